From an optimization exercise on the open Yosys and OpenROAD flow, aimed at small area; shortcuts taken in it are not production practice.
At most, simulation tests tie the RTL to the original design; equivalence was not proved.
The runs stand in the order in which they began. Some may have run side by side, so a run need not build on the results above it, and the first need not be the original design.
The series may have gaps, and a smaller design here may also do less where the tests do not look.
Only the layout flow was run in runs 6, 13, 18, 20 and 22; the RTL was not checked for function there.
In runs 3 to 22 the design's own scripts or RTL, not TritonCTS, make the clock network.
The clock input has no modelled driver; a real chip could not lean on it and would need a root buffer or a full tree.
Power and IR drop assume default switching activity.

==> design.v <==
module debouncer #(
  parameter DB_CNT_W = 20
)(
  input  logic clk_i,
  input  logic s_rst_i,
  input  logic pin_i,
  output logic pin_state_o
);
logic [2:0] pin_d;
always_ff @( posedge clk_i )
  begin
    pin_d[0] <= pin_i;
    pin_d[1] <= pin_d[0];
    pin_d[2] <= pin_d[1];
  end
logic [DB_CNT_W-1:0] db_counter;
logic                pin_differ;
logic                db_counter_max;
assign db_counter_max = ( &db_counter );
assign pin_differ = pin_d[2] ^ pin_d[1];
always_ff @( posedge clk_i )
  if( s_rst_i )
    db_counter <= '0;
  else
    begin
      if( db_counter_max || pin_differ )
        db_counter <= '0;
      else
        db_counter <= db_counter + (DB_CNT_W)'(1);
    end
always_ff @( posedge clk_i )
  if( s_rst_i )
    pin_state_o <= 1'b0;
  else
    if( db_counter_max )
      pin_state_o <= pin_d[2];
endmodule
module posedge_detector (
  input  clk_i,
  input  d_i,
  output posedge_stb_o
);
logic d_delay;
always_ff @( posedge clk_i )
  d_delay <= d_i;
assign posedge_stb_o = d_i && !d_delay;
endmodule
module lfsr_9bit(
  input  logic clk_i,
  input  logic s_rst_i,
  input  logic ack_i,
  output logic prbs_o
);
parameter WIDTH = 9;
parameter TAP1  = WIDTH-1;
parameter TAP2  = 4;
logic [WIDTH-1:0] prbs_state;
always_ff @( posedge clk_i )
  if( s_rst_i )
    prbs_state <= (WIDTH)'(1);
  else
    begin
      if( ack_i )
        begin
          prbs_state[0]         <= prbs_state[TAP1] ^ prbs_state[TAP2];
          prbs_state[WIDTH-1:1] <= prbs_state[WIDTH-2:0];
        end
    end
assign prbs_o = prbs_state[0];
endmodule
module nback_logic #(
  parameter N                        = 3,
  parameter SYMBOL_W                 = 7,
  parameter SYMBOL_DURATION_HW_TICKS = 3000,
  parameter PAUSE_DURATINON_HW_TICKS = 500
)(
  input  logic                clk_i,
  input  logic                s_rst_i,
  input  logic                answer_stb_i,
  input  logic                prbs_i,
  output logic                prbs_ack_o,
  output logic [SYMBOL_W-1:0] current_symbol_o,
  output logic                user_in_game_o,
  output logic                user_win_nlost_o
);
localparam PAUSE_CNT_W  = $clog2(PAUSE_DURATINON_HW_TICKS);
localparam SYMBOL_CNT_W = $clog2( SYMBOL_W );
localparam SYMBOL_DUR_W = $clog2(SYMBOL_DURATION_HW_TICKS);
logic [PAUSE_CNT_W-1:0]   pause_cnt;
logic                     pause_done;
logic [SYMBOL_W-1:0]      collected_symbol;
logic [SYMBOL_CNT_W-1:0]  symbol_cnt;
logic                     symbol_collected;
logic [SYMBOL_W-1:0]      next_symbol;
logic [N:0][SYMBOL_W-1:0] symbols_queue;
logic [$clog2(N+1):0]     symbols_queue_size;
logic [SYMBOL_DUR_W-1:0]  symbol_pause_cnt;
logic                     symbol_pause_done;
enum logic [2:0] {
  IDLE_S,
  PAUSE_S,
  COLLECT_PRBS_S,
  REPLACE_SYMBOL_S,
  SHIFT_SYMBOL_QUEUE_S,
  SHOW_SYNBOL_S,
  WIN_S,
  LOOSE_S
} state, next_state;
always_ff @( posedge clk_i )
  if( s_rst_i )
    state <= IDLE_S;
  else
    state <= next_state;
always_comb
  begin
    next_state = state;
    case( state )
      IDLE_S:
        begin
          if( answer_stb_i )
            next_state = PAUSE_S;
        end
      PAUSE_S:
        begin
          if( pause_done )
            next_state = COLLECT_PRBS_S;
        end
      COLLECT_PRBS_S:
        begin
          if( symbol_collected )
            next_state = REPLACE_SYMBOL_S;
        end
      REPLACE_SYMBOL_S:
        begin
          next_state = SHIFT_SYMBOL_QUEUE_S;
        end
      SHIFT_SYMBOL_QUEUE_S:
        begin
          next_state = SHOW_SYNBOL_S;
        end
      SHOW_SYNBOL_S:
        begin
          if( answer_stb_i )
            begin
              if( ( symbols_queue[0] == symbols_queue[N] ) &&
                  ( symbols_queue_size == N + 1          ) )
                next_state = WIN_S;
              else
                next_state = LOOSE_S;
            end
          if( symbol_pause_done )
            begin
              if( ( symbols_queue[0] == symbols_queue[N] ) &&
                  ( symbols_queue_size == N + 1          ) )
                next_state = LOOSE_S;
              else
                next_state = PAUSE_S;
            end
        end
      WIN_S,
      LOOSE_S:
        begin
          if( symbol_pause_done )
            next_state = IDLE_S;
        end
      default:
        begin
          next_state = IDLE_S;
        end
    endcase
  end
always_ff @( posedge clk_i )
  if( state == PAUSE_S )
    pause_cnt <= pause_cnt + (PAUSE_CNT_W)'(1);
  else
    pause_cnt <= '0;
assign pause_done = ( pause_cnt == ( PAUSE_DURATINON_HW_TICKS - 1 ) );
always_ff @( posedge clk_i )
  if( state == COLLECT_PRBS_S )
    begin
      collected_symbol[0]            <= prbs_i;
      collected_symbol[SYMBOL_W-1:1] <= collected_symbol[SYMBOL_W-2:0];
    end
assign prbs_ack_o = (state == COLLECT_PRBS_S);
always_ff @( posedge clk_i )
  if( state == COLLECT_PRBS_S )
    symbol_cnt <= symbol_cnt + (SYMBOL_CNT_W)'(1);
  else
    symbol_cnt <= '0;
assign symbol_collected = ( symbol_cnt == ( SYMBOL_W - 1 ) );
always_ff @( posedge clk_i )
  if( state == REPLACE_SYMBOL_S )
    begin
      if( ( symbols_queue_size >= N ) && ( collected_symbol[1:0] == 2'b00 ) )
        next_symbol <= symbols_queue[N-1];
      else
        next_symbol <= collected_symbol;
    end
always_ff @( posedge clk_i )
  if( s_rst_i )
    symbols_queue_size <= '0;
  else
    if( state == IDLE_S )
      symbols_queue_size <= '0;
    else
      if( state == SHIFT_SYMBOL_QUEUE_S )
        if( symbols_queue_size != N + 1 )
          symbols_queue_size <= symbols_queue_size + ($clog2(N+1)+1)'(1);
always_ff @( posedge clk_i )
  if( state == SHIFT_SYMBOL_QUEUE_S )
    begin
      symbols_queue[0]   <= next_symbol;
      symbols_queue[N:1] <= symbols_queue[N-1:0];
    end
always_ff @( posedge clk_i )
  if( state != next_state )
    symbol_pause_cnt <= '0;
  else
    begin
      if( ( state == SHOW_SYNBOL_S ) ||
          ( state == WIN_S         ) ||
          ( state == LOOSE_S       ) )
          symbol_pause_cnt <= symbol_pause_cnt + (SYMBOL_DUR_W)'(1);
    end
assign symbol_pause_done = ( symbol_pause_cnt == SYMBOL_DURATION_HW_TICKS - 1 );
always_comb
  begin
    current_symbol_o = '0;
    user_in_game_o   = 1'b0;
    user_win_nlost_o = 1'b0;
    case( state )
      IDLE_S:
        begin
          user_in_game_o   = 1'b0;
          user_win_nlost_o = 1'b0;
         end
      PAUSE_S,
      COLLECT_PRBS_S,
      REPLACE_SYMBOL_S,
      SHIFT_SYMBOL_QUEUE_S:
        begin
          user_in_game_o   = 1'b1;
          current_symbol_o = '0;
        end
      SHOW_SYNBOL_S:
        begin
          user_in_game_o   = 1'b1;
          current_symbol_o = symbols_queue[0];
        end
      WIN_S:
        begin
          user_in_game_o   = 1'b0;
          user_win_nlost_o = 1'b1;
        end
      LOOSE_S:
        begin
          user_in_game_o   = 1'b0;
          user_win_nlost_o = 1'b0;
        end
      default:
        begin
          current_symbol_o = '0;
          user_in_game_o   = 1'b0;
          user_win_nlost_o = 1'b0;
        end
    endcase
  end
endmodule
module led_driver #(
  parameter SYMBOL_W = 8,
  parameter LEDS_CNT = 8
)(
  input  logic                clk_i,
  input  logic                s_rst_i,
  input  logic [SYMBOL_W-1:0] current_symbol_i,
  input  logic                user_in_game_i,
  input  logic                user_win_nlost_i,
  output logic [LEDS_CNT-1:0] leds_o
);
localparam WIN_LOOSE_PAUSE   = 625;
localparam WIN_LOOSE_PAUSE_W = $clog2(WIN_LOOSE_PAUSE);
logic [LEDS_CNT-1:0]          leds;
logic [WIN_LOOSE_PAUSE_W-1:0] win_cnt_period;
logic [WIN_LOOSE_PAUSE_W-1:0] loose_cnt_period;
logic [LEDS_CNT-1:0] win_cnt;
logic [LEDS_CNT-1:0] loose_cnt;
always_ff @( posedge clk_i )
  begin
    if( s_rst_i )
      begin
        win_cnt_period   <= '0;
        loose_cnt_period <= '0;
      end
    else
      if( win_cnt_period == ( WIN_LOOSE_PAUSE - 1 ) )
        begin
          win_cnt_period   <= '0;
          loose_cnt_period <= '0;
        end
      else
        begin
          win_cnt_period   <= win_cnt_period   + (WIN_LOOSE_PAUSE_W)'(1);
          loose_cnt_period <= loose_cnt_period + (WIN_LOOSE_PAUSE_W)'(1);
        end
  end
always_ff @( posedge clk_i )
  begin
    if( s_rst_i )
      win_cnt <= (LEDS_CNT)'(1);
    if( win_cnt_period == ( WIN_LOOSE_PAUSE - 1 ) )
      begin
        if( win_cnt[LEDS_CNT-1] )
          begin
            win_cnt[0]            <= 1'b1;
            win_cnt[LEDS_CNT-1:1] <= '0;
          end
        else
          begin
            win_cnt[0] <= 1'b0;
            win_cnt[LEDS_CNT-1:1] <= win_cnt[LEDS_CNT-2:0];
          end
      end
  end
always_ff @( posedge clk_i )
  begin
    if( s_rst_i )
      loose_cnt <= '1;
    if( win_cnt_period == ( WIN_LOOSE_PAUSE - 1 ) )
      begin
        loose_cnt <= ~loose_cnt;
      end
  end
always_comb
  case( { user_in_game_i, user_win_nlost_i } )
    2'b11,
    2'b10:
      begin
        leds = current_symbol_i;
      end
    2'b01:
      begin
        leds = win_cnt;
      end
    2'b00:
      begin
        leds = loose_cnt;
      end
    default:
      begin
        leds = '0;
      end
  endcase
always_ff @( posedge clk_i )
  if( s_rst_i )
    leds_o <= '0;
  else
    leds_o <= leds;
endmodule
module nback_top (
  input  logic       clk_50_mhz_i,
  input  logic       key_0_i,
  input  logic       key_1_i,
  output logic [7:0] leds_o
);
logic [1:0] pin_1_d;
logic       s_rst;
logic       user_answer;
logic       user_answer_stb;
logic      key_0_inv;
logic      key_1_inv;
assign key_0_inv = !key_0_i;
assign key_1_inv = !key_1_i;
always_ff @( posedge clk_50_mhz_i )
  begin
    pin_1_d[0] <= key_1_inv;
    pin_1_d[1] <= pin_1_d[0];
  end
assign s_rst = pin_1_d[1];
debouncer #(
  .DB_CNT_W      ( 10              )
) db_inst (
  .clk_i         ( clk_50_mhz_i    ),
  .s_rst_i       ( s_rst           ),
  .pin_i         ( key_0_inv       ),
  .pin_state_o   ( user_answer     )
);
posedge_detector pd_inst(
  .clk_i         ( clk_50_mhz_i    ),
  .d_i           ( user_answer     ),
  .posedge_stb_o ( user_answer_stb )
);
logic prbs_ack;
logic prbs;
logic [7:0] current_symbol;
logic       user_in_game;
logic       user_win_nlost;
nback_logic #(
  .N                        ( 3              ),
  .SYMBOL_W                 ( 8              ),
  .SYMBOL_DURATION_HW_TICKS ( 20000          ),
  .PAUSE_DURATINON_HW_TICKS ( 20000          )
) nback_inst (
  .clk_i                    ( clk_50_mhz_i   ),
  .s_rst_i                  ( s_rst          ),
  .answer_stb_i             ( user_answer_stb ),
  .prbs_i                   ( prbs           ),
  .prbs_ack_o               ( prbs_ack       ),
  .current_symbol_o         ( current_symbol ),
  .user_in_game_o           ( user_in_game   ),
  .user_win_nlost_o         ( user_win_nlost )
);
lfsr_9bit prbs_inst(
 .clk_i   ( clk_50_mhz_i ),
 .s_rst_i ( s_rst        ),
 .ack_i   ( prbs_ack     ),
 .prbs_o  ( prbs         )
);
led_driver #(
  .SYMBOL_W         ( 8              ),
  .LEDS_CNT         ( 8              )
) leds_inst (
  .clk_i            ( clk_50_mhz_i   ),
  .s_rst_i          ( s_rst          ),
  .current_symbol_i ( current_symbol ),
  .user_in_game_i   ( user_in_game   ),
  .user_win_nlost_i ( user_win_nlost ),
  .leds_o           ( leds_o         )
);
endmodule
==> run.sh <==
#!/bin/bash
# synth_recipe.tcl (not shown) runs the flow's synth.tcl, then flattens the netlist and writes it again
# the make line also repeats each setting of config.mk as NAME=value (left out here)
make -C /OpenROAD-flow-scripts/flow DESIGN_CONFIG=/design/flow/config.mk WORK_HOME=/design/flow/orfs CLKGATE_MAP_FILE= SYNTH_SCRIPT=/design/flow/synth_recipe.tcl finish
==> config.mk <==
export PLATFORM = sky130hd
export DESIGN_NAME = nback_top
export DESIGN_NICKNAME = nback_top
export VERILOG_FILES = /design/flow/design.v
export SDC_FILE = /design/flow/constraint.sdc
export NUM_CORES = 4
export LEC_CHECK = 0
export CAP_MARGIN = 20
export CORE_MARGIN = 2
export CORE_UTILIZATION = 40
export SLEW_MARGIN = 20
==> constraint.sdc <==
create_clock -name core_clock -period 5.0 [get_ports {clk_50_mhz_i}]
set_input_delay 1.0000 -clock core_clock [delete_from_list [all_inputs] [get_ports {clk_50_mhz_i}]]
set_output_delay 1.0000 -clock core_clock [all_outputs]
set_load 0.01 [all_outputs]
==> impl_metrics.toml, run 1 <==
[critical_path]
required_ns = 5.05
startpoint_type = "register"
critPathMaxStageDelay_ns = 0.85
crit_path_end_kind = "register"
timing.rr.start = "nback_inst.state[1]$_SDFF_PP0_"
crit_type = "register to register"
startpoint = "nback_inst.state[1]$_SDFF_PP0_"
cp_cell_sequence = "nand3b_1 > inv_1"
critPathArrivalTime_ns = 2.42
cpMaxStageDelayCell = "dfxtp_1"
crit_fanout = 26

[status]
status = "no timing/DRC/antenna violations"

[placed_design]
dp.cells = 697
gp_congestion = 0.772
port_buffers = 10
hpwl_mm = 6.77

[logic_synthesis]
synth_fp_nets = 537
synth-seq-cells = 147
synth_cell_type_count = 51
syn_inst = 524
yosysWarnings = 6
syn_area_per_cell_um2 = 11.1
synth_edf_count = 64
async_flop_share_pct = 0
synth_area_um2 = 5790
ys_seq_area_share_pct = 61.9
synthFlopType = "dfxtp_1"

[clock_tree]
root_buffer = "clkbuf_16"
numCtsBuffers = 17
clk_latency_ns = 0.42
cts_tree = "built"
h-tree-depth = 4
cts_resized = 0
cts_max_path_buffers = 2
ctsHoldBuffers = 0
cts.sinks = 147
postCtsSetupBuffers = 0
clkSlewWorstSetupHoldPaths_ns = 0.06

[detailed_routing]
drt-wirelength-per-cell_um = 13.9
remaining_drc_errors = 0
dr.pass1.iters = 4
via_per_inst = 5.05
ant_nets = 0
via_count = 3678
routed_wl_mm = 10.1
drt-initial-drc-count = 265

[pwr]
powerDensity_nw_per_um2 = 409
power.leakage_uw = 0.00238
ir_worst_vdd_mv = 0.283

[grt]
grt_pass1_wl_mm = 17.2
grt_usage_pct = 14.0
grt_overflow_total = 0
grt_max_degree = 33
grt_pass1_vias = 3594
antenna_found_initial = 0

[sta]
period_share_pct = 47.3
hold_slack_ns = 0.326
fmax_ghz = 0.422
fin_crit_ns = 2.37
finalSetupViolCount = 0
worst_pin_slew_ns = 0.961
tns_ns = 0
finalHoldViolCount = 0
slew_viol_final = 0
rsz0062_at_grt = "false"
relSlewSlack_pct = 35.4
final.setup_skew_ns = 0.00728

[floorplan]
fp-row-count = 43
fp.coreArea_um2 = 14000
die_h_um = 124
start_util_pct = 41.4
die_w_um = 124
die-area_um2 = 15500
pin_count = 11

[layout]
drive_above_1_share_pct = 8.74
area_growth_pct = 15.6
nets = 549
fillers = 1258
finalNonFillerCells = 729
diodes = 0

[worst_hold_path]
worstHoldStart = "pin_1_d[0]$_DFF_P_"
min_path_type = "register to register"

[flow_run]
cap_viol_max_count = 0
through the flow:
| stage | instance area, um^2 | total power, uW | worst slack [ns] | utilization (%) |
|---|---|---|---|---|
| global route | 6690 | 2850 | 2.39 | 47.8 |
| floorplan | 5790 | 1410 | 2.66 | - |
| detailed placement | 6060 | 1460 | 2.42 | 43.3 |
| CTS | 6690 | 2770 | 2.41 | 47.8 |
| finish | 6690 | 2740 | 2.63 | 47.8 |
| global placement | 6060 | 1450 | 2.54 | 43.3 |
cell usage in the layout, fill, tap and decap left out, drive strengths merged, types with 5 or more instances in the layout:
cell           instances
nand3                 16
clkinv                 5
and2                  10
dfxtp                 83
a21oi                 18
ha                    10
and3                   9
nand4                 10
a22oi                  8
inv                   21
nor3                   7
mux2                   8
nand2                 67
nor2                  68
xor2                  25
xnor2                 26
a22o                   8
edfxtp                64
clkdlybuf4s50         10
clkbuf                23
final cells by class:
class / count / area [um^2] / area share (%)
Clock buffer: 23 / 543 / 8.11
Clock inverter: 9 / 85.1 / 1.27
Inverter: 19 / 71.3 / 1.07
Multi-Input combinational cell: 339 / 2070 / 30.9
Sequential cell: 147 / 3580 / 53.5
Tap cell: 180 / 225 / 3.37
Timing Repair Buffer: 12 / 115 / 1.72
synthesized netlist by cell type (4+ instances only):
master	count	area share [%]
or3_1	4	0.43
mux2_2	8	1.6
xor2_1	25	3.8
and2_1	10	1.1
edfxtp_1	64	33
clkbuf_1	15	0.97
ha_1	10	2.2
a22oi_1	8	1.0
nand2_1	67	4.3
a21oi_1	18	1.6
dfxtp_1	83	29
nor2_1	68	4.4
nor2b_1	4	0.43
o21ai_0	4	0.35
nand4_1	10	1.1
and3_1	9	0.97
a22o_1	8	1.2
or4_1	4	0.52
inv_1	18	1.2
nor3_1	7	0.60
xnor2_1	26	3.9
nand3_1	16	1.4
final timing paths:
check        cells after the start                                        to  slack (ns)
max reg2reg                      2  nback_inst.collected_symbol[1]$_DFFE_PP_        2.63
max                              2  nback_inst.collected_symbol[1]$_DFFE_PP_        2.63
min reg2reg                      0                        pin_1_d[1]$_DFF_P_        0.33
min                              0                        pin_1_d[1]$_DFF_P_        0.33
cell families (layout without fill, tap and decap cells):
| logic type | after synthesis | in the layout | synth area share, % |
|---|---|---|---|
| flip-flops | 147 | 147 | 61.9 |
| XOR/XNOR | 51 | 51 | 7.71 |
| AND/OR/NAND/NOR | 217 | 217 | 17.9 |
| buffers and inverters | 38 | 63 | 2.51 |
| adder cells (fa/ha/maj) | 11 | 11 | 2.33 |
| AO/OA/AOI/OAI | 51 | 51 | 5.94 |
| multiplexers | 9 | 9 | 1.73 |
power by group:
part | internal (uW) | switching [uW]
logic | 52.7 | 59.9
clock network | 818 | 490
registers | 1290 | 30.4
registers in the layout (all words and copies together) (netlist names):
name                           flops
pin_1_d                            2
db_inst.pin_state_o                1
leds_inst.win_cnt                  8
nback_inst.pause_cnt              15
nback_inst.symbols_queue_size      3
nback_inst.symbol_pause_cnt       15
nback_inst.symbol_cnt              3
leds_inst.loose_cnt                8
prbs_inst.prbs_state               9
nback_inst.next_symbol             8
leds_inst.leds_o                   8
nback_inst.collected_symbol        8
nback_inst.state                   3
db_inst.pin_d                      3
leds_inst.win_cnt_period          10
nback_inst.symbols_queue          32
db_inst.db_counter                10
pd_inst.d_delay                    1
layer usage:
metal  vias up  GRT usage [%]  routed length [um]
met5         -              0                   0
met3        10           5.15                 322
li1       1837              -                   -
met2        47           21.3                4650
met1      1784           18.0                5000
met4         0           5.75                 135
worst max-delay path: cells and delay by family (launching register included):
family	cells	cell delay (ns)
flops	1	0.85
simple gates	1	0.53
buf+inv	1	0.62
==> run 2: changes to the inputs <==
==> design.v (replaced) <==
module nback_top (
  input  logic       clk_50_mhz_i,
  input  logic       key_0_i,
  input  logic       key_1_i,
  output logic [7:0] leds_o
);
logic [1:0] rst_d;
always_ff @( posedge clk_50_mhz_i )
  rst_d <= { rst_d[0], !key_1_i };
logic rst;
assign rst = rst_d[1];
logic [2:0] pin_d;
always_ff @( posedge clk_50_mhz_i )
  pin_d <= { pin_d[1:0], !key_0_i };
logic [9:0] db_cnt;
logic       db_low0;
logic       db_max;
logic       pin_state;
logic       pin_state_d;
logic       answer;
assign db_low0 = ( db_cnt[8:0] == '0 );
assign db_max  = db_cnt[9] && db_low0;
always_ff @( posedge clk_50_mhz_i )
  if( rst || ( pin_d[2] ^ pin_d[1] ) )
    db_cnt <= '0;
  else
    db_cnt <= { db_cnt[8:0], db_cnt[9] ^ db_cnt[6] ^ db_low0 };
always_ff @( posedge clk_50_mhz_i )
  if( rst )
    pin_state <= 1'b0;
  else
    if( db_max )
      pin_state <= pin_d[2];
always_ff @( posedge clk_50_mhz_i )
  pin_state_d <= pin_state;
assign answer = pin_state && !pin_state_d;
logic [9:0] led_cnt;
logic       led_low0;
logic       led_end;
logic [2:0] led_pos;
assign led_low0 = ( led_cnt[8:0] == '0 );
assign led_end  = ( led_cnt == 10'd419 );
always_ff @( posedge clk_50_mhz_i )
  if( rst || led_end )
    led_cnt <= '0;
  else
    led_cnt <= { led_cnt[8:0], led_cnt[9] ^ led_cnt[6] ^ led_low0 };
always_ff @( posedge clk_50_mhz_i )
  if( led_end )
    led_pos <= led_pos + 3'd1;
  else
    if( rst )
      led_pos <= '0;
localparam logic [2:0] IDLE_S = 3'd0,
                       PRE_S  = 3'd1,
                       SHOW_S = 3'd2,
                       WIN_S  = 3'd3,
                       LOSE_S = 3'd4;
logic [2:0]  state;
logic [14:0] cnt;
logic        done;
logic [1:0]  shown;
logic [8:0]  w;
logic [7:0]  sym_new;
logic [7:0]  sym_old;
logic        repl;
logic        match;
assign done    = ( cnt == 15'd1 );
assign sym_new = { w[8], w[7], w[6], w[5], w[4], w[3], w[2], w[1] };
assign sym_old = { w[1] ^ w[3] ^ w[5] ^ w[7] ^ w[8], w[0] ^ w[2] ^ w[4] ^ w[6] ^ w[7], w[1] ^ w[3] ^ w[4] ^ w[5] ^ w[6] ^ w[8], w[0] ^ w[2] ^ w[3] ^ w[4] ^ w[5] ^ w[7], w[1] ^ w[2] ^ w[3] ^ w[6] ^ w[8], w[0] ^ w[1] ^ w[2] ^ w[5] ^ w[7], w[0] ^ w[1] ^ w[6] ^ w[8], w[0] ^ w[4] ^ w[5] ^ w[7] ^ w[8] };
assign repl    = ( shown == 2'd3 ) && ( sym_new[1:0] == 2'b00 );
assign match   = repl || ( ( shown == 2'd3 ) && ( w == 9'd215 ) );
always_ff @( posedge clk_50_mhz_i )
  if( rst )
    state <= IDLE_S;
  else
    case( state )
      IDLE_S: if( answer ) state <= PRE_S;
      PRE_S:  if( done )   state <= SHOW_S;
      SHOW_S:
        if( done )
          state <= match ? LOSE_S : PRE_S;
        else
          if( answer )
            state <= match ? WIN_S : LOSE_S;
      default: if( done ) state <= IDLE_S;
    endcase
always_ff @( posedge clk_50_mhz_i )
  if( ( state == IDLE_S ) || ( ( state == SHOW_S ) && done && !match ) )
    cnt <= 15'd30673;
  else
    if( done || ( ( state == SHOW_S ) && answer ) )
      cnt <= 15'd17603;
    else
      cnt <= { cnt[13:0], cnt[14] ^ cnt[13] };
always_ff @( posedge clk_50_mhz_i )
  if( state == IDLE_S )
    shown <= '0;
  else
    if( ( state == SHOW_S ) && done && !match && ( shown != 2'd3 ) )
      shown <= shown + 2'd1;
always_ff @( posedge clk_50_mhz_i )
  if( rst )
    w <= 9'd1;
  else
    if( ( state == PRE_S ) && done )
      w <= { w[0], w[4] ^ w[8], w[3] ^ w[7], w[2] ^ w[6], w[1] ^ w[5], w[0] ^ w[4], w[3] ^ w[4] ^ w[8], w[2] ^ w[3] ^ w[7], w[1] ^ w[2] ^ w[6] };
logic [7:0] leds;
always_comb
  case( state )
    IDLE_S,
    LOSE_S:  leds = { 8{ !led_pos[0] } };
    WIN_S:   leds = 8'd1 << led_pos;
    SHOW_S:  leds = repl ? sym_old : sym_new;
    default: leds = '0;
  endcase
always_ff @( posedge clk_50_mhz_i )
  if( rst )
    leds_o <= '0;
  else
    leds_o <= leds;
endmodule
==> run 2 against run 1 <==
Still clean on timing, DRC and antenna. Routed wire length decreased by 53%. Flip-flop and latch count decreased by 80. Maximum frequency increased by 8.6%. Sequential share of layout area decreased by 11 points. Synthesized area decreased by 51%. Critical endpoint is now leds_o[6]. Largest power group unchanged.
==> impl_metrics.toml, run 2 <==
[clock_tree]
root_buffer = "clkbuf_8"
postCtsSetupBuffers = 0
cts_max_path_buffers = 2
numCtsBuffers = 9
clkSlewWorstSetupHoldPaths_ns = 0.07
h-tree-depth = 3
clk_latency_ns = 0.34
cts.sinks = 67
ctsHoldBuffers = 0
cts_resized = 0
cts_tree = "built"

[critical_path]
cpMaxStageDelayCell = "clkdlybuf4s50_1"
required_ns = 4.00
cp.buffers_inverters = 1
startpoint_type = "register"
r2r_setup_slack_ns = 2.99
critPathMaxStageDelay_ns = 0.53
crit_type = "register to output port"
crit_path_end_kind = "output port"
cp_cell_sequence = "clkdlybuf4s50_1"
critPathArrivalTime_ns = 1.18
crit_fanout = 1
cpLargestDelayFamily = "buffers and inverters"

[floorplan]
die_h_um = 88.4
die_w_um = 88.4
fp-row-count = 30
die-area_um2 = 7820
pin_count = 11
fp.coreArea_um2 = 6830
start_util_pct = 41.7

[layout]
finish.utilization_pct = 46.9
top_register = "cnt"
diodes = 0
largest_reg_flops = 15
layout_common_cells = "64 x dfxtp_1, 22 x nor2_1, 21 x and2_1"
drive_above_1_share_pct = 8.45
nets = 305
reg.largest.list = "cnt (15), db_cnt (10), led_cnt (10)"
area_growth_pct = 12.4
finalNonFillerCells = 392
final_common_cell = "dfxtp_1"

[placed_design]
gp_congestion = 0.836
pre_cts_ws_ns = 3.02
port_buffers = 10
hpwl_mm = 3.33
dp.cells = 376

[pwr]
seqPwrFrac_pct = 54.2
power.leakage_uw = 0.00127
p_sw_uw = 227
p_int_uw = 792
powerDensity_nw_per_um2 = 318
p_sw_share_pct = 22.3
pwr-share-clk_pct = 42.6
ir_worst_vdd_mv = 0.140
pwr-share-comb_pct = 3.2

[logic_synthesis]
synth_fp_nets = 295
synth_area_um2 = 2850
synth-seq-cells = 67
synth_edf_count = 3
async_flop_share_pct = 0
synthFlopType = "dfxtp_1"
yosysWarnings = 1
synth_area_leaders = "dfxtp_1 45%, xnor2_1 5.5%, ha_1 4.8%, and2_1 4.6%, mux2i_1 3.2%"
ys_seq_area_share_pct = 48.1
synth_cell_type_count = 46
syn_inst = 281
yosysMostFrequentCell = "dfxtp_1"
synth_top_area_share_pct = 44.9
yosys-top-cells-count = "64 x dfxtp_1, 22 x nor2_1, 21 x and2_1, 18 x xnor2_1, 12 x a21oi_1"
syn_area_per_cell_um2 = 10.1
yosysTopAreaCell = "dfxtp_1"

[worst_hold_path]
min_path_type = "register to register"

[sta]
relSlewSlack_pct = 45.0
slew_viol_final = 0
period_share_pct = 43.6
tns_ns = 0
worst_pin_slew_ns = 0.818
finalSetupViolCount = 0
final.setup_skew_ns = 0.00508
fin_crit_ns = 2.18
rsz0062_at_grt = "false"
fmax_ghz = 0.459
finalHoldViolCount = 0
fin_ws_ns = 2.82

[detailed_routing]
dr.pass1.iters = 4
remaining_drc_errors = 0
routed_wl_mm = 4.77
via_per_inst = 4.76
via_count = 1864
ant_nets = 0
drt-wirelength-per-cell_um = 12.2
drt-initial-drc-count = 68

[flow_run]
cap_viol_max_count = 0

[status]
status = "no timing/DRC/antenna violations"

[grt]
grt_pass1_wl_mm = 8.39
antenna_found_initial = 0
grt_pass1_vias = 1829
grt_max_degree = 22
grt_usage_pct = 14.3
grt_overflow_total = 0
==> run 2: changes by cell type after synthesis, moves of 10 or more <==
cell	before	now
nor2_1	68	22
xor2_1	25	8
dfxtp_1	83	64
nand3_1	16	2
nand2_1	67	11
and2_1	10	21
clkbuf_1	15	5
edfxtp_1	64	3
==> run 2: cell type report <==
class,count,area (um^2)
fillers,649,3630
well taps,96,120
clock inverters,7,67.6
flip-flops and latches,67,1370
inverters,11,41.3
repair buffers,11,108
clock buffers,9,124
multi-input cells,191,1370
==> run 2: metrics by stage <==
stage / total power [uW] / hold WS, ns / cell area [um^2]
floorplan: 584 / 0.310 / 2850
global placement: 598 / 0.313 / 3010
detailed placement: 598 / 0.313 / 3010
CTS: 1040 / 0.330 / 3210
global route: 1060 / 0.335 / 3210
finish: 1020 / 0.329 / 3210
==> run 2: final timing paths <==
| check | startpoint | to | cells past startpoint |
|---|---|---|---|
| min reg2reg | rst_d[0]$_DFF_P_ | rst_d[1]$_DFF_P_ | 0 |
| max reg2reg | w[1]$_SDFFE_PP0P_ | leds_o[1]$_SDFF_PP0_ | 6 |
| max | leds_o[6]$_SDFF_PP0_ | leds_o[6] | 1 |
| min | rst_d[0]$_DFF_P_ | rst_d[1]$_DFF_P_ | 0 |
==> run 2: logic make-up (layout without fill, tap and decap cells) <==
family	after synthesis	in the layout	share of synthesized area, %
multiplexers	11	11	3.95
AO/OA/AOI/OAI	41	41	9.08
XOR/XNOR	28	28	9.57
buffers and inverters	23	38	3.73
adder cells (fa/ha/maj)	11	11	4.83
flip-flops	67	67	48.1
AND/OR/NAND/NOR	100	100	20.8
==> run 2: metal layers <==
metal / vias up / routed length (um) / track usage [%]
met5: - / 0 / 0
li1: 984 / - / -
met2: 33 / 1960 / 20.1
met1: 838 / 2510 / 19.4
met3: 9 / 179 / 4.20
met4: 0 / 125 / 8.26
==> run 2: power by group through the flow <==
| stage | combinational, uW | sequential (uW) | clock (uW) |
|---|---|---|---|
| finish | 33.1 | 552 | 434 |
| floorplan | 18.6 | 565 | 0 |
| detailed placement | 33.5 | 564 | 0 |
| CTS | 33.6 | 552 | 451 |
| global route | 37.9 | 553 | 472 |
| global placement | 33.2 | 564 | 0 |
==> run 3: changes to the inputs <==
--- a/design.v
+++ b/design.v
@@ -4,14 +4,14 @@
   input  logic       key_1_i,
   output logic [7:0] leds_o
 );
-logic [1:0] rst_d;
+logic [2:0] rst_d;
 always_ff @( posedge clk_50_mhz_i )
-  rst_d <= { rst_d[0], !key_1_i };
+  rst_d <= { rst_d[1:0], !key_1_i };
 logic rst;
-assign rst = rst_d[1];
-logic [2:0] pin_d;
+assign rst = rst_d[2];
+logic [3:0] pin_d;
 always_ff @( posedge clk_50_mhz_i )
-  pin_d <= { pin_d[1:0], !key_0_i };
+  pin_d <= { pin_d[2:0], !key_0_i };
 logic [9:0] db_cnt;
 logic       db_low0;
 logic       db_max;
@@ -21,7 +21,7 @@
 assign db_low0 = ( db_cnt[8:0] == '0 );
 assign db_max  = db_cnt[9] && db_low0;
 always_ff @( posedge clk_50_mhz_i )
-  if( rst || ( pin_d[2] ^ pin_d[1] ) )
+  if( rst || ( pin_d[3] ^ pin_d[2] ) )
     db_cnt <= '0;
   else
     db_cnt <= { db_cnt[8:0], db_cnt[9] ^ db_cnt[6] ^ db_low0 };
@@ -30,7 +30,7 @@
     pin_state <= 1'b0;
   else
     if( db_max )
-      pin_state <= pin_d[2];
+      pin_state <= pin_d[3];
 always_ff @( posedge clk_50_mhz_i )
   pin_state_d <= pin_state;
 assign answer = pin_state && !pin_state_d;
@@ -67,7 +67,7 @@
 logic        match;
 assign done    = ( cnt == 15'd1 );
 assign sym_new = { w[8], w[7], w[6], w[5], w[4], w[3], w[2], w[1] };
-assign sym_old = { w[1] ^ w[3] ^ w[5] ^ w[7] ^ w[8], w[0] ^ w[2] ^ w[4] ^ w[6] ^ w[7], w[1] ^ w[3] ^ w[4] ^ w[5] ^ w[6] ^ w[8], w[0] ^ w[2] ^ w[3] ^ w[4] ^ w[5] ^ w[7], w[1] ^ w[2] ^ w[3] ^ w[6] ^ w[8], w[0] ^ w[1] ^ w[2] ^ w[5] ^ w[7], w[0] ^ w[1] ^ w[6] ^ w[8], w[0] ^ w[4] ^ w[5] ^ w[7] ^ w[8] };
+assign sym_old = { w[3] ^ w[5] ^ w[7] ^ w[8], w[0] ^ w[4] ^ w[6] ^ w[7], w[3] ^ w[4] ^ w[5] ^ w[6] ^ w[8], w[0] ^ w[3] ^ w[4] ^ w[5] ^ w[7], w[3] ^ w[6] ^ w[8], w[0] ^ w[5] ^ w[7], w[0] ^ w[6] ^ w[8], w[0] ^ w[4] ^ w[5] ^ w[7] ^ w[8] };   
 assign repl    = ( shown == 2'd3 ) && ( sym_new[1:0] == 2'b00 );
 assign match   = repl || ( ( shown == 2'd3 ) && ( w == 9'd215 ) );
 always_ff @( posedge clk_50_mhz_i )
@@ -114,9 +114,5 @@
     SHOW_S:  leds = repl ? sym_old : sym_new;
     default: leds = '0;
   endcase
-always_ff @( posedge clk_50_mhz_i )
-  if( rst )
-    leds_o <= '0;
-  else
-    leds_o <= leds;
+assign leds_o = rst ? '0 : leds;
 endmodule
==> flow/run.sh (new file) <==
#!/bin/bash
# Layout flow: the standard synthesis, then the combinational logic is
# mapped again for area (registers untouched), then the standard layout
# steps with adjusted clock tree and port buffer settings.
set -euo pipefail
LIB=$FLOW_HOME/platforms/sky130hd/lib/sky130_fd_sc_hd__tt_025C_1v80.lib
R=orfs/results/sky130hd/nback_top/base
L=orfs/logs/sky130hd/nback_top/base

bash standard.sh synth > flow_1_synth.log 2>&1
cp $R/1_2_yosys.v $R/1_2_yosys_standard.v

DU=$(grep -o -- '-dont_use [A-Za-z0-9_]*' $L/1_2_yosys.log | sort -u | tr '\n' ' ')
cat > remap.ys <<EOS
read_liberty -ignore_miss_func $LIB
read_verilog $R/1_2_yosys_standard.v
hierarchy -top $FLOW_TOP
blackbox sky130_fd_sc_hd__*df*
flatten
hierarchy -top $FLOW_TOP
opt -purge
read_liberty -lib -nooverwrite -ignore_miss_func $LIB
abc -liberty $LIB $DU -script flow/area.abc
opt_clean -purge
splitnets
opt_clean -purge
rename -hide w:*.*
hilomap -singleton -hicell sky130_fd_sc_hd__conb_1 HI -locell sky130_fd_sc_hd__conb_1 LO
insbuf -buf sky130_fd_sc_hd__buf_4 A X
check -assert -mapped
stat -liberty $LIB
write_verilog -noattr -nohex -nodec $R/1_2_yosys.v
EOS
yosys -s remap.ys > flow_2_remap.log 2>&1
rm -f $R/1_synth.odb $R/1_synth.sdc

export CLOCK_GROUPS=${CLOCK_GROUPS:-3}
export CLOCK_BUF=${CLOCK_BUF:-sky130_fd_sc_hd__clkbuf_8}
bash standard.sh finish \
  "PRE_CTS_TCL=$PWD/flow/pre_cts.tcl" \
  "BUFFER_PORTS_ARGS=-buffer_cell sky130_fd_sc_hd__buf_1" \
  > flow_3_finish.log 2>&1
==> flow/area.abc (new file) <==
strash
balance
 rewrite
 refactor
 balance
 rewrite
 rewrite -z
 balance
 refactor -z
 rewrite -z
 balance
dch -f
amap
strash
balance
 rewrite
 refactor
 balance
 rewrite
 rewrite -z
 balance
 refactor -z
 rewrite -z
 balance
dch -f
amap
topo
==> flow/pre_cts.tcl (new file) <==
# Clock tree: the registers are split into CLOCK_GROUPS groups of equal size
# by their angle around the registers' centre; one clock buffer at the centre
# of each group drives that group's clock pins, and the clock port drives
# only those buffers.
set block [ord::get_db_block]
set dbu [$block getDbUnitsPerMicron]
set regs {}
set sx 0.0
set sy 0.0
foreach inst [$block getInsts] {
  if { [string match "*df*" [[$inst getMaster] getName]] } {
    set bb [$inst getBBox]
    set x [expr { ([$bb xMin] + [$bb xMax]) / 2.0 / $dbu }]
    set y [expr { ([$bb yMin] + [$bb yMax]) / 2.0 / $dbu }]
    lappend regs [list [$inst getName] $x $y]
    set sx [expr { $sx + $x }]
    set sy [expr { $sy + $y }]
  }
}
set n [llength $regs]
set cx [expr { $sx / $n }]
set cy [expr { $sy / $n }]
set k $::env(CLOCK_GROUPS)
set tagged {}
foreach r $regs {
  lappend tagged [concat $r [expr { atan2([lindex $r 2] - $cy, [lindex $r 1] - $cx) }]]
}
set tagged [lsort -real -index 3 $tagged]
for { set i 0 } { $i < $k } { incr i } {
  set lo [expr { $i * $n / $k }]
  set hi [expr { ($i + 1) * $n / $k - 1 }]
  set g [lrange $tagged $lo $hi]
  set pins {}
  set gx 0.0
  set gy 0.0
  foreach r $g {
    lappend pins [get_pins "[lindex $r 0]/CLK"]
    set gx [expr { $gx + [lindex $r 1] }]
    set gy [expr { $gy + [lindex $r 2] }]
  }
  set m [llength $g]
  set loc [list [expr { $gx / $m }] [expr { $gy / $m }]]
  puts "Clock buffer $i at $loc for $m registers"
  insert_buffer -buffer_cell $::env(CLOCK_BUF) -net clk_50_mhz_i \
    -load_pins $pins -location $loc -buffer_name clkbuf_leaf_$i -net_name clk_leaf_$i
}
set_propagated_clock [all_clocks]
proc clock_tree_synthesis { args } {
  puts "clock_tree_synthesis skipped: the clock buffers are already in place"
}
==> standard.sh (new file) <==
#!/bin/bash
# synth_recipe.tcl (not shown) runs the flow's synth.tcl, then flattens the netlist and writes it again
# the make line also repeats each setting of config.mk as NAME=value (left out here)
make -C /OpenROAD-flow-scripts/flow DESIGN_CONFIG=/design/flow/config.mk WORK_HOME=/design/flow/orfs CLKGATE_MAP_FILE= SYNTH_SCRIPT=/design/flow/synth_recipe.tcl "${@:-finish}"
removed: run.sh
==> run 3 against run 2 <==
Via count up 2.4%. Synthesized cell count unchanged. Core utilization down 4.0 points. Power down 31%. Maximum frequency down 35%. Sequential power down 9.2%. Largest power group unchanged. Critical path depth up 7. Synthesized area down 15%. Cell count down 7.9%. Flip-flop and latch count down 6. Critical path type unchanged. Still clean.
==> impl_metrics.toml, run 3 <==
[status]
status = "no timing/DRC/antenna violations"

[sta]
relSlewSlack_pct = 53.4
tns_ns = 0
finalHoldViolCount = 0
finalSetupViolCount = 0
final.setup_skew_ns = 0.0107
worst_pin_slew_ns = 0.696
fin_crit_ns = 3.34
fmax_ghz = 0.299
period_share_pct = 66.9
slew_viol_final = 0
rsz0062_at_grt = "false"

[critical_path]
startpoint = "shown[0]$_SDFFE_PN0P_"
cpMaxStageDelayCell = "nor3_1"
crit_path_end_kind = "output port"
critPathArrivalTime_ns = 2.34
crit_fanout = 6
cp.buffers_inverters = 2
startpoint_type = "register"
r2r_setup_slack_ns = 2.52
cpLargestDelayFamily = "simple AND/OR/NAND/NOR gates"
crit_type = "register to output port"
required_ns = 4.00
critPathMaxStageDelay_ns = 0.54
cp_cell_sequence = "nand2_1 > nor3_1 > clkinv_1 > a211oi_1 > nor2_1 > a21oi_1 > o22ai_1 > buf_1"
timing.rr.start = "cnt[9]$_SDFF_PP1_"

[floorplan]
die_h_um = 81.7
fp-row-count = 28
fp.coreArea_um2 = 5890
die-area_um2 = 6670
start_util_pct = 41.0
die_w_um = 81.7
pin_count = 11

[flow_run]
cap_viol_max_count = 0

[clock_tree]
cts_resized = 0
clk_latency_ns = 0.18
postCtsSetupBuffers = 0
ctsHoldBuffers = 0
clkSlewWorstSetupHoldPaths_ns = 0.11

[worst_hold_path]
worstHoldStart = "pin_d[0]$_DFF_P_"
min_path_type = "register to register"

[layout]
diodes = 0
finish.utilization_pct = 42.9
largest_reg_flops = 15
fillers = 608
final_common_cell = "dfxtp_1"
reg.largest.list = "cnt (15), db_cnt (10), led_cnt (10)"
nets = 291
layout_common_cells = "58 x dfxtp_1, 47 x clkinv_1, 30 x nor2_1"
drive_above_1_share_pct = 1.05
top_register = "cnt"
finalNonFillerCells = 361
area_growth_pct = 4.67

[pwr]
powerDensity_nw_per_um2 = 279
power.leakage_uw = 0.000852
ir_worst_vdd_mv = 0.178
p_total_uw = 705

[detailed_routing]
drt-wirelength-per-cell_um = 12.2
via_per_inst = 5.29
remaining_drc_errors = 0
drt-initial-drc-count = 74
dr.pass1.iters = 4
ant_nets = 0
routed_wl_mm = 4.39
via_count = 1908

[grt]
grt_pass1_vias = 1676
grt_overflow_total = 0
grt_pass1_wl_mm = 7.35
antenna_found_initial = 0
grt_usage_pct = 13.2
grt_max_degree = 22

[logic_synthesis]
synth_area_um2 = 2410
synth_fp_nets = 284
syn_area_per_cell_um2 = 8.58
syn_inst = 281
yosysWarnings = 1

[placed_design]
dp.cells = 358
gp_congestion = 0.911
port_buffers = 10
hpwl_mm = 3.30
-- run 3: where the power goes --
part           switching, uW  total [uW]  internal (uW)
logic                   17.6        28.4           10.8
registers               4.30         501            497
clock network            119         176           56.4
-- run 3: final cells by class, without the clock buffers --
class	instances	area, um^2	share of cell area [%]
Multi-Input combinational cell	165	925	36.6
Tap cell	75	93.8	3.72
Timing Repair Buffer	10	37.5	1.49
Sequential cell	61	1250	49.6
Inverter	47	176	6.99
-- run 3: stage by stage --
step	hold WS [ns]	setup WS [ns]	cell area, um^2
floorplan	0.310	2.28	2410
global placement	0.310	1.98	2480
detailed placement	0.314	1.95	2480
CTS	0.341	1.75	2520
global route	0.345	1.45	2520
finish	0.337	1.66	2520
-- run 3: worst paths after layout --
check	endpoint	cells after the start
worst max-delay path	leds_o[6]	8
worst max register to register	w[4]$_SDFFE_PP0P_	6
worst min register to register	pin_d[1]$_DFF_P_	0
worst min-delay path	pin_d[1]$_DFF_P_	0
-- run 3: layer usage --
metal	routed length, um	global-route usage [%]	vias to the layer above
met5	0	0	-
met4	53	1.67	0
met3	196	0.989	7
met2	1910	22.5	45
met1	2230	19.0	867
li1	-	-	989
==> run 4: changes to the inputs <==
--- a/flow/run.sh
+++ b/flow/run.sh
@@ -34,8 +34,8 @@
 yosys -s remap.ys > flow_2_remap.log 2>&1
 rm -f $R/1_synth.odb $R/1_synth.sdc
 
-export CLOCK_GROUPS=${CLOCK_GROUPS:-3}
-export CLOCK_BUF=${CLOCK_BUF:-sky130_fd_sc_hd__clkbuf_8}
+export CLOCK_GROUPS=${CLOCK_GROUPS:-2}
+export CLOCK_BUF=${CLOCK_BUF:-sky130_fd_sc_hd__clkbuf_16}
 bash standard.sh finish \
   "PRE_CTS_TCL=$PWD/flow/pre_cts.tcl" \
   "BUFFER_PORTS_ARGS=-buffer_cell sky130_fd_sc_hd__buf_1" \
==> run 4 against run 3 <==
Still clean on timing, DRC and antenna. Combinational power about the same. Core utilization up 0.15 points. Synthesized cell count unchanged. Maximum frequency up 0.68%. Via count down 0.63%. Synthesized area unchanged. Die area unchanged. Critical path type unchanged. Critical endpoint unchanged. Largest power group unchanged. Highest routed layer unchanged.
==> impl_metrics.toml, run 4 <==
[layout]
fin_area_um2 = 2530
diodes = 0
area_growth_pct = 5.03
fillers = 606
drive_above_1_share_pct = 0.702
final_common_cell = "dfxtp_1"
largest_reg_flops = 15
layout_common_cells = "58 x dfxtp_1, 47 x clkinv_1, 30 x nor2_1"
finalNonFillerCells = 360
nets = 290
top_register = "cnt"
reg.largest.list = "cnt (15), db_cnt (10), led_cnt (10)"

[critical_path]
startpoint = "shown[0]$_SDFFE_PN0P_"
critPathArrivalTime_ns = 2.32
crit_path_end_kind = "output port"
critPathMaxStageDelay_ns = 0.53
crit_type = "register to output port"
crit_fanout = 6
timing.rr.start = "cnt[9]$_SDFF_PP1_"
cpMaxStageDelayCell = "nor3_1"
required_ns = 4.00
startpoint_type = "register"
r2r_cells = 6
cp_cell_sequence = "nand2_1 > nor3_1 > clkinv_1 > a211oi_1 > nor2_1 > a21oi_1 > o22ai_1 > buf_1"

[sta]
fmax_ghz = 0.301
period_share_pct = 66.4
final.setup_skew_ns = 0.00697
fin_crit_ns = 3.32
finalSetupViolCount = 0
tns_ns = 0
slew_viol_final = 0
fin_ws_ns = 1.68
rsz0062_at_grt = "false"
finalHoldViolCount = 0
worst_pin_slew_ns = 0.695
relSlewSlack_pct = 53.4

[floorplan]
fp.coreArea_um2 = 5890
die_w_um = 81.7
pin_count = 11
start_util_pct = 41.0
fp-row-count = 28
die_h_um = 81.7
die-area_um2 = 6670

[grt]
antenna_found_initial = 0
grt_max_degree = 32
grt_pass1_wl_mm = 7.31
grt_usage_pct = 13.1
grt_pass1_vias = 1682
grt_overflow_total = 0

[placed_design]
port_buffers = 10
place_area_um2 = 2480
hpwl_mm = 3.30
gp_congestion = 0.911
pre_cts_ws_ns = 1.95
dp.cells = 358

[pwr]
powerDensity_nw_per_um2 = 286
p_sw_uw = 142
ir_worst_vdd_mv = 0.214
p_sw_share_pct = 19.6
power.leakage_uw = 0.000855
p_total_uw = 725
seqPwrFrac_pct = 69.2
p_int_uw = 582
pwr-share-clk_pct = 26.9
pwr-share-comb_pct = 3.9

[detailed_routing]
ant_nets = 0
routed_wl_mm = 4.36
dr.pass1.iters = 5
via_per_inst = 5.27
remaining_drc_errors = 0
drt-wirelength-per-cell_um = 12.1
drt-initial-drc-count = 79
via_count = 1896

[logic_synthesis]
syn_area_per_cell_um2 = 8.58
synth_fp_nets = 284
yosysWarnings = 1
synth_area_um2 = 2410
syn_inst = 281

[worst_hold_path]
min_path_type = "register to register"
worstHoldStart = "pin_d[1]$_DFF_P_"
min_path_cells = 0

[clock_tree]
ctsHoldBuffers = 0
cts_resized = 0
postCtsSetupBuffers = 0
clkSlewWorstSetupHoldPaths_ns = 0.11
clk_latency_ns = 0.17

[flow_run]
cap_viol_max_count = 0

[status]
status = "no timing/DRC/antenna violations"
## run 4: power groups by stage
stage / Sequential, uW / Clock, uW / Combinational, uW
3_3_place_gp: 512 / 0 / 28.2
3_5_place_dp: 512 / 0 / 28.4
4_1_cts: 502 / 202 / 28.5
6_report: 501 / 195 / 28.3
2_1_floorplan: 511 / 0 / 25.6
5_1_grt: 502 / 217 / 31.6
## run 4: critical path: cells and delay by family (launching register included)
kind	cells	cell delay [ns]
buffers and inverters	2	0.49
AO/OA/AOI/OAI	3	0.59
flip-flops	1	0.39
AND/OR/NAND/NOR	3	0.69
## run 4: final cells by class, without the clock buffers
cell class	instances	area (um^2)	area share, %
flip-flops and latches	61	1250	49.4
multi-input cells	165	925	36.5
inverters	47	176	6.96
well taps	75	93.8	3.70
repair buffers	10	37.5	1.48
## run 4: routing by layer
layer  track usage (%)  wire length, um
met1              18.7             2230
met2              22.5             1890
met3             0.659              160
met4              2.33               70
met5                 0                0
## run 4: per-stage QoR
stage	hold slack (ns)	utilization, %
after floorplan	0.310	-
final	0.338	43.0
after global placement	0.310	42.2
after CTS	0.340	43.0
after detailed placement	0.314	42.2
after global routing	0.344	43.0
## run 4: path summary, 6_finish.rpt
path | endpoint | slack [ns]
worst max-delay path | leds_o[6] | 1.68
worst min-delay path | pin_d[2]$_DFF_P_ | 0.34
worst max register to register | w[4]$_SDFFE_PP0P_ | 2.50
worst min register to register | pin_d[2]$_DFF_P_ | 0.34
==> run 5: changes to the inputs <==
--- a/design.v
+++ b/design.v
@@ -4,47 +4,49 @@
   input  logic       key_1_i,
   output logic [7:0] leds_o
 );
-logic [2:0] rst_d;
+logic [2:0] key_1_d;
 always_ff @( posedge clk_50_mhz_i )
-  rst_d <= { rst_d[1:0], !key_1_i };
+  key_1_d <= { key_1_d[1:0], key_1_i };
 logic rst;
-assign rst = rst_d[2];
+assign rst = !key_1_d[2];
 logic [3:0] pin_d;
 always_ff @( posedge clk_50_mhz_i )
-  pin_d <= { pin_d[2:0], !key_0_i };
+  pin_d <= { pin_d[2:0], key_0_i };
+logic [9:0] db_s;
 logic [9:0] db_cnt;
 logic       db_low0;
 logic       db_max;
-logic       pin_state;
-logic       pin_state_d;
+logic       released;
+logic       released_d;
 logic       answer;
+assign db_cnt  = db_s ^ 10'h2aa;
 assign db_low0 = ( db_cnt[8:0] == '0 );
 assign db_max  = db_cnt[9] && db_low0;
 always_ff @( posedge clk_50_mhz_i )
   if( rst || ( pin_d[3] ^ pin_d[2] ) )
-    db_cnt <= '0;
+    db_s <= 10'h2aa;
   else
-    db_cnt <= { db_cnt[8:0], db_cnt[9] ^ db_cnt[6] ^ db_low0 };
+    db_s <= { db_cnt[8:0], db_cnt[9] ^ db_cnt[6] ^ db_low0 } ^ 10'h2aa;
 always_ff @( posedge clk_50_mhz_i )
   if( rst )
-    pin_state <= 1'b0;
+    released <= 1'b1;
   else
     if( db_max )
-      pin_state <= pin_d[3];
+      released <= pin_d[3];
 always_ff @( posedge clk_50_mhz_i )
-  pin_state_d <= pin_state;
-assign answer = pin_state && !pin_state_d;
+  released_d <= released;
+assign answer = !released && released_d;
+logic [9:0] led_s;
 logic [9:0] led_cnt;
-logic       led_low0;
 logic       led_end;
 logic [2:0] led_pos;
-assign led_low0 = ( led_cnt[8:0] == '0 );
-assign led_end  = ( led_cnt == 10'd419 );
+assign led_cnt = led_s ^ 10'h2aa;
+assign led_end = ( led_cnt == 10'd838 );
 always_ff @( posedge clk_50_mhz_i )
   if( rst || led_end )
-    led_cnt <= '0;
+    led_s <= 10'd1 ^ 10'h2aa;
   else
-    led_cnt <= { led_cnt[8:0], led_cnt[9] ^ led_cnt[6] ^ led_low0 };
+    led_s <= { led_cnt[8:0], led_cnt[9] ^ led_cnt[6] } ^ 10'h2aa;
 always_ff @( posedge clk_50_mhz_i )
   if( led_end )
     led_pos <= led_pos + 3'd1;
@@ -57,6 +59,7 @@
                        WIN_S  = 3'd3,
                        LOSE_S = 3'd4;
 logic [2:0]  state;
+logic [14:0] cnt_s;
 logic [14:0] cnt;
 logic        done;
 logic [1:0]  shown;
@@ -65,6 +68,7 @@
 logic [7:0]  sym_old;
 logic        repl;
 logic        match;
+assign cnt     = cnt_s ^ 15'h2aaa;
 assign done    = ( cnt == 15'd1 );
 assign sym_new = { w[8], w[7], w[6], w[5], w[4], w[3], w[2], w[1] };
 assign sym_old = { w[3] ^ w[5] ^ w[7] ^ w[8], w[0] ^ w[4] ^ w[6] ^ w[7], w[3] ^ w[4] ^ w[5] ^ w[6] ^ w[8], w[0] ^ w[3] ^ w[4] ^ w[5] ^ w[7], w[3] ^ w[6] ^ w[8], w[0] ^ w[5] ^ w[7], w[0] ^ w[6] ^ w[8], w[0] ^ w[4] ^ w[5] ^ w[7] ^ w[8] };   
@@ -87,12 +91,12 @@
     endcase
 always_ff @( posedge clk_50_mhz_i )
   if( ( state == IDLE_S ) || ( ( state == SHOW_S ) && done && !match ) )
-    cnt <= 15'd30673;
+    cnt_s <= 15'd30673 ^ 15'h2aaa;
   else
     if( done || ( ( state == SHOW_S ) && answer ) )
-      cnt <= 15'd17603;
+      cnt_s <= 15'd17603 ^ 15'h2aaa;
     else
-      cnt <= { cnt[13:0], cnt[14] ^ cnt[13] };
+      cnt_s <= { cnt[13:0], cnt[14] ^ cnt[13] } ^ 15'h2aaa;
 always_ff @( posedge clk_50_mhz_i )
   if( state == IDLE_S )
     shown <= '0;
--- a/flow/run.sh
+++ b/flow/run.sh
@@ -11,27 +11,47 @@
 cp $R/1_2_yosys.v $R/1_2_yosys_standard.v
 
 DU=$(grep -o -- '-dont_use [A-Za-z0-9_]*' $L/1_2_yosys.log | sort -u | tr '\n' ' ')
-cat > remap.ys <<EOS
+# One mapping pass: the combinational cells are turned back into logic and
+# mapped again by ABC with an area script; the registers stay as they are.
+remap() {
+  cat > remap_$3.ys <<EOS
 read_liberty -ignore_miss_func $LIB
-read_verilog $R/1_2_yosys_standard.v
+read_verilog $1
 hierarchy -top $FLOW_TOP
 blackbox sky130_fd_sc_hd__*df*
 flatten
 hierarchy -top $FLOW_TOP
 opt -purge
 read_liberty -lib -nooverwrite -ignore_miss_func $LIB
-abc -liberty $LIB $DU -script flow/area.abc
+abc -liberty $LIB $DU -script $4
 opt_clean -purge
 splitnets
 opt_clean -purge
 rename -hide w:*.*
 hilomap -singleton -hicell sky130_fd_sc_hd__conb_1 HI -locell sky130_fd_sc_hd__conb_1 LO
-insbuf -buf sky130_fd_sc_hd__buf_4 A X
 check -assert -mapped
-stat -liberty $LIB
-write_verilog -noattr -nohex -nodec $R/1_2_yosys.v
+tee -o $2.stat stat -liberty $LIB
+write_verilog -noattr -nohex -nodec $2
 EOS
-yosys -s remap.ys > flow_2_remap.log 2>&1
+  yosys -s remap_$3.ys > flow_2_remap_$3.log 2>&1
+  grep 'Chip area' $2.stat | awk '{print $NF}'
+}
+# Several passes, each starting from the best netlist so far; keep the best.
+best=$R/1_2_yosys_standard.v
+best_area=1e9
+for k in 1 2 3 4; do
+  for sc in area area2; do
+    a=$(remap $best remap_${k}_$sc.v ${k}_$sc flow/$sc.abc)
+    echo "pass $k script $sc area $a" >> flow_2_remap.log
+    if awk -v a="$a" -v b="$best_area" 'BEGIN { exit !(a != "" && a + 0 < b + 0) }'; then
+      best_next=remap_${k}_$sc.v
+      best_area=$a
+    fi
+  done
+  best=${best_next:-$best}
+done
+echo "kept $best area $best_area" >> flow_2_remap.log
+cp $best $R/1_2_yosys.v
 rm -f $R/1_synth.odb $R/1_synth.sdc
 
 export CLOCK_GROUPS=${CLOCK_GROUPS:-2}
==> flow/area2.abc (new file) <==
strash
dc2
balance
 rewrite
 refactor
 balance
 rewrite
 rewrite -z
 balance
 refactor -z
 rewrite -z
 balance
dc2
balance
 rewrite
 refactor
 balance
 rewrite
 rewrite -z
 balance
 refactor -z
 rewrite -z
 balance
dch -f
amap
topo
==> run 5 against run 4 <==
Via count fell by 5.7%. Largest cell class unchanged. Highest routed layer unchanged. Core utilization rose by 1.3 points. Cell count fell by 4.7%. Synthesized area fell by 6.7%. Sequential share of layout area rose by 2.2 points. Critical path depth rose by 2. Power fell by 1.4%. Synthesized cell count fell by 7.8%. Clock skew rose by 0.0041 ns. Die area fell by 6.4%. Sequential power barely moved. Still clean.
==> impl_metrics.toml, run 5 <==
[layout]
largest_reg_flops = 15
diodes = 0
fillers = 540
drive_above_1_share_pct = 0.738
layout_common_cells = "58 x dfxtp_1, 40 x clkinv_1, 33 x nor2_1"
finish.utilization_pct = 44.4
nets = 276
final_common_cell = "dfxtp_1"
area_growth_pct = 7.90
top_register = "cnt_s"
reg.largest.list = "cnt_s (15), db_s (10), led_s (10)"

[grt]
grt_overflow_total = 0
grt_max_degree = 32
grt_pass1_vias = 1666
grt_usage_pct = 13.7
use_met1_pct = 19.7
grtUsageMet3_pct = 0.682
antenna_found_initial = 0
grt-busiest-layer = "met2"
grt_pass1_wl_mm = 7.36
met2_usage_pct = 22.7

[critical_path]
required_ns = 4.00
timing.rr.start = "cnt_s[13]$_SDFF_PP0_"
cpMaxStageDelayCell = "dfxtp_1"
crit_path_end_kind = "output port"
r2r_cells = 6
reg2reg_to = "w[3]$_SDFFE_PN0P_"
crit_top_cell = "clkinv_1"
crit_type = "register to output port"
startpoint_type = "register"
r2r_setup_slack_ns = 2.60
critPathArrivalTime_ns = 2.23
cp_cell_sequence = "clkinv_1 > o21ai_0 > clkinv_1 > o22ai_1 > clkinv_1 > o221ai_1 > nor2_1 > a21oi_1 > o22ai_1 > buf_1"
cp.buffers_inverters = 4
cpLargestDelayFamily = "compound AO/OA/AOI/OAI gates"
critPathMaxStageDelay_ns = 0.40
crit_fanout = 4

[sta]
period_share_pct = 64.6
tns_ns = 0
fmax_ghz = 0.309
finalHoldViolCount = 0
finalSetupViolCount = 0
worst_pin_slew_ns = 0.864
fin_ws_ns = 1.77
final.setup_skew_ns = 0.0111
relSlewSlack_pct = 41.9
slew_viol_final = 0
hold_slack_ns = 0.331
rsz0062_at_grt = "false"
fin_crit_ns = 3.23

[status]
status = "no timing/DRC/antenna violations"

[floorplan]
fp.coreArea_um2 = 5470
fp-row-count = 27
die_h_um = 79.0
die-area_um2 = 6240
start_util_pct = 41.1
pin_count = 11
die_w_um = 79.0

[detailed_routing]
via_count = 1787
routed_wl_mm = 4.20
drt-initial-drc-count = 197
dr.pass1.iters = 5
ant_nets = 0
drt-wirelength-per-cell_um = 12.2
via_per_inst = 5.21
remaining_drc_errors = 0

[placed_design]
pre_cts_ws_ns = 2.04
hpwl_mm = 3.11
port_buffers = 10
gp_congestion = 0.889

[logic_synthesis]
syn_inst = 259
yosysWarnings = 1
synth_fp_nets = 262
synth_area_um2 = 2250
syn_area_per_cell_um2 = 8.69

[worst_hold_path]
min_path_cells = 0
worstHoldStart = "key_1_d[0]$_DFF_P_"
min_path_type = "register to register"
hold_end = "key_1_d[1]$_DFF_P_"

[pwr]
ir_worst_vdd_mv = 0.163
power.leakage_uw = 0.000801
powerDensity_nw_per_um2 = 294

[clock_tree]
clk_latency_ns = 0.17
ctsHoldBuffers = 0
postCtsSetupBuffers = 0
cts_resized = 0
clkSlewWorstSetupHoldPaths_ns = 0.11

[flow_run]
cap_viol_max_count = 0
==> run 5: worst max-delay path by stage <==
stage / endpoint / from / slack [ns] / cells past startpoint
final: leds_o[5] / w[8]$_SDFFE_PN0P_ / 1.77 / 10
after global routing: leds_o[5] / w[8]$_SDFFE_PN0P_ / 1.58 / 10
after floorplan: leds_o[0] / w[5]$_SDFFE_PN0P_ / 2.31 / 8
after global placement: leds_o[0] / w[5]$_SDFFE_PN0P_ / 2.11 / 9
after detailed placement: leds_o[0] / w[5]$_SDFFE_PN0P_ / 2.04 / 9
after CTS: leds_o[0] / w[5]$_SDFFE_PN0P_ / 1.82 / 9
==> run 5: stage by stage <==
stage / area (um^2) / total power, uW / std cells
after global routing: 2430 / 743 / 343
after global placement: 2380 / 533 / 341
after floorplan: 2250 / 526 / 259
after CTS: 2430 / 723 / 343
after detailed placement: 2380 / 533 / 341
final: 2430 / 714 / 343
==> run 5: cell type report, without the clock buffers <==
type	instances	area, um^2	area share, %
Timing Repair Buffer	10	37.5	1.55
Inverter	40	150	6.19
Multi-Input combinational cell	158	848	34.9
Sequential cell	61	1250	51.5
Tap cell	72	90.1	3.71
==> run 5: power breakdown <==
part	switching, uW	internal [uW]
Sequential	4.29	496
Clock	118	74.4
Combinational	13.8	7.26
==> run 5: routing by layer <==
metal / vias to the layer above / share of wire [%]
li1: 945 / -
met1: 796 / 50
met2: 38 / 46
met3: 8 / 2.3
met4: 0 / 2.1
met5: - / 0
==> run 6: changes to the inputs <==
--- a/design.v
+++ b/design.v
@@ -54,7 +54,8 @@
     if( rst )
       led_pos <= '0;
 localparam logic [2:0] IDLE_S = 3'd0,
-                       PRE_S  = 3'd1,
+                       PRE2_S = 3'd1,
+                       PRE1_S = 3'd5,
                        SHOW_S = 3'd2,
                        WIN_S  = 3'd3,
                        LOSE_S = 3'd4;
@@ -63,37 +64,37 @@
 logic [14:0] cnt;
 logic        done;
 logic [1:0]  shown;
+logic        flag;
 logic [8:0]  w;
-logic [7:0]  sym_new;
-logic [7:0]  sym_old;
-logic        repl;
 logic        match;
-assign cnt     = cnt_s ^ 15'h2aaa;
-assign done    = ( cnt == 15'd1 );
-assign sym_new = { w[8], w[7], w[6], w[5], w[4], w[3], w[2], w[1] };
-assign sym_old = { w[3] ^ w[5] ^ w[7] ^ w[8], w[0] ^ w[4] ^ w[6] ^ w[7], w[3] ^ w[4] ^ w[5] ^ w[6] ^ w[8], w[0] ^ w[3] ^ w[4] ^ w[5] ^ w[7], w[3] ^ w[6] ^ w[8], w[0] ^ w[5] ^ w[7], w[0] ^ w[6] ^ w[8], w[0] ^ w[4] ^ w[5] ^ w[7] ^ w[8] };   
-assign repl    = ( shown == 2'd3 ) && ( sym_new[1:0] == 2'b00 );
-assign match   = repl || ( ( shown == 2'd3 ) && ( w == 9'd215 ) );
+logic        next_pre;
+logic        fwd;
+logic        back;
+assign cnt      = cnt_s ^ 15'h2aaa;
+assign done     = ( cnt == 15'd1 );
+assign match    = flag || ( ( shown == 2'd3 ) && ( w == 9'd215 ) );
+assign next_pre = ( state == SHOW_S ) && done && !match;
 always_ff @( posedge clk_50_mhz_i )
   if( rst )
     state <= IDLE_S;
   else
     case( state )
-      IDLE_S: if( answer ) state <= PRE_S;
-      PRE_S:  if( done )   state <= SHOW_S;
+      IDLE_S: if( answer ) state <= PRE2_S;
+      PRE2_S: if( done )   state <= PRE1_S;
+      PRE1_S: if( done )   state <= SHOW_S;
       SHOW_S:
         if( done )
-          state <= match ? LOSE_S : PRE_S;
+          state <= match ? LOSE_S : PRE2_S;
         else
           if( answer )
             state <= match ? WIN_S : LOSE_S;
       default: if( done ) state <= IDLE_S;
     endcase
 always_ff @( posedge clk_50_mhz_i )
-  if( ( state == IDLE_S ) || ( ( state == SHOW_S ) && done && !match ) )
-    cnt_s <= 15'd30673 ^ 15'h2aaa;
+  if( ( state == PRE2_S ) && done )
+    cnt_s <= 15'd32704 ^ 15'h2aaa;
   else
-    if( done || ( ( state == SHOW_S ) && answer ) )
+    if( ( state == IDLE_S ) || done || ( ( state == SHOW_S ) && answer ) )
       cnt_s <= 15'd17603 ^ 15'h2aaa;
     else
       cnt_s <= { cnt[13:0], cnt[14] ^ cnt[13] } ^ 15'h2aaa;
@@ -101,21 +102,33 @@
   if( state == IDLE_S )
     shown <= '0;
   else
-    if( ( state == SHOW_S ) && done && !match && ( shown != 2'd3 ) )
+    if( next_pre && ( shown != 2'd3 ) )
       shown <= shown + 2'd1;
+always_ff @( posedge clk_50_mhz_i )
+  if( state == IDLE_S )
+    flag <= 1'b0;
+  else
+    if( next_pre )
+      flag <= shown[1] && !( w[2] ^ w[3] ^ w[7] ) && !( w[3] ^ w[4] ^ w[8] );
+assign fwd  = led_end && ( ( ( state == PRE2_S ) && !flag && ( led_pos[1:0] == 2'd1 ) ) ||
+                           ( ( ( state == WIN_S ) || ( state == LOSE_S ) ) && flag && ( led_pos[1:0] != 2'd0 ) ) );
+assign back = led_end && ( state == PRE2_S ) && flag && led_pos[0];
 always_ff @( posedge clk_50_mhz_i )
   if( rst )
     w <= 9'd1;
   else
-    if( ( state == PRE_S ) && done )
-      w <= { w[0], w[4] ^ w[8], w[3] ^ w[7], w[2] ^ w[6], w[1] ^ w[5], w[0] ^ w[4], w[3] ^ w[4] ^ w[8], w[2] ^ w[3] ^ w[7], w[1] ^ w[2] ^ w[6] };
+    if( fwd )
+      w <= { w[7:0], w[8] ^ w[4] };
+    else
+      if( back )
+        w <= { w[0] ^ w[5], w[8:1] };
 logic [7:0] leds;
 always_comb
   case( state )
     IDLE_S,
     LOSE_S:  leds = { 8{ !led_pos[0] } };
     WIN_S:   leds = 8'd1 << led_pos;
-    SHOW_S:  leds = repl ? sym_old : sym_new;
+    SHOW_S:  leds = w[8:1];
     default: leds = '0;
   endcase
 assign leds_o = rst ? '0 : leds;
==> run 6 against run 5 <==
Die area increased by 2.4%. Critical endpoint is now leds_o[1]. Synthesized area rose by 2.5%. Combinational power rose by 120%. Register-to-register slack lost 0.48 ns. Routed wire length increased by 7.7%. Sequential share of layout area fell by 0.64 points.
==> impl_metrics.toml, run 6 <==
[status]
status = "no timing/DRC/antenna violations"

[clock_tree]
cts_resized = 0
postCtsSetupBuffers = 0
ctsHoldBuffers = 0
clk_latency_ns = 0.17
clkSlewWorstSetupHoldPaths_ns = 0.11

[layout]
layout_common_cells = "59 x dfxtp_1, 36 x nor2_1, 35 x clkinv_1"
nets = 286
drive_above_1_share_pct = 1.42
largest_reg_flops = 15
area_growth_pct = 8.30
fillers = 563
reg.largest.list = "cnt_s (15), db_s (10), led_s (10)"
top_register = "cnt_s"
final_common_cell = "dfxtp_1"
diodes = 0
fin_area_um2 = 2500

[sta]
tns_ns = 0
final.setup_skew_ns = 0.0135
fmax_ghz = 0.305
finalSetupViolCount = 0
finalHoldViolCount = 0
rsz0062_at_grt = "false"
fin_crit_ns = 3.28
fin_ws_ns = 1.72
period_share_pct = 65.6
slew_viol_final = 0
worst_pin_slew_ns = 0.723
relSlewSlack_pct = 51.6
hold_slack_ns = 0.337

[logic_synthesis]
syn_inst = 268
syn_area_per_cell_um2 = 8.60
synth_fp_nets = 271
synth_area_um2 = 2310
yosysWarnings = 1

[grt]
grtUsageMet3_pct = 0.566
grt_pass1_wl_mm = 7.93
use_met1_pct = 22.0
antenna_found_initial = 0
grt_pass1_vias = 1718
met2_usage_pct = 24.1
grt_usage_pct = 14.8
grt_max_degree = 32
grt-busiest-layer = "met2"
grt_overflow_total = 0

[critical_path]
crit_path_end_kind = "output port"
reg2reg_to = "w[6]$_SDFFE_PN0P_"
startpoint = "state[1]$_SDFFE_PN0P_"
crit_type = "register to output port"
critPathArrivalTime_ns = 2.28
startpoint_type = "register"
timing.rr.start = "led_s[0]$_SDFF_PP1_"
crit_fanout = 11
r2r_cells = 9
required_ns = 4.00
r2r_setup_slack_ns = 2.12

[pwr]
seqPwrFrac_pct = 68.3
pwr-share-clk_pct = 25.6
ir_worst_vdd_mv = 0.218
pwr-share-comb_pct = 6.1
p_int_uw = 601
power.leakage_uw = 0.000850
p_sw_uw = 162
p_sw_share_pct = 21.2
p_total_uw = 764
powerDensity_nw_per_um2 = 306

[floorplan]
pin_count = 11
die_w_um = 79.9
start_util_pct = 41.6
fp.coreArea_um2 = 5540
die_h_um = 79.9
die-area_um2 = 6390
fp-row-count = 27

[detailed_routing]
drt-wirelength-per-cell_um = 12.8
via_per_inst = 5.44
via_count = 1922
ant_nets = 0
routed_wl_mm = 4.52
remaining_drc_errors = 0
drt-initial-drc-count = 142
dr.pass1.iters = 5

[worst_hold_path]
worstHoldStart = "pin_d[0]$_DFF_P_"
min_path_type = "register to register"
min_path_cells = 0
hold_end = "pin_d[1]$_DFF_P_"

[placed_design]
gp_congestion = 0.858
place_area_um2 = 2440
pre_cts_ws_ns = 1.73
hpwl_mm = 3.40
port_buffers = 10

[flow_run]
cap_viol_max_count = 0
## run 6: worst max path at each step
stage | endpoint | slack (ns)
finish | leds_o[1] | 1.72
global route | leds_o[1] | 1.52
CTS | w[6]$_SDFFE_PN0P_ | 1.71
detailed placement | w[6]$_SDFFE_PN0P_ | 1.73
global placement | w[6]$_SDFFE_PN0P_ | 1.86
floorplan | w[2]$_SDFFE_PN0P_ | 2.31
## run 6: through the flow
stage                     instances  utilization (%)
after floorplan                 268                -
after detailed placement        351             44.1
after CTS                       353             45.0
after global routing            353             45.1
final                           353             45.1
after global placement          351             44.1
## run 6: area by class of cell, without the clock buffers
cell class	count	area [um^2]	share of cell area, %
repair buffers	11	45.0	1.80
multi-input cells	171	910	36.4
inverters	35	131	5.26
well taps	72	90.1	3.61
flip-flops and latches	62	1270	50.9
## run 6: worst max-delay path: stages, from the launching register on
cell and delay, ns:
dfxtp_1 0.48, clkinv_1 0.14, nor2_1 0.57, nand3_1 0.22, or3_1 0.36, a31oi_1 0.17, buf_1 0.17
## run 6: layer usage
layer | up-vias | wire length [um]
li1 | 983 | -
met1 | 880 | 2200
met2 | 52 | 2030
met3 | 7 | 198
met4 | 0 | 91
met5 | - | 0
## run 6: power by group through the flow
stage / clock [uW] / combinational [uW] / sequential [uW]
finish: 195 / 47.0 / 521
global route: 227 / 54.0 / 523
CTS: 206 / 46.8 / 521
detailed placement: 0 / 46.6 / 533
global placement: 0 / 46.5 / 532
floorplan: 0 / 32.6 / 531
==> run 7: changes to the inputs <==
--- a/design.v
+++ b/design.v
@@ -68,8 +68,7 @@
 logic [8:0]  w;
 logic        match;
 logic        next_pre;
-logic        fwd;
-logic        back;
+logic        step;
 assign cnt      = cnt_s ^ 15'h2aaa;
 assign done     = ( cnt == 15'd1 );
 assign match    = flag || ( ( shown == 2'd3 ) && ( w == 9'd215 ) );
@@ -110,18 +109,15 @@
   else
     if( next_pre )
       flag <= shown[1] && !( w[2] ^ w[3] ^ w[7] ) && !( w[3] ^ w[4] ^ w[8] );
-assign fwd  = led_end && ( ( ( state == PRE2_S ) && !flag && ( led_pos[1:0] == 2'd1 ) ) ||
-                           ( ( ( state == WIN_S ) || ( state == LOSE_S ) ) && flag && ( led_pos[1:0] != 2'd0 ) ) );
-assign back = led_end && ( state == PRE2_S ) && flag && led_pos[0];
+assign step = cnt[0] && (
+                ( ( state == PRE2_S ) && ( flag ? ( cnt[1] && cnt[9] ) : ( cnt[7] && !cnt[13] ) ) ) ||
+                ( ( ( state == WIN_S ) || ( state == LOSE_S ) ) && flag && ( cnt[10] && cnt[11] ) ) );
 always_ff @( posedge clk_50_mhz_i )
   if( rst )
     w <= 9'd1;
   else
-    if( fwd )
+    if( step )
       w <= { w[7:0], w[8] ^ w[4] };
-    else
-      if( back )
-        w <= { w[0] ^ w[5], w[8:1] };
 logic [7:0] leds;
 always_comb
   case( state )
--- a/flow/run.sh
+++ b/flow/run.sh
@@ -40,7 +40,7 @@
 best=$R/1_2_yosys_standard.v
 best_area=1e9
 for k in 1 2 3 4; do
-  for sc in area area2; do
+  for sc in area area2 area3; do
     a=$(remap $best remap_${k}_$sc.v ${k}_$sc flow/$sc.abc)
     echo "pass $k script $sc area $a" >> flow_2_remap.log
     if awk -v a="$a" -v b="$best_area" 'BEGIN { exit !(a != "" && a + 0 < b + 0) }'; then
==> flow/area3.abc (new file) <==
strash
balance
 rewrite
 refactor
 balance
 rewrite
 rewrite -z
 balance
 refactor -z
 rewrite -z
 balance
dch -f
if -a -K 4
mfs2
strash
dch -f
amap
topo
==> run 7 against run 6 <==
Critical path depth is 2 lower. Core utilization rose by 0.38 points. Clock power shrank 2%. Sequential share of layout area increased by 3.2 points. Largest power group unchanged.
==> impl_metrics.toml, run 7 <==
[detailed_routing]
dr.pass1.iters = 4
drt-wirelength-per-cell_um = 11.5
drt-initial-drc-count = 136
via_count = 1654
via_per_inst = 5.00
ant_nets = 0
remaining_drc_errors = 0
routed_wl_mm = 3.79

[layout]
fin_area_um2 = 2350
nets = 266
largest_reg_flops = 15
area_growth_pct = 8.42
finish.utilization_pct = 45.5
top_register = "cnt_s"
reg.largest.list = "cnt_s (15), db_s (10), led_s (10)"
diodes = 0
final_common_cell = "dfxtp_1"
layout_common_cells = "59 x dfxtp_1, 46 x nor2_1, 26 x nand2_1"
drive_above_1_share_pct = 1.15

[sta]
rsz0062_at_grt = "false"
final.setup_skew_ns = 0.00525
fmax_ghz = 0.321
tns_ns = 0
period_share_pct = 62.3
slew_viol_final = 0
relSlewSlack_pct = 53.8
fin_crit_ns = 3.12
finalHoldViolCount = 0
worst_pin_slew_ns = 0.688
hold_slack_ns = 0.336
finalSetupViolCount = 0

[logic_synthesis]
yosysWarnings = 1
synth_area_um2 = 2170
syn_inst = 248
synth_fp_nets = 251
syn_area_per_cell_um2 = 8.74

[grt]
grt_max_degree = 32
grt_pass1_vias = 1549
antenna_found_initial = 0
grt_overflow_total = 0
grt_pass1_wl_mm = 6.87
grt_usage_pct = 13.2

[critical_path]
crit_type = "register to output port"
crit_path_end_kind = "output port"
r2r_setup_slack_ns = 2.57
timing.rr.start = "key_1_d[2]$_DFF_P_"
required_ns = 4.00
startpoint_type = "register"
crit_fanout = 21
critPathArrivalTime_ns = 2.12
startpoint = "key_1_d[2]$_DFF_P_"
reg2reg_to = "db_s[0]$_SDFF_PP0_"
r2r_cells = 4

[pwr]
power.leakage_uw = 0.000802
powerDensity_nw_per_um2 = 306
ir_worst_vdd_mv = 0.163

[floorplan]
fp-row-count = 26
die_w_um = 77.6
pin_count = 11
die_h_um = 77.6
fp.coreArea_um2 = 5170
die-area_um2 = 6030
start_util_pct = 41.9

[clock_tree]
cts_resized = 0
ctsHoldBuffers = 0
clk_latency_ns = 0.17
clkSlewWorstSetupHoldPaths_ns = 0.11
postCtsSetupBuffers = 0

[worst_hold_path]
worstHoldStart = "pin_d[1]$_DFF_P_"
min_path_type = "register to register"
min_path_cells = 0
hold_end = "pin_d[2]$_DFF_P_"

[placed_design]
hpwl_mm = 2.86
place_area_um2 = 2300
port_buffers = 10
gp_congestion = 0.827

[flow_run]
cap_viol_max_count = 0

[status]
status = "no timing/DRC/antenna violations"
-- run 7: worst max-delay path: stages (launching register included) --
cell and delay [ns]:
dfxtp_1 0.51, clkinv_1 0.52, or3_1 0.56, o21ai_0 0.17, buf_1 0.18
-- run 7: worst max-delay path by stage --
stage	end	slack, ns
after floorplan	leds_o[4]	2.44
after global placement	leds_o[6]	2.17
after detailed placement	leds_o[4]	2.07
after CTS	leds_o[4]	1.86
after global routing	leds_o[0]	1.61
final	leds_o[4]	1.88
-- run 7: cell type report, without the clock buffers --
| class | count | area, um^2 |
|---|---|---|
| Timing Repair Buffer | 11 | 45.0 |
| Multi-Input combinational cell | 161 | 803 |
| Tap cell | 70 | 87.6 |
| Inverter | 25 | 93.8 |
| Fill cell | 509 | 2820 |
| Sequential cell | 62 | 1270 |
-- run 7: metal layers --
| layer | GRT usage (%) | share of wire, % | vias to the layer above |
|---|---|---|---|
| li1 | - | - | 886 |
| met1 | 19.6 | 53 | 742 |
| met2 | 22.2 | 43 | 22 |
| met3 | 0.698 | 2.8 | 4 |
| met4 | 1.25 | 1.1 | 0 |
| met5 | 0 | 0 | - |
-- run 7: report_power, final --
group / switching (uW) / internal [uW] / leakage, uW
combinational: 13.8 / 6.78 / 0.000266
clock: 116 / 74.4 / 0.0000246
sequential: 4.29 / 504 / 0.000511
total: 134 / 585 / 0.000802
-- run 7: per-stage QoR --
stage,cells,total power [uW],worst slack (ns)
after floorplan,248,533,2.44
after global placement,329,540,2.17
after detailed placement,329,540,2.07
after CTS,331,730,1.86
after global routing,331,748,1.61
final,331,720,1.88
==> run 8: changes to the inputs <==
--- a/flow/run.sh
+++ b/flow/run.sh
@@ -36,19 +36,28 @@
   yosys -s remap_$3.ys > flow_2_remap_$3.log 2>&1
   grep 'Chip area' $2.stat | awk '{print $NF}'
 }
-# Several passes, each starting from the best netlist so far; keep the best.
+# Several passes; in each, every script maps the best netlist so far (4 at a
+# time); keep the smallest.
 best=$R/1_2_yosys_standard.v
 best_area=1e9
-for k in 1 2 3 4; do
-  for sc in area area2 area3; do
-    a=$(remap $best remap_${k}_$sc.v ${k}_$sc flow/$sc.abc)
-    echo "pass $k script $sc area $a" >> flow_2_remap.log
+for k in 1 2 3; do
+  for sc in flow/abc_*.abc; do
+    n=$(basename $sc .abc)
+    ( remap $best remap_${k}_$n.v ${k}_$n $sc > remap_${k}_$n.area ) &
+    while [ $(jobs -r | wc -l) -ge 4 ]; do sleep 0.2; done
+  done
+  wait
+  prev=$best
+  for sc in flow/abc_*.abc; do
+    n=$(basename $sc .abc)
+    a=$(cat remap_${k}_$n.area)
+    echo "pass $k script $n area $a" >> flow_2_remap.log
     if awk -v a="$a" -v b="$best_area" 'BEGIN { exit !(a != "" && a + 0 < b + 0) }'; then
-      best_next=remap_${k}_$sc.v
+      best=remap_${k}_$n.v
       best_area=$a
     fi
   done
-  best=${best_next:-$best}
+  if [ "$best" = "$prev" ]; then break; fi
 done
 echo "kept $best area $best_area" >> flow_2_remap.log
 cp $best $R/1_2_yosys.v
==> flow/abc_a7.abc (new file) <==
strash
balance
 rewrite
 refactor
 balance
 rewrite
 rewrite -z
 balance
 refactor -z
 rewrite -z
 balance
dch -f
amap
strash
balance
 rewrite
 refactor
 balance
 rewrite
 rewrite -z
 balance
 refactor -z
 rewrite -z
 balance
dch -f
amap
topo
==> flow/abc_b2.abc (new file) <==
strash
dc2
balance
 rewrite
 refactor
 balance
 rewrite
 rewrite -z
 balance
 refactor -z
 rewrite -z
 balance
dc2
balance
 rewrite
 refactor
 balance
 rewrite
 rewrite -z
 balance
 refactor -z
 rewrite -z
 balance
dch -f
amap
topo
==> flow/abc_c7.abc (new file) <==
strash
balance
 rewrite
 refactor
 balance
 rewrite
 rewrite -z
 balance
 refactor -z
 rewrite -z
 balance
dch -f
if -a -K 4
mfs2
strash
dch -f
amap
topo
==> flow/abc_d2.abc (new file) <==
strash
balance
 rewrite
 refactor
 balance
 rewrite
 rewrite -z
 balance
 refactor -z
 rewrite -z
 balance
dch -f
if -a -K 5
mfs2
strash
dch -f
amap
topo
==> flow/abc_d3.abc (new file) <==
strash
balance
 rewrite
 refactor
 balance
 rewrite
 rewrite -z
 balance
 refactor -z
 rewrite -z
 balance
dch -f
if -a -K 3
mfs2
strash
dch -f
amap
topo
==> flow/abc_d7.abc (new file) <==
strash
balance
 rewrite
 refactor
 balance
 rewrite
 rewrite -z
 balance
 refactor -z
 rewrite -z
 balance
balance
 rewrite
 refactor
 balance
 rewrite
 rewrite -z
 balance
 refactor -z
 rewrite -z
 balance
dch -f
if -a -K 4
mfs2
strash
balance
 rewrite
 refactor
 balance
 rewrite
 rewrite -z
 balance
 refactor -z
 rewrite -z
 balance
dch -f
amap
topo
==> flow/abc_d8.abc (new file) <==
strash
balance
 rewrite
 refactor
 balance
 rewrite
 rewrite -z
 balance
 refactor -z
 rewrite -z
 balance
dch -f
if -a -K 4
mfs2
lutpack
strash
dch -f
amap
topo
removed: flow/area.abc
removed: flow/area2.abc
removed: flow/area3.abc
==> run 8 against run 7 <==
Still clean. Synthesized cell count down 2.8%. Cell count is 2.1% lower. Sequential share of layout area increased by 0.46 points. Hold slack better by 0.0013 ns. Setup slack gained 0.032 ns. Die area fell by 0.87%. Global-route usage is 0.54 points lower. Via count is 2.4% lower. Critical path depth unchanged. Register-to-register slack got worse by 0.10 ns. Maximum frequency rose by 1.0%.
==> impl_metrics.toml, run 8 <==
[detailed_routing]
drt-initial-drc-count = 53
routed_wl_mm = 3.72
dr.pass1.iters = 4
via_count = 1614
ant_nets = 0
remaining_drc_errors = 0
drt-wirelength-per-cell_um = 11.5
via_per_inst = 4.98

[pwr]
p_sw_uw = 137
ir_worst_vdd_mv = 0.177
power.leakage_uw = 0.000804
seqPwrFrac_pct = 70.4
powerDensity_nw_per_um2 = 310
p_sw_share_pct = 19.0
pwr-share-comb_pct = 2.9
p_total_uw = 723
pwr-share-clk_pct = 26.7
p_int_uw = 586

[critical_path]
crit_type = "register to output port"
cpLargestDelayFamily = "buffers and inverters"
r2r_setup_slack_ns = 2.47
startpoint_type = "register"
cp_cell_sequence = "clkinv_1 > or3_1 > o21ai_0 > buf_1"
cpMaxStageDelayCell = "or3_1"
critPathMaxStageDelay_ns = 0.52
crit_path_end_kind = "output port"
timing.rr.start = "key_1_d[2]$_DFF_P_"
critPathArrivalTime_ns = 2.08
r2r_cells = 4
required_ns = 4.00
cp.buffers_inverters = 2
crit_fanout = 21
reg2reg_to = "db_s[0]$_SDFF_PP0_"

[layout]
diodes = 0
top_register = "cnt_s"
final_common_cell = "dfxtp_1"
area_growth_pct = 8.50
layout_common_cells = "59 x dfxtp_1, 44 x nor2_1, 25 x nand2_1"
finalNonFillerCells = 324
reg.largest.list = "cnt_s (15), db_s (10), led_s (10)"
nets = 259
largest_reg_flops = 15
drive_above_1_share_pct = 1.18
finish.utilization_pct = 45.4

[grt]
grt_max_degree = 32
grt_usage_pct = 12.7
grt_overflow_total = 0
antenna_found_initial = 0
grt_pass1_vias = 1446
grt_pass1_wl_mm = 6.60

[sta]
finalSetupViolCount = 0
finalHoldViolCount = 0
relSlewSlack_pct = 45.4
fin_ws_ns = 1.92
worst_pin_slew_ns = 0.814
rsz0062_at_grt = "false"
period_share_pct = 61.7
final.setup_skew_ns = 0.0121
fin_crit_ns = 3.08
fmax_ghz = 0.324
tns_ns = 0
slew_viol_final = 0

[floorplan]
die_h_um = 77.3
die_w_um = 77.3
pin_count = 11
fp.coreArea_um2 = 5140
fp-row-count = 26
start_util_pct = 41.8
die-area_um2 = 5970

[clock_tree]
ctsHoldBuffers = 0
cts_resized = 0
postCtsSetupBuffers = 0
clkSlewWorstSetupHoldPaths_ns = 0.10
clk_latency_ns = 0.17

[placed_design]
hpwl_mm = 2.79
dp.cells = 322
gp_congestion = 0.769
pre_cts_ws_ns = 2.09
port_buffers = 10

[logic_synthesis]
syn_area_per_cell_um2 = 8.91
synth_fp_nets = 244
yosysWarnings = 1
syn_inst = 241
synth_area_um2 = 2150

[worst_hold_path]
hold_end = "pin_d[1]$_DFF_P_"
min_path_type = "register to register"
min_path_cells = 0
worstHoldStart = "pin_d[0]$_DFF_P_"

[flow_run]
cap_viol_max_count = 0

[status]
status = "no timing/DRC/antenna violations"
run 8: layout make-up, without the clock buffers:
| cell class | instances | area (um^2) |
|---|---|---|
| Tap cell | 70 | 87.6 |
| Inverter | 23 | 86.3 |
| Multi-Input combinational cell | 156 | 791 |
| Sequential cell | 62 | 1270 |
| Fill cell | 533 | 2810 |
| Timing Repair Buffer | 11 | 45.0 |
run 8: metrics by stage:
| stage | hold slack (ns) | area, um^2 |
|---|---|---|
| floorplan | 0.310 | 2150 |
| global placement | 0.311 | 2280 |
| global route | 0.348 | 2330 |
| CTS | 0.338 | 2330 |
| detailed placement | 0.312 | 2280 |
| finish | 0.337 | 2330 |
run 8: worst max path at each step:
stage,to,start,depth (start not counted),slack [ns]
6_report,leds_o[0],key_1_d[2]$_DFF_P_,4,1.92
4_1_cts,leds_o[0],key_1_d[2]$_DFF_P_,4,1.88
2_1_floorplan,leds_o[4],key_1_d[2]$_DFF_P_,3,2.43
5_1_grt,leds_o[0],key_1_d[2]$_DFF_P_,4,1.68
3_3_place_gp,leds_o[4],key_1_d[2]$_DFF_P_,4,2.16
3_5_place_dp,leds_o[0],key_1_d[2]$_DFF_P_,4,2.09
run 8: power by group through the flow:
stage               combinational [uW]  clock (uW)  sequential (uW)
global placement                  20.7           0              520
finish                            20.9         193              509
floorplan                         15.1           0              519
CTS                               21.1         200              509
global route                      24.4         219              510
detailed placement                21.1           0              520
run 8: worst register-to-register path, stage by stage, from the launching register on:
cell,delay [ns]
dfxtp_1,0.50
clkinv_1,0.51
a211oi_1,0.82
clkinv_1,0.34
a211oi_1,0.27
run 8: metal layers:
layer	GRT usage, %	wire length (um)	part of all wire, %
met4	1.07	39	1.0
met5	0	0	0
met2	21.0	1600	43
met1	19.1	2000	54
met3	0.706	78	2.1
==> run 9: changes to the inputs <==
--- a/design.v
+++ b/design.v
@@ -54,8 +54,7 @@
     if( rst )
       led_pos <= '0;
 localparam logic [2:0] IDLE_S = 3'd0,
-                       PRE2_S = 3'd1,
-                       PRE1_S = 3'd5,
+                       PRE_S  = 3'd1,
                        SHOW_S = 3'd2,
                        WIN_S  = 3'd3,
                        LOSE_S = 3'd4;
@@ -78,22 +77,21 @@
     state <= IDLE_S;
   else
     case( state )
-      IDLE_S: if( answer ) state <= PRE2_S;
-      PRE2_S: if( done )   state <= PRE1_S;
-      PRE1_S: if( done )   state <= SHOW_S;
+      IDLE_S: if( answer ) state <= PRE_S;
+      PRE_S:  if( done )   state <= SHOW_S;
       SHOW_S:
         if( done )
-          state <= match ? LOSE_S : PRE2_S;
+          state <= match ? LOSE_S : PRE_S;
         else
           if( answer )
             state <= match ? WIN_S : LOSE_S;
       default: if( done ) state <= IDLE_S;
     endcase
 always_ff @( posedge clk_50_mhz_i )
-  if( ( state == PRE2_S ) && done )
-    cnt_s <= 15'd32704 ^ 15'h2aaa;
+  if( ( state == IDLE_S ) || next_pre )
+    cnt_s <= 15'd30673 ^ 15'h2aaa;
   else
-    if( ( state == IDLE_S ) || done || ( ( state == SHOW_S ) && answer ) )
+    if( done || ( ( state == SHOW_S ) && answer ) )
       cnt_s <= 15'd17603 ^ 15'h2aaa;
     else
       cnt_s <= { cnt[13:0], cnt[14] ^ cnt[13] } ^ 15'h2aaa;
@@ -109,9 +107,8 @@
   else
     if( next_pre )
       flag <= shown[1] && !( w[2] ^ w[3] ^ w[7] ) && !( w[3] ^ w[4] ^ w[8] );
-assign step = cnt[0] && (
-                ( ( state == PRE2_S ) && ( flag ? ( cnt[1] && cnt[9] ) : ( cnt[7] && !cnt[13] ) ) ) ||
-                ( ( ( state == WIN_S ) || ( state == LOSE_S ) ) && flag && ( cnt[10] && cnt[11] ) ) );
+assign step = ( ( state == PRE_S ) && ( flag ? ( cnt[8] && cnt[14] ) : ( cnt[0] && cnt[7] && !cnt[13] ) ) ) ||
+              ( ( ( state == WIN_S ) || ( state == LOSE_S ) ) && flag && ( cnt[0] && cnt[10] && cnt[11] ) );
 always_ff @( posedge clk_50_mhz_i )
   if( rst )
     w <= 9'd1;
==> run 9 against run 8 <==
Still clean. Combinational power hardly changed. Clock skew is 0.0062 ns lower. Register-to-register slack better by 0.16 ns. Critical path depth is 1 higher. Sequential share of layout area is 0.59 points higher. Setup slack worse by 0.23 ns. Cell area is 1.1% lower. Flip-flop and latch count stayed put. Core utilization is 0.49 points lower. Sequential power hardly changed. Via count is 2.2% lower. First-iteration DRC count is 47% higher. Critical path type unchanged. Largest cell class unchanged. Largest power group unchanged. Highest routed layer unchanged.
==> impl_metrics.toml, run 9 <==
[layout]
area_growth_pct = 8.22
diodes = 0
fillers = 548
layout.area.seq_um2 = 1270
multiInputGateArea_um2 = 754
top_register = "cnt_s"
layout_common_cells = "59 x dfxtp_1, 29 x nor2_1, 28 x clkinv_1"
finish.utilization_pct = 44.9
reg.largest.list = "cnt_s (15), db_s (10), led_s (10)"
largest_reg_flops = 15
nets = 251
drive_above_1_share_pct = 0.813
final_common_cell = "dfxtp_1"

[logic_synthesis]
synth_fp_nets = 237
syn_area_per_cell_um2 = 9.11
yosysWarnings = 1
syn_inst = 234
synth_area_um2 = 2130

[sta]
finalHoldViolCount = 0
final.setup_skew_ns = 0.00585
tns_ns = 0
fin_crit_ns = 3.31
period_share_pct = 66.3
fmax_ghz = 0.302
rsz0062_at_grt = "false"
finalSetupViolCount = 0
relSlewSlack_pct = 49.4
worst_pin_slew_ns = 0.754
slew_viol_final = 0

[critical_path]
cpMaxStageDelayCell = "nor3_1"
cp.buffers_inverters = 2
cp_cell_sequence = "clkinv_1 > nor3_1 > a21oi_1 > o21ai_0 > buf_1"
startpoint_type = "register"
cpLargestDelayFamily = "simple AND/OR/NAND/NOR gates"
required_ns = 4.00
crit_type = "register to output port"
critPathMaxStageDelay_ns = 0.75
crit_fanout = 17
critPathArrivalTime_ns = 2.31
crit_path_end_kind = "output port"

[clock_tree]
clk_latency_ns = 0.17
ctsHoldBuffers = 0
postCtsSetupBuffers = 0
cts_resized = 0
clkSlewWorstSetupHoldPaths_ns = 0.10

[detailed_routing]
drt-initial-drc-count = 78
remaining_drc_errors = 0
ant_nets = 0
drt-wirelength-per-cell_um = 11.9
via_count = 1578
dr.pass1.iters = 4
routed_wl_mm = 3.76
via_per_inst = 4.99

[placed_design]
hpwl_mm = 2.84
port_buffers = 10
gp_congestion = 0.781

[pwr]
powerDensity_nw_per_um2 = 312
pwr-share-comb_pct = 2.9
ir_worst_vdd_mv = 0.208
p_sw_share_pct = 18.6
power.leakage_uw = 0.000778
pwr-share-clk_pct = 26.3
seqPwrFrac_pct = 70.7
p_int_uw = 586
p_sw_uw = 134

[grt]
grt_pass1_wl_mm = 6.73
antenna_found_initial = 0
grt_usage_pct = 13.1
grt_pass1_vias = 1398
grt_overflow_total = 0
grt_max_degree = 32

[floorplan]
die_w_um = 77.0
fp-row-count = 26
fp.coreArea_um2 = 5140
pin_count = 11
start_util_pct = 41.5
die_h_um = 77.0
die-area_um2 = 5930

[worst_hold_path]
min_path_type = "register to register"

[flow_run]
cap_viol_max_count = 0

[status]
status = "no timing/DRC/antenna violations"
-- run 9: worst register-to-register path, cell delays in order, from the launching register on --
cell and delay [ns]:
dfxtp_1 0.41, or2_0 0.24, nor2_1 0.13, and3_1 0.24, nor2_1 0.17, clkinv_1 0.16
nor2_1 0.57, a21oi_1 0.09, a32o_1 0.25
-- run 9: stage by stage --
step / setup slack, ns / power, uW / instances / hold slack [ns] / instance area, um^2
2_1_floorplan: 2.31 / 534 / 234 / 0.310 / 2130
3_3_place_gp: 1.97 / 541 / 314 / 0.312 / 2260
3_5_place_dp: 1.92 / 542 / 314 / 0.312 / 2260
4_1_cts: 1.69 / 734 / 316 / 0.339 / 2310
5_1_grt: 1.39 / 753 / 316 / 0.349 / 2310
6_report: 1.69 / 719 / 316 / 0.337 / 2310
-- run 9: area by class of cell, without the clock buffers --
| type | count | area share (%) |
|---|---|---|
| inverter | 28 | 4.56 |
| tap | 70 | 3.80 |
| multi-input combinational | 144 | 32.7 |
| timing repair buffer | 10 | 1.63 |
| sequential | 62 | 55.1 |
-- run 9: final timing paths --
kind                               from                     to  slack (ns)  cells past startpoint
setup / recovery     key_1_d[2]$_DFF_P_              leds_o[4]        1.69                      5
hold / removal       key_1_d[0]$_DFF_P_     key_1_d[1]$_DFF_P_        0.34                      0
setup reg to reg  state[0]$_SDFFE_PN0P_  state[0]$_SDFFE_PN0P_        2.63                      8
hold reg to reg      key_1_d[0]$_DFF_P_     key_1_d[1]$_DFF_P_        0.34                      0
-- run 9: power by group through the flow --
stage | combinational, uW | sequential, uW | clock, uW
global route | 24.4 | 510 | 218
CTS | 21.5 | 509 | 204
detailed placement | 21.5 | 520 | 0
floorplan | 15.4 | 519 | 0
finish | 21.2 | 509 | 189
global placement | 21.1 | 520 | 0
-- run 9: layer usage --
layer	share of wire, %	GRT usage, %
met1	53	20.6
met2	43	20.8
met3	2.4	0.588
met4	1.1	1.25
met5	0	0
==> run 10: changes to the inputs <==
--- a/flow/run.sh
+++ b/flow/run.sh
@@ -40,7 +40,7 @@
 # time); keep the smallest.
 best=$R/1_2_yosys_standard.v
 best_area=1e9
-for k in 1 2 3; do
+for k in 1 2 3 4 5 6 7 8; do
   for sc in flow/abc_*.abc; do
     n=$(basename $sc .abc)
     ( remap $best remap_${k}_$n.v ${k}_$n $sc > remap_${k}_$n.area ) &
==> run 10 against run 9 <==
Still clean on timing, DRC and antenna. Combinational power rose by 2%. Setup slack got worse by 0.024 ns. Sequential power barely moved. Clock skew rose by 0.0083 ns. Register-to-register slack improved by 0.04 ns. First-iteration DRC count fell by 35%. Maximum frequency fell by 0.71%. Critical endpoint is now leds_o[5]. Highest routed layer unchanged.
==> impl_metrics.toml, run 10 <==
[logic_synthesis]
yosysWarnings = 1
synth_area_um2 = 2130
synth_fp_nets = 243
syn_area_per_cell_um2 = 8.86
syn_inst = 240

[floorplan]
fp-row-count = 26
die-area_um2 = 5910
fp.coreArea_um2 = 5110
die_w_um = 76.9
pin_count = 11
die_h_um = 76.9
start_util_pct = 41.6

[layout]
reg.largest.list = "cnt_s (15), db_s (10), led_s (10)"
nets = 257
area_growth_pct = 8.24
final_common_cell = "dfxtp_1"
top_register = "cnt_s"
multiInputGateArea_um2 = 738
fillers = 523
drive_above_1_share_pct = 0.794
diodes = 0
layout.area.seq_um2 = 1270
layout_common_cells = "59 x dfxtp_1, 41 x nor2_1, 31 x clkinv_1"
largest_reg_flops = 15

[clock_tree]
clk_latency_ns = 0.17
clkSlewWorstSetupHoldPaths_ns = 0.10
ctsHoldBuffers = 0
postCtsSetupBuffers = 0
cts_resized = 0

[grt]
grt_max_degree = 32
grt_usage_pct = 12.8
grt_pass1_wl_mm = 6.56
grt_pass1_vias = 1494
antenna_found_initial = 0
grt_overflow_total = 0

[sta]
slew_viol_final = 0
relSlewSlack_pct = 46.7
fmax_ghz = 0.300
finalSetupViolCount = 0
final.setup_skew_ns = 0.0142
worst_pin_slew_ns = 0.794
tns_ns = 0
fin_crit_ns = 3.34
period_share_pct = 66.7
rsz0062_at_grt = "false"
hold_slack_ns = 0.337
finalHoldViolCount = 0

[detailed_routing]
remaining_drc_errors = 0
drt-wirelength-per-cell_um = 11.4
drt-initial-drc-count = 51
via_per_inst = 4.82
ant_nets = 0
dr.pass1.iters = 4
routed_wl_mm = 3.66
via_count = 1553

[placed_design]
port_buffers = 10
gp_congestion = 0.813
hpwl_mm = 2.76

[pwr]
ir_worst_vdd_mv = 0.188
power.leakage_uw = 0.000779
powerDensity_nw_per_um2 = 315

[critical_path]
crit_fanout = 17
crit_path_end_kind = "output port"
required_ns = 4.00
startpoint_type = "register"
crit_type = "register to output port"
critPathArrivalTime_ns = 2.34

[status]
status = "no timing/DRC/antenna violations"

[flow_run]
cap_viol_max_count = 0

[worst_hold_path]
min_path_type = "register to register"
==> run 10: cell count changes in the layout (fill, tap and decap cells not counted), moves of 3 or more <==
cell      before  now
nor2_1        29   41
a21oi_1       16    5
a31oi_1        0    9
o22ai_1        3   10
a221oi_1       5    1
clkinv_1      28   31
nand2_1       26   23
or2_0          4    1
==> run 10: area by class of cell, without the clock buffers <==
| class | instances | area share, % |
|---|---|---|
| Tap cell | 70 | 3.81 |
| Inverter | 31 | 5.06 |
| Sequential cell | 62 | 55.2 |
| Multi-Input combinational cell | 147 | 32.1 |
| Timing Repair Buffer | 10 | 1.63 |
==> run 10: layer usage <==
metal  up-vias  track usage [%]  part of all wire [%]
met5         -                0                     0
met4         0             1.45                   1.3
met3         4            0.706                   2.6
met2        19             21.8                    43
met1       682             18.5                    53
li1        848                -                     -
==> run 10: critical path, cell delays in order, from the launching register on <==
cell,delay [ns]
dfxtp_1,0.67
clkinv_1,0.46
nor3_1,0.69
a31oi_1,0.09
o21ai_0,0.10
buf_1,0.17
==> run 10: path summary, 6_finish.rpt <==
| kind | slack [ns] | to | from | cells past startpoint |
|---|---|---|---|---|
| hold reg to reg | 0.34 | pin_d[1]$_DFF_P_ | pin_d[0]$_DFF_P_ | 0 |
| setup / recovery | 1.66 | leds_o[5] | key_1_d[2]$_DFF_P_ | 5 |
| hold / removal | 0.34 | pin_d[1]$_DFF_P_ | pin_d[0]$_DFF_P_ | 0 |
| setup reg to reg | 2.67 | db_s[0]$_SDFF_PP0_ | key_1_d[2]$_DFF_P_ | 4 |
==> run 10: power breakdown <==
group	switching, uW	internal, uW	total [uW]	leakage (uW)
Sequential	5.05	504	509	0.000511
Clock	120	74.5	195	0.0000246
Combinational	14.0	7.68	21.7	0.000244
Total	139	586	726	0.000779
==> run 10: through the flow <==
step	cells	cell area, um^2	setup slack (ns)	power, uW	util, %
floorplan	240	2130	2.38	535	-
detailed placement	320	2250	1.87	543	44.1
global route	322	2300	1.31	755	45.1
finish	322	2300	1.66	726	45.1
global placement	320	2250	1.95	542	44.1
CTS	322	2300	1.67	735	45.1
==> run 11: changes to the inputs <==
--- a/design.v
+++ b/design.v
@@ -53,12 +53,11 @@
   else
     if( rst )
       led_pos <= '0;
-localparam logic [2:0] IDLE_S = 3'd0,
-                       PRE_S  = 3'd1,
-                       SHOW_S = 3'd2,
-                       WIN_S  = 3'd3,
-                       LOSE_S = 3'd4;
-logic [2:0]  state;
+localparam logic [1:0] IDLE_P = 2'd0,
+                       PRE_P  = 2'd1,
+                       SHOW_P = 2'd2,
+                       END_P  = 2'd3;
+logic [1:0]  phase;
 logic [14:0] cnt_s;
 logic [14:0] cnt;
 logic        done;
@@ -71,44 +70,55 @@
 assign cnt      = cnt_s ^ 15'h2aaa;
 assign done     = ( cnt == 15'd1 );
 assign match    = flag || ( ( shown == 2'd3 ) && ( w == 9'd215 ) );
-assign next_pre = ( state == SHOW_S ) && done && !match;
+assign next_pre = ( phase == SHOW_P ) && done && !match;
 always_ff @( posedge clk_50_mhz_i )
   if( rst )
-    state <= IDLE_S;
+    phase <= IDLE_P;
   else
-    case( state )
-      IDLE_S: if( answer ) state <= PRE_S;
-      PRE_S:  if( done )   state <= SHOW_S;
-      SHOW_S:
+    case( phase )
+      IDLE_P: if( answer ) phase <= PRE_P;
+      PRE_P:  if( done )   phase <= SHOW_P;
+      SHOW_P:
         if( done )
-          state <= match ? LOSE_S : PRE_S;
+          phase <= match ? END_P : PRE_P;
         else
           if( answer )
-            state <= match ? WIN_S : LOSE_S;
-      default: if( done ) state <= IDLE_S;
+            phase <= END_P;
+      default: if( done ) phase <= IDLE_P;
     endcase
 always_ff @( posedge clk_50_mhz_i )
-  if( ( state == IDLE_S ) || next_pre )
+  if( ( phase == IDLE_P ) || next_pre )
     cnt_s <= 15'd30673 ^ 15'h2aaa;
   else
-    if( done || ( ( state == SHOW_S ) && answer ) )
+    if( done || ( ( phase == SHOW_P ) && answer ) )
       cnt_s <= 15'd17603 ^ 15'h2aaa;
     else
       cnt_s <= { cnt[13:0], cnt[14] ^ cnt[13] } ^ 15'h2aaa;
 always_ff @( posedge clk_50_mhz_i )
-  if( state == IDLE_S )
-    shown <= '0;
-  else
-    if( next_pre && ( shown != 2'd3 ) )
-      shown <= shown + 2'd1;
+  case( phase )
+    IDLE_P: shown <= '0;
+    SHOW_P:
+      if( done )
+        begin
+          if( match )
+            shown[0] <= 1'b0;
+          else
+            if( shown != 2'd3 )
+              shown <= shown + 2'd1;
+        end
+      else
+        if( answer )
+          shown[0] <= match;
+    default: ;
+  endcase
 always_ff @( posedge clk_50_mhz_i )
-  if( state == IDLE_S )
+  if( phase == IDLE_P )
     flag <= 1'b0;
   else
     if( next_pre )
       flag <= shown[1] && !( w[2] ^ w[3] ^ w[7] ) && !( w[3] ^ w[4] ^ w[8] );
-assign step = ( ( state == PRE_S ) && ( flag ? ( cnt[8] && cnt[14] ) : ( cnt[0] && cnt[7] && !cnt[13] ) ) ) ||
-              ( ( ( state == WIN_S ) || ( state == LOSE_S ) ) && flag && ( cnt[0] && cnt[10] && cnt[11] ) );
+assign step = ( ( phase == PRE_P ) && ( flag ? ( cnt[8] && cnt[14] ) : ( cnt[0] && cnt[7] && !cnt[13] ) ) ) ||
+              ( ( phase == END_P ) && flag && ( cnt[0] && cnt[10] && cnt[11] ) );
 always_ff @( posedge clk_50_mhz_i )
   if( rst )
     w <= 9'd1;
@@ -117,12 +127,11 @@
       w <= { w[7:0], w[8] ^ w[4] };
 logic [7:0] leds;
 always_comb
-  case( state )
-    IDLE_S,
-    LOSE_S:  leds = { 8{ !led_pos[0] } };
-    WIN_S:   leds = 8'd1 << led_pos;
-    SHOW_S:  leds = w[8:1];
-    default: leds = '0;
+  case( phase )
+    SHOW_P:  leds = w[8:1];
+    PRE_P:   leds = '0;
+    END_P:   leds = shown[0] ? 8'd1 << led_pos : { 8{ !led_pos[0] } };
+    default: leds = { 8{ !led_pos[0] } };
   endcase
 assign leds_o = rst ? '0 : leds;
 endmodule
==> run 11 against run 10 <==
Global-route usage decreased by 0.60 points. Sequential power decreased by 1%. Hold slack got worse by 0.0073 ns. Sequential share of layout area increased by 0.55 points. Critical endpoint is now leds_o[0].
==> impl_metrics.toml, run 11 <==
[status]
status = "no timing/DRC/antenna violations"

[clock_tree]
postCtsSetupBuffers = 0
clkSlewWorstSetupHoldPaths_ns = 0.11
clk_latency_ns = 0.17
ctsHoldBuffers = 0
cts_resized = 0

[detailed_routing]
routed_wl_mm = 3.57
dr.pass1.iters = 4
via_per_inst = 5.00
ant_nets = 0
via_count = 1540
remaining_drc_errors = 0
drt-initial-drc-count = 63
drt-wirelength-per-cell_um = 11.6

[logic_synthesis]
synth_area_um2 = 2100
syn_inst = 226
synth_fp_nets = 229
yosysWarnings = 1
syn_area_per_cell_um2 = 9.31

[placed_design]
dp.cells = 306
gp_congestion = 0.823
hpwl_mm = 2.68
port_buffers = 10

[critical_path]
startpoint_type = "register"
cpLargestDelayFamily = "compound AO/OA/AOI/OAI gates"
critPathMaxStageDelay_ns = 0.51
crit_type = "register to output port"
startpoint = "shown[0]$_DFFE_PP_"
critPathArrivalTime_ns = 1.72
crit_top_cell = "o21ai_0"
timing.rr.start = "phase[0]$_SDFFE_PN0P_"
required_ns = 4.00
cp_cell_sequence = "o21ai_0 > o21ai_0 > a211oi_1 > buf_1"
crit_path_end_kind = "output port"
r2r_setup_slack_ns = 2.81
crit_fanout = 8
cpMaxStageDelayCell = "edfxtp_1"
cp.buffers_inverters = 1

[sta]
fin_crit_ns = 2.72
period_share_pct = 54.4
rsz0062_at_grt = "false"
finalHoldViolCount = 0
tns_ns = 0
slew_viol_final = 0
worst_pin_slew_ns = 1.07
relSlewSlack_pct = 27.9
fmax_ghz = 0.367
finalSetupViolCount = 0
final.setup_skew_ns = 0.0107

[pwr]
pwr-share-comb_pct = 2.7
power.leakage_uw = 0.000755
p_total_uw = 713
seqPwrFrac_pct = 70.5
p_sw_uw = 133
powerDensity_nw_per_um2 = 313
p_int_uw = 580
pwr-share-clk_pct = 26.7
ir_worst_vdd_mv = 0.164
p_sw_share_pct = 18.7

[floorplan]
fp-row-count = 26
pin_count = 11
die_w_um = 76.5
fp.coreArea_um2 = 5070
die_h_um = 76.5
die-area_um2 = 5850
start_util_pct = 41.4

[layout]
finalNonFillerCells = 308
reg.largest.list = "cnt_s (15), db_s (10), led_s (10)"
area_growth_pct = 8.33
layout_common_cells = "56 x dfxtp_1, 32 x nor2_1, 32 x clkinv_1"
drive_above_1_share_pct = 0.840
final_common_cell = "dfxtp_1"
top_register = "cnt_s"
nets = 243
diodes = 0
largest_reg_flops = 15

[grt]
grt_usage_pct = 12.2
grt_pass1_wl_mm = 6.30
grt_max_degree = 32
grt_overflow_total = 0
antenna_found_initial = 0
grt_pass1_vias = 1391

[worst_hold_path]
min_path_type = "register to register"
worstHoldStart = "pin_d[1]$_DFF_P_"

[flow_run]
cap_viol_max_count = 0
[run 11: worst reg2reg max path, delay by kind of cell, from the launching register on]
kind	cells	cell delay, ns
simple gates	3	1.20
flops	1	0.46
buf+inv	2	0.47
[run 11: final timing paths]
check / end / depth (start not counted)
worst min register to register: pin_d[2]$_DFF_P_ / 0
worst max register to register: cnt_s[2]$_SDFF_PP0_ / 5
worst min-delay path: pin_d[2]$_DFF_P_ / 0
worst max-delay path: leds_o[0] / 4
[run 11: layout make-up, without the clock buffers]
| class | count | area (um^2) |
|---|---|---|
| Fill cell | 503 | 2800 |
| Sequential cell | 61 | 1270 |
| Multi-Input combinational cell | 133 | 712 |
| Inverter | 32 | 120 |
| Tap cell | 70 | 87.6 |
| Timing Repair Buffer | 10 | 37.5 |
[run 11: power by group through the flow]
stage	Clock (uW)	Combinational, uW	Sequential [uW]
after global routing	213	22.2	504
after global placement	0	19.7	514
final	191	19.5	503
after CTS	197	19.7	503
after detailed placement	0	19.7	514
after floorplan	0	14.0	513
[run 11: layer usage]
layer  global-route usage, %  part of all wire, %
met5                       0                    0
met2                    20.4                   44
met4                   0.727                 0.81
met3                   0.711                  2.9
met1                    18.3                   53
[run 11: per-stage QoR]
stage                     instance area (um^2)  worst slack (ns)  hold WS [ns]  utilization, %
after detailed placement                  2230              2.53         0.313            43.9
after global routing                      2280              2.15         0.343            44.9
final                                     2280              2.28         0.329            44.9
after CTS                                 2280              2.33         0.335            44.9
after global placement                    2230              2.54         0.311            43.9
after floorplan                           2100              2.76         0.310               -
==> run 12: changes to the inputs <==
--- a/flow/run.sh
+++ b/flow/run.sh
@@ -40,7 +40,7 @@
 # time); keep the smallest.
 best=$R/1_2_yosys_standard.v
 best_area=1e9
-for k in 1 2 3 4 5 6 7 8; do
+for k in 1 2 3 4 5 6 7 8 9 10 11 12; do
   for sc in flow/abc_*.abc; do
     n=$(basename $sc .abc)
     ( remap $best remap_${k}_$n.v ${k}_$n $sc > remap_${k}_$n.area ) &
@@ -63,8 +63,8 @@
 cp $best $R/1_2_yosys.v
 rm -f $R/1_synth.odb $R/1_synth.sdc
 
-export CLOCK_GROUPS=${CLOCK_GROUPS:-2}
-export CLOCK_BUF=${CLOCK_BUF:-sky130_fd_sc_hd__clkbuf_16}
+export CLOCK_GROUPS=${CLOCK_GROUPS:-3}
+export CLOCK_BUF=${CLOCK_BUF:-sky130_fd_sc_hd__clkbuf_8}
 bash standard.sh finish \
   "PRE_CTS_TCL=$PWD/flow/pre_cts.tcl" \
   "BUFFER_PORTS_ARGS=-buffer_cell sky130_fd_sc_hd__buf_1" \
==> flow/abc_e3.abc (new file) <==
strash
dch -f
if -a -K 4
mfs2
lutpack
strash
dch -f
amap
topo
==> flow/abc_e8.abc (new file) <==
strash
&get -n
&st
&if -a -K 4
&mfs
&put
lutpack
strash
dch -f
amap
topo
==> run 12 against run 11 <==
Register-to-register slack worse by 0.08 ns. Clock skew is 0.0052 ns lower. Largest cell class unchanged. Synthesized cell count is 3.5% higher. Still clean on timing, DRC and antenna. Sequential power hardly changed. Die area is 0.27% higher. Hold slack better by 0.010 ns. Clock power is 11% lower.
==> impl_metrics.toml, run 12 <==
[pwr]
ir_worst_vdd_mv = 0.140
power.leakage_uw = 0.000765
powerDensity_nw_per_um2 = 304

[sta]
final.setup_skew_ns = 0.00551
fmax_ghz = 0.361
period_share_pct = 55.4
slew_viol_final = 0
relSlewSlack_pct = 40.2
worst_pin_slew_ns = 0.889
fin_crit_ns = 2.77
tns_ns = 0
hold_slack_ns = 0.340
finalHoldViolCount = 0
finalSetupViolCount = 0
rsz0062_at_grt = "false"

[grt]
grt_max_degree = 22
grt_pass1_wl_mm = 6.43
grt_pass1_vias = 1471
grt_overflow_total = 0
antenna_found_initial = 0
grt_usage_pct = 12.6

[logic_synthesis]
syn_area_per_cell_um2 = 9.02
synth_area_um2 = 2110
synth_fp_nets = 237
yosysWarnings = 1
syn_inst = 234

[critical_path]
cpMaxStageDelayCell = "dfxtp_1"
crit_type = "register to output port"
critPathMaxStageDelay_ns = 0.46
critPathArrivalTime_ns = 1.77
crit_fanout = 8
startpoint_type = "register"
cp_cell_sequence = "clkinv_1 > o31ai_1 > o21ai_0 > nor3_1 > buf_1"
cpLargestDelayFamily = "flip-flops"
crit_path_end_kind = "output port"
cp.buffers_inverters = 2
required_ns = 4.00

[placed_design]
place_area_um2 = 2230
gp_congestion = 0.800
dp.cells = 314
port_buffers = 10
hpwl_mm = 2.83

[clock_tree]
ctsHoldBuffers = 0
cts_resized = 0
clkSlewWorstSetupHoldPaths_ns = 0.11
postCtsSetupBuffers = 0
clk_latency_ns = 0.17

[detailed_routing]
routed_wl_mm = 3.71
wl_met1_mm = 1.94
via_count = 1589
drt-wirelength-per-cell_um = 11.7
wl_met3_um = 108
dr.pass1.iters = 4
drt-initial-drc-count = 58
top_layer = "met4"
met2_wirelength_mm = 1.62
ant_nets = 0
remaining_drc_errors = 0
via_per_inst = 5.01

[worst_hold_path]
min_path_type = "register to register"

[floorplan]
fp-row-count = 26
die_w_um = 76.6
die-area_um2 = 5870
start_util_pct = 41.3
die_h_um = 76.6
pin_count = 11
fp.coreArea_um2 = 5110

[layout]
final_common_cell = "dfxtp_1"
top_register = "cnt_s"
largest_reg_flops = 15
finish.utilization_pct = 44.6
drive_above_1_share_pct = 1.21
nets = 252
area_growth_pct = 7.89
fin_area_um2 = 2280
layout_common_cells = "56 x dfxtp_1, 38 x nor2_1, 29 x nand2_1"
reg.largest.list = "cnt_s (15), db_s (10), led_s (10)"
finalNonFillerCells = 317
diodes = 0

[flow_run]
cap_viol_max_count = 0

[status]
status = "no timing/DRC/antenna violations"
## run 12: cell count changes in the layout (fill, tap and decap cells not counted), sizes merged, moves of 3 or more
| cell | previous run | this run |
|---|---|---|
| a211oi | 9 | 4 |
| a31oi | 5 | 2 |
| clkinv | 32 | 28 |
| nand2 | 16 | 29 |
| nand3 | 7 | 3 |
| nor2 | 32 | 38 |
| nor3 | 8 | 16 |
| o211ai | 3 | 0 |
| o21ai | 14 | 18 |
| or2 | 4 | 1 |
## run 12: report_power, final
| group | leakage, uW | internal, uW | switching [uW] |
|---|---|---|---|
| logic | 0.000232 | 6.93 | 13.1 |
| registers | 0.000512 | 498 | 4.36 |
| clock network | 0.0000216 | 56.2 | 114 |
| total | 0.000765 | 562 | 131 |
## run 12: path summary, 6_finish.rpt
path | startpoint | end | slack (ns) | depth (start not counted)
worst max register to register | w[7]$_SDFFE_PN0P_ | cnt_s[1]$_SDFF_PP1_ | 2.73 | 7
worst max-delay path | key_1_d[2]$_DFF_P_ | leds_o[4] | 2.23 | 5
worst min register to register | pin_d[0]$_DFF_P_ | pin_d[1]$_DFF_P_ | 0.34 | 0
worst min-delay path | pin_d[0]$_DFF_P_ | pin_d[1]$_DFF_P_ | 0.34 | 0
## run 12: per-layer routing
| layer | global-route usage, % | vias up |
|---|---|---|
| li1 | - | 833 |
| met1 | 19.0 | 727 |
| met2 | 20.7 | 24 |
| met3 | 0.948 | 5 |
| met4 | 1.09 | 0 |
| met5 | 0 | - |
## run 12: layout make-up, without the clock buffers
cell class                 instances  area [um^2]
multi-input combinational        145          733
fill                             540         2830
timing repair buffer              10         37.5
sequential                        61         1270
tap                               70         87.6
inverter                          28          105
## run 12: worst reg2reg max path, delay by kind of cell (launching register included)
family	cells	cell delay (ns)
AOI/OAI and AO/OA	3	1.20
and+or+nand+nor	4	0.53
DFF	1	0.41
## run 12: stage by stage
step | total power [uW] | worst slack (ns)
global route | 724 | 1.95
detailed placement | 534 | 2.42
floorplan | 527 | 2.58
finish | 693 | 2.23
global placement | 534 | 2.46
CTS | 701 | 2.20
==> run 13: changes to the inputs <==
--- a/design.v
+++ b/design.v
@@ -41,10 +41,10 @@
 logic       led_end;
 logic [2:0] led_pos;
 assign led_cnt = led_s ^ 10'h2aa;
-assign led_end = ( led_cnt == 10'd838 );
+assign led_end = ( ( led_cnt & 10'd187 ) == 10'd32 );
 always_ff @( posedge clk_50_mhz_i )
   if( rst || led_end )
-    led_s <= 10'd1 ^ 10'h2aa;
+    led_s <= 10'd51 ^ 10'h2aa;
   else
     led_s <= { led_cnt[8:0], led_cnt[9] ^ led_cnt[6] } ^ 10'h2aa;
 always_ff @( posedge clk_50_mhz_i )
--- a/flow/run.sh
+++ b/flow/run.sh
@@ -36,28 +36,47 @@
   yosys -s remap_$3.ys > flow_2_remap_$3.log 2>&1
   grep 'Chip area' $2.stat | awk '{print $NF}'
 }
-# Several passes; in each, every script maps the best netlist so far (4 at a
-# time); keep the smallest.
-best=$R/1_2_yosys_standard.v
-best_area=1e9
-for k in 1 2 3 4 5 6 7 8 9 10 11 12; do
+# Run every script on a netlist (4 at a time); print "area file" lines.
+pass_all() {
+  local src=$1 tag=$2 sc n
   for sc in flow/abc_*.abc; do
     n=$(basename $sc .abc)
-    ( remap $best remap_${k}_$n.v ${k}_$n $sc > remap_${k}_$n.area ) &
+    ( remap $src remap_${tag}_$n.v ${tag}_$n $sc > remap_${tag}_$n.area ) &
     while [ $(jobs -r | wc -l) -ge 4 ]; do sleep 0.2; done
   done
   wait
-  prev=$best
   for sc in flow/abc_*.abc; do
     n=$(basename $sc .abc)
-    a=$(cat remap_${k}_$n.area)
-    echo "pass $k script $n area $a" >> flow_2_remap.log
-    if awk -v a="$a" -v b="$best_area" 'BEGIN { exit !(a != "" && a + 0 < b + 0) }'; then
-      best=remap_${k}_$n.v
-      best_area=$a
+    echo "$(cat remap_${tag}_$n.area) remap_${tag}_$n.v"
+  done | awk '$1 != ""' | sort -g
+}
+# The three best first mappings each start a chain: each pass maps the
+# chain's best netlist with every script, until a pass brings no gain.
+pass_all $R/1_2_yosys_standard.v 0 > heads.txt
+cat heads.txt >> flow_2_remap.log
+best=$(head -1 heads.txt | awk '{print $2}')
+best_area=$(head -1 heads.txt | awk '{print $1}')
+for c in 1 2 3; do
+  cur=$(sed -n "${c}p" heads.txt | awk '{print $2}')
+  cur_area=$(sed -n "${c}p" heads.txt | awk '{print $1}')
+  [ -n "$cur" ] || continue
+  for k in 1 2 3 4 5 6 7 8 9 10; do
+    pass_all $cur c${c}p$k > pass_c${c}p$k.txt
+    top=$(head -1 pass_c${c}p$k.txt)
+    a=$(echo $top | awk '{print $1}')
+    f=$(echo $top | awk '{print $2}')
+    echo "chain $c pass $k best $a $f" >> flow_2_remap.log
+    if awk -v a="$a" -v b="$cur_area" 'BEGIN { exit !(a != "" && a + 0 < b + 0) }'; then
+      cur=$f
+      cur_area=$a
+    else
+      break
     fi
   done
-  if [ "$best" = "$prev" ]; then break; fi
+  if awk -v a="$cur_area" -v b="$best_area" 'BEGIN { exit !(a + 0 < b + 0) }'; then
+    best=$cur
+    best_area=$cur_area
+  fi
 done
 echo "kept $best area $best_area" >> flow_2_remap.log
 cp $best $R/1_2_yosys.v
==> run 13 against run 12 <==
Still clean. Sequential power rose by 0.8%. Synthesized area rose by 0.30%. Clock skew rose by 0.0087 ns. Power is 2.4% higher. First-iteration DRC count is 43% higher. Setup slack improved by 0.026 ns. Maximum frequency increased by 0.95%. Core utilization rose by 0.12 points. Clock power grew 4%. Global-route usage is 0.15 points lower. Critical path type unchanged. Largest cell class unchanged.
==> impl_metrics.toml, run 13 <==
[status]
status = "no timing/DRC/antenna violations"

[logic_synthesis]
synth_fp_nets = 236
syn_inst = 233
synth_area_um2 = 2120
syn_area_per_cell_um2 = 9.08
yosysWarnings = 1

[sta]
hold_slack_ns = 0.339
worst_pin_slew_ns = 0.925
fin_ws_ns = 2.26
rsz0062_at_grt = "false"
final.setup_skew_ns = 0.0142
fin_crit_ns = 2.74
fmax_ghz = 0.365
slew_viol_final = 0
tns_ns = 0
relSlewSlack_pct = 37.7
finalSetupViolCount = 0
period_share_pct = 54.9
finalHoldViolCount = 0

[critical_path]
r2r_cells = 5
critPathMaxStageDelay_ns = 0.47
crit_fanout = 11
critPathArrivalTime_ns = 1.74
crit_cells = 5
cp_cell_sequence = "clkinv_1 > nand2_1 > o22ai_1 > a31o_1 > buf_1"
cpMaxStageDelayCell = "dfxtp_1"
required_ns = 4.00
crit_path_end_kind = "output port"
cpLargestDelayFamily = "flip-flops"
crit_type = "register to output port"
cp.buffers_inverters = 2
startpoint_type = "register"

[pwr]
powerDensity_nw_per_um2 = 311
power.leakage_uw = 0.000799
pwr-share-comb_pct = 3.6
p_sw_uw = 142
ir_worst_vdd_mv = 0.171
p_sw_share_pct = 20.0
pwr-share-clk_pct = 24.9
seqPwrFrac_pct = 71.5
p_int_uw = 567

[layout]
reg.largest.list = "cnt_s (15), db_s (10), led_s (10)"
final_common_cell = "dfxtp_1"
area_growth_pct = 7.87
largest_reg_flops = 15
multiInputGateArea_um2 = 728
fin_area_um2 = 2280
layout.area.seq_um2 = 1270
diodes = 0
top_register = "cnt_s"
layout_common_cells = "56 x dfxtp_1, 41 x nor2_1, 31 x clkinv_1"
drive_above_1_share_pct = 1.22
fillers = 514
nets = 251

[detailed_routing]
via_count = 1605
routed_wl_mm = 3.76
dr.pass1.iters = 4
via_per_inst = 5.08
drt-initial-drc-count = 83
ant_nets = 0
remaining_drc_errors = 0
drt-wirelength-per-cell_um = 11.9

[floorplan]
die_w_um = 76.7
fp-row-count = 26
start_util_pct = 41.4
die_h_um = 76.7
fp.coreArea_um2 = 5110
pin_count = 11
die-area_um2 = 5890

[placed_design]
place_area_um2 = 2240
gp_congestion = 0.828
pre_cts_ws_ns = 2.48
port_buffers = 10
hpwl_mm = 2.81

[clock_tree]
ctsHoldBuffers = 0
clk_latency_ns = 0.17
postCtsSetupBuffers = 0
cts_resized = 0
clkSlewWorstSetupHoldPaths_ns = 0.12

[grt]
grt_pass1_vias = 1438
grt_usage_pct = 12.5
grt_overflow_total = 0
grt_pass1_wl_mm = 6.38
antenna_found_initial = 0
grt_max_degree = 22

[worst_hold_path]
min_path_cells = 0
min_path_type = "register to register"

[flow_run]
cap_viol_max_count = 0
[run 13: power by group through the flow]
stage | Clock, uW | Combinational (uW) | Sequential (uW)
after CTS | 179 | 25.9 | 508
after floorplan | 0 | 18.9 | 517
after detailed placement | 0 | 25.9 | 518
after global placement | 0 | 25.7 | 519
after global routing | 199 | 29.3 | 509
final | 176 | 25.5 | 507
[run 13: metal layers]
metal | track usage (%) | part of all wire [%] | vias up
li1 | - | - | 840
met3 | 1.18 | 3.0 | 3
met1 | 17.3 | 50 | 738
met4 | 1.27 | 1.1 | 0
met5 | 0 | 0 | -
met2 | 21.9 | 46 | 24
[run 13: path summary, 6_finish.rpt]
check	endpoint	startpoint	slack [ns]
worst max-delay path	leds_o[7]	phase[0]$_SDFFE_PN0P_	2.26
worst min register to register	pin_d[2]$_DFF_P_	pin_d[1]$_DFF_P_	0.34
worst max register to register	shown[1]$_DFFE_PP_	cnt_s[13]$_SDFF_PP0_	2.61
worst min-delay path	pin_d[2]$_DFF_P_	pin_d[1]$_DFF_P_	0.34
[run 13: cell type report, without the clock buffers]
cell class | count | area share (%)
multi-input combinational | 141 | 31.9
tap | 70 | 3.84
timing repair buffer | 10 | 1.64
sequential | 61 | 55.7
inverter | 31 | 5.10
[run 13: metrics by stage]
stage | total power, uW | util (%) | cells
floorplan | 536 | - | 233
global placement | 544 | 43.9 | 313
detailed placement | 544 | 43.9 | 313
CTS | 713 | 44.7 | 316
global route | 737 | 44.7 | 316
finish | 709 | 44.7 | 316
==> run 14: changes to the inputs <==
--- a/design.v
+++ b/design.v
@@ -41,10 +41,10 @@
 logic       led_end;
 logic [2:0] led_pos;
 assign led_cnt = led_s ^ 10'h2aa;
-assign led_end = ( ( led_cnt & 10'd187 ) == 10'd32 );
+assign led_end = ( led_cnt == 10'd838 );
 always_ff @( posedge clk_50_mhz_i )
   if( rst || led_end )
-    led_s <= 10'd51 ^ 10'h2aa;
+    led_s <= 10'd1 ^ 10'h2aa;
   else
     led_s <= { led_cnt[8:0], led_cnt[9] ^ led_cnt[6] } ^ 10'h2aa;
 always_ff @( posedge clk_50_mhz_i )
==> flow/abc_f3.abc (new file) <==
strash
balance
 rewrite
 refactor
 balance
 rewrite
 rewrite -z
 balance
 refactor -z
 rewrite -z
 balance
dch -f
if -a -K 4
mfs2
strash
&get -n
&deepsyn -T 20
&put
dch -f
amap
topo
==> flow/abc_g0.abc (new file) <==
strash
&get -n
&deepsyn -T 20 -S 0
&put
dch -f
amap
topo
==> flow/abc_g1.abc (new file) <==
strash
&get -n
&deepsyn -T 20 -S 1
&put
dch -f
amap
topo
==> flow/abc_g2.abc (new file) <==
strash
&get -n
&deepsyn -T 20 -S 2
&put
dch -f
amap
topo
==> flow/abc_g3.abc (new file) <==
strash
&get -n
&deepsyn -T 20 -S 3
&put
dch -f
amap
topo
==> run 14 against run 13 <==
Hold slack got worse by 0.0024 ns. Sequential power barely moved. Global-route usage rose by 0.50 points. Synthesized area fell by 1.6%. Synthesized cell count fell by 5.2%. Combinational power fell by 23%. Via count fell by 3.8%. Setup slack got worse by 0.083 ns. Critical endpoint is now leds_o[6]. Clock power fell by 3%. Highest routed layer unchanged. Sequential share of layout area rose by 0.84 points. Cell count fell by 3.8%. Flip-flop and latch count did not move.
==> impl_metrics.toml, run 14 <==
[status]
status = "no timing/DRC/antenna violations"

[floorplan]
pin_count = 11
die_w_um = 76.1
fp.coreArea_um2 = 5070
die_h_um = 76.1
start_util_pct = 41.0
die-area_um2 = 5800
fp-row-count = 26

[sta]
final.setup_skew_ns = 0.0158
period_share_pct = 56.5
fin_crit_ns = 2.83
tns_ns = 0
rsz0062_at_grt = "false"
finalHoldViolCount = 0
worst_pin_slew_ns = 0.749
relSlewSlack_pct = 49.8
finalSetupViolCount = 0
fmax_ghz = 0.354
slew_viol_final = 0

[clock_tree]
clkSlewWorstSetupHoldPaths_ns = 0.11
cts_resized = 0
postCtsSetupBuffers = 0
ctsHoldBuffers = 0
clk_latency_ns = 0.17

[placed_design]
place_area_um2 = 2210
port_buffers = 10
gp_congestion = 0.867
hpwl_mm = 2.72

[pwr]
ir_worst_vdd_mv = 0.223
pwr-share-clk_pct = 24.6
p_int_uw = 562
power.leakage_uw = 0.000741
seqPwrFrac_pct = 72.6
p_sw_uw = 132
pwr-share-comb_pct = 2.8
p_sw_share_pct = 19.0
powerDensity_nw_per_um2 = 309

[critical_path]
critPathMaxStageDelay_ns = 0.61
cp.buffers_inverters = 1
required_ns = 4.00
cp_cell_sequence = "nand4_1 > or3_1 > o221ai_1 > buf_1"
critPathArrivalTime_ns = 1.83
timing.rr.start = "cnt_s[0]$_SDFF_PP1_"
cpMaxStageDelayCell = "dfxtp_1"
startpoint = "key_1_d[2]$_DFF_P_"
crit_fanout = 12
crit_path_end_kind = "output port"
crit_type = "register to output port"
cpLargestDelayFamily = "simple AND/OR/NAND/NOR gates"
startpoint_type = "register"

[layout]
layout_common_cells = "56 x dfxtp_1, 28 x clkinv_1, 27 x nor2_1"
top_register = "cnt_s"
drive_above_1_share_pct = 1.28
area_growth_pct = 7.99
nets = 239
fin_area_um2 = 2250
final_common_cell = "dfxtp_1"
diodes = 0
reg.largest.list = "cnt_s (15), db_s (10), led_s (10)"
largest_reg_flops = 15

[grt]
grt_usage_pct = 13.0
grt_overflow_total = 0
grt_pass1_vias = 1461
grt_max_degree = 22
antenna_found_initial = 0
grt_pass1_wl_mm = 6.60

[worst_hold_path]
worstHoldStart = "key_1_d[1]$_DFF_P_"
min_path_type = "register to register"

[logic_synthesis]
yosysWarnings = 1
syn_area_per_cell_um2 = 9.42
synth_fp_nets = 224
syn_inst = 221
synth_area_um2 = 2080

[detailed_routing]
remaining_drc_errors = 0
via_per_inst = 5.08
drt-initial-drc-count = 110
dr.pass1.iters = 4
ant_nets = 0
via_count = 1544
routed_wl_mm = 3.70
drt-wirelength-per-cell_um = 12.2

[flow_run]
cap_viol_max_count = 0
[run 14: worst reg2reg max path, stage by stage, from the launching register on]
cell and delay [ns]:
dfxtp_1 0.40, nand2_1 0.09, or3_1 0.32, nor3_1 0.51, clkinv_1 0.33, o21ai_0 0.45, o21ai_0 0.16, o311a_1 0.13
[run 14: per-layer routing]
metal / global-route usage [%] / part of all wire, %
met5: 0 / 0
met4: 1.27 / 1.1
met3: 0.829 / 3.0
met2: 21.5 / 44
met1: 19.5 / 52
[run 14: power by group through the flow]
stage / Combinational (uW) / Sequential, uW / Clock [uW]
4_1_cts: 19.9 / 504 / 176
2_1_floorplan: 14.5 / 513 / 0
6_report: 19.7 / 504 / 170
3_5_place_dp: 19.9 / 515 / 0
3_3_place_gp: 19.7 / 515 / 0
5_1_grt: 22.4 / 505 / 196
[run 14: final timing paths]
path         slack (ns)  depth (start not counted)                     to
max                2.17                          4              leds_o[6]
min                0.34                          0     key_1_d[2]$_DFF_P_
max reg2reg        2.52                          7  phase[1]$_SDFFE_PN0P_
min reg2reg        0.34                          0     key_1_d[2]$_DFF_P_
[run 14: per-stage QoR]
step,utilization (%),power (uW),setup slack [ns],hold WS [ns],cells
5_1_grt,44.3,723,2.02,0.348,304
4_1_cts,44.3,699,2.17,0.342,304
3_3_place_gp,43.5,534,2.39,0.311,301
3_5_place_dp,43.5,535,2.38,0.318,301
2_1_floorplan,-,528,2.72,0.310,221
6_report,44.3,694,2.17,0.337,304
[run 14: area by class of cell, without the clock buffers]
type | count | area, um^2
fillers | 524 | 2830
inverters | 28 | 105
multi-input cells | 132 | 706
flip-flops and latches | 61 | 1270
well taps | 70 | 87.6
repair buffers | 10 | 37.5
==> run 15: changes to the inputs <==
--- a/flow/run.sh
+++ b/flow/run.sh
@@ -82,8 +82,8 @@
 cp $best $R/1_2_yosys.v
 rm -f $R/1_synth.odb $R/1_synth.sdc
 
-export CLOCK_GROUPS=${CLOCK_GROUPS:-3}
-export CLOCK_BUF=${CLOCK_BUF:-sky130_fd_sc_hd__clkbuf_8}
+export CLOCK_GROUPS=${CLOCK_GROUPS:-2}
+export CLOCK_BUF=${CLOCK_BUF:-sky130_fd_sc_hd__clkbuf_16}
 bash standard.sh finish \
   "PRE_CTS_TCL=$PWD/flow/pre_cts.tcl" \
   "BUFFER_PORTS_ARGS=-buffer_cell sky130_fd_sc_hd__buf_1" \
==> run 15 against run 14 <==
Global-route usage shrank 0.10 points. Via count shrank 0.97%. Die area did not move. Clock power up 13%. Largest cell class unchanged. Still clean. Critical path depth stayed put. First-iteration DRC count grew 18%. Synthesized area stayed put. Maximum frequency grew 0.17%.
==> impl_metrics.toml, run 15 <==
[sta]
hold_slack_ns = 0.328
rsz0062_at_grt = "false"
final.setup_skew_ns = 0.00936
slew_viol_final = 0
fin_crit_ns = 2.82
relSlewSlack_pct = 48.7
worst_pin_slew_ns = 0.765
finalHoldViolCount = 0
tns_ns = 0
finalSetupViolCount = 0
fmax_ghz = 0.355
period_share_pct = 56.4

[clock_tree]
postCtsSetupBuffers = 0
clk_latency_ns = 0.17
cts_resized = 0
ctsHoldBuffers = 0
clkSlewWorstSetupHoldPaths_ns = 0.11

[critical_path]
cpMaxStageDelayCell = "dfxtp_1"
required_ns = 4.00
critPathArrivalTime_ns = 1.82
crit_fanout = 12
startpoint_type = "register"
cp_cell_sequence = "nand4_1 > or3_1 > o221ai_1 > buf_1"
crit_path_end_kind = "output port"
startpoint = "key_1_d[2]$_DFF_P_"
crit_type = "register to output port"
critPathMaxStageDelay_ns = 0.61
timing.rr.start = "cnt_s[0]$_SDFF_PP1_"

[worst_hold_path]
worstHoldStart = "key_1_d[1]$_DFF_P_"
min_path_type = "register to register"

[placed_design]
port_buffers = 10
gp_congestion = 0.867
hpwl_mm = 2.72

[layout]
nets = 238
top_register = "cnt_s"
layout_common_cells = "56 x dfxtp_1, 28 x clkinv_1, 27 x nor2_1"
diodes = 0
layout.area.seq_um2 = 1270
drive_above_1_share_pct = 0.858
largest_reg_flops = 15
multiInputGateArea_um2 = 706
area_growth_pct = 8.41
reg.largest.list = "cnt_s (15), db_s (10), led_s (10)"
fillers = 521
final_common_cell = "dfxtp_1"

[logic_synthesis]
synth_area_um2 = 2080
syn_area_per_cell_um2 = 9.42
yosysWarnings = 1
synth_fp_nets = 224
syn_inst = 221

[flow_run]
cap_viol_max_count = 0

[detailed_routing]
dr.pass1.iters = 4
met2_wirelength_mm = 1.62
wl_met3_um = 74
ant_nets = 0
via_count = 1529
routed_wl_mm = 3.68
via_per_inst = 5.05
remaining_drc_errors = 0
drt-wirelength-per-cell_um = 12.1
top_layer = "met4"
wl_met1_mm = 1.94
drt-initial-drc-count = 130

[grt]
antenna_found_initial = 0
grt_overflow_total = 0
grt_usage_pct = 12.9
grt_pass1_vias = 1446
grt_pass1_wl_mm = 6.57
grt_max_degree = 32

[floorplan]
die_w_um = 76.1
fp.coreArea_um2 = 5070
die-area_um2 = 5800
fp-row-count = 26
pin_count = 11
die_h_um = 76.1
start_util_pct = 41.0

[pwr]
ir_worst_vdd_mv = 0.170
powerDensity_nw_per_um2 = 317
power.leakage_uw = 0.000744

[status]
status = "no timing/DRC/antenna violations"
[run 15: report_power, final]
part / leakage [uW] / internal [uW] / switching (uW)
sequential: 0.000512 / 498 / 4.98
clock: 0.0000246 / 74.4 / 117
combinational: 0.000207 / 7.27 / 12.5
[run 15: critical path, delay by kind of cell, from the launching register on]
family,cells,cell delay (ns)
AOI/OAI and AO/OA,1,0.20
buffers and inverters,1,0.18
DFF,1,0.61
and+or+nand+nor,2,0.67
[run 15: cell type report, without the clock buffers]
| type | count | area share (%) |
|---|---|---|
| multi-input cells | 132 | 31.3 |
| well taps | 70 | 3.88 |
| inverters | 28 | 4.66 |
| repair buffers | 10 | 1.66 |
| flip-flops and latches | 61 | 56.3 |
[run 15: per-layer routing]
metal  up-vias  track usage (%)
met4         0             1.09
met3         2            0.474
met5         -                0
met2        21             21.3
li1        809                -
met1       697             19.7
[run 15: final timing paths]
kind / depth (start not counted) / slack (ns) / to
max: 4 / 2.18 / leds_o[6]
min: 0 / 0.33 / key_1_d[2]$_DFF_P_
max reg2reg: 7 / 2.54 / phase[1]$_SDFFE_PN0P_
min reg2reg: 0 / 0.33 / key_1_d[2]$_DFF_P_
[run 15: stage by stage]
stage	power, uW	cells	worst slack, ns	utilization [%]	instance area (um^2)
floorplan	528	221	2.72	-	2080
global placement	534	301	2.39	43.5	2210
detailed placement	535	301	2.38	43.5	2210
CTS	719	303	2.16	44.5	2260
global route	741	303	2.02	44.5	2260
finish	715	303	2.18	44.5	2260
==> run 16: changes to the inputs <==
==> flow/abc_g0.abc (replaced) <==
strash
&get -n
&deepsyn -T 30 -S 0
&put
dch -f
amap
topo
==> flow/abc_g1.abc (replaced) <==
strash
&get -n
&deepsyn -T 30 -S 1
&put
dch -f
amap
topo
==> flow/abc_g2.abc (replaced) <==
strash
&get -n
&deepsyn -T 30 -S 2
&put
dch -f
amap
topo
==> flow/abc_g3.abc (replaced) <==
strash
&get -n
&deepsyn -T 30 -S 3
&put
dch -f
amap
topo
==> flow/abc_g4.abc (new file) <==
strash
&get -n
&deepsyn -T 30 -S 4
&put
dch -f
amap
topo
==> flow/abc_g5.abc (new file) <==
strash
&get -n
&deepsyn -T 30 -S 5
&put
dch -f
amap
topo
==> flow/abc_g6.abc (new file) <==
strash
&get -n
&deepsyn -T 30 -S 6
&put
dch -f
amap
topo
==> flow/abc_g7.abc (new file) <==
strash
&get -n
&deepsyn -T 30 -S 7
&put
dch -f
amap
topo
==> run 16 against run 15 <==
Synthesized cell count fell by 0.90%. Setup slack got worse by 0.59 ns. Critical path type unchanged. Cell area hardly changed. First-iteration DRC count decreased by 25%. Hold slack gained 0.0026 ns. Maximum frequency down 17%. Sequential share of layout area is essentially flat. Highest routed layer unchanged.
==> impl_metrics.toml, run 16 <==
[pwr]
ir_worst_vdd_mv = 0.186
powerDensity_nw_per_um2 = 317
power.leakage_uw = 0.000747
p_total_uw = 716

[floorplan]
pin_count = 11
start_util_pct = 41.1
die_w_um = 76.2
fp.coreArea_um2 = 5070
fp-row-count = 26
die-area_um2 = 5800
die_h_um = 76.2

[critical_path]
critPathArrivalTime_ns = 2.41
crit_fanout = 10
critPathMaxStageDelay_ns = 0.58
cp_cell_sequence = "clkinv_1 > nor2_1 > clkinv_1 > or4_1 > o221ai_1 > buf_1"
required_ns = 4.00
cpMaxStageDelayCell = "or4_1"
r2r_setup_slack_ns = 2.25
crit_type = "register to output port"
crit_path_end_kind = "output port"
crit_top_cell = "clkinv_1"
startpoint_type = "register"

[layout]
layout_common_cells = "56 x dfxtp_1, 31 x clkinv_1, 26 x nor2_1"
diodes = 0
final_common_cell = "dfxtp_1"
top_register = "cnt_s"
reg.largest.list = "cnt_s (15), db_s (10), led_s (10)"
area_growth_pct = 8.41
nets = 236
largest_reg_flops = 15
finish.utilization_pct = 44.5
drive_above_1_share_pct = 0.866

[clock_tree]
clk_latency_ns = 0.17
ctsHoldBuffers = 0
clkSlewWorstSetupHoldPaths_ns = 0.11
cts_resized = 0
postCtsSetupBuffers = 0

[placed_design]
pre_cts_ws_ns = 1.83
hpwl_mm = 2.84
gp_congestion = 0.867
port_buffers = 10

[grt]
grt_overflow_total = 0
use_met1_pct = 18.8
met2_usage_pct = 21.7
grt-busiest-layer = "met2"
grt_max_degree = 32
grt_pass1_vias = 1409
grt_pass1_wl_mm = 6.52
antenna_found_initial = 0
grt_usage_pct = 12.8
grtUsageMet3_pct = 0.592

[sta]
fin_ws_ns = 1.59
finalSetupViolCount = 0
fmax_ghz = 0.293
fin_crit_ns = 3.41
tns_ns = 0
rsz0062_at_grt = "false"
slew_viol_final = 0
finalHoldViolCount = 0
period_share_pct = 68.2
relSlewSlack_pct = 53.9
final.setup_skew_ns = 0.0123
worst_pin_slew_ns = 0.686

[flow_run]
cap_viol_max_count = 0

[detailed_routing]
routed_wl_mm = 3.78
drt-wirelength-per-cell_um = 12.6
via_count = 1538
remaining_drc_errors = 0
dr.pass1.iters = 4
ant_nets = 0
via_per_inst = 5.11
drt-initial-drc-count = 97

[logic_synthesis]
syn_inst = 219
syn_area_per_cell_um2 = 9.51
synth_fp_nets = 222
synth_area_um2 = 2080
yosysWarnings = 1

[status]
status = "no timing/DRC/antenna violations"

[worst_hold_path]
min_path_type = "register to register"
[run 16: through the flow]
step                      instance area [um^2]  hold WS (ns)  cells
final                                     2260         0.331    301
after global routing                      2260         0.344    301
after CTS                                 2260         0.339    301
after detailed placement                  2210         0.315    299
after global placement                    2210         0.312    299
after floorplan                           2080         0.310    219
[run 16: per-layer routing]
metal / routed length, um / up-vias
li1: - / 804
met5: 0 / -
met3: 108 / 4
met2: 1710 / 27
met1: 1920 / 703
met4: 39 / 0
[run 16: critical path, delay by kind of cell, from the launching register on]
family | cells | cell delay, ns
DFF | 1 | 0.55
and+or+nand+nor | 2 | 0.86
AOI/OAI and AO/OA | 1 | 0.25
buffers and inverters | 3 | 0.57
[run 16: area by class of cell, without the clock buffers]
type | count | area (um^2)
fill | 524 | 2820
sequential | 61 | 1270
tap | 70 | 87.6
multi-input combinational | 127 | 696
timing repair buffer | 10 | 37.5
inverter | 31 | 116
[run 16: path summary, 6_finish.rpt]
| path | to | depth (start not counted) | from |
|---|---|---|---|
| worst max-delay path | leds_o[1] | 6 | key_1_d[2]$_DFF_P_ |
| worst min-delay path | pin_d[1]$_DFF_P_ | 0 | pin_d[0]$_DFF_P_ |
| worst max register to register | cnt_s[13]$_SDFF_PP0_ | 7 | cnt_s[13]$_SDFF_PP0_ |
| worst min register to register | pin_d[1]$_DFF_P_ | 0 | pin_d[0]$_DFF_P_ |
[run 16: where the power goes]
| group | total [uW] | switching [uW] | leakage, uW | internal [uW] |
|---|---|---|---|---|
| Clock | 192 | 118 | 0.0000246 | 74.4 |
| Combinational | 20.8 | 13.4 | 0.000211 | 7.41 |
| Sequential | 503 | 4.26 | 0.000512 | 498 |
| Total | 716 | 135 | 0.000747 | 580 |
==> run 17: changes to the inputs <==
--- a/design.v
+++ b/design.v
@@ -41,10 +41,10 @@
 logic       led_end;
 logic [2:0] led_pos;
 assign led_cnt = led_s ^ 10'h2aa;
-assign led_end = ( led_cnt == 10'd838 );
+assign led_end = ( ( led_cnt & 10'd187 ) == 10'd32 );
 always_ff @( posedge clk_50_mhz_i )
   if( rst || led_end )
-    led_s <= 10'd1 ^ 10'h2aa;
+    led_s <= 10'd51 ^ 10'h2aa;
   else
     led_s <= { led_cnt[8:0], led_cnt[9] ^ led_cnt[6] } ^ 10'h2aa;
 always_ff @( posedge clk_50_mhz_i )
@@ -69,7 +69,7 @@
 logic        step;
 assign cnt      = cnt_s ^ 15'h2aaa;
 assign done     = ( cnt == 15'd1 );
-assign match    = flag || ( ( shown == 2'd3 ) && ( w == 9'd215 ) );
+assign match    = flag || ( ( shown == 2'b10 ) && ( w == 9'd215 ) );
 assign next_pre = ( phase == SHOW_P ) && done && !match;
 always_ff @( posedge clk_50_mhz_i )
   if( rst )
@@ -103,8 +103,7 @@
           if( match )
             shown[0] <= 1'b0;
           else
-            if( shown != 2'd3 )
-              shown <= shown + 2'd1;
+            shown <= { shown[0] || shown[1], !shown[1] };
         end
       else
         if( answer )
==> flow/abc_g0.abc (replaced) <==
strash
&get -n
&deepsyn -T 20 -S 0
&put
dch -f
amap
topo
==> flow/abc_g1.abc (replaced) <==
strash
&get -n
&deepsyn -T 20 -S 1
&put
dch -f
amap
topo
==> flow/abc_g2.abc (replaced) <==
strash
&get -n
&deepsyn -T 20 -S 2
&put
dch -f
amap
topo
==> flow/abc_g3.abc (replaced) <==
strash
&get -n
&deepsyn -T 20 -S 3
&put
dch -f
amap
topo
removed: flow/abc_g4.abc
removed: flow/abc_g5.abc
removed: flow/abc_g6.abc
removed: flow/abc_g7.abc
==> run 17 against run 16 <==
Clock power about the same. Critical path type unchanged. Still clean on timing, DRC and antenna. Synthesized area down 2.9%. Maximum frequency up 26%.
==> impl_metrics.toml, run 17 <==
[placed_design]
place_area_um2 = 2140
hpwl_mm = 2.66
gp_congestion = 0.771
port_buffers = 10

[layout]
area_growth_pct = 8.48
drive_above_1_share_pct = 0.889
finish.utilization_pct = 45.8
top_register = "cnt_s"
layout_common_cells = "56 x dfxtp_1, 29 x nor2_1, 27 x nand2_1"
reg.largest.list = "cnt_s (15), db_s (10), led_s (10)"
final_common_cell = "dfxtp_1"
largest_reg_flops = 15
fin_area_um2 = 2190
diodes = 0
nets = 230

[logic_synthesis]
synth_area_um2 = 2020
syn_area_per_cell_um2 = 9.49
yosysWarnings = 1
synth_fp_nets = 216
syn_inst = 213

[floorplan]
fp-row-count = 25
die_w_um = 75.1
die_h_um = 75.1
fp.coreArea_um2 = 4790
die-area_um2 = 5640
start_util_pct = 42.2
pin_count = 11

[detailed_routing]
routed_wl_mm = 3.52
via_per_inst = 5.03
remaining_drc_errors = 0
via_count = 1469
ant_nets = 0
drt-wirelength-per-cell_um = 12.0
drt-initial-drc-count = 55
dr.pass1.iters = 5

[clock_tree]
ctsHoldBuffers = 0
clk_latency_ns = 0.17
cts_resized = 0
clkSlewWorstSetupHoldPaths_ns = 0.11
postCtsSetupBuffers = 0

[sta]
worst_pin_slew_ns = 0.727
finalHoldViolCount = 0
final.setup_skew_ns = 0.0100
slew_viol_final = 0
relSlewSlack_pct = 51.3
hold_slack_ns = 0.339
tns_ns = 0
period_share_pct = 54.2
fmax_ghz = 0.369
finalSetupViolCount = 0
fin_crit_ns = 2.71
rsz0062_at_grt = "false"

[critical_path]
cp_cell_sequence = "nor2_1 > o211ai_1 > o221ai_1 > buf_1"
cpMaxStageDelayCell = "dfxtp_1"
critPathArrivalTime_ns = 1.71
crit_type = "register to output port"
critPathMaxStageDelay_ns = 0.52
crit_path_end_kind = "output port"
crit_fanout = 10
required_ns = 4.00
startpoint_type = "register"

[status]
status = "no timing/DRC/antenna violations"

[flow_run]
cap_viol_max_count = 0

[grt]
grt_overflow_total = 0
antenna_found_initial = 0
grt_pass1_wl_mm = 5.89
grt_pass1_vias = 1270
grt_usage_pct = 12.9
grt_max_degree = 32

[pwr]
powerDensity_nw_per_um2 = 330
ir_worst_vdd_mv = 0.180
power.leakage_uw = 0.000736

[worst_hold_path]
min_path_type = "register to register"
-- run 17: worst max-delay path, delay by kind of cell (launching register included) --
kind / cells / cell delay (ns)
buffers and inverters: 1 / 0.17
AND/OR/NAND/NOR: 1 / 0.10
flip-flops: 1 / 0.52
AO/OA/AOI/OAI: 2 / 0.74
-- run 17: cell type report, without the clock buffers --
type | instances | area, um^2
Timing Repair Buffer | 10 | 37.5
Multi-Input combinational cell | 126 | 653
Tap cell | 67 | 83.8
Sequential cell | 61 | 1270
Inverter | 26 | 97.6
Fill cell | 480 | 2590
-- run 17: path summary, 6_finish.rpt --
path / startpoint / end / slack, ns / cells after the start
max: phase[0]$_SDFFE_PN0P_ / leds_o[7] / 2.29 / 4
min: pin_d[0]$_DFF_P_ / pin_d[1]$_DFF_P_ / 0.34 / 0
max reg2reg: key_1_d[2]$_DFF_P_ / db_s[0]$_SDFF_PP0_ / 2.88 / 4
min reg2reg: pin_d[0]$_DFF_P_ / pin_d[1]$_DFF_P_ / 0.34 / 0
-- run 17: per-layer routing --
layer	GRT usage [%]	part of all wire (%)	wire (um)
met1	19.9	53	1850
met2	20.8	44	1530
met4	0.992	0.74	26
met3	0.669	3.0	105
met5	0	0	0
-- run 17: power breakdown --
part | total [uW] | switching [uW] | internal [uW]
combinational | 22.4 | 14.5 | 7.91
sequential | 508 | 5.92 | 502
clock | 193 | 118 | 74.4
total | 723 | 139 | 584
-- run 17: stage by stage --
step / total power, uW / std cells / setup WS, ns
6_report: 723 / 292 / 2.29
4_1_cts: 729 / 292 / 2.31
2_1_floorplan: 534 / 213 / 2.83
5_1_grt: 747 / 292 / 2.16
3_5_place_dp: 541 / 290 / 2.52
3_3_place_gp: 541 / 290 / 2.59
==> run 18: changes to the inputs <==
--- a/design.v
+++ b/design.v
@@ -48,11 +48,10 @@
   else
     led_s <= { led_cnt[8:0], led_cnt[9] ^ led_cnt[6] } ^ 10'h2aa;
 always_ff @( posedge clk_50_mhz_i )
-  if( led_end )
-    led_pos <= led_pos + 3'd1;
+  if( rst && !led_end )
+    led_pos <= '0;
   else
-    if( rst )
-      led_pos <= '0;
+    led_pos <= led_pos + { 2'd0, led_end };
 localparam logic [1:0] IDLE_P = 2'd0,
                        PRE_P  = 2'd1,
                        SHOW_P = 2'd2,
==> run 18 against run 17 <==
Flip-flop and latch count did not move. Routed wire length down 0.82%. Via count down 0.41%. Synthesized cell count stayed put. Sequential power decreased by 1%. Sequential share of layout area down 1.1 points. Hold slack about the same. Power shrank 0.71%. Maximum frequency decreased by 11%. Global-route usage rose by 0.27 points. Critical path type unchanged. Largest cell class unchanged.
==> impl_metrics.toml, run 18 <==
[clock_tree]
postCtsSetupBuffers = 0
cts_resized = 0
clkSlewWorstSetupHoldPaths_ns = 0.11
clk_latency_ns = 0.17
ctsHoldBuffers = 0

[placed_design]
gp_congestion = 0.830
hpwl_mm = 2.63
port_buffers = 10
place_area_um2 = 2130
dp.cells = 290

[detailed_routing]
drt-initial-drc-count = 59
routed_wl_mm = 3.49
via_count = 1463
dr.pass1.iters = 4
drt-wirelength-per-cell_um = 11.9
ant_nets = 0
via_per_inst = 5.01
remaining_drc_errors = 0

[logic_synthesis]
syn_area_per_cell_um2 = 9.44
synth_fp_nets = 216
yosysWarnings = 1
synth_area_um2 = 2010
syn_inst = 213

[critical_path]
r2r_setup_slack_ns = 2.65
timing.rr.start = "w[7]$_SDFFE_PN0P_"
r2r_cells = 7
critPathArrivalTime_ns = 2.04
crit_path_end_kind = "output port"
required_ns = 4.00
startpoint_type = "register"
reg2reg_to = "shown[1]$_DFFE_PP_"
crit_fanout = 7
crit_type = "register to output port"

[layout]
reg.largest.list = "cnt_s (15), db_s (10), led_s (10)"
finalNonFillerCells = 292
finish.utilization_pct = 45.6
nets = 230
fin_area_um2 = 2180
fillers = 467
final_common_cell = "dfxtp_1"
top_register = "cnt_s"
drive_above_1_share_pct = 0.889
largest_reg_flops = 15
layout_common_cells = "59 x dfxtp_1, 27 x nor2_1, 27 x clkinv_1"
layout.area.seq_um2 = 1240
multiInputGateArea_um2 = 668
diodes = 0
area_growth_pct = 8.53

[pwr]
pwr-share-clk_pct = 26.8
pwr-share-comb_pct = 3.3
p_sw_share_pct = 19.2
p_sw_uw = 137
ir_worst_vdd_mv = 0.205
seqPwrFrac_pct = 69.9
powerDensity_nw_per_um2 = 329
p_int_uw = 580
power.leakage_uw = 0.000727

[sta]
fmax_ghz = 0.329
period_share_pct = 60.9
rsz0062_at_grt = "false"
finalHoldViolCount = 0
final.setup_skew_ns = 0.00529
slew_viol_final = 0
worst_pin_slew_ns = 1.02
relSlewSlack_pct = 31.4
hold_slack_ns = 0.338
tns_ns = 0
fin_crit_ns = 3.04
finalSetupViolCount = 0

[worst_hold_path]
min_path_cells = 0
worstHoldStart = "key_1_d[0]$_DFF_P_"
min_path_type = "register to register"
hold_end = "key_1_d[1]$_DFF_P_"

[floorplan]
pin_count = 11
start_util_pct = 42.0
die_w_um = 74.9
fp-row-count = 25
die_h_um = 74.9
die-area_um2 = 5610
fp.coreArea_um2 = 4790

[grt]
grt_usage_pct = 13.1
grt_max_degree = 32
antenna_found_initial = 0
grt_pass1_wl_mm = 6.03
grt_pass1_vias = 1310
grt_overflow_total = 0

[flow_run]
cap_viol_max_count = 0

[status]
status = "no timing/DRC/antenna violations"
## run 18: per-stage QoR
| step | worst slack (ns) | total power, uW |
|---|---|---|
| floorplan | 2.58 | 529 |
| global placement | 2.30 | 536 |
| detailed placement | 2.17 | 537 |
| CTS | 1.97 | 721 |
| global route | 1.75 | 742 |
| finish | 1.96 | 718 |
## run 18: power by group through the flow
stage                     clock [uW]  combinational, uW  sequential, uW
after global routing             212               27.3             503
after global placement             0               23.8             513
final                            193               23.6             502
after floorplan                    0               17.3             512
after detailed placement           0               24.0             513
after CTS                        195               24.1             502
## run 18: worst max path at each step
stage	startpoint	end	slack [ns]	cells after the start
final	key_1_d[2]$_DFF_P_	leds_o[1]	1.96	9
after global routing	key_1_d[2]$_DFF_P_	leds_o[1]	1.75	9
after CTS	key_1_d[2]$_DFF_P_	leds_o[1]	1.97	9
after detailed placement	key_1_d[2]$_DFF_P_	leds_o[1]	2.17	9
after global placement	key_1_d[2]$_DFF_P_	leds_o[7]	2.30	9
after floorplan	key_1_d[2]$_DFF_P_	leds_o[1]	2.58	8
## run 18: area by class of cell, without the clock buffers
class / instances / area share, %
inverter: 27 / 4.64
multi-input combinational: 125 / 30.6
sequential: 61 / 56.9
tap: 67 / 3.84
timing repair buffer: 10 / 1.72
## run 18: worst max-delay path, stage by stage (launching register included)
cell and delay, ns:
dfxtp_1 0.47, clkinv_1 0.26, nor2_1 0.19, nand2_1 0.11
nand3_1 0.13, o21a_1 0.21, o21ai_0 0.11, o31ai_1 0.15
a211oi_1 0.09, buf_1 0.15
## run 18: layer usage
layer	global-route usage (%)	share of wire (%)
met2	21.9	44
met1	19.6	52
met5	0	0
met4	1.39	1.2
met3	0.535	2.2
==> run 19: changes to the inputs <==
--- a/design.v
+++ b/design.v
@@ -48,10 +48,11 @@
   else
     led_s <= { led_cnt[8:0], led_cnt[9] ^ led_cnt[6] } ^ 10'h2aa;
 always_ff @( posedge clk_50_mhz_i )
-  if( rst && !led_end )
-    led_pos <= '0;
+  if( led_end )
+    led_pos <= led_pos + 3'd1;
   else
-    led_pos <= led_pos + { 2'd0, led_end };
+    if( rst )
+      led_pos <= '0;
 localparam logic [1:0] IDLE_P = 2'd0,
                        PRE_P  = 2'd1,
                        SHOW_P = 2'd2,
@@ -123,13 +124,14 @@
   else
     if( step )
       w <= { w[7:0], w[8] ^ w[4] };
-logic [7:0] leds;
+logic sel_sym;
+logic sel_win;
+logic sel_blink;
+assign sel_sym   = !rst && ( phase == SHOW_P );
+assign sel_win   = !rst && ( phase == END_P ) && shown[0];
+assign sel_blink = !rst && !led_pos[0] &&
+                   ( ( phase == IDLE_P ) || ( ( phase == END_P ) && !shown[0] ) );
 always_comb
-  case( phase )
-    SHOW_P:  leds = w[8:1];
-    PRE_P:   leds = '0;
-    END_P:   leds = shown[0] ? 8'd1 << led_pos : { 8{ !led_pos[0] } };
-    default: leds = { 8{ !led_pos[0] } };
-  endcase
-assign leds_o = rst ? '0 : leds;
+  for( int j = 0; j < 8; j++ )
+    leds_o[j] = ( sel_sym && w[j + 1] ) || ( sel_win && ( led_pos == 3'( j ) ) ) || sel_blink;
 endmodule
==> run 19 against run 18 <==
Via count up 0.68%. Routed wire length down 2.1%. Cell area down 0.29%. Sequential power up 1%. Register-to-register slack better by 0.33 ns. Combinational power up 5%. Cell count up 0.68%. Still clean. Critical path depth down 4.
==> impl_metrics.toml, run 19 <==
[layout]
drive_above_1_share_pct = 0.881
reg.largest.list = "cnt_s (15), db_s (10), led_s (10)"
nets = 232
area_growth_pct = 8.55
diodes = 0
fillers = 482
layout_common_cells = "56 x dfxtp_1, 30 x nor2_1, 25 x clkinv_1, 25 x nand2_1, 16 x o22ai_1"
top_register = "cnt_s"
largest_reg_flops = 15
fin_area_um2 = 2180
final_common_cell = "dfxtp_1"

[critical_path]
cpLargestDelayFamily = "simple AND/OR/NAND/NOR gates"
crit_type = "register to output port"
required_ns = 4.00
startpoint_type = "register"
cpMaxStageDelayCell = "nor3_1"
cp_cell_sequence = "clkinv_1 > nor3_1 > a21oi_1 > o22ai_1 > buf_1"
critPathArrivalTime_ns = 1.88
critPathMaxStageDelay_ns = 0.48
crit_fanout = 7
crit_path_end_kind = "output port"
cp.buffers_inverters = 2

[grt]
grt_max_degree = 32
antenna_found_initial = 0
grt_pass1_vias = 1383
grt_overflow_total = 0
grt_pass1_wl_mm = 5.98
grt_usage_pct = 13.0

[logic_synthesis]
syn_area_per_cell_um2 = 9.32
yosysWarnings = 1
synth_area_um2 = 2000
syn_inst = 215
synth_fp_nets = 218

[floorplan]
die-area_um2 = 5590
fp-row-count = 25
die_h_um = 74.8
start_util_pct = 41.9
pin_count = 11
fp.coreArea_um2 = 4790
die_w_um = 74.8

[sta]
period_share_pct = 57.5
tns_ns = 0
rsz0062_at_grt = "false"
relSlewSlack_pct = 53.5
slew_viol_final = 0
finalSetupViolCount = 0
finalHoldViolCount = 0
fmax_ghz = 0.348
worst_pin_slew_ns = 0.693
final.setup_skew_ns = 0.00450
fin_crit_ns = 2.88

[detailed_routing]
via_per_inst = 5.01
remaining_drc_errors = 0
routed_wl_mm = 3.42
dr.pass1.iters = 4
via_count = 1473
drt-initial-drc-count = 53
drt-wirelength-per-cell_um = 11.6
ant_nets = 0

[placed_design]
place_area_um2 = 2130
port_buffers = 10
hpwl_mm = 2.58
gp_congestion = 0.810

[flow_run]
cap_viol_max_count = 0

[clock_tree]
ctsHoldBuffers = 0
cts_resized = 0
clk_latency_ns = 0.17
clkSlewWorstSetupHoldPaths_ns = 0.10
postCtsSetupBuffers = 0

[status]
status = "no timing/DRC/antenna violations"

[pwr]
power.leakage_uw = 0.000720
powerDensity_nw_per_um2 = 332
ir_worst_vdd_mv = 0.196

[worst_hold_path]
min_path_type = "register to register"
[run 19: where the power goes]
part	total (uW)	internal (uW)	switching (uW)
Clock	190	74.3	116
Combinational	24.7	8.64	16.0
Sequential	507	502	5.55
[run 19: metrics by stage]
stage | setup WS (ns) | util [%] | hold slack [ns] | instances | power [uW]
after floorplan | 2.64 | - | 0.310 | 215 | 536
after global placement | 2.38 | 44.4 | 0.311 | 292 | 543
after detailed placement | 2.34 | 44.4 | 0.312 | 292 | 544
after CTS | 2.14 | 45.5 | 0.338 | 294 | 728
after global routing | 1.88 | 45.5 | 0.348 | 294 | 750
final | 2.12 | 45.5 | 0.337 | 294 | 722
[run 19: final cells by class, without the clock buffers]
type / count / area, um^2 / area share [%]
flip-flops and latches: 61 / 1270 / 58.4
multi-input cells: 129 / 639 / 29.4
inverters: 25 / 93.8 / 4.31
well taps: 67 / 83.8 / 3.85
repair buffers: 10 / 37.5 / 1.73
[run 19: per-layer routing]
layer | vias to the layer above | part of all wire [%] | GRT usage [%]
li1 | 774 | - | -
met1 | 670 | 52 | 18.9
met2 | 25 | 44 | 21.9
met3 | 4 | 2.8 | 0.803
met4 | 0 | 1.3 | 1.79
met5 | - | 0 | 0
[run 19: path summary, 6_finish.rpt]
path                        start                  end  slack (ns)  cells past startpoint
max reg2reg  cnt_s[13]$_SDFF_PP0_  cnt_s[8]$_SDFF_PP1_        2.98                      7
min            key_1_d[1]$_DFF_P_   key_1_d[2]$_DFF_P_        0.34                      0
min reg2reg    key_1_d[1]$_DFF_P_   key_1_d[2]$_DFF_P_        0.34                      0
max            key_1_d[2]$_DFF_P_            leds_o[5]        2.12                      5
==> run 20: changes to the inputs <==
--- a/design.v
+++ b/design.v
@@ -48,11 +48,10 @@
   else
     led_s <= { led_cnt[8:0], led_cnt[9] ^ led_cnt[6] } ^ 10'h2aa;
 always_ff @( posedge clk_50_mhz_i )
-  if( led_end )
-    led_pos <= led_pos + 3'd1;
+  if( rst && !led_end )
+    led_pos <= '0;
   else
-    if( rst )
-      led_pos <= '0;
+    led_pos <= led_pos + { 2'd0, led_end };
 localparam logic [1:0] IDLE_P = 2'd0,
                        PRE_P  = 2'd1,
                        SHOW_P = 2'd2,
==> run 20 against run 19 <==
Routed wire length is 0.35% higher. Highest routed layer unchanged. Register-to-register slack worse by 0.23 ns. Critical endpoint is now leds_o[1]. Cell area is 0.52% higher.
==> impl_metrics.toml, run 20 <==
[sta]
finalSetupViolCount = 0
rsz0062_at_grt = "false"
fin_crit_ns = 2.89
finalHoldViolCount = 0
slew_viol_final = 0
tns_ns = 0
fmax_ghz = 0.346
period_share_pct = 57.9
worst_pin_slew_ns = 0.947
fin_ws_ns = 2.11
relSlewSlack_pct = 36.3
final.setup_skew_ns = 0.00579

[floorplan]
die-area_um2 = 5620
die_w_um = 75.0
start_util_pct = 42.1
fp.coreArea_um2 = 4790
pin_count = 11
die_h_um = 75.0
fp-row-count = 25

[detailed_routing]
via_count = 1506
ant_nets = 0
drt-wirelength-per-cell_um = 11.3
routed_wl_mm = 3.43
dr.pass1.iters = 4
via_per_inst = 4.99
drt-initial-drc-count = 74
remaining_drc_errors = 0

[layout]
top_register = "cnt_s"
drive_above_1_share_pct = 0.851
reg.largest.list = "cnt_s (15), db_s (10), led_s (10)"
multiInputGateArea_um2 = 688
layout_common_cells = "59 x dfxtp_1, 33 x nor2_1, 29 x nand2_1"
layout.area.seq_um2 = 1240
fillers = 486
nets = 240
diodes = 0
largest_reg_flops = 15
final_common_cell = "dfxtp_1"
area_growth_pct = 8.50

[pwr]
powerDensity_nw_per_um2 = 350
ir_worst_vdd_mv = 0.199
power.leakage_uw = 0.000725

[grt]
grt_overflow_total = 0
grt_pass1_wl_mm = 5.94
antenna_found_initial = 0
grt_pass1_vias = 1394
grt_usage_pct = 12.8
grt_max_degree = 32

[critical_path]
crit_fanout = 8
cpLargestDelayFamily = "flip-flops"
cp.buffers_inverters = 2
crit_top_cell = "nor2_1"
startpoint_type = "register"
r2r_cells = 7
crit_path_end_kind = "output port"
crit_type = "register to output port"
required_ns = 4.00
cpMaxStageDelayCell = "dfxtp_1"
timing.rr.start = "cnt_s[10]$_SDFF_PP1_"
cp_cell_sequence = "clkinv_1 > o32a_1 > nor2_1 > nor2_1 > o21ai_0 > buf_1"
r2r_setup_slack_ns = 2.75
reg2reg_to = "cnt_s[8]$_SDFF_PP1_"
critPathMaxStageDelay_ns = 0.47
critPathArrivalTime_ns = 1.89

[placed_design]
pre_cts_ws_ns = 2.31
port_buffers = 10
gp_congestion = 0.810
hpwl_mm = 2.58

[logic_synthesis]
synth_fp_nets = 226
syn_area_per_cell_um2 = 9.04
yosysWarnings = 1
syn_inst = 223
synth_area_um2 = 2020

[clock_tree]
clk_latency_ns = 0.17
cts_resized = 0
clkSlewWorstSetupHoldPaths_ns = 0.11
postCtsSetupBuffers = 0
ctsHoldBuffers = 0

[worst_hold_path]
min_path_type = "register to register"
hold_end = "pin_d[2]$_DFF_P_"
min_path_cells = 0
worstHoldStart = "pin_d[1]$_DFF_P_"

[flow_run]
cap_viol_max_count = 0

[status]
status = "no timing/DRC/antenna violations"
[run 20: cell count changes in the layout (fill, tap and decap cells not counted), moves of 3 or more]
cell / delta
nand2_1: +4
dfxtp_1: +3
a21oi_1: -5
nor2_1: +3
edfxtp_1: -3
o21ai_0: +9
o22ai_1: -8
[run 20: worst max-delay path by stage]
stage	start	to	slack, ns	depth (start not counted)
after floorplan	key_1_d[2]$_DFF_P_	leds_o[0]	2.60	5
after CTS	key_1_d[2]$_DFF_P_	leds_o[4]	2.09	6
after detailed placement	key_1_d[2]$_DFF_P_	leds_o[4]	2.31	6
after global placement	key_1_d[2]$_DFF_P_	leds_o[3]	2.33	6
final	key_1_d[2]$_DFF_P_	leds_o[1]	2.11	6
after global routing	key_1_d[2]$_DFF_P_	leds_o[1]	1.90	6
[run 20: area by class of cell, without the clock buffers]
class	instances	share of cell area (%)
timing repair buffer	10	1.72
tap	67	3.83
sequential	61	56.8
inverter	23	3.95
multi-input combinational	139	31.5
[run 20: metal layers]
layer	vias up	share of wire, %	global-route usage, %
li1	795	-	-
met1	702	53	18.5
met5	-	0	0
met4	0	1.3	1.39
met2	6	44	21.9
met3	3	1.3	0.535
[run 20: worst register-to-register path, cell delays in order (launching register included)]
cell and delay, ns:
dfxtp_1 0.35, nor2_1 0.10, nand3_1 0.08, nor4_1 0.82, o21ai_0 0.24, nor2_1 0.32, clkinv_1 0.18, o21ai_0 0.10
[run 20: per-stage QoR]
stage / utilization (%) / std cells / total power, uW / hold WS, ns / area [um^2]
floorplan: - / 223 / 567 / 0.310 / 2020
global placement: 44.7 / 300 / 587 / 0.312 / 2140
detailed placement: 44.7 / 300 / 588 / 0.315 / 2140
CTS: 45.7 / 302 / 774 / 0.341 / 2190
global route: 45.7 / 302 / 802 / 0.344 / 2190
finish: 45.7 / 302 / 766 / 0.338 / 2190
[run 20: where the power goes]
part	internal, uW	switching [uW]	leakage (uW)
sequential	502	12.9	0.000506
clock	74.3	115	0.0000246
combinational	21.9	39.7	0.000194
==> run 21: changes to the inputs <==
--- a/design.v
+++ b/design.v
@@ -48,10 +48,11 @@
   else
     led_s <= { led_cnt[8:0], led_cnt[9] ^ led_cnt[6] } ^ 10'h2aa;
 always_ff @( posedge clk_50_mhz_i )
-  if( rst && !led_end )
-    led_pos <= '0;
+  if( led_end )
+    led_pos <= led_pos + 3'd1;
   else
-    led_pos <= led_pos + { 2'd0, led_end };
+    if( rst )
+      led_pos <= '0;
 localparam logic [1:0] IDLE_P = 2'd0,
                        PRE_P  = 2'd1,
                        SHOW_P = 2'd2,
--- a/flow/run.sh
+++ b/flow/run.sh
@@ -82,8 +82,8 @@
 cp $best $R/1_2_yosys.v
 rm -f $R/1_synth.odb $R/1_synth.sdc
 
-export CLOCK_GROUPS=${CLOCK_GROUPS:-2}
-export CLOCK_BUF=${CLOCK_BUF:-sky130_fd_sc_hd__clkbuf_16}
+export CLOCK_GROUPS=${CLOCK_GROUPS:-3}
+export CLOCK_BUF=${CLOCK_BUF:-sky130_fd_sc_hd__clkbuf_8}
 bash standard.sh finish \
   "PRE_CTS_TCL=$PWD/flow/pre_cts.tcl" \
   "BUFFER_PORTS_ARGS=-buffer_cell sky130_fd_sc_hd__buf_1" \
==> run 21 against run 20 <==
Flip-flop and latch count is the same. Power fell by 8.6%. Cell area fell by 0.92%. Critical endpoint is now leds_o[5]. Hold slack worse by 0.0014 ns. Clock skew is 0.0049 ns higher. Highest routed layer unchanged. Critical path depth down 1. Synthesized area fell by 0.56%. Cell count down 2.3%. Synthesized cell count down 3.6%.
==> impl_metrics.toml, run 21 <==
[status]
status = "no timing/DRC/antenna violations"

[logic_synthesis]
yosysWarnings = 1
syn_inst = 215
synth_area_um2 = 2000
synth_fp_nets = 218
syn_area_per_cell_um2 = 9.32

[clock_tree]
cts_resized = 0
ctsHoldBuffers = 0
clk_latency_ns = 0.17
clkSlewWorstSetupHoldPaths_ns = 0.10
postCtsSetupBuffers = 0

[critical_path]
required_ns = 4.00
crit_fanout = 7
cp_cell_sequence = "clkinv_1 > nor3_1 > a21oi_1 > o22ai_1 > buf_1"
crit_type = "register to output port"
crit_path_end_kind = "output port"
critPathArrivalTime_ns = 1.85
startpoint_type = "register"
critPathMaxStageDelay_ns = 0.48
cpMaxStageDelayCell = "nor3_1"

[pwr]
p_int_uw = 567
p_sw_uw = 133
pwr-share-comb_pct = 3.5
seqPwrFrac_pct = 72.5
power.leakage_uw = 0.000717
ir_worst_vdd_mv = 0.203
p_sw_share_pct = 19.0
powerDensity_nw_per_um2 = 323
pwr-share-clk_pct = 24.0
p_total_uw = 700

[grt]
grt_pass1_wl_mm = 5.98
grt_pass1_vias = 1369
antenna_found_initial = 0
grt_overflow_total = 0
grt_max_degree = 22
grt_usage_pct = 13.0

[floorplan]
pin_count = 11
start_util_pct = 41.9
die_h_um = 74.8
fp.coreArea_um2 = 4790
die_w_um = 74.8
fp-row-count = 25
die-area_um2 = 5590

[sta]
finalHoldViolCount = 0
slew_viol_final = 0
fin_ws_ns = 2.15
tns_ns = 0
hold_slack_ns = 0.337
fin_crit_ns = 2.85
period_share_pct = 57.0
fmax_ghz = 0.351
rsz0062_at_grt = "false"
final.setup_skew_ns = 0.0107
relSlewSlack_pct = 53.4
worst_pin_slew_ns = 0.694
finalSetupViolCount = 0

[flow_run]
cap_viol_max_count = 0

[layout]
top_register = "cnt_s"
fin_area_um2 = 2170
largest_reg_flops = 15
nets = 233
final_common_cell = "dfxtp_1"
layout_common_cells = "56 x dfxtp_1, 30 x nor2_1, 25 x clkinv_1, 25 x nand2_1, 16 x o22ai_1"
area_growth_pct = 8.11
diodes = 0
drive_above_1_share_pct = 1.32
reg.largest.list = "cnt_s (15), db_s (10), led_s (10)"

[detailed_routing]
via_count = 1469
remaining_drc_errors = 0
drt-initial-drc-count = 70
dr.pass1.iters = 5
routed_wl_mm = 3.37
ant_nets = 0
drt-wirelength-per-cell_um = 11.4
via_per_inst = 4.98

[placed_design]
port_buffers = 10
pre_cts_ws_ns = 2.34
gp_congestion = 0.810
place_area_um2 = 2130
hpwl_mm = 2.58

[worst_hold_path]
min_path_type = "register to register"
==> run 21: path summary, 6_finish.rpt <==
check / startpoint / endpoint / slack, ns / cells past startpoint
worst max-delay path: key_1_d[2]$_DFF_P_ / leds_o[5] / 2.15 / 5
worst min-delay path: key_1_d[1]$_DFF_P_ / key_1_d[2]$_DFF_P_ / 0.34 / 0
worst max register to register: cnt_s[13]$_SDFF_PP0_ / cnt_s[12]$_SDFF_PP1_ / 3.00 / 7
worst min register to register: key_1_d[1]$_DFF_P_ / key_1_d[2]$_DFF_P_ / 0.34 / 0
==> run 21: power groups by stage <==
| stage | Combinational [uW] | Clock (uW) | Sequential [uW] |
|---|---|---|---|
| 2_1_floorplan | 18.5 | 0 | 517 |
| 3_3_place_gp | 24.7 | 0 | 518 |
| 3_5_place_dp | 25.1 | 0 | 518 |
| 4_1_cts | 25.0 | 177 | 508 |
| 5_1_grt | 28.5 | 195 | 509 |
| 6_report | 24.6 | 168 | 507 |
==> run 21: layer usage <==
layer / share of wire [%] / vias up / global-route usage [%]
met5: 0 / - / 0
met4: 1.3 / 0 / 2.18
met3: 4.3 / 4 / 1.20
met2: 44 / 27 / 21.1
met1: 51 / 662 / 19.1
li1: - / 776 / -
==> run 21: area by class of cell, without the clock buffers <==
type | instances | area [um^2]
Tap cell | 67 | 83.8
Inverter | 25 | 93.8
Timing Repair Buffer | 10 | 37.5
Multi-Input combinational cell | 129 | 639
Fill cell | 483 | 2620
Sequential cell | 61 | 1270
==> run 21: stage by stage <==
stage               util (%)  std cells
floorplan                  -        215
global placement        44.4        292
detailed placement      44.4        292
CTS                     45.3        295
global route            45.3        295
finish                  45.3        295
==> run 21: worst max-delay path, delay by kind of cell, from the launching register on <==
kind / cells / cell delay [ns]
AND/OR/NAND/NOR: 1 / 0.48
flip-flops: 1 / 0.46
buffers and inverters: 2 / 0.40
AO/OA/AOI/OAI: 2 / 0.35
==> run 22: changes to the inputs <==
--- a/design.v
+++ b/design.v
@@ -17,7 +17,6 @@
 logic       db_low0;
 logic       db_max;
 logic       released;
-logic       released_d;
 logic       answer;
 assign db_cnt  = db_s ^ 10'h2aa;
 assign db_low0 = ( db_cnt[8:0] == '0 );
@@ -34,8 +33,7 @@
     if( db_max )
       released <= pin_d[3];
 always_ff @( posedge clk_50_mhz_i )
-  released_d <= released;
-assign answer = !released && released_d;
+  answer <= released && !rst && db_max && !pin_d[3];
 logic [9:0] led_s;
 logic [9:0] led_cnt;
 logic       led_end;
==> run 22 against run 21 <==
Global-route usage decreased by 0.38 points. Synthesized area rose by 1.2%. Still clean on timing, DRC and antenna. Combinational power shrank 8.1%. Synthesized cell count down 1.9%. Register-to-register slack got worse by 0.30 ns. Routed wire length grew 2.6%. Hold slack got worse by 0.0066 ns. Largest cell class unchanged. Critical path depth shrank 1.
==> impl_metrics.toml, run 22 <==
[status]
status = "no timing/DRC/antenna violations"

[sta]
fmax_ghz = 0.382
relSlewSlack_pct = 54.0
period_share_pct = 52.4
finalSetupViolCount = 0
slew_viol_final = 0
final.setup_skew_ns = 0.00979
tns_ns = 0
finalHoldViolCount = 0
fin_crit_ns = 2.62
worst_pin_slew_ns = 0.686
rsz0062_at_grt = "false"

[detailed_routing]
remaining_drc_errors = 0
via_per_inst = 5.14
ant_nets = 0
drt-wirelength-per-cell_um = 11.9
via_count = 1495
drt-initial-drc-count = 74
dr.pass1.iters = 4
routed_wl_mm = 3.45

[layout]
layout.area.seq_um2 = 1270
diodes = 0
area_growth_pct = 8.02
drive_above_1_share_pct = 1.34
reg.largest.list = "cnt_s (15), db_s (10), led_s (10)"
finalNonFillerCells = 291
final_common_cell = "dfxtp_1"
layout_common_cells = "56 x dfxtp_1, 28 x clkinv_1, 27 x nand2_1"
finish.utilization_pct = 45.5
multiInputGateArea_um2 = 652
fillers = 498
nets = 229
top_register = "cnt_s"
largest_reg_flops = 15

[clock_tree]
clk_latency_ns = 0.17
ctsHoldBuffers = 0
cts_resized = 0
clkSlewWorstSetupHoldPaths_ns = 0.11
postCtsSetupBuffers = 0

[pwr]
powerDensity_nw_per_um2 = 319
ir_worst_vdd_mv = 0.245
power.leakage_uw = 0.000728
p_total_uw = 700

[floorplan]
die_w_um = 75.2
die_h_um = 75.2
pin_count = 11
start_util_pct = 42.1
fp.coreArea_um2 = 4820
die-area_um2 = 5660
fp-row-count = 25

[critical_path]
startpoint_type = "register"
timing.rr.start = "cnt_s[0]$_SDFF_PP1_"
worstSetupEndpoint = "leds_o[1]"
crit_cells = 4
cp_cell_sequence = "nor2_1 > o211ai_1 > o221ai_1 > buf_1"
cpMaxStageDelayCell = "o211ai_1"
r2r_cells = 7
cp.buffers_inverters = 1
crit_path_end_kind = "output port"
cpLargestDelayFamily = "compound AO/OA/AOI/OAI gates"
crit_type = "register to output port"
required_ns = 4.00
startpoint = "phase[0]$_SDFFE_PN0P_"
critPathArrivalTime_ns = 1.62
reg2reg_to = "cnt_s[12]$_SDFF_PP1_"
crit_fanout = 8
critPathMaxStageDelay_ns = 0.48
r2r_setup_slack_ns = 2.70

[logic_synthesis]
synth_fp_nets = 214
synth_area_um2 = 2030
yosysWarnings = 1
syn_inst = 211
syn_area_per_cell_um2 = 9.61

[grt]
grt_pass1_vias = 1305
grt_max_degree = 22
grt_usage_pct = 12.6
antenna_found_initial = 0
grt_pass1_wl_mm = 5.87
grt_overflow_total = 0

[flow_run]
cap_viol_max_count = 0

[placed_design]
port_buffers = 10
gp_congestion = 0.836
dp.cells = 288
hpwl_mm = 2.62

[worst_hold_path]
min_path_type = "register to register"
## run 22: area by class of cell, without the clock buffers
| type | count | area share [%] |
|---|---|---|
| Sequential cell | 61 | 58.0 |
| Multi-Input combinational cell | 122 | 29.8 |
| Inverter | 28 | 4.80 |
| Tap cell | 67 | 3.83 |
| Timing Repair Buffer | 10 | 1.71 |
## run 22: worst min-delay path by stage
stage / startpoint / to / slack [ns] / cells past startpoint
after floorplan: key_1_d[0]$_DFF_P_ / key_1_d[1]$_DFF_P_ / 0.31 / 0
after global placement: pin_d[1]$_DFF_P_ / pin_d[2]$_DFF_P_ / 0.31 / 0
after detailed placement: key_1_d[1]$_DFF_P_ / key_1_d[2]$_DFF_P_ / 0.32 / 0
after CTS: pin_d[1]$_DFF_P_ / pin_d[2]$_DFF_P_ / 0.33 / 0
after global routing: key_1_d[0]$_DFF_P_ / key_1_d[1]$_DFF_P_ / 0.35 / 0
final: pin_d[1]$_DFF_P_ / pin_d[2]$_DFF_P_ / 0.33 / 0
## run 22: power breakdown
part	switching (uW)	internal, uW
clock network	114	56.2
logic	14.9	7.67
registers	5.39	502
## run 22: stage by stage
step                      instance area, um^2  worst slack [ns]  hold WS [ns]
after global routing                     2190              2.25         0.347
after floorplan                          2030              2.77         0.310
after global placement                   2150              2.61         0.314
after detailed placement                 2150              2.59         0.315
after CTS                                2190              2.39         0.331
final                                    2190              2.38         0.330
## run 22: per-layer routing
layer	vias up	routed length [um]	global-route usage, %
met1	708	1810	19.3
met5	-	0	0
met3	4	105	1.07
li1	766	-	-
met4	0	54	1.56
met2	17	1480	20.0

## afterwards: timing with drivers on the ports
No port has a modelled driver above. Below, the same layouts with a new extraction and two added sets of constraints.
Step 1: set_driving_cell puts a clkbuf_16 on clk_50_mhz_i and a buf_2 on each other input, an assumption about the parent block.
Step 2 adds t to the input delays and takes it off the output delays; t is the mean of the earliest and latest rising clock arrival at the registers after step 1. Input paths then give back, and output paths get back, about the clock's delay inside the block.
Slacks: ideal ports / drivers / drivers and shift; pairs: ideal ports / drivers.
run	t (ns)	setup slack, ns	worst setup path at the end	cell pins on the clock port's net
run 1	0.456	2.633 / 2.633 / 2.633	register to register	1
run 2	0.369	2.819 / 2.791 / 2.987	register to register	1
run 3	0.214	1.657 / 1.613 / 1.827	register to output	3
run 4	0.213	1.680 / 1.633 / 1.847	register to output	2
run 5	0.217	1.768 / 1.717 / 1.934	register to output	2
run 6	0.215	1.722 / 1.674 / 1.890	register to output	2
run 7	0.212	1.885 / 1.838 / 2.050	register to output	2
run 8	0.212	1.917 / 1.870 / 2.082	register to output	2
run 9	0.209	1.686 / 1.641 / 1.850	register to output	2
run 10	0.213	1.663 / 1.616 / 1.829	register to output	2
run 11	0.209	2.278 / 2.234 / 2.443	register to output	2
run 12	0.212	2.231 / 2.183 / 2.396	register to output	3
run 13	0.213	2.257 / 2.212 / 2.425	register to output	3
run 14	0.214	2.174 / 2.127 / 2.341	register to output	3
run 15	0.211	2.179 / 2.134 / 2.345	register to output	2
run 16	0.208	1.592 / 1.549 / 1.757	register to output	2
run 17	0.210	2.290 / 2.247 / 2.457	register to output	2
run 18	0.210	1.957 / 1.913 / 2.123	register to output	2
run 19	0.211	2.125 / 2.077 / 2.289	register to output	2
run 20	0.210	2.106 / 2.059 / 2.270	register to output	2
run 21	0.207	2.152 / 2.107 / 2.314	register to output	3
run 22	0.210	2.381 / 2.334 / 2.544	register to output	3
After both steps every run listed still meets setup and hold.
